This design comes from an exercise in tuning for small area, a short achievable clock period and few clock cycles on the open sky130 flow, not from production work. RTL that was checked went through simulation tests only; none was proved equivalent to the original. Runs are listed by start time; runs that overlapped did not see each other's results, and the first one shown may already differ from the original design. Not every run is shown, and edits may drop behaviour that the tests do not exercise. Only the layout flow was run in runs 7, 9, 10, 12 and 13; the RTL was not checked for function there. No activity file was given, so power comes from the tool's default toggle rates.

==> flow/design.v <==
`default_nettype none
`timescale 1ns/1ps
module qoi_skid #(
		parameter	[0:0]	OPT_LOWPOWER = 0,
		parameter	[0:0]	OPT_OUTREG = 1,
		parameter	[0:0]	OPT_PASSTHROUGH = 0,
		parameter		DW = 8,
		parameter	[0:0]	OPT_INITIAL = 1'b1
	) (
		input	wire			i_clk, i_reset,
		input	wire			i_valid,
		output	wire			o_ready,
		input	wire	[DW-1:0]	i_data,
		output	wire			o_valid,
		input	wire			i_ready,
		output	reg	[DW-1:0]	o_data
	);
	wire	[DW-1:0]	w_data;
	generate if (OPT_PASSTHROUGH)
	begin : PASSTHROUGH
		assign	{ o_valid, o_ready } = { i_valid, i_ready };
		always @(*)
		if (!i_valid && OPT_LOWPOWER)
			o_data = 0;
		else
			o_data = i_data;
		assign	w_data = 0;
		/*verilator lint_off UNUSED*/
		wire	unused_passthrough;
		assign	unused_passthrough = &{ 1'b0, i_clk, i_reset };
		/*verilator lint_on UNUSED*/
	end else begin : LOGIC
		reg			r_valid;
		reg	[DW-1:0]	r_data;
		always @(posedge i_clk)
		if (i_reset)
			r_valid <= 0;
		else if ((i_valid && o_ready) && (o_valid && !i_ready))
			r_valid <= 1;
		else if (i_ready)
			r_valid <= 0;
		always @(posedge i_clk)
		if (OPT_LOWPOWER && i_reset)
			r_data <= 0;
		else if (OPT_LOWPOWER && (!o_valid || i_ready))
			r_data <= 0;
		else if ((!OPT_LOWPOWER || !OPT_OUTREG || i_valid) && o_ready)
			r_data <= i_data;
		assign	w_data = r_data;
		assign o_ready = !r_valid;
		if (!OPT_OUTREG)
		begin : NET_OUTPUT
			assign	o_valid = !i_reset && (i_valid || r_valid);
			always @(*)
			if (r_valid)
				o_data = r_data;
			else if (!OPT_LOWPOWER || i_valid)
				o_data = i_data;
			else
				o_data = 0;
		end else begin : REG_OUTPUT
			reg	ro_valid;
			always @(posedge i_clk)
			if (i_reset)
				ro_valid <= 0;
			else if (!o_valid || i_ready)
				ro_valid <= (i_valid || r_valid);
			assign	o_valid = ro_valid;
			always @(posedge i_clk)
			if (OPT_LOWPOWER && i_reset)
				o_data <= 0;
			else if (!o_valid || i_ready)
			begin
				if (r_valid)
					o_data <= r_data;
				else if (!OPT_LOWPOWER || i_valid)
					o_data <= i_data;
				else
					o_data <= 0;
			end
		end
	end endgenerate
	/*verilator lint_off UNUSED*/
	wire	unused;
	assign	unused = &{ 1'b0, w_data };
	/*verilator lint_on UNUSED*/
endmodule
`default_nettype none
module	qoi_compress (
		input	wire	i_clk, i_reset,
		input	wire		s_vid_valid,
		output	wire		s_vid_ready,
		input	wire	[23:0]	s_vid_data,
		input	wire		s_vid_hlast,
		input	wire		s_vid_vlast,
		output	reg		m_valid,
		input	wire		m_ready,
		output	reg	[31:0]	m_data,
		output	reg	[1:0]	m_bytes,
		output	reg		m_last
	);
	wire		skd_valid, skd_ready, skd_hlast, skd_vlast;
	wire	[23:0]	skd_data;
	reg		s1_valid, s1_last;
	reg	[5:0]	s1_rhash, s1_ghash, s1_bhash;
	reg	[23:0]	s1_pixel;
	wire		s1_ready;
	reg		s2_valid, s2_last;
	reg	[5:0]	s2_tbl_index;
	reg	[23:0]	s2_pixel;
	reg	[7:0]	s2_gdiff;
	wire		s2_ready;
	reg		s3_valid, s3_last, s3_tbl_valid, s3_rptvalid;
	reg	[23:0]	s3_pixel, s3_tbl_pixel;
	reg	[5:0]	s3_repeats, s3_tblidx;
	reg	[7:0]	s3_rdiff, s3_gdiff, s3_bdiff, s3_rgdiff, s3_bgdiff;
	wire		s3_continue, s3_ready;
	reg	[63:0]	tbl_valid;
	reg	[23:0]	tbl_pixel	[0:63];
	reg		s4_valid, s4_tblset, s4_rptset, s4_last,
			s4_small, s4_bigdf;
	reg	[5:0]	s4_tblidx, s4_repeats, s4_gdiff;
	reg	[23:0]	s4_pixel;
	reg	[3:0]	s4_rgdiff, s4_bgdiff;
	reg	[1:0]	s4_rdiff, s4_bdiff;
	wire		s4_ready;
	wire		gbl_ready;
	reg		gbl_last;
	qoi_skid #(
		.OPT_OUTREG(1'b0), .DW(2+24)
	) u_skid (
		.i_clk(i_clk), .i_reset(i_reset),
		.i_valid(s_vid_valid), .o_ready(s_vid_ready),
		.i_data({ s_vid_hlast, s_vid_vlast, s_vid_data }),
		.o_valid(skd_valid), .i_ready(skd_ready),
		.o_data({ skd_hlast, skd_vlast, skd_data })
	);
	always @(posedge i_clk)
	if (i_reset)
		s1_valid <= 0;
	else if (skd_valid && skd_ready)
		s1_valid <= skd_valid;
	else if (s1_ready)
		s1_valid <= 0;
	always @(posedge i_clk)
	if (i_reset)
		s1_last <= 0;
	else if (skd_valid && skd_ready)
		s1_last <= skd_hlast && skd_vlast;
	else if (s1_ready)
		s1_last <= 0;
	always @(posedge i_clk)
	if (i_reset)
		s1_pixel <= 0;
	else if (skd_valid && skd_ready)
		s1_pixel <= skd_data;
	else if (s1_ready && s1_last)
		s1_pixel <= 0;
	always @(posedge i_clk)
	if (skd_valid && skd_ready)
	begin
		s1_rhash <= skd_data[21:16] + { skd_data[20:16], 1'b0 };
		s1_ghash <= skd_data[13: 8] + { skd_data[11: 8], 2'b0 };
		s1_bhash <= { skd_data[2:0], 3'h0} - skd_data[ 5: 0];
	end
	always @(posedge i_clk)
	if (i_reset)
		s2_valid <= 0;
	else if (s1_valid && s1_ready)
		s2_valid <= 1'b1;
	else if (s2_ready)
		s2_valid <= 1'b0;
	always @(posedge i_clk)
	if (i_reset)
		s2_pixel <= 0;
	else if (s1_valid && s1_ready)
		s2_pixel <= s1_pixel;
	else if (s2_ready && s2_last)
		s2_pixel <= 0;
	always @(posedge i_clk)
	if (i_reset)
		s2_last <= 1'b0;
	else if (s1_valid && s1_ready)
		s2_last <= s1_last;
	else if (s2_ready)
		s2_last <= 1'b0;
	always @(posedge i_clk)
	if (s1_valid && s1_ready)
	begin
		s2_tbl_index <= s1_rhash + s1_ghash + s1_bhash + 6'h35;
		s2_gdiff <= s1_pixel[15: 8] - s2_pixel[15: 8];
	end
	always @(posedge i_clk)
	if (i_reset)
		s3_valid <= 0;
	else if (s2_valid && s2_ready)
		s3_valid <= 1'b1;
	else if (s3_ready)
		s3_valid <= 1'b0;
	always @(posedge i_clk)
	if (i_reset)
	begin
		s3_repeats   <= 0;
		s3_rptvalid  <= 0;
	end else if (s2_valid && s2_ready)
	begin
		if (!s3_continue)
		begin
			s3_rptvalid <= s3_rptvalid && (s3_pixel == s2_pixel);
			s3_repeats <= 0;
		end else if (!s3_rptvalid)
		begin
			s3_rptvalid  <= 1;
			s3_repeats <= 0;
		end else begin
			s3_rptvalid  <= 1;
			s3_repeats <= s3_repeats + 1;
		end
	end else if (s3_valid && s3_ready && s3_last)
	begin
		s3_repeats   <= 0;
		s3_rptvalid  <= 0;
	end
	always @(posedge i_clk)
	if (s2_valid && s2_ready)
		s3_tbl_valid <= tbl_valid[s2_tbl_index];
	always @(posedge i_clk)
	if (s2_valid && s2_ready)
		s3_tbl_pixel <= tbl_pixel[s2_tbl_index];
	always @(posedge i_clk)
	if (i_reset)
		tbl_valid <= 0;
	else if (s2_valid && s2_ready && s2_last)
		tbl_valid <= 0;
	else if (s2_valid && s2_ready)
		tbl_valid[s2_tbl_index] <= 1'b1;
	always @(posedge i_clk)
	if (s2_valid && s2_ready)
		tbl_pixel[s2_tbl_index] <= s2_pixel;
	always @(posedge i_clk)
	if (i_reset)
		s3_pixel <= 0;
	else if (s2_valid && s2_ready)
		s3_pixel <= s2_pixel;
	else if (s3_ready && s3_last)
		s3_pixel <= 0;
	always @(posedge i_clk)
	if (i_reset)
		s3_last <= 1'b0;
	else if (s2_valid && s2_ready)
		s3_last <= s2_last;
	else if (s3_ready)
		s3_last <= 1'b0;
	always @(posedge i_clk)
	if (s2_valid && s2_ready)
	begin
		s3_tblidx <= s2_tbl_index;
		s3_rdiff <= s2_pixel[23:16] - s3_pixel[23:16];
		s3_gdiff <= s2_gdiff;
		s3_bdiff <= s2_pixel[ 7: 0] - s3_pixel[ 7: 0];
		s3_rgdiff <= (s2_pixel[23:16] - s3_pixel[23:16]) - s2_gdiff;
		s3_bgdiff <= (s2_pixel[ 7: 0] - s3_pixel[ 7: 0]) - s2_gdiff;
	end
	assign	s3_continue = (s3_pixel == s2_pixel) &&(s3_repeats < 6'd61)
					&& !s3_last;
	always @(posedge i_clk)
	if (i_reset)
		s4_valid <= 0;
	else if (s3_valid && s3_ready)
		s4_valid <= (!s3_rptvalid || !s3_continue);
	else if (s4_ready)
		s4_valid <= 1'b0;
	always @(posedge i_clk)
	if (i_reset)
		s4_pixel <= 0;
	else if (s3_valid && s3_ready && (!s3_rptvalid || !s3_continue))
		s4_pixel <= s3_pixel;
	else if (s4_ready && s4_last)
		s4_pixel <= 0;
	always @(posedge i_clk)
	if (i_reset)
		s4_last <= 1'b0;
	else if (s3_valid && s3_ready)
		s4_last <= s3_last;
	else if (s4_ready)
		s4_last <= 1'b0;
	always @(posedge i_clk)
	if (s3_valid && s3_ready)
	begin
		s4_tblset <= (s3_pixel == s3_tbl_pixel) && s3_tbl_valid
						&& (s3_tblidx != s4_tblidx);
		s4_tblidx <= s3_tblidx;
		s4_rptset  <= s3_rptvalid && !s3_continue;
		s4_repeats <= s3_repeats;
		s4_small <= ((&s3_rdiff[7:1]) || (s3_rdiff <= 1))
			&&  ((&s3_gdiff[7:1]) || (s3_gdiff <= 1))
			&&  ((&s3_bdiff[7:1]) || (s3_bdiff <= 1));
		s4_bigdf <= ((&s3_gdiff[7:5]) || (s3_gdiff <= 8'd31))	 
			&& ((&s3_rgdiff[7:3]) || (s3_rgdiff <= 8'd7))	 
			&& ((&s3_bgdiff[7:3]) || (s3_bgdiff <= 8'd7));	 
		s4_rdiff <= s3_rdiff[1:0];
		s4_gdiff <= s3_gdiff[5:0];
		s4_bdiff <= s3_bdiff[1:0];
		s4_rgdiff <= s3_rgdiff[3:0];
		s4_bgdiff <= s3_bgdiff[3:0];
	end
	always @(posedge i_clk)
	if (i_reset)
		m_valid <= 1'b0;
	else if (!m_valid || m_ready)
		m_valid <= s4_valid && s4_ready;
	always @(posedge i_clk)
	if (i_reset)
		m_last <= 1'b0;
	else if (s4_valid && s4_ready)
		m_last <= s4_last;
	else if (m_ready)
		m_last <= 1'b0;
	always @(posedge i_clk)
	if (s4_valid && s4_ready)
	begin
		if (s4_rptset)
		begin
			m_data <= { 2'b11, s4_repeats, 24'h0 };
			m_bytes <= 2'd1;
		end else if (s4_tblset)
		begin
			m_data <= { 2'b00, s4_tblidx, 24'h0 };
			m_bytes <= 2'd1;
		end else if (s4_small)
		begin
			m_data <= { 2'b01, s4_rdiff[1:0], s4_gdiff[1:0],
					s4_bdiff[1:0], 24'h0 };
			m_data[29:28] <= s4_rdiff[1:0] + 2'b10;
			m_data[27:26] <= s4_gdiff[1:0] + 2'b10;
			m_data[25:24] <= s4_bdiff[1:0] + 2'b10;
			m_bytes <= 2'd1;
		end else if (s4_bigdf)
		begin
			m_data <= { 2'b10, s4_gdiff[5:0],
				s4_rgdiff[3:0],
				s4_bgdiff[3:0], 16'h0 };
			m_data[29:24] <= s4_gdiff[5:0] + 6'h20;
			m_data[23:20] <= s4_rgdiff[3:0] + 4'h8;
			m_data[19:16] <= s4_bgdiff[3:0] + 4'h8;
			m_bytes <= 2'd2;
		end else begin
			m_data <= { 8'hfe, s4_pixel };
			m_bytes <= 2'd0;
		end
	end
	assign	skd_ready = skd_valid && (!m_valid || m_ready) && !gbl_last;
	assign	s1_ready = gbl_ready;
	assign	s2_ready = gbl_ready;
	assign	s3_ready = gbl_ready;
	assign	s4_ready = gbl_ready;
	assign	gbl_ready = (skd_valid || gbl_last) && (!m_valid || m_ready);
	always @(posedge i_clk)
	if (i_reset)
		gbl_last <= 1'b0;
	else if (skd_valid && skd_ready)
		gbl_last <= skd_hlast && skd_vlast;
	else if (m_valid && m_ready && m_last)
		gbl_last <= 1'b0;
endmodule
`default_nettype none
module	qoi_encoder #(
		parameter	[0:0]	OPT_TUSER_IS_SOF = 1'b0,
		parameter	[0:0]	OPT_LOWPOWER = 1'b0,
		parameter	[15:0]	LGFRAME=16,
		parameter		DW = 64,
		localparam		DB = DW/8,
		localparam		LGDB = $clog2(DB)
	) (
		input	wire		i_clk, i_reset,
		input	wire			s_valid,
		output	wire			s_ready,
		input	wire	[23:0]		s_data,
		input	wire			s_last, s_user,
		output	reg			o_qvalid,
		input	wire			i_qready,
		output	reg	[DW-1:0]	o_qdata,
		output	reg	[LGDB-1:0]	o_qbytes,
		output	reg			o_qlast
	);
	localparam	[1:0]	S_NO_SYNC = 2'b00,
				S_START   = 2'b01,
				S_SYNCD   = 2'b10;
	wire		s_hlast;
	reg	[1:0]	h_state;
	reg	[LGFRAME-1:0]	h_count, h_width;
	wire		syncd, s_vlast;
	reg	[1:0]	v_state;
	reg	[LGFRAME-1:0]	v_count, v_height;
	wire		e_valid, e_ready;
	wire		enc_valid, enc_ready, enc_last;
	wire	[31:0]	enc_data;
	wire	[1:0]	enc_bytes;
	reg	[3:0]	frm_state;
	reg		frm_valid, frm_last;
	reg	[31:0]	frm_data;
	reg	[1:0]	frm_bytes;
	wire		frm_ready;
	assign	s_hlast = (OPT_TUSER_IS_SOF) ? s_last : s_user;
	always @(posedge i_clk)
	if (i_reset)
		h_state <= S_NO_SYNC;
	else if (s_valid && s_ready && s_hlast)
	case(h_state)
	S_NO_SYNC: h_state <= S_START;
	default: h_state <= S_SYNCD;
	endcase
	always @(posedge i_clk)
	if (i_reset)
		{ h_count, h_width } <= 0;
	else if (s_valid && s_ready)
	begin
		if (s_hlast)
		begin
			h_count <= 0;
			h_width <= h_count + 1;
		end else
			h_count <= h_count + 1;
	end
	generate if (OPT_TUSER_IS_SOF)
	begin : GEN_VLAST
		wire	s_sof;
		reg	r_vlast, r_syncd;
		assign	s_sof = s_user;
		always @(posedge i_clk)
		if (i_reset)
			v_state <= S_NO_SYNC;
		else if (s_valid && s_ready && s_sof)
		case(v_state)
		S_NO_SYNC: v_state <= S_START;
		default: v_state <= S_SYNCD;
		endcase
		always @(posedge i_clk)
		if (i_reset)
			{ v_count, v_height } <= 0;
		else if (s_valid && s_ready)
		begin
			if (s_sof)
			begin
				v_count  <= 0;
				v_height <= v_count;
			end else if (s_hlast)
				v_count <= v_count + 1;
		end
		always @(posedge i_clk)
		if (i_reset)
			r_vlast <= 0;
		else if (s_valid && s_ready && s_hlast)
		begin
			r_vlast <= (v_count + 2 >= v_height);
			if (v_state != S_SYNCD)
				r_vlast <= 1'b0;
			else if (r_vlast && s_hlast)
				r_vlast <= 1'b0;
		end
		assign	s_vlast = r_vlast;
		always @(*)
		begin
			r_syncd = (v_state == S_SYNCD);
			if (v_state == S_START && s_valid && s_sof)
				r_syncd = 1'b1;
			if (h_state != S_SYNCD)
				r_syncd = 1'b0;
		end
		assign	syncd = r_syncd;
	end else begin : GEN_SIZES
		assign	s_vlast = s_last;
		always @(posedge i_clk)
		if (i_reset)
			v_state <= S_START;
		else if (s_valid && s_ready && s_vlast && s_hlast)
		case(v_state)
		S_NO_SYNC: v_state <= S_START;
		default: v_state <= S_SYNCD;
		endcase
		always @(posedge i_clk)
		if (i_reset)
			{ v_count, v_height } <= 0;
		else if (s_valid && s_ready)
		begin
			if (s_hlast && s_vlast)
			begin
				v_count  <= 0;
				v_height <= v_count + 1;
			end else if (s_hlast)
				v_count <= v_count + 1;
		end
		assign	syncd = (h_state == S_SYNCD) && (v_state == S_SYNCD);
	end endgenerate
	assign	e_valid = syncd && s_valid;
	assign	s_ready = !syncd || e_ready;
	qoi_compress
	u_compress (
		.i_clk(i_clk), .i_reset(i_reset),
		.s_vid_valid(e_valid), .s_vid_ready(e_ready),
		.s_vid_data(s_data),
		.s_vid_hlast(s_hlast), .s_vid_vlast(s_vlast),
		.m_valid(enc_valid), .m_ready(enc_ready),
		.m_data( enc_data), .m_bytes(enc_bytes),
		.m_last( enc_last)
	);
	assign	enc_ready = (frm_state == FRM_DATA)&&(!frm_valid || frm_ready);
	localparam [3:0]	FRM_IDLE      = 4'h0,
				FRM_START     = 4'h1,
				FRM_HDRMAGIC  = 4'h2,
				FRM_HDRWIDTH  = 4'h3,
				FRM_HDRHEIGHT = 4'h4,
				FRM_HDRFORMAT = 4'h5,
				FRM_DATA      = 4'h6,
				FRM_TRAILER   = 4'h7,
				FRM_LAST      = 4'h8;
	always @(posedge i_clk)
	if (i_reset || !syncd)
	begin
		frm_state <= FRM_IDLE;
		frm_valid <= 1'b0;
		frm_data  <= "qoif";
		frm_bytes <= 2'b00;
		frm_last  <= 1'b0;
	end else if (!frm_valid || frm_ready)
	case(frm_state)
	FRM_IDLE: begin
		if (syncd && (s_valid || enc_valid))
			frm_state <= FRM_START;
		frm_valid <= 1'b0;
		frm_data  <= "qoif";
		frm_bytes <= 2'b00;
		frm_last  <= 1'b0;
		end
	FRM_START: begin
		frm_state <= FRM_HDRMAGIC;
		frm_valid <= 1'b0;
		frm_data  <= "qoif";
		frm_bytes <= 2'b00;
		frm_last  <= 1'b0;
		end
	FRM_HDRMAGIC: begin
		if (!o_qvalid && !sr_last)
		begin
		frm_state <= FRM_HDRWIDTH;
		frm_valid <= 1'b1;
		frm_data  <= "qoif";
		frm_bytes <= 2'b00;
		frm_last  <= 1'b0;
		end end
	FRM_HDRWIDTH: begin
		frm_state <= FRM_HDRHEIGHT;
		frm_valid <= 1'b1;
		frm_data  <= { {(32-LGFRAME){1'b0}}, h_width };
		frm_bytes <= 2'b00;
		frm_last  <= 1'b0;
		end
	FRM_HDRHEIGHT: begin
		frm_state <= FRM_HDRFORMAT;
		frm_valid <= 1'b1;
		frm_data  <= { {(32-LGFRAME){1'b0}}, v_height };
		frm_bytes <= 2'b00;
		frm_last  <= 1'b0;
		end
	FRM_HDRFORMAT: begin
		frm_state <= FRM_DATA;
		frm_valid <= 1'b1;
		frm_data  <= { 8'd3, 8'd1, 16'h0 };
		frm_bytes <= 2'b10;
		frm_last  <= 1'b0;
		end
	FRM_DATA: begin
		if (enc_valid && enc_last)
			frm_state <= FRM_TRAILER;
		frm_valid <= enc_valid;
		case(enc_bytes)
		2'b00: frm_data  <= enc_data;
		2'b01: frm_data  <= { enc_data[31:24], 24'h0 };
		2'b10: frm_data  <= { enc_data[31:16], 16'h0 };
		2'b11: frm_data  <= { enc_data[31: 8],  8'h0 };
		endcase
		frm_bytes <= enc_bytes;
		frm_last  <= 1'b0;
		end
	FRM_TRAILER: begin
		frm_state <= FRM_LAST;
		frm_valid <= 1'b1;
		frm_data  <= 32'h0;
		frm_bytes <= 2'b00;
		frm_last  <= 1'b0;
		end
	FRM_LAST: begin
		frm_state <= FRM_IDLE;
		frm_valid <= 1'b1;
		frm_data  <= 32'h01;
		frm_bytes <= 2'b00;
		frm_last  <= 1'b1;
		end
	default: begin
		frm_state <= FRM_IDLE;
		frm_valid <= 1'b0;
		frm_data  <= 32'b0;
		frm_bytes <= 2'b0;
		frm_last  <= 1'b0;
		end
	endcase
	/*verilator lint_off WIDTH*/
	assign	frm_ready = ((!o_qvalid || i_qready)&&sr_fill <= DB)||(sr_fill < DB && !sr_last);
	/*verilator lint_on WIDTH*/
	reg	[DW+32-1:0]		sreg, new_data;
	reg	[$clog2(DW+32)-3:0]	sr_fill, new_fill;
	reg				sr_last, fl_last, flush;
	always @(*)
	begin
		new_fill = sr_fill;
		/*verilator lint_off WIDTH*/
		if (frm_valid && frm_ready)
		begin
			if (frm_bytes == 0)
				new_fill = new_fill + 4;
			else
				new_fill = new_fill + frm_bytes;
		end
		fl_last = sr_last && (sr_fill <= DB);
		if (frm_valid && frm_ready && !sr_last
					&& (new_fill <= DB))
			fl_last = frm_last;
		flush = sr_last || frm_last;
		if (sr_fill >= DW/8)
			flush = 1'b1;
		if (frm_valid && frm_ready && (new_fill >= DB))
			flush = 1'b1;
		new_data = sreg| ({{(DW){1'b0}}, frm_data}
							<< (DW - (sr_fill*8)));
		/*verilator lint_on WIDTH*/
	end
	always @(posedge i_clk)
	if (i_reset)
	begin
		sr_fill <= 0;
		o_qvalid <= 1'b0;
	end else if ((!o_qvalid || i_qready) && flush)
	begin
		o_qvalid <= 1'b1;
		/*verilator lint_off WIDTH*/
		sr_fill <= new_fill - DB;
		/*verilator lint_on WIDTH*/
		if (sr_last && sr_fill <= DB)
			sr_fill <= (frm_valid) ? new_fill : 0;
		else if (fl_last)
			sr_fill <= 0;
	end else begin
		if (i_qready)
			o_qvalid <= 1'b0;
		if (frm_valid && frm_ready)
			sr_fill <= new_fill;
	end
	always @(posedge i_clk)
	if (i_reset)
		sreg <= 0;
	else if ((!o_qvalid || i_qready) && flush)
	begin
		if (sr_last && sr_fill <= DB)
			sreg <= (frm_valid) ? { frm_data, {(DW){1'b0}} } : {(DW+32){1'b0}};
		else if (fl_last)
			sreg <= 0;
		else if (frm_valid)
			sreg <= { new_data[31:0], {(DW){1'b0}} };
		else
			sreg <= { sreg[31:0], {(DW){1'b0}} };
	end else if (frm_valid && frm_ready)
		sreg <= new_data;
	always @(posedge i_clk)
	if ((!o_qvalid || i_qready)&&(!OPT_LOWPOWER || flush))
		o_qdata <= new_data[DW+31:32];
	always @(posedge i_clk)
	if ((!o_qvalid || i_qready)&&(!OPT_LOWPOWER || flush))
	begin
		/*verilator lint_off WIDTH*/
		if (sr_last && sr_fill <= DB)
			o_qbytes <= sr_fill[LGDB-1:0];
		else if (new_fill >= DB)
			o_qbytes <= 0;
		else
			o_qbytes <= new_fill;
		/*verilator lint_on WIDTH*/
	end
	always @(posedge i_clk)
	if (i_reset || !syncd)
		sr_last <= 1'b0;
	else if ((!o_qvalid || i_qready) && flush)
		sr_last <= (sr_last && sr_fill > DB)
			|| (frm_valid && frm_ready && frm_last && !fl_last);
	else if (frm_valid && frm_ready)
		sr_last <= frm_last;
	always @(posedge i_clk)
	if (!o_qvalid || i_qready)
		o_qlast <= fl_last;
endmodule
==> flow/run.sh <==
#!/bin/bash
# synth_recipe.tcl (not shown) runs the flow's synth.tcl, then flattens the netlist and writes it again
# the make line also repeats each setting of config.mk as NAME=value (left out here)
make -C /OpenROAD-flow-scripts/flow DESIGN_CONFIG=/design/flow/config.mk WORK_HOME=/design/flow/orfs CLKGATE_MAP_FILE= SYNTH_SCRIPT=/design/flow/synth_recipe.tcl finish
==> flow/config.mk <==
export PLATFORM = sky130hd
export DESIGN_NAME = qoi_encoder
export DESIGN_NICKNAME = qoi_encoder
export VERILOG_FILES = /design/flow/design.v
export SDC_FILE = /design/flow/constraint.sdc
export NUM_CORES = 4
export LEC_CHECK = 0
export CAP_MARGIN = 20
export CORE_MARGIN = 2
export CORE_UTILIZATION = 40
export SLEW_MARGIN = 20
==> flow/constraint.sdc <==
create_clock -name core_clock -period 5.5 [get_ports {i_clk}]
set_input_delay 1.1000 -clock core_clock [delete_from_list [all_inputs] [get_ports {i_clk}]]
set_output_delay 1.1000 -clock core_clock [all_outputs]
set_load 0.01 [all_outputs]
==> metrics.md, run 1 <==
| Metric | Value |
|---|---|
| Unrepaired setup endpoints after global routing | false |
| Clock Latency Late Sink | between 800 and 900 ps |
| Antenna-violating nets left | 0 |
| Hold Crit Class | register to register |
| Core ar. | ~210000 um^2 |
| Syn Area/Cell | 14.2 um^2 |
| Setup CP Type | register to register |
| Final worst-path cycle share | 80.8% |
| Hold Crit Depth | 0 |
| Layout area overhead | 14.5% |
| WP data required | about 6000 ps |
| Critical Path AT | between 4000 and 5000 ps |
| Worst vdd ir | ~0.34 mV |
| FF-to-FF setup slack | between 1000 and 1500 ps |
| WL/cell | between 20 and 30 um |
| Register area | about 62000 um^2 |
| Cell variety after synth | 84 |
| Clock Skews | 112 ps |
| Rel. slew slack | a little over a quarter |
| Row cnt | roughly 170 |
| Sequential share of the synthesized area | ~73% |
| Synthesized area | 84800 um^2 |
| Hpwl dp | approximately 150 mm |
| CTS tree | done |
| Nets | approximately 6200 |
| Pins Over Slew Limit | 0 |
| DR vias/cell | ~5.9 |
| Final Hold Viols | 0 |
| Worst-Margin Slew | about 1100 ps |
| Yosys reg bits | 2191 |
| Synthesized instance count | 5973 |
| # IOs | 100 |
| Comb pwr share | approximately 6.8% |
| DRC viols | 0 |
| Die height | between 400 and 500 um |
| Hold path startpoint | u_compress.s3_bgdiff[2]$_DFFE_PN_ |
| Starting density of the core | between 40 and 50% |
| Max-cap violations | 0 |
| Detailed Routing Iterations Pass 1 | 6 |
| Die area | about 220000 um^2 |
| Synth warn | 3 |
| DP Area | roughly 90000 um^2 |
| DR vias | around 54000 |
| Total CTS buffers | around 210 |
| Fill count | 18500 |
| Most common cell in the netlist | edfxtp_1 |
| Share of the synthesized area in the top cell type | 62.8% |
| Setup tns final | 0 ps |
| Multi-input gate area | between 20000 and 25000 um^2 |
| Net load switching power | around 8000 uW |
| Largest buffer count on any clock path | 3 |
| Sequential Power Share | 51.8% |
| Fmax | 225 MHz |
| Setup bufs post-CTS | 0 |
| Synth Flop Type | edfxtp_1 |
| Total congestion overflow | 0 |
| Synth Net Count | ~6100 |
| Startpoint types | register |
| Slowest-stage cell, CP | nor4_1 |
| Buf/Inv on CP | 2 |
| Final-report setup violation count | 0 |
| Cell family with most CP delay | simple AND/OR/NAND/NOR gates |
| Port bufs | between 90 and 100 |
| Worst-path fanout max | 33 |
| Worst Hold Endpoint | u_compress.s4_bgdiff[2]$_DFFE_PP_ |
| Critical path capture point type | register |
| Clk slew on worst S/H paths | about 60 ps |
| Post-CTS resize count | 0 |
| First-pass GRT wire length | 364 mm |
| Clock network fraction of design power | 41.5% |
| Die width | between 400 and 500 um |
| Status | complete, no violations |
| CTS root buf | clkbuf_16 |
| Reg-to-reg endpoint | u_compress.s3_tbl_pixel[0]$_DFFE_PN_ |
| Cell taking the most area after synthesis | edfxtp_1 |
| Number of global-route vias before repair | about 52000 |
| Final Wtd Congestion | about 0.89 |
| Ranking of synthesized cells by area | edfxtp_1 63%, dfxtp_1 9.8%, a22oi_1 6.2%, nor2_1 2.4%, a21oi_1 1.8% |
| Critical Path Max Stage Delay | 1020 ps |
| Async S/R FF share, synth | 0% |
| Count of flip-flops with a built-in enable after synthesis | about 1800 |
| Final WL | 252 mm |
| DRT iter0 DRCs | around 6900 |
| Power per cell area | 362 nW/um^2 |
| Largest net degree at the start of global routing | about 180 |
| Post-synth top cells | 1775 x edfxtp_1, 696 x a22oi_1, 552 x nor2_1 |
| Switching Fraction | 22.9% |
| Layout cells sized above 1 | a little under an eighth |
| Antenna violations before repair | 7 |
| Final Critical Period | 4440 ps |
| Clk sink count | ~2200 |
| Leak | around 0.028 uW |
| Hold buffer count at CTS | 0 |
| Internal power | between 20000 and 30000 uW |
| CP Cell Sequence | clkinv_1, and3_4, buf_4, a22oi_1, a41oi_1, nor4_1, nand3_1 |
| RR Startpoint | u_compress.s2_tbl_index[1]$_DFFE_PP_ |
| H-tree depth | 4 |
| R2r worst-path depth | 7 |
| Fin area | about 97000 um^2 |
| GRT Util Overall | 22.7% |
flip-flops by register name (all words and copies together) (netlist names), 16 cells and up:
| signal | cells |
|---|---|
| u_compress.tbl_valid | 64 |
| u_compress.s3_pixel | 24 |
| u_compress.tbl_pixel | 1536 |
| v_height | 16 |
| h_count | 16 |
| frm_data | 32 |
| u_compress.s1_pixel | 24 |
| v_count | 16 |
| u_compress.s4_pixel | 24 |
| u_compress.u_skid.LOGIC.r_data | 26 |
| u_compress.m_data | 32 |
| u_compress.s2_pixel | 24 |
| sreg | 96 |
| h_width | 16 |
| o_qdata | 64 |
| u_compress.s3_tbl_pixel | 24 |
how the worst max path moves through the flow:
| stage | startpoint | to | slack [ps] | cells past startpoint |
|---|---|---|---|---|
| after floorplan | i_qready | u_compress.tbl_pixel[40][0]$_DFFE_PP_ | 350 | 11 |
| after global placement | i_qready | u_compress.tbl_valid[33]$_SDFFE_PP0N_ | 530 | 12 |
| after detailed placement | i_qready | u_compress.tbl_valid[37]$_SDFFE_PP0N_ | 490 | 12 |
| after CTS | u_compress.s2_tbl_index[1]$_DFFE_PP_ | u_compress.s3_tbl_pixel[13]$_DFFE_PN_ | 1150 | 8 |
| after global routing | sr_fill[2]$_SDFFE_PP0P_ | sreg[65]$_SDFFE_PP0P_ | 790 | 13 |
| final | u_compress.s2_tbl_index[1]$_DFFE_PP_ | u_compress.s3_tbl_pixel[0]$_DFFE_PN_ | 1060 | 7 |
cells by family after synthesis:
logic type / Yosys count / synth area share, %
compound gates: 1848 / 15.4
mux: 74 / 0.928
simple gates: 1151 / 6.11
buf+inv: 494 / 2.23
flops: 2191 / 72.6
fa+ha+maj: 82 / 1.32
xor+xnor: 133 / 1.37
final cells by class:
class,instances,share of cell area [%]
Multi-Input combinational cell,3288,22.2
Timing Repair Buffer,325,3.10
Clock buffer,279,5.82
Sequential cell,2191,63.5
Clock inverter,112,1.32
Inverter,110,0.427
Tap cell,2821,3.63
Antenna cell,2,0.00515
worst register-to-register path: cells and delay by family (launching register included):
kind            cells  cell delay [ps]
flops               1              790
simple gates        3             1800
buf+inv             2              930
compound gates      2              580
per-stage QoR:
stage               cells  total power (uW)  hold slack [ps]  util, %  worst slack [ps]
floorplan            5973             20000              400        -               350
global placement     8735             20900              405     42.7               534
detailed placement   8735             20900              405     42.7               486
CTS                  9126             35300              420     46.0              1150
global route         9127             36200              433     46.0               788
finish               9128             35200              411     46.0              1060
layout by cell type, fill, tap and decap left out, types with 16 or more instances in the layout:
cell type | netlist | layout
a31oi_1 | 147 | 147
a211oi_1 | 39 | 39
clkinv_2 | 0 | 32
a22o_1 | 105 | 105
clkbuf_1 | 291 | 57
nand4_1 | 51 | 51
dfxtp_2 | 0 | 25
nand2_1 | 223 | 222
xnor2_1 | 79 | 79
ha_1 | 69 | 69
buf_12 | 0 | 26
a21oi_1 | 299 | 298
clkdlybuf4s50_1 | 0 | 98
a22oi_1 | 696 | 696
a221oi_1 | 104 | 104
nand3_1 | 86 | 82
mux2_2 | 37 | 37
nor4_1 | 39 | 38
or2_2 | 16 | 16
o21ai_0 | 138 | 138
buf_4 | 1 | 200
a41oi_1 | 61 | 61
and2_1 | 42 | 41
mux2i_1 | 37 | 37
nor2_2 | 1 | 65
and3_1 | 24 | 22
nor3_1 | 48 | 43
nor2_1 | 552 | 486
clkbuf_16 | 0 | 213
xor2_1 | 54 | 53
o21bai_1 | 22 | 22
bufinv_16 | 0 | 20
dfxtp_1 | 416 | 391
inv_1 | 104 | 103
clkinv_1 | 5 | 41
o21a_1 | 52 | 52
o21ai_1 | 21 | 17
edfxtp_1 | 1775 | 1775
a21o_1 | 54 | 54
power groups by stage:
stage | clock, uW | combinational [uW] | sequential, uW
CTS | 14800 | 2350 | 18200
global route | 15400 | 2570 | 18200
global placement | 0 | 2320 | 18500
finish | 14600 | 2390 | 18200
detailed placement | 0 | 2330 | 18600
floorplan | 0 | 1380 | 18600
metal layers:
layer  vias up  routed length, um  track usage, %
met5         -                 21               0
met4         4              10500            9.00
met3       467              22300            4.38
met2      2685             117000            36.2
met1     27400             102000            30.7
li1      23800                  -               -
Testbench counts, summed over its fixed seeds: cycles 35,586.
==> run 2: changes to the inputs <==
==> flow/design.v (replaced) <==
`default_nettype none
module	qoi_encoder (
		input	wire		i_clk, i_reset,
		input	wire		s_valid,
		output	wire		s_ready,
		input	wire	[23:0]	s_data,
		input	wire		s_last, s_user,
		output	reg		o_qvalid,
		input	wire		i_qready,
		output	wire	[63:0]	o_qdata,
		output	reg	[2:0]	o_qbytes,
		output	reg		o_qlast
	);
	wire	stall;
	reg		ir_v, ir_h, ir_l;
	reg	[23:0]	ir_px;
	assign	s_ready = !stall;
	always @(posedge i_clk)
	if (i_reset)
		ir_v <= 1'b0;
	else if (!stall)
		ir_v <= s_valid;
	always @(posedge i_clk)
	if (!stall)
	begin
		ir_px <= s_data;
		ir_h  <= s_user;
		ir_l  <= s_user && s_last;
	end
	reg		hseen, h2, vseen;
	reg	[15:0]	wcnt, hcnt;
	wire		syncd = h2 && vseen;
	always @(posedge i_clk)
	if (i_reset)
	begin
		hseen <= 1'b0;
		h2    <= 1'b0;
		vseen <= 1'b0;
		wcnt  <= 16'h0;
		hcnt  <= 16'h0;
	end else if (!stall && ir_v)
	begin
		if (!hseen)
			wcnt <= wcnt + 1'b1;
		if (ir_h)
		begin
			hseen <= 1'b1;
			if (hseen)
				h2 <= 1'b1;
			if (!vseen)
				hcnt <= hcnt + 1'b1;
			if (ir_l)
				vseen <= 1'b1;
		end
	end
	reg		a_v, a_l, a_ep;
	reg	[23:0]	a_px;
	reg	[7:0]	a_dr, a_dg, a_db;
	reg	[5:0]	a_idx;
	wire	[23:0]	prevpx = (a_v && !a_l) ? a_px : 24'h0;
	wire		eq = (ir_px == prevpx);
	wire		in_a = ir_v && syncd;
	wire		mv_a = a_v && (in_a || a_l);
	wire	[5:0]	ir_r6 = ir_px[21:16], ir_g6 = ir_px[13:8], ir_b6 = ir_px[5:0];
	wire	[5:0]	ir_hash = ir_r6 + { ir_r6[4:0], 1'b0 }
				+ ir_g6 + { ir_g6[3:0], 2'b0 }
				+ { ir_b6[2:0], 3'b0 } - ir_b6 + 6'd53;
	always @(posedge i_clk)
	if (i_reset)
		a_v <= 1'b0;
	else if (!stall)
	begin
		if (in_a)
			a_v <= 1'b1;
		else if (a_l)
			a_v <= 1'b0;
	end
	always @(posedge i_clk)
	if (!stall && in_a)
	begin
		a_px  <= ir_px;
		a_l   <= ir_l;
		a_ep  <= eq;
		a_dr  <= ir_px[23:16] - prevpx[23:16];
		a_dg  <= ir_px[15: 8] - prevpx[15: 8];
		a_db  <= ir_px[ 7: 0] - prevpx[ 7: 0];
		a_idx <= ir_hash;
	end
	reg	[17:0]	tbl	[0:63];
	reg	[63:0]	tbl_v;
	always @(posedge i_clk)
	if (!stall && mv_a)
		tbl[a_idx] <= { a_px[23:8], a_px[7:6] };
	always @(posedge i_clk)
	if (i_reset)
		tbl_v <= 64'h0;
	else if (!stall && mv_a)
	begin
		if (a_l)
			tbl_v <= 64'h0;
		else
			tbl_v[a_idx] <= 1'b1;
	end
	reg		b_v, b_l, b_ep, b_en, b_tv, b_small, b_luma;
	reg	[23:0]	b_px;
	reg	[17:0]	b_tpx;
	reg	[5:0]	b_idx, b_dc;
	reg	[13:0]	b_lc;
	wire	[7:0]	a_drg = a_dr - a_dg;
	wire	[7:0]	a_dbg = a_db - a_dg;
	always @(posedge i_clk)
	if (i_reset)
		b_v <= 1'b0;
	else if (!stall)
		b_v <= mv_a;
	always @(posedge i_clk)
	if (!stall && mv_a)
	begin
		b_px  <= a_px;
		b_l   <= a_l;
		b_ep  <= a_ep;
		b_en  <= eq;
		b_idx <= a_idx;
		b_tv  <= tbl_v[a_idx];
		b_tpx <= tbl[a_idx];
		b_small <= ((&a_dr[7:1]) || !(|a_dr[7:1]))
			&& ((&a_dg[7:1]) || !(|a_dg[7:1]))
			&& ((&a_db[7:1]) || !(|a_db[7:1]));
		b_luma <= ((&a_dg[7:5]) || !(|a_dg[7:5]))
			&& ((&a_drg[7:3]) || !(|a_drg[7:3]))
			&& ((&a_dbg[7:3]) || !(|a_dbg[7:3]));
		b_dc <= { !a_dr[1], a_dr[0], !a_dg[1], a_dg[0],
				!a_db[1], a_db[0] };
		b_lc <= { !a_dg[5], a_dg[4:0], !a_drg[3], a_drg[2:0],
				!a_dbg[3], a_dbg[2:0] };
	end
	reg		run_on;
	reg	[5:0]	rep;
	reg		d_v, d_l;
	reg	[31:0]	d_data;
	reg	[2:0]	d_n;
	wire	[5:0]	rep_i = (b_ep && run_on && (rep != 6'd61))
					? (rep + 1'b1) : 6'd0;
	wire		emit_run = b_l || !b_en || (rep_i == 6'd61);
	wire		hit = b_tv && (b_tpx == { b_px[23:8], b_px[7:6] });
	always @(posedge i_clk)
	if (i_reset)
		run_on <= 1'b0;
	else if (!stall && b_v)
		run_on <= b_ep && !b_l;
	always @(posedge i_clk)
	if (!stall && b_v)
		rep <= rep_i;
	always @(posedge i_clk)
	if (i_reset)
		d_v <= 1'b0;
	else if (!stall)
		d_v <= b_v;
	always @(posedge i_clk)
	if (!stall && b_v)
	begin
		d_l <= b_l;
		if (b_ep)
		begin
			d_data <= emit_run ? { 2'b11, rep_i, 24'h0 } : 32'h0;
			d_n    <= emit_run ? 3'd1 : 3'd0;
		end else if (hit)
		begin
			d_data <= { 2'b00, b_idx, 24'h0 };
			d_n    <= 3'd1;
		end else if (b_small)
		begin
			d_data <= { 2'b01, b_dc, 24'h0 };
			d_n    <= 3'd1;
		end else if (b_luma)
		begin
			d_data <= { 2'b10, b_lc, 16'h0 };
			d_n    <= 3'd2;
		end else begin
			d_data <= { 8'hfe, b_px };
			d_n    <= 3'd4;
		end
	end
	localparam	[1:0]	P_IDLE = 2'd0, P_FILE = 2'd1, P_TRL = 2'd2,
				P_DRAIN = 2'd3;
	reg	[1:0]	pst;
	reg	[4:0]	fill;
	reg		acc_ok;
	reg	[7:0]	acc	[0:15];
	assign	stall = d_v && !acc_ok;
	wire		take = o_qvalid && i_qready;
	wire		hdr = (pst == P_IDLE) && (a_v || b_v || d_v);
	wire		app_c = d_v && acc_ok;
	wire		app_t = (pst == P_TRL) && ((fill <= 5'd8) || take);
	wire		lastword = (pst == P_DRAIN) && (fill <= 5'd8);
	wire	[7:0]	ck	[0:3];
	assign	ck[0] = d_data[31:24];
	assign	ck[1] = d_data[23:16];
	assign	ck[2] = d_data[15: 8];
	assign	ck[3] = d_data[ 7: 0];
	reg	[7:0]	hb	[0:15];
	reg	[7:0]	xb	[0:23];
	reg	[7:0]	nb	[0:15];
	reg	[4:0]	fa, fn;
	reg	[1:0]	pn;
	integer	k;
	always @(*)
	begin
		hb[ 0] = 8'h71; hb[ 1] = 8'h6f; hb[ 2] = 8'h69; hb[ 3] = 8'h66;
		hb[ 4] = 8'h00; hb[ 5] = 8'h00;
		hb[ 6] = wcnt[15:8]; hb[ 7] = wcnt[7:0];
		hb[ 8] = 8'h00; hb[ 9] = 8'h00;
		hb[10] = hcnt[15:8]; hb[11] = hcnt[7:0];
		hb[12] = 8'h03; hb[13] = 8'h01;
		hb[14] = 8'h00; hb[15] = 8'h00;
		for (k = 0; k < 24; k = k + 1)
		begin
			xb[k] = (k < 16) ? acc[k[3:0]] : 8'h0;
			if (app_c && (k[4:0] >= fill) && (k[4:0] < fill + 5'd4))
				xb[k] = xb[k] | ck[k[1:0] - fill[1:0]];
			if (app_t && (k[4:0] == fill + 5'd7))
				xb[k] = xb[k] | 8'h01;
		end
		for (k = 0; k < 16; k = k + 1)
		begin
			if (hdr)
				nb[k] = hb[k];
			else if (take)
				nb[k] = xb[k+8];
			else
				nb[k] = xb[k];
		end
		fa = fill;
		if (app_c)
			fa = fa + d_n;
		if (app_t)
			fa = fa + 5'd8;
		pn = pst;
		case (pst)
		P_IDLE:  if (hdr) pn = P_FILE;
		P_FILE:  if (app_c && d_l) pn = P_TRL;
		P_TRL:   if (app_t) pn = P_DRAIN;
		P_DRAIN: if (take && lastword) pn = P_IDLE;
		endcase
		if (hdr)
			fn = 5'd14;
		else if (take && lastword)
			fn = 5'd0;
		else if (take)
			fn = fa - 5'd8;
		else
			fn = fa;
	end
	always @(posedge i_clk)
	for (k = 0; k < 16; k = k + 1)
		acc[k] <= nb[k];
	always @(posedge i_clk)
	if (i_reset)
	begin
		pst      <= P_IDLE;
		fill     <= 5'd0;
		acc_ok   <= 1'b0;
		o_qvalid <= 1'b0;
		o_qlast  <= 1'b0;
		o_qbytes <= 3'd0;
	end else begin
		pst      <= pn;
		fill     <= fn;
		acc_ok   <= (pn == P_FILE) && (fn <= 5'd12);
		o_qvalid <= (fn >= 5'd8) || ((pn == P_DRAIN) && (fn != 5'd0));
		o_qlast  <= (pn == P_DRAIN) && (fn <= 5'd8);
		o_qbytes <= ((pn == P_DRAIN) && (fn <= 5'd8)) ? fn[2:0] : 3'd0;
	end
	assign	o_qdata = { acc[0], acc[1], acc[2], acc[3],
				acc[4], acc[5], acc[6], acc[7] };
endmodule
==> run 2 against run 1 <==
Compared with the run above:
- via count shrank 24%
- maximum frequency up 11%
- global-route usage rose by 0.71 points
- combinational power is 45% lower
- non-clock buffer count down 48
- synthesized area down 23%
- clock skew decreased by 78 ps
- register-to-register slack gained 450 ps
- synthesized cell count is 26% lower
- die area fell by 23%
- largest cell class unchanged
==> metrics.md, run 2 <==
| Metric | Value |
|---|---|
| Reg-to-reg endpoint | b_tpx[10]$_DFFE_PP_ |
| Antenna-violating nets left | 0 (unchanged) |
| Layout area overhead | 14.7% (about the same) |
| Synthesized area | 65200 um^2 (-23%) |
| Cell variety after synth | 91 (+8.3%) |
| Clk slew on worst S/H paths | 60 ps (about the same) |
| Setup CP Type | register to register |
| Yosys reg bits | 1594 (-27%) |
| Hpwl dp | 124 mm (-17%) |
| Final-report setup violation count | 0 (unchanged) |
| Largest buffer count on any clock path | 3 (unchanged) |
| Hold Crit Depth | 0 (unchanged) |
| DRC viols | 0 (unchanged) |
| RR Startpoint | a_idx[0]$_DFFE_PP_ |
| Largest net degree at the start of global routing | 67 (-62%) |
| Number of global-route vias before repair | 39700 (-24%) |
| Row cnt | 148 (-12%) |
| Count of flip-flops with a built-in enable after synthesis | 1365 (-23%) |
| Register area | 45600 um^2 (-26%) |
| Core ar. | 162000 um^2 (-23%) |
| Cell taking the most area after synthesis | edfxtp_1 |
| Max FFs per register | 1152 (-25%) |
| Max-cap violations | 0 (unchanged) |
| DR vias/cell | 5.99 (+0.68%) |
| Total CTS buffers | 163 (-23%) |
| Most common cell in the netlist | edfxtp_1 |
| Syn Area/Cell | 14.8 um^2 (+4.2%) |
| H-tree depth | 4 (unchanged) |
| Commonest non-fill, non-tap cells in the layout | 1365 x edfxtp_1, 291 x nor2_1, 227 x dfxtp_1 |
| Critical Path AT | 4510 ps (-450 ps) |
| Final WL | 200 mm (-21%) |
| Multi-input gate area | 18500 um^2 (-14%) |
| WP data required | 6020 ps (about the same) |
| DR vias | 41300 (-24%) |
| Die height | 408 um (-12%) |
| Final Hold Viols | 0 (unchanged) |
| CTS tree | done |
| WL/cell | 28.9 um (+5.0%) |
| Worst vdd ir | 0.345 mV (+2.6%) |
| Layout cells sized above 1 | 15.9% (+4.6 points) |
| Final Wtd Congestion | 0.947 (+6.9%) |
| # IOs | 100 (unchanged) |
| Worst Hold Endpoint | b_ep$_DFFE_PP_ |
| Hold Crit Class | register to register |
| Synth Net Count | 4511 (-26%) |
| Hold buffer count at CTS | 0 (unchanged) |
| Critical path capture point type | register |
| Final worst-path cycle share | 72.5% (-8.2 points) |
| Commonest non-fill, non-tap cell in the layout | edfxtp_1 |
| Worst-Margin Slew | 1100 ps (+11.7 ps) |
| Synth Flop Type | edfxtp_1 |
| Unrepaired setup endpoints after global routing | false |
| Final Non-Filler Cells | 6897 (-24%) |
| Placed cell count | 6593 (-25%) |
| Status | complete, no violations |
| Async S/R FF share, synth | 0% (unchanged) |
| Power per cell area | 343 nW/um^2 (-5.2%) |
| Fin area | 74800 um^2 (-23%) |
| Ranking of synthesized cells by area | edfxtp_1 63%, dfxtp_1 7.0%, mux4_2 3.0%, a221oi_1 2.6%, mux2i_1 2.2% |
| Total power | 25600 uW (-27%) |
| Synth warn | 5 (+2) |
| Share of the synthesized area in the top cell type | 62.9% (about the same) |
| Post-synth top cells | 1365 x edfxtp_1, 360 x nor2_1, 229 x dfxtp_1 |
| Final Critical Period | 3990 ps (-454 ps) |
| Port bufs | 99 (unchanged) |
| Hold path startpoint | a_ep$_DFFE_PP_ |
| CTS root buf | clkbuf_16 |
| Starting density of the core | 40.2% (about the same) |
| Leak | 0.0245 uW (-14%) |
| Fmax | 251 MHz (+11%) |
| Most flops, register | tbl |
| DRT iter0 DRCs | 5881 (-15%) |
| Worst-path fanout max | 42 (+27%) |
| Sequential share of the synthesized area | 69.9% (-2.8 points) |
| Nets | 4688 (-25%) |
| Startpoint types | register |
| Detailed Routing Iterations Pass 1 | 6 (unchanged) |
| Total congestion overflow | 0 (unchanged) |
| FF-to-FF setup slack | 1510 ps (+450 ps) |
| Rel. slew slack | 26.7% (-0.52 points) |
| Fill count | 14200 (-23%) |
| Clk sink count | 1594 (-27%) |
| DP Area | 69500 um^2 (-23%) |
| Final Hold Slack | 418 ps (+7.59 ps) |
| R2r worst-path depth | 9 (+2) |
| Die width | 408 um (-12%) |
| Antenna violations before repair | 10 (+3) |
| Pins Over Slew Limit | 0 (unchanged) |
| Post-CTS resize count | 0 (unchanged) |
| Clock Latency Late Sink | 810 ps (-80 ps) |
| Setup tns final | 0 ps (unchanged) |
| GRT Util Overall | 23.5% (+0.71 points) |
| First-pass GRT wire length | 286 mm (-21%) |
| Synthesized instance count | 4406 (-26%) |
| Biggest regs | tbl: 1152 flops, acc: 128 flops, tbl_v: 64 flops |
| Clock Skews | 34.3 ps (-77.6 ps) |
| Setup bufs post-CTS | 0 (unchanged) |
| Die area | 166000 um^2 (-23%) |
run 2: changes by cell type in the layout (fill, tap and decap cells not counted), moves of 80 or more:
cell,before,now
a22oi_1,696,74
edfxtp_1,1775,1365
nor2_1,486,291
dfxtp_1,391,227
mux2i_1,37,144
a31oi_1,147,51
a221oi_1,104,197
o22ai_1,4,96
mux4_2,0,87
a22o_1,105,24
mux2_2,37,117
run 2: worst max-delay path by stage:
stage / startpoint / to
after floorplan: d_v$_SDFFE_PP0N_ / tbl[11][0]$_DFFE_PP_
after global placement: fill[3]$_SDFF_PP0_ / acc[10][1]$_DFF_P_
after detailed placement: fill[3]$_SDFF_PP0_ / acc[11][3]$_DFF_P_
after CTS: fill[3]$_SDFF_PP0_ / acc[11][3]$_DFF_P_
after global routing: fill[3]$_SDFF_PP0_ / acc[11][3]$_DFF_P_
final: a_idx[0]$_DFFE_PP_ / b_tpx[10]$_DFFE_PP_
run 2: final cells by class:
class / instances / area share, %
Clock inverter: 83 / 1.09
Sequential cell: 1594 / 61.0
Inverter: 77 / 0.390
Tap cell: 2175 / 3.64
Clock buffer: 219 / 5.92
Timing Repair Buffer: 277 / 3.25
Antenna cell: 2 / 0.00669
Multi-Input combinational cell: 2470 / 24.8
run 2: critical path, cell delays in order (launching register included):
cell and delay [ps]:
edfxtp_1 480, buf_12 310, buf_4 520, nor2_4 240, buf_4 300, a221oi_1 280
nor2_1 100, o21ai_0 550, nor4bb_1 640, nand4_1 200
run 2: kinds of logic (layout without fill, tap and decap cells):
family	count (synthesis)	count (layout)	share of synthesized area, %
other	0	2	0
flip-flops	1594	1594	69.9
XOR/XNOR	91	91	1.22
AO/OA/AOI/OAI	1066	1066	11.4
multiplexers	348	348	7.23
AND/OR/NAND/NOR	890	890	6.34
buffers and inverters	342	656	2.25
adder cells (fa/ha/maj)	75	75	1.66
run 2: metal layers:
layer	global-route usage, %	routed length [um]	vias to the layer above
met5	0	57	-
met4	9.39	8200	8
met3	4.81	18200	393
met2	36.8	92100	2201
met1	32.0	81100	20900
li1	-	-	17700
run 2: through the flow:
step | setup WS (ps) | util, %
3_3_place_gp | 1550 | 42.8
3_5_place_dp | 1650 | 42.8
2_1_floorplan | 833 | -
5_1_grt | 1280 | 46.0
4_1_cts | 1640 | 46.0
6_report | 1510 | 46.0
run 2: where the power goes:
group	total [uW]	switching (uW)	internal [uW]
clock network	10900	4750	6160
registers	13400	184	13200
logic	1320	651	670
Testbench counts for the RTL of run 2, summed over its fixed seeds: cycles 35,502.
==> run 3: changes to the inputs <==
--- a/flow/config.mk
+++ b/flow/config.mk
@@ -7,5 +7,7 @@
 export LEC_CHECK = 0
+export ABC_CLOCK_PERIOD_IN_PS = 3000
 export CAP_MARGIN = 20
 export CORE_MARGIN = 2
-export CORE_UTILIZATION = 40
+export CORE_UTILIZATION = 60
+export SETUP_SLACK_MARGIN = 2.5
 export SLEW_MARGIN = 20
==> run 3 against run 2 <==
Compared with the run above:
- critical path depth up 2
- setup slack better by 510 ps
- clock-buffer cell count is 11 lower
- die area shrank 33%
- global-route usage grew 12 points
- clock skew shrank 15 ps
- still clean on timing, DRC and antenna
- register-to-register slack gained 510 ps
==> metrics.md, run 3 <==
| Metric | Value |
|---|---|
| Starting density of the core | 60.7% (+21 points) |
| # IOs | 100 (unchanged) |
| WL/cell | 32.4 um (+12%) |
| Critical Path Max Stage Delay | 510 ps (-130 ps) |
| Die width | 334 um (-18%) |
| Die area | 111000 um^2 (-33%) |
| Final worst-path cycle share | 63.2% (-9.3 points) |
| Synthesized area | 65200 um^2 (unchanged) |
| Highest routed layer | met5 |
| Port bufs | 99 (unchanged) |
| Worst-Margin Slew | 1220 ps (+125 ps) |
| Max FFs per register | 1152 (unchanged) |
| Clock network fraction of design power | 42.0% (-0.6 points) |
| Hpwl dp | 117 mm (-5.8%) |
| CP Cell Sequence | fa_1, inv_1, fa_1, fa_1, fa_1, inv_2, ha_4, xnor2_2, xnor2_1, xnor2_1, xnor2_1 |
| Synth Net Count | 4511 (unchanged) |
| Net load switching power | 5450 uW (-2.4%) |
| Synth Flop Type | edfxtp_1 |
| Total CTS buffers | 161 (-1.2%) |
| Fmax | 288 MHz (+15%) |
| Biggest regs | tbl: 1152 flops, acc: 128 flops, tbl_v: 64 flops |
| Antenna violations before repair | 7 (-3) |
| Most frequent CP cell | fa_1 |
| Post-Synth Simple-Gate Area | 6.34% (unchanged) |
| Worst slack, placed | 1460 ps (-188 ps) |
| Rel. slew slack | 18.4% (-8.3 points) |
| WP data required | 6030 ps (about the same) |
| Largest net degree at the start of global routing | 82 (+22%) |
| Largest buffer count on any clock path | 3 (unchanged) |
| Metal2 WL | 90.0 mm (-2.3%) |
| H-tree depth | 4 (unchanged) |
| Startpoint types | register |
| Synth warn | 5 (unchanged) |
| CTS tree | done |
| Final WS setup | 2020 ps (+513 ps) |
| Final Critical Period | 3480 ps (-513 ps) |
| Core ar. | 108000 um^2 (-34%) |
| Setup CP Type | register to register |
| GRT Util Overall | 35.6% (+12 points) |
| Sequential Power Share | 52.6% (+0.3 points) |
| Setup tns final | 0 ps (unchanged) |
| Yosys reg bits | 1594 (unchanged) |
| Worst vdd ir | 0.335 mV (-2.9%) |
| Internal power | 20000 uW (-0.27%) |
| Count of flip-flops with a built-in enable after synthesis | 1365 (unchanged) |
| Clock Latency Late Sink | 790 ps (-20 ps) |
| Final Wtd Congestion | 0.947 (about the same) |
| DRC viols | 0 (unchanged) |
| Unrepaired setup endpoints after global routing | true |
| Post-synth top cells | 1365 x edfxtp_1, 360 x nor2_1, 229 x dfxtp_1 |
| Commonest non-fill, non-tap cell in the layout | edfxtp_1 |
| Worst-path fanout max | 4 (-90%) |
| First-pass GRT wire length | 285 mm (-0.51%) |
| Detailed Routing Iterations Pass 1 | 8 (+2) |
| Most flops, register | tbl |
| Met3 Wirelength | 24.6 mm (+35%) |
| Slowest-stage cell, CP | fa_1 |
| Final Hold Slack | 444 ps (+25.2 ps) |
| CTS root buf | clkbuf_16 |
| Max-cap violations | 0 (unchanged) |
| Synth Area in Compound Gates | 11.4% (unchanged) |
| Final WL | 202 mm (+1.1%) |
| Die height | 334 um (-18%) |
| Power per cell area | 333 nW/um^2 (-2.9%) |
| Status | complete, no violations |
| Share of the synthesized area in the top cell type | 62.9% (unchanged) |
| Antenna-violating nets left | 0 (unchanged) |
| Metal-1 WL | 79.2 mm (-2.4%) |
| Pins Over Slew Limit | 0 (unchanged) |
| DRT iter0 DRCs | 6642 (+13%) |
| Clk sink count | 1594 (unchanged) |
| Final Hold Viols | 0 (unchanged) |
| Row cnt | 120 (-19%) |
| Mux contribution to synthesized area | 7.23% (unchanged) |
| Cell family with most CP delay | adder cells |
| Commonest non-fill, non-tap cells in the layout | 1365 x edfxtp_1, 283 x nor2_1, 224 x dfxtp_1 |
| Final-report setup violation count | 0 (unchanged) |
| Switching Fraction | 21.4% (-0.37 points) |
| Nets | 4808 (+2.6%) |
| Layout cells sized above 1 | 20.5% (+4.5 points) |
| Sequential share of the synthesized area | 69.9% (unchanged) |
| Buf/Inv on CP | 2 (-1) |
| Main combinational cell family by area after synthesis | compound AO/OA/AOI/OAI gates |
| Cell variety after synth | 91 (unchanged) |
| Cell taking the most area after synthesis | edfxtp_1 |
| DR vias | 42900 (+3.8%) |
| Critical Path AT | 4000 ps (-510 ps) |
| Critical path capture point type | register |
| Total congestion overflow | 0 (unchanged) |
| Most common cell in the netlist | edfxtp_1 |
| Post-Synth XOR/XNOR Area | 1.22% (unchanged) |
| Layout area overhead | 17.2% |
| Leak | 0.0255 uW (+4.1%) |
| Hold Crit Class | register to register |
| Ranking of synthesized cells by area | edfxtp_1 63%, dfxtp_1 7.0%, mux4_2 3.0%, a221oi_1 2.6%, mux2i_1 2.2% |
| Number of global-route vias before repair | 40300 (+1.4%) |
| Clock Skews | 19.1 ps (-15.2 ps) |
| Fill count | 7112 (-50%) |
| Hold buffer count at CTS | 0 (unchanged) |
| Syn Area/Cell | 14.8 um^2 (unchanged) |
| Comb pwr share | 5.4% (+0.2 points) |
| Synthesized instance count | 4406 (unchanged) |
| Clk slew on worst S/H paths | 60 ps (about the same) |
| Post-Synth Adder-Cell Area | 1.66% (unchanged) |
| DR vias/cell | 6.87 (+15%) |
| Async S/R FF share, synth | 0% (unchanged) |
run 3: cell count changes in the layout (fill, tap and decap cells not counted), moves of 10 or more:
cell	before	now
clkbuf_16	166	176
nor2_2	64	40
nand2_1	204	194
buf_16	0	12
nor2_4	9	42
a221oi_2	0	21
buf_4	168	215
a221oi_1	197	171
o21ai_0	139	122
a21oi_1	226	212
a21oi_2	1	11
buf_12	9	37
buf_6	0	15
run 3: kinds of logic after synthesis:
family | Yosys count
AOI/OAI and AO/OA | 1066
xor gates and xnor gates | 91
buffers and inverters | 342
and+or+nand+nor | 890
adders and majority gates | 75
muxes | 348
DFF | 1594
run 3: stage by stage:
step                      utilization [%]  power, uW  area [um^2]  instances
after floorplan                         -      14300        65500       4406
after global placement               63.6      15000        68400       5794
after detailed placement             63.6      15000        68400       5794
after CTS                            69.6      25500        74800       6150
after global routing                 71.1      26100        76400       6236
final                                71.1      25500        76400       6237
run 3: cell type report:
cell class	instances	area, um^2	area share, %
timing repair buffer	395	4220	5.52
antenna	1	2.50	0.00327
clock inverter	85	728	0.953
clock buffer	208	4370	5.72
sequential	1594	45600	59.6
tap	1403	1760	2.30
inverter	77	313	0.409
multi-input combinational	2474	19400	25.4
run 3: metal layers:
layer / global-route usage, % / up-vias
met5: 0.738 / -
met4: 13.4 / 4
met3: 8.80 / 452
met2: 52.8 / 2818
met1: 51.4 / 21600
li1: - / 18000
run 3: power groups by stage:
| stage | Sequential (uW) | Clock, uW | Combinational [uW] |
|---|---|---|---|
| 2_1_floorplan | 13700 | 0 | 632 |
| 3_3_place_gp | 13700 | 0 | 1300 |
| 3_5_place_dp | 13700 | 0 | 1320 |
| 4_1_cts | 13400 | 10800 | 1340 |
| 5_1_grt | 13400 | 11200 | 1490 |
| 6_report | 13400 | 10700 | 1370 |
run 3: final timing paths:
| path | startpoint | endpoint | slack (ps) | cells after the start |
|---|---|---|---|---|
| worst max-delay path | ir_px[19]$_DFFE_PN_ | a_idx[5]$_DFFE_PP_ | 2020 | 11 |
| worst min-delay path | a_db[0]$_DFFE_PP_ | b_dc[0]$_DFFE_PP_ | 440 | 0 |
| worst max register to register | ir_px[19]$_DFFE_PN_ | a_idx[5]$_DFFE_PP_ | 2020 | 11 |
| worst min register to register | a_db[0]$_DFFE_PP_ | b_dc[0]$_DFFE_PP_ | 440 | 0 |
run 3: timing repair:
action,4_1_cts,5_1_grt
gates resized for setup,127,141
endpoints found under the setup margin,1269,304
buffers inserted,54,75
pin swaps,19,49
cloned,9,11
==> run 4: changes to the inputs <==
--- a/flow/config.mk
+++ b/flow/config.mk
@@ -7,3 +7,3 @@
 export LEC_CHECK = 0
-export ABC_CLOCK_PERIOD_IN_PS = 3000
+export ABC_CLOCK_PERIOD_IN_PS = 2300
 export CAP_MARGIN = 20
@@ -11,3 +11,3 @@
 export CORE_UTILIZATION = 60
-export SETUP_SLACK_MARGIN = 2.5
+export SETUP_SLACK_MARGIN = 3.2
 export SLEW_MARGIN = 20
==> run 4 against run 3 <==
Compared with the run above:
- largest cell class unchanged
- synthesized area did not move
- combinational power rose by about 40%
- sequential share of layout area fell by 6.2 points
- design area rose by 12%
- register-to-register slack got worse by 140 ps
==> metrics.md, run 4 <==
| Metric | Value |
|---|---|
| DRC viols | 0 (unchanged) |
| Detailed Routing Iterations Pass 1 | 8 (unchanged) |
| Power per cell area | 307 nW/um^2 (-7.8%) |
| Critical path capture point type | register |
| Total CTS buffers | 160 (-0.62%) |
| Layout cells sized above 1 | 37.4% (+17 points) |
| Count of flip-flops with a built-in enable after synthesis | 1365 (unchanged) |
| Core ar. | 108000 um^2 (unchanged) |
| Syn Area/Cell | 14.8 um^2 (unchanged) |
| DR vias | 46700 (+9.0%) |
| Most common cell in the netlist | edfxtp_1 |
| Hold Crit Class | register to register |
| Post-synth top cells | 1365 x edfxtp_1, 360 x nor2_1, 229 x dfxtp_1 |
| Number of global-route vias before repair | 43000 (+6.8%) |
| Port bufs | 99 (unchanged) |
| Commonest non-fill, non-tap cells in the layout | 1365 x edfxtp_1, 353 x buf_4, 262 x nor2_1 |
| Critical Path Max Stage Delay | 610 ps (+100 ps) |
| Placed cell count | 5748 (-0.79%) |
| Setup tns final | 0 ps (unchanged) |
| WL/cell | 34.6 um (+6.7%) |
| WP data required | 6000 ps (-30 ps) |
| Total congestion overflow | 0 (unchanged) |
| Worst-Margin Slew | 990 ps (-233 ps) |
| Total power | 26200 uW (+3.0%) |
| Die width | 334 um (unchanged) |
| Sequential share of the synthesized area | 69.9% (unchanged) |
| Cell taking the most area after synthesis | edfxtp_1 |
| Hpwl dp | 117 mm (+0.25%) |
| Layout area overhead | 31.0% |
| CTS root buf | clkbuf_16 |
| GRT Util Overall | 38.9% (+3.3 points) |
| Clock Skews | 36.9 ps (+17.7 ps) |
| Synth Net Count | 4511 (unchanged) |
| Startpoint types | register |
| Nets | 5203 (+8.2%) |
| Critical Path AT | 4120 ps (+120 ps) |
| Final WL | 229 mm (+13%) |
| Antenna violations before repair | 14 (+7) |
| Final Critical Period | 3620 ps (+145 ps) |
| Worst vdd ir | 0.298 mV (-11%) |
| Ranking of synthesized cells by area | edfxtp_1 63%, dfxtp_1 7.0%, mux4_2 3.0%, a221oi_1 2.6%, mux2i_1 2.2% |
| Status | complete, no violations |
| Synth warn | 5 (unchanged) |
| Max FFs per register | 1152 (unchanged) |
| Share of the synthesized area in the top cell type | 62.9% (unchanged) |
| Worst-path fanout max | 4 (unchanged) |
| Final Non-Filler Cells | 6632 (+6.3%) |
| Final-report setup violation count | 0 (unchanged) |
| CP Cell Sequence | inv_1, ha_1, fa_1, fa_1, fa_1, inv_2, ha_4, xnor2_2, xnor2_1, xnor2_1, xnor2_1 |
| Pins Over Slew Limit | 0 (unchanged) |
| DRT iter0 DRCs | 8039 (+21%) |
| Cell variety after synth | 91 (unchanged) |
| Largest net degree at the start of global routing | 83 (+1.2%) |
| R2r worst-path depth | 11 (unchanged) |
| Most flops, register | tbl |
| Final worst-path cycle share | 65.8% (+2.6 points) |
| Die height | 334 um (unchanged) |
| Final Wtd Congestion | 0.946 (about the same) |
| Clock Latency Late Sink | 790 ps (about the same) |
| # IOs | 100 (unchanged) |
| Max-cap violations | 0 (unchanged) |
| Rel. slew slack | 34.0% (+16 points) |
| Final Hold Viols | 0 (unchanged) |
| Biggest regs | tbl: 1152 flops, acc: 128 flops, tbl_v: 64 flops |
| Synthesized area | 65200 um^2 (unchanged) |
| Clk sink count | 1594 (unchanged) |
| Row cnt | 120 (unchanged) |
| Synthesized instance count | 4406 (unchanged) |
| Unrepaired setup endpoints after global routing | true |
| H-tree depth | 4 (unchanged) |
| Clk slew on worst S/H paths | 60 ps (about the same) |
| Starting density of the core | 60.7% (unchanged) |
| Fmax | 276 MHz (-4.0%) |
| Antenna-violating nets left | 0 (unchanged) |
| Async S/R FF share, synth | 0% (unchanged) |
| Leak | 0.0291 uW (+14%) |
| Commonest non-fill, non-tap cell in the layout | edfxtp_1 |
| Slowest-stage cell, CP | fa_1 |
| CTS tree | done |
| Die area | 111000 um^2 (unchanged) |
| Yosys reg bits | 1594 (unchanged) |
| Synth Flop Type | edfxtp_1 |
| First-pass GRT wire length | 309 mm (+8.4%) |
| Hold Crit Depth | 0 (unchanged) |
| Largest buffer count on any clock path | 3 (unchanged) |
| DR vias/cell | 7.05 (+2.5%) |
| Setup CP Type | register to register |
==> run 4: cells by family (layout without fill, tap and decap cells) <==
family / after synthesis / in the layout / share of synthesized area [%]
AOI/OAI and AO/OA: 1066 / 1068 / 11.4
xor gates and xnor gates: 91 / 92 / 1.22
adders and majority gates: 75 / 75 / 1.66
buffers and inverters: 342 / 1147 / 2.25
DFF: 1594 / 1594 / 69.9
muxes: 348 / 348 / 7.23
other: 0 / 7 / 0
and+or+nand+nor: 890 / 898 / 6.34
==> run 4: cell type report <==
type	instances	area, um^2
diodes	7	17.5
clock inverters	80	718
well taps	1403	1760
repair buffers	784	9610
clock buffers	206	4370
inverters	77	354
fillers	5781	22100
flip-flops and latches	1594	45700
multi-input cells	2481	22900
==> run 4: power breakdown <==
part	internal [uW]	switching (uW)
logic	1050	869
clock network	6190	4600
registers	13300	250
==> run 4: worst paths after layout <==
| path | startpoint | slack (ps) | end |
|---|---|---|---|
| max | ir_px[1]$_DFFE_PN_ | 1880 | a_idx[5]$_DFFE_PP_ |
| min reg2reg | a_ep$_DFFE_PP_ | 420 | b_ep$_DFFE_PP_ |
| max reg2reg | ir_px[1]$_DFFE_PN_ | 1880 | a_idx[5]$_DFFE_PP_ |
| min | a_ep$_DFFE_PP_ | 420 | b_ep$_DFFE_PP_ |
==> run 4: worst max-delay path, delay by kind of cell (launching register included) <==
kind | cells | cell delay [ps]
flops | 1 | 470
buf+inv | 2 | 190
xor+xnor | 4 | 590
fa+ha+maj | 5 | 2120
==> run 4: timing repair <==
action,in CTS,in global routing
gates resized for setup,1130,415
setup buffers,361,162
cloned,42,26
pin swaps,271,277
hold buffers,0,0
setup endpoints to repair,1690,1577
==> run 4: routing by layer <==
layer | wire, um | global-route usage, % | share of wire [%]
met5 | 124 | 0 | 0.054
met4 | 14700 | 19.3 | 6.4
met3 | 32400 | 10.8 | 14
met2 | 99200 | 56.2 | 43
met1 | 82800 | 54.7 | 36
==> run 4: stage by stage <==
step / cell area [um^2] / util (%) / setup slack [ps] / hold WS (ps)
final: 85400 / 79.5 / 1880 / 416
after global routing: 85400 / 79.4 / 1800 / 424
after CTS: 81500 / 75.8 / 2020 / 418
after detailed placement: 68300 / 63.6 / 1860 / 405
after global placement: 68300 / 63.5 / 1870 / 406
after floorplan: 65800 / - / 2090 / 400
==> run 5: changes to the inputs <==
--- a/flow/design.v
+++ b/flow/design.v
@@ -13,6 +13,8 @@
 	);
-	wire	stall;
+	reg	r_ready;
+	wire	stall = !r_ready;
+	assign	s_ready = r_ready;
 	reg		ir_v, ir_h, ir_l;
 	reg	[23:0]	ir_px;
-	assign	s_ready = !stall;
+	reg	[5:0]	ir_hx, ir_hy;
 	always @(posedge i_clk)
@@ -28,2 +30,5 @@
 		ir_l  <= s_user && s_last;
+		ir_hx <= s_data[21:16] + { s_data[20:16], 1'b0 }
+			+ s_data[13:8] + { s_data[11:8], 2'b0 };
+		ir_hy <= { s_data[2:0], 3'b0 } - s_data[5:0] + 6'd53;
 	end
@@ -58,3 +63,3 @@
 	reg	[7:0]	a_dr, a_dg, a_db;
-	reg	[5:0]	a_idx;
+	reg	[7:0]	a_hi, a_lo;	 
 	wire	[23:0]	prevpx = (a_v && !a_l) ? a_px : 24'h0;
@@ -63,6 +68,3 @@
 	wire		mv_a = a_v && (in_a || a_l);
-	wire	[5:0]	ir_r6 = ir_px[21:16], ir_g6 = ir_px[13:8], ir_b6 = ir_px[5:0];
-	wire	[5:0]	ir_hash = ir_r6 + { ir_r6[4:0], 1'b0 }
-				+ ir_g6 + { ir_g6[3:0], 2'b0 }
-				+ { ir_b6[2:0], 3'b0 } - ir_b6 + 6'd53;
+	wire	[5:0]	ir_idx = ir_hx + ir_hy;
 	always @(posedge i_clk)
@@ -86,3 +88,4 @@
 		a_db  <= ir_px[ 7: 0] - prevpx[ 7: 0];
-		a_idx <= ir_hash;
+		a_hi  <= 8'h1 << ir_idx[5:3];
+		a_lo  <= 8'h1 << ir_idx[2:0];
 	end
@@ -90,14 +93,25 @@
 	reg	[63:0]	tbl_v;
-	always @(posedge i_clk)
-	if (!stall && mv_a)
-		tbl[a_idx] <= { a_px[23:8], a_px[7:6] };
-	always @(posedge i_clk)
-	if (i_reset)
-		tbl_v <= 64'h0;
-	else if (!stall && mv_a)
+	reg	[17:0]	rd_px;
+	reg		rd_v;
+	reg	[5:0]	a_idx;
+	integer	j, m;
+	always @(*)
 	begin
-		if (a_l)
-			tbl_v <= 64'h0;
-		else
-			tbl_v[a_idx] <= 1'b1;
+		rd_px = 18'h0;
+		rd_v  = 1'b0;
+		for (j = 0; j < 8; j = j + 1)
+		for (m = 0; m < 8; m = m + 1)
+		if (a_hi[j] && a_lo[m])
+		begin
+			rd_px = rd_px | tbl[j*8+m];
+			rd_v  = rd_v  | tbl_v[j*8+m];
+		end
+		a_idx = 6'h0;
+		for (j = 0; j < 8; j = j + 1)
+		begin
+			if (a_hi[j])
+				a_idx[5:3] = a_idx[5:3] | j[2:0];
+			if (a_lo[j])
+				a_idx[2:0] = a_idx[2:0] | j[2:0];
+		end
 	end
@@ -123,4 +137,4 @@
 		b_idx <= a_idx;
-		b_tv  <= tbl_v[a_idx];
-		b_tpx <= tbl[a_idx];
+		b_tv  <= rd_v && !(b_v && (b_l || (b_idx == a_idx)));
+		b_tpx <= rd_px;
 		b_small <= ((&a_dr[7:1]) || !(|a_dr[7:1]))
@@ -136,7 +150,24 @@
 	end
+	always @(posedge i_clk)
+	if (!stall && b_v)
+		tbl[b_idx] <= { b_px[23:8], b_px[7:6] };
+	always @(posedge i_clk)
+	if (i_reset)
+		tbl_v <= 64'h0;
+	else if (!stall && b_v)
+	begin
+		if (b_l)
+			tbl_v <= 64'h0;
+		else
+			tbl_v[b_idx] <= 1'b1;
+	end
 	reg		run_on;
 	reg	[5:0]	rep;
+	reg	[1:0]	boff;	 
 	reg		d_v, d_l;
-	reg	[31:0]	d_data;
+	reg	[31:0]	d_data;	 
 	reg	[2:0]	d_n;
+	reg	[31:0]	ck;
+	reg	[2:0]	cn;
+	reg	[31:0]	ckr;
 	wire	[5:0]	rep_i = (b_ep && run_on && (rep != 6'd61))
@@ -145,2 +176,31 @@
 	wire		hit = b_tv && (b_tpx == { b_px[23:8], b_px[7:6] });
+	always @(*)
+	begin
+		if (b_ep)
+		begin
+			ck = emit_run ? { 2'b11, rep_i, 24'h0 } : 32'h0;
+			cn = emit_run ? 3'd1 : 3'd0;
+		end else if (hit)
+		begin
+			ck = { 2'b00, b_idx, 24'h0 };
+			cn = 3'd1;
+		end else if (b_small)
+		begin
+			ck = { 2'b01, b_dc, 24'h0 };
+			cn = 3'd1;
+		end else if (b_luma)
+		begin
+			ck = { 2'b10, b_lc, 16'h0 };
+			cn = 3'd2;
+		end else begin
+			ck = { 8'hfe, b_px };
+			cn = 3'd4;
+		end
+		case (boff)
+		2'd0: ckr = ck;
+		2'd1: ckr = { ck[7:0], ck[31:8] };
+		2'd2: ckr = { ck[15:0], ck[31:16] };
+		2'd3: ckr = { ck[23:0], ck[31:24] };
+		endcase
+	end
 	always @(posedge i_clk)
@@ -155,2 +215,7 @@
 	if (i_reset)
+		boff <= 2'd2;
+	else if (!stall && b_v)
+		boff <= b_l ? 2'd2 : (boff + cn[1:0]);
+	always @(posedge i_clk)
+	if (i_reset)
 		d_v <= 1'b0;
@@ -161,23 +226,5 @@
 	begin
-		d_l <= b_l;
-		if (b_ep)
-		begin
-			d_data <= emit_run ? { 2'b11, rep_i, 24'h0 } : 32'h0;
-			d_n    <= emit_run ? 3'd1 : 3'd0;
-		end else if (hit)
-		begin
-			d_data <= { 2'b00, b_idx, 24'h0 };
-			d_n    <= 3'd1;
-		end else if (b_small)
-		begin
-			d_data <= { 2'b01, b_dc, 24'h0 };
-			d_n    <= 3'd1;
-		end else if (b_luma)
-		begin
-			d_data <= { 2'b10, b_lc, 16'h0 };
-			d_n    <= 3'd2;
-		end else begin
-			d_data <= { 8'hfe, b_px };
-			d_n    <= 3'd4;
-		end
+		d_l    <= b_l;
+		d_data <= ckr;
+		d_n    <= cn;
 	end
@@ -189,3 +236,2 @@
 	reg	[7:0]	acc	[0:15];
-	assign	stall = d_v && !acc_ok;
 	wire		take = o_qvalid && i_qready;
@@ -195,7 +241,7 @@
 	wire		lastword = (pst == P_DRAIN) && (fill <= 5'd8);
-	wire	[7:0]	ck	[0:3];
-	assign	ck[0] = d_data[31:24];
-	assign	ck[1] = d_data[23:16];
-	assign	ck[2] = d_data[15: 8];
-	assign	ck[3] = d_data[ 7: 0];
+	wire	[7:0]	lane	[0:3];
+	assign	lane[0] = d_data[31:24];
+	assign	lane[1] = d_data[23:16];
+	assign	lane[2] = d_data[15: 8];
+	assign	lane[3] = d_data[ 7: 0];
 	reg	[7:0]	hb	[0:15];
@@ -219,3 +265,3 @@
 			if (app_c && (k[4:0] >= fill) && (k[4:0] < fill + 5'd4))
-				xb[k] = xb[k] | ck[k[1:0] - fill[1:0]];
+				xb[k] = xb[k] | lane[k[1:0]];
 			if (app_t && (k[4:0] == fill + 5'd7))
@@ -265,2 +311,3 @@
 		o_qbytes <= 3'd0;
+		r_ready  <= 1'b1;
 	end else begin
@@ -272,2 +319,4 @@
 		o_qbytes <= ((pn == P_DRAIN) && (fn <= 5'd8)) ? fn[2:0] : 3'd0;
+		r_ready  <= !((stall ? d_v : b_v)
+				&& !((pn == P_FILE) && (fn <= 5'd12)));
 	end
--- a/flow/config.mk
+++ b/flow/config.mk
@@ -7,7 +7,7 @@
 export LEC_CHECK = 0
-export ABC_CLOCK_PERIOD_IN_PS = 2300
+export ABC_CLOCK_PERIOD_IN_PS = 2500
 export CAP_MARGIN = 20
 export CORE_MARGIN = 2
-export CORE_UTILIZATION = 60
-export SETUP_SLACK_MARGIN = 3.2
+export CORE_UTILIZATION = 40
+export SETUP_SLACK_MARGIN = 3.0
 export SLEW_MARGIN = 20
==> run 5 against run 4 <==
Compared with the run above:
- still clean on timing, DRC and antenna
- synthesized cell count shrank 0.73%
- first-iteration DRC count grew 21%
- register-to-register slack better by 720 ps
- non-clock buffer count fell by 126
- critical endpoint is now d_data[28]$_DFFE_PP_
- largest cell class unchanged
==> metrics.md, run 5 <==
| Metric | Value |
|---|---|
| Synthesized area | 63800 um^2 (-2.2%) |
| Largest buffer count on any clock path | 3 (unchanged) |
| Final-report setup violation count | 0 (unchanged) |
| Synth Flop Type | edfxtp_1 |
| Synth warn | 5 (unchanged) |
| DP Area | 68500 um^2 (+0.19%) |
| Cell taking the most area after synthesis | edfxtp_1 |
| WL/cell | 36.2 um (+4.8%) |
| Worst-path fanout max | 7 (+3) |
| Final WL | 260 mm (+14%) |
| WP data required | 6040 ps (+40 ps) |
| Sequential Power Share | 52.1% (+0.6 points) |
| Fill count | 12900 (+120%) |
| Port bufs | 99 (unchanged) |
| Number of global-route vias before repair | 43100 (+0.10%) |
| Most common cell in the netlist | edfxtp_1 |
| Layout area overhead | 26.1% |
| CTS root buf | clkbuf_16 |
| Worst vdd ir | 0.354 mV (+19%) |
| Worst-Margin Slew | 1310 ps (+320 ps) |
| DRT iter0 DRCs | 9761 (+21%) |
| Reg-to-reg endpoint | d_data[28]$_DFFE_PP_ |
| Biggest regs | tbl: 1152 flops, acc: 128 flops, tbl_v: 64 flops |
| Most frequent CP cell | buf_4 |
| Ranking of synthesized cells by area | edfxtp_1 65%, dfxtp_1 7.3%, a22oi_1 3.1%, a22o_1 2.6%, nor2_1 2.3% |
| Internal power | 20100 uW (-1.8%) |
| Register area | 46300 um^2 (+1.4%) |
| DR vias/cell | 6.64 (-5.7%) |
| Largest net degree at the start of global routing | 70 (-16%) |
| Count of flip-flops with a built-in enable after synthesis | 1386 (+1.5%) |
| H-tree depth | 4 (unchanged) |
| Critical Path Max Stage Delay | 570 ps (-40 ps) |
| Final Hold Viols | 0 (unchanged) |
| Final worst-path cycle share | 52.7% (-13 points) |
| Layout cells sized above 1 | 28.3% (-9.1 points) |
| Clock network fraction of design power | 42.8% (+1.7 points) |
| Fmax | 345 MHz (+25%) |
| Startpoint types | register |
| Hold Crit Class | register to register |
| Most flops, register | tbl |
| Core ar. | 158000 um^2 (+47%) |
| Max FFs per register | 1152 (unchanged) |
| R2r worst-path depth | 11 (unchanged) |
| Final Critical Period | 2900 ps (-722 ps) |
| Total congestion overflow | 0 (unchanged) |
| Syn Area/Cell | 14.6 um^2 (-1.5%) |
| Hpwl dp | 151 mm (+29%) |
| Synth Net Count | 4486 (-0.55%) |
| Nets | 5087 (-2.2%) |
| Hold buffer count at CTS | 0 (unchanged) |
| Die width | 403 um (+21%) |
| Leak | 0.0272 uW (-6.5%) |
| Clk slew on worst S/H paths | 60 ps (about the same) |
| Async S/R FF share, synth | 0% (unchanged) |
| Post-synth top cells | 1386 x edfxtp_1, 386 x nor2_1, 263 x a22oi_1 |
| Share of the synthesized area in the top cell type | 65.3% (+2.4 points) |
| Critical path endpoint | d_data[28]$_DFFE_PP_ |
| Cell variety after synth | 89 (-2.2%) |
| Clock Latency Late Sink | 850 ps (+60 ps) |
| Unrepaired setup endpoints after global routing | true |
| Setup tns final | 0 ps (unchanged) |
| Switching Fraction | 22.4% (+0.63 points) |
| Fin area | 80400 um^2 (-5.8%) |
| Comb pwr share | 5.1% (-2.2 points) |
| Synthesized instance count | 4374 (-0.73%) |
| Sequential share of the synthesized area | 72.5% (+2.7 points) |
| Crit path launch | b_tpx[5]$_DFFE_PP_ |
| First-pass GRT wire length | 348 mm (+13%) |
| Clock Skews | 71.6 ps (+34.7 ps) |
| Antenna violations before repair | 17 (+3) |
| Starting density of the core | 40.3% (-20 points) |
| DRC viols | 0 (unchanged) |
| Yosys reg bits | 1618 (+1.5%) |
| Commonest non-fill, non-tap cell in the layout | edfxtp_1 |
| RR Startpoint | b_tpx[5]$_DFFE_PP_ |
| Clk sink count | 1618 (+1.5%) |
| Status | complete, no violations |
| Setup CP Type | register to register |
| FF-to-FF setup slack | 2600 ps (+720 ps) |
| Die height | 403 um (+21%) |
| # IOs | 100 (unchanged) |
| Pins Over Slew Limit | 0 (unchanged) |
| Net load switching power | 5830 uW (+1.9%) |
| Commonest non-fill, non-tap cells in the layout | 1386 x edfxtp_1, 375 x buf_4, 291 x nor2_1 |
| Row cnt | 146 (+22%) |
| Total CTS buffers | 167 (+4.4%) |
| Antenna-violating nets left | 0 (unchanged) |
| Max-cap violations | 0 (unchanged) |
| Final Wtd Congestion | 0.979 (+3.5%) |
| Power per cell area | 323 nW/um^2 (+5.2%) |
| Multi-input gate area | 19300 um^2 (-16%) |
| DR vias | 47700 (+2.2%) |
| Critical path capture point type | register |
| Slowest-stage cell, CP | edfxtp_1 |
| Rel. slew slack | 12.7% (-21 points) |
| CP Cell Sequence | xor2_2, nor4_4, buf_4, nand3_4, or2_4, nand2_8, clkinvlp_4, buf_4, a21oi_2, o21bai_4, o21ai_2 |
| CTS tree | done |
| GRT Util Overall | 30.7% (-8.2 points) |
| Detailed Routing Iterations Pass 1 | 10 (+2) |
| Critical Path AT | 3440 ps (-680 ps) |
| Die area | 163000 um^2 (+46%) |
[run 5: changes by cell type after synthesis, sizes merged, moves of 28 or more]
cell,delta
a221oi,-91
a222oi,+81
a22o,+164
a22oi,+189
a31oi,-28
buf,-51
mux2,-98
mux2i,-129
mux4,-87
nand4,+29
o21ai,-63
[run 5: kinds of logic after synthesis]
family,count (synthesis),synth area share (%)
compound gates,1254,14.5
xor+xnor,110,1.54
fa+ha+maj,82,1.80
buf+inv,318,1.94
flops,1618,72.5
mux,34,0.577
simple gates,958,7.10
[run 5: layer usage]
metal,vias to the layer above,track usage [%],routed length (um)
met5,-,1.01,387
met3,1056,11.2,40400
li1,18700,-,-
met4,28,19.7,21000
met1,23600,39.6,90600
met2,4341,43.5,108000
[run 5: timing repair]
action,CTS,global route
endpoints found under the setup margin,1381,795
pin swaps,147,167
gates cloned,17,6
resized for setup,869,280
hold endpoints to repair,0,0
buffers inserted,224,112
[run 5: per-stage QoR]
stage                     worst slack (ps)  power, uW  util [%]  hold WS [ps]  std cells
final                                 2600      26000      50.8           431       7187
after detailed placement              1790      15000      43.2           415       6519
after global routing                  2630      26600      50.8           451       7180
after CTS                             2730      25800      49.3           427       7062
after floorplan                       2450      14400         -           400       4374
after global placement                1440      15000      43.2           419       6516
[run 5: power by group through the flow]
stage	clock network (uW)	logic [uW]	registers (uW)
2_1_floorplan	0	676	13800
3_3_place_gp	0	1190	13800
3_5_place_dp	0	1190	13800
4_1_cts	11100	1190	13500
5_1_grt	11600	1410	13500
6_report	11100	1320	13500
[run 5: final cells by class]
class                           count  area share (%)
Clock buffer                      218            5.62
Clock inverter                     84           0.969
Inverter                           85           0.554
Timing Repair inverter              3          0.0280
Timing Repair Buffer              658            7.99
Multi-Input combinational cell   2442            24.0
Sequential cell                  1618            57.6
Antenna cell                        7          0.0218
Tap cell                         2072            3.22
[run 5: worst min-delay path by stage]
| stage | from | endpoint | slack [ps] | depth (start not counted) |
|---|---|---|---|---|
| after global routing | a_ep$_DFFE_PP_ | b_ep$_DFFE_PP_ | 450 | 0 |
| after global placement | a_ep$_DFFE_PP_ | b_ep$_DFFE_PP_ | 420 | 0 |
| after detailed placement | a_ep$_DFFE_PP_ | b_ep$_DFFE_PP_ | 410 | 0 |
| final | a_ep$_DFFE_PP_ | b_ep$_DFFE_PP_ | 430 | 0 |
| after CTS | a_ep$_DFFE_PP_ | b_ep$_DFFE_PP_ | 430 | 0 |
| after floorplan | a_ep$_DFFE_PP_ | b_ep$_DFFE_PP_ | 400 | 0 |
[run 5: worst max-delay path, delay by kind of cell (launching register included)]
| kind | cells | cell delay (ps) |
|---|---|---|
| AOI/OAI and AO/OA | 3 | 380 |
| xor gates and xnor gates | 1 | 240 |
| buffers and inverters | 3 | 560 |
| DFF | 1 | 570 |
| and+or+nand+nor | 4 | 850 |
Testbench counts for the RTL of run 5, summed over its fixed seeds: cycles 35,502.
==> run 6: changes to the inputs <==
--- a/flow/config.mk
+++ b/flow/config.mk
@@ -11,3 +11,5 @@
 export CORE_UTILIZATION = 40
-export SETUP_SLACK_MARGIN = 3.0
+export CTS_CLUSTER_DIAMETER = 70
+export CTS_CLUSTER_SIZE = 24
+export SETUP_SLACK_MARGIN = 2.6
 export SLEW_MARGIN = 20
==> run 6 against run 5 <==
Compared with the run above:
- die area did not move
- clock skew shrank 22 ps
- cell count down 4.6%
- still clean on timing, DRC and antenna
- clock power down 23%
- sequential share of layout area rose by 4.2 points
- critical endpoint is now b_tpx[13]$_DFFE_PP_
- combinational power barely moved
- maximum frequency down 15%
- clock-buffer cell count is 105 lower
- power down 10%
==> metrics.md, run 6 <==
| Metric | Value |
|---|---|
| Leak | 0.0246 uW (-9.7%) |
| Final Hold Viols | 0 (unchanged) |
| Fill count | 13600 (+5.2%) |
| Ranking of synthesized cells by area | edfxtp_1 65%, dfxtp_1 7.3%, a22oi_1 3.1%, a22o_1 2.6%, nor2_1 2.3% |
| Clk slew on worst S/H paths | 90 ps (+30 ps) |
| WL/cell | 37.2 um (+2.8%) |
| GRT Util Overall | 30.4% (-0.35 points) |
| Status | complete, no violations |
| Most flops, register | tbl |
| DRT iter0 DRCs | 9274 (-5.0%) |
| Rel. slew slack | 17.6% (+4.9 points) |
| Antenna-violating nets left | 0 (unchanged) |
| RR Startpoint | a_lo[0]$_SDFFCE_PP0P_ |
| Starting density of the core | 40.3% (unchanged) |
| Final Wtd Congestion | 1.06 (+8.1%) |
| Critical path endpoint | b_tpx[13]$_DFFE_PP_ |
| Setup tns final | 0 ps (unchanged) |
| Total CTS buffers | 101 (-40%) |
| H-tree depth | 3 (-1) |
| First-pass GRT wire length | 343 mm (-1.4%) |
| FF-to-FF setup slack | 2100 ps (-500 ps) |
| Biggest regs | tbl: 1152 flops, acc: 128 flops, tbl_v: 64 flops |
| Layout Utilization | 47.3% (-3.5 points) |
| Synth Area in Compound Gates | 14.5% (unchanged) |
| Count of flip-flops with a built-in enable after synthesis | 1386 (unchanged) |
| Final worst-path cycle share | 61.8% (+9.1 points) |
| DR vias | 45900 (-3.9%) |
| Largest buffer count on any clock path | 3 (unchanged) |
| Internal power | 17800 uW (-12%) |
| Main combinational cell family by area after synthesis | compound AO/OA/AOI/OAI gates |
| Final-report setup violation count | 0 (unchanged) |
| Synth Flop Type | edfxtp_1 |
| Switching Fraction | 23.7% (+1.3 points) |
| Syn Area/Cell | 14.6 um^2 (unchanged) |
| Layout cells sized above 1 | 17.3% (-11 points) |
| Share of the synthesized area in the top cell type | 65.3% (unchanged) |
| Cell taking the most area after synthesis | edfxtp_1 |
| Post-Synth Adder-Cell Area | 1.80% (unchanged) |
| DRC viols | 0 (unchanged) |
| Synth warn | 5 (unchanged) |
| Synthesized area | 63800 um^2 (unchanged) |
| Synth Net Count | 4486 (unchanged) |
| Final Hold Slack | 449 ps (+18.0 ps) |
| Commonest non-fill, non-tap cells in the layout | 1386 x edfxtp_1, 308 x nor2_1, 277 x buf_4 |
| Async S/R FF share, synth | 0% (unchanged) |
| Clk sink count | 1618 (unchanged) |
| Die width | 403 um (unchanged) |
| Post-synth top cells | 1386 x edfxtp_1, 386 x nor2_1, 263 x a22oi_1 |
| Clock Skews | 49.4 ps (-22.2 ps) |
| Clock Latency Late Sink | 780 ps (-70 ps) |
| Commonest non-fill, non-tap cell in the layout | edfxtp_1 |
| Sequential share of the synthesized area | 72.5% (unchanged) |
| Comb pwr share | 5.7% (+0.6 points) |
| Sequential Power Share | 57.8% (+5.7 points) |
| Most common cell in the netlist | edfxtp_1 |
| Max-cap violations | 0 (unchanged) |
| Port bufs | 99 (unchanged) |
| Hpwl dp | 156 mm (+3.3%) |
| Worst-path fanout max | 16 (+9) |
| Layout area overhead | 17.4% |
| WP data required | 5970 ps (-70 ps) |
| Pins Over Slew Limit | 0 (unchanged) |
| Post-Synth Simple-Gate Area | 7.10% (unchanged) |
| Hold buffer count at CTS | 0 (unchanged) |
| Startpoint types | register |
| Critical Path AT | 3870 ps (+430 ps) |
| Die height | 403 um (unchanged) |
| Yosys reg bits | 1618 (unchanged) |
| R2r worst-path depth | 10 (-1) |
| Cell variety after synth | 89 (unchanged) |
| Synthesized instance count | 4374 (unchanged) |
| Nets | 4814 (-5.4%) |
| Clock network fraction of design power | 36.5% (-6.3 points) |
| Hold Crit Class | register to register |
| Worst-Margin Slew | 1230 ps (-78.0 ps) |
| Hold Crit Depth | 0 (unchanged) |
| CTS root buf | clkbuf_16 |
| Reg-to-reg endpoint | b_tpx[13]$_DFFE_PP_ |
| Power per cell area | 312 nW/um^2 (-3.4%) |
| CTS tree | done |
| Row cnt | 146 (unchanged) |
| Final WL | 255 mm (-2.0%) |
| Crit path launch | a_lo[0]$_SDFFCE_PP0P_ |
| Post-Synth XOR/XNOR Area | 1.54% (unchanged) |
| Critical path capture point type | register |
| Worst vdd ir | 0.241 mV (-32%) |
| Detailed Routing Iterations Pass 1 | 11 (+1) |
| Core ar. | 158000 um^2 (unchanged) |
| Max FFs per register | 1152 (unchanged) |
| Net load switching power | 5540 uW (-5.0%) |
| DR vias/cell | 6.69 (+0.78%) |
| Setup CP Type | register to register |
| Total congestion overflow | 0 (unchanged) |
| Final Non-Filler Cells | 6855 (-4.6%) |
| Final Critical Period | 3400 ps (+499 ps) |
| # IOs | 100 (unchanged) |
| Largest net degree at the start of global routing | 70 (unchanged) |
| Unrepaired setup endpoints after global routing | true |
| Fmax | 294 MHz (-15%) |
| Die area | 163000 um^2 (unchanged) |
| Mux contribution to synthesized area | 0.577% (unchanged) |
| Placed cell count | 6515 (-0.061%) |
| Antenna violations before repair | 8 (-9) |
| Number of global-route vias before repair | 41500 (-3.6%) |
run 6: changes by cell type in the layout (fill, tap and decap cells not counted), sizes merged, moves of 6 or more:
cell	before	now
bufinv	10	4
clkinv	70	30
clkdlybuf4s50	18	90
inv	76	104
clkbuf	229	115
buf	614	349
run 6: cells by family after synthesis:
family,after synthesis
simple gates,958
xor+xnor,110
fa+ha+maj,82
buf+inv,318
mux,34
compound gates,1254
flops,1618
run 6: worst max-delay path: stages, from the launching register on:
cell,delay (ps)
edfxtp_1,460
inv_4,170
buf_12,220
nor2_1,70
buf_4,240
a22o_1,220
a221oi_2,250
nand4_1,250
nor4_4,830
buf_4,280
nand3_2,60
run 6: area by class of cell:
type	instances	area, um^2	share of cell area [%]
repair inverters	2	15.0	0.0201
repair buffers	454	4420	5.90
multi-input cells	2440	17600	23.6
well taps	2072	2590	3.46
inverters	85	378	0.505
clock inverters	68	860	1.15
diodes	3	7.51	0.0100
clock buffers	113	2670	3.56
flip-flops and latches	1618	46300	61.8
run 6: timing repair:
item | CTS | global route
gates cloned | 7 | 4
endpoints found under the setup margin | 1191 | 374
resized for setup | 135 | 182
pin swaps | 35 | 54
buffers inserted | 57 | 84
run 6: power groups by stage:
stage	combinational (uW)	sequential (uW)	clock, uW
global placement	1200	13800	0
detailed placement	1220	13800	0
global route	1430	13500	8940
finish	1330	13500	8520
floorplan	676	13800	0
CTS	1230	13500	8530
run 6: per-stage QoR:
| stage | area [um^2] | total power (uW) | setup slack, ps |
|---|---|---|---|
| 3_5_place_dp | 68500 | 15000 | 1650 |
| 2_1_floorplan | 63900 | 14400 | 2350 |
| 3_3_place_gp | 68400 | 15000 | 1640 |
| 4_1_cts | 73200 | 23300 | 2260 |
| 6_report | 74900 | 23300 | 2100 |
| 5_1_grt | 74900 | 23900 | 2200 |
run 6: how the worst min path moves through the flow:
stage | start | end
4_1_cts | a_ep$_DFFE_PP_ | b_ep$_DFFE_PP_
5_1_grt | ir_px[0]$_DFFE_PP_ | a_px[0]$_DFFE_PP_
3_3_place_gp | a_ep$_DFFE_PP_ | b_ep$_DFFE_PP_
3_5_place_dp | a_ep$_DFFE_PP_ | b_ep$_DFFE_PP_
2_1_floorplan | a_ep$_DFFE_PP_ | b_ep$_DFFE_PP_
6_report | a_ep$_DFFE_PP_ | b_ep$_DFFE_PP_
run 6: metal layers:
layer	global-route usage, %	wire length, um	up-vias
li1	-	-	18100
met1	39.2	88100	22600
met2	43.3	106000	4199
met3	10.5	39300	982
met4	20.0	21100	12
met5	0	140	-
==> run 7: changes to the inputs <==
--- a/flow/design.v
+++ b/flow/design.v
@@ -13,4 +13,4 @@
 	);
-	reg	r_ready;
-	wire	stall = !r_ready;
+	reg	r_ready, r_stall;
+	wire	stall = r_stall;
 	assign	s_ready = r_ready;
@@ -63,3 +63,3 @@
 	reg	[7:0]	a_dr, a_dg, a_db;
-	reg	[7:0]	a_hi, a_lo;	 
+	reg	[63:0]	a_sel;		 
 	wire	[23:0]	prevpx = (a_v && !a_l) ? a_px : 24'h0;
@@ -88,4 +88,3 @@
 		a_db  <= ir_px[ 7: 0] - prevpx[ 7: 0];
-		a_hi  <= 8'h1 << ir_idx[5:3];
-		a_lo  <= 8'h1 << ir_idx[2:0];
+		a_sel <= 64'h1 << ir_idx;
 	end
@@ -96,3 +95,3 @@
 	reg	[5:0]	a_idx;
-	integer	j, m;
+	integer	j;
 	always @(*)
@@ -101,16 +100,9 @@
 		rd_v  = 1'b0;
-		for (j = 0; j < 8; j = j + 1)
-		for (m = 0; m < 8; m = m + 1)
-		if (a_hi[j] && a_lo[m])
-		begin
-			rd_px = rd_px | tbl[j*8+m];
-			rd_v  = rd_v  | tbl_v[j*8+m];
-		end
 		a_idx = 6'h0;
-		for (j = 0; j < 8; j = j + 1)
+		for (j = 0; j < 64; j = j + 1)
+		if (a_sel[j])
 		begin
-			if (a_hi[j])
-				a_idx[5:3] = a_idx[5:3] | j[2:0];
-			if (a_lo[j])
-				a_idx[2:0] = a_idx[2:0] | j[2:0];
+			rd_px = rd_px | tbl[j];
+			rd_v  = rd_v  | tbl_v[j];
+			a_idx = a_idx | j[5:0];
 		end
@@ -165,5 +157,4 @@
 	reg	[5:0]	rep;
-	reg	[1:0]	boff;	 
 	reg		d_v, d_l;
-	reg	[31:0]	d_data;	 
+	reg	[31:0]	d_data;
 	reg	[2:0]	d_n;
@@ -171,6 +162,6 @@
 	reg	[2:0]	cn;
-	reg	[31:0]	ckr;
 	wire	[5:0]	rep_i = (b_ep && run_on && (rep != 6'd61))
 					? (rep + 1'b1) : 6'd0;
-	wire		emit_run = b_l || !b_en || (rep_i == 6'd61);
+	wire		emit_run = b_l || !b_en
+				|| (run_on && (rep == 6'd60));
 	wire		hit = b_tv && (b_tpx == { b_px[23:8], b_px[7:6] });
@@ -198,8 +189,2 @@
 		end
-		case (boff)
-		2'd0: ckr = ck;
-		2'd1: ckr = { ck[7:0], ck[31:8] };
-		2'd2: ckr = { ck[15:0], ck[31:16] };
-		2'd3: ckr = { ck[23:0], ck[31:24] };
-		endcase
 	end
@@ -215,7 +200,2 @@
 	if (i_reset)
-		boff <= 2'd2;
-	else if (!stall && b_v)
-		boff <= b_l ? 2'd2 : (boff + cn[1:0]);
-	always @(posedge i_clk)
-	if (i_reset)
 		d_v <= 1'b0;
@@ -227,3 +207,3 @@
 		d_l    <= b_l;
-		d_data <= ckr;
+		d_data <= ck;
 		d_n    <= cn;
@@ -241,7 +221,15 @@
 	wire		lastword = (pst == P_DRAIN) && (fill <= 5'd8);
+	reg	[31:0]	ckr;
 	wire	[7:0]	lane	[0:3];
-	assign	lane[0] = d_data[31:24];
-	assign	lane[1] = d_data[23:16];
-	assign	lane[2] = d_data[15: 8];
-	assign	lane[3] = d_data[ 7: 0];
+	always @(*)
+	case (fill[1:0])
+	2'd0: ckr = d_data;
+	2'd1: ckr = { d_data[7:0], d_data[31:8] };
+	2'd2: ckr = { d_data[15:0], d_data[31:16] };
+	2'd3: ckr = { d_data[23:0], d_data[31:24] };
+	endcase
+	assign	lane[0] = ckr[31:24];
+	assign	lane[1] = ckr[23:16];
+	assign	lane[2] = ckr[15: 8];
+	assign	lane[3] = ckr[ 7: 0];
 	reg	[7:0]	hb	[0:15];
@@ -312,2 +300,3 @@
 		r_ready  <= 1'b1;
+		r_stall  <= 1'b0;
 	end else begin
@@ -321,2 +310,4 @@
 				&& !((pn == P_FILE) && (fn <= 5'd12)));
+		r_stall  <= ((stall ? d_v : b_v)
+				&& !((pn == P_FILE) && (fn <= 5'd12)));
 	end
--- a/flow/config.mk
+++ b/flow/config.mk
@@ -13,3 +13,3 @@
 export CTS_CLUSTER_SIZE = 24
-export SETUP_SLACK_MARGIN = 2.6
+export SETUP_SLACK_MARGIN = 3.0
 export SLEW_MARGIN = 20
==> run 7 against run 6 <==
Compared with the run above:
- design area grew 2.0%
- clock-buffer cell count fell by 5
- maximum frequency grew 17%
- worst hold slack worse by 26 ps
- combinational power increased by 42%
- non-clock buffer count shrank 7
- sequential power increased by 4%
- synthesized cell count down 1.7%
- synthesized area up 1.3%
- flip-flop and latch count rose by 47
==> metrics.md, run 7 <==
| Metric | Value |
|---|---|
| Status | complete, no violations |
| Total congestion overflow | 0 (unchanged) |
| Commonest non-fill, non-tap cells in the layout | 1434 x edfxtp_1, 316 x a22o_1, 283 x nor2_1 |
| Post-synth top cells | 1434 x edfxtp_1, 360 x nor2_1, 316 x a22o_1 |
| Commonest non-fill, non-tap cell in the layout | edfxtp_1 |
| Setup CP Type | register to register |
| Unrepaired setup endpoints after global routing | true |
| Core ar. | 160000 um^2 (+1.3%) |
| Port bufs | 99 (unchanged) |
| Fmax | 344 MHz (+17%) |
| Nets | 4735 (-1.6%) |
| WL/cell | 36.2 um (-2.7%) |
| Syn Area/Cell | 15.0 um^2 (+3.0%) |
| Met2 Usage GRT | 44.5% (+1.2 points) |
| Fin area | 76300 um^2 (+2.0%) |
| Max FFs per register | 1152 (unchanged) |
| Clk sink count | 1665 (+2.9%) |
| Worst-path fanout max | 10 (-6) |
| Clock Skews | 69.8 ps (+20.5 ps) |
| DR vias | 44600 (-2.9%) |
| Largest net degree at the start of global routing | 85 (+21%) |
| Detailed Routing Iterations Pass 1 | 9 (-2) |
| DP Area | 69000 um^2 (+0.81%) |
| # IOs | 100 (unchanged) |
| Row cnt | 147 (+0.68%) |
| Final Wtd Congestion | 0.937 (-12%) |
| Final-report setup violation count | 0 (unchanged) |
| Biggest regs | tbl: 1152 flops, acc: 128 flops |
| Total power | 24600 uW (+5.4%) |
| Clock Latency Late Sink | 790 ps (about the same) |
| CTS root buf | clkbuf_16 |
| Share of the synthesized area in the top cell type | 66.7% (+1.4 points) |
| Max-cap violations | 0 (unchanged) |
| Worst-Margin Slew | 965 ps (-267 ps) |
| Final Hold Viols | 0 (unchanged) |
| Final WL | 249 mm (-2.5%) |
| CTS tree | done |
| Antenna-violating nets left | 0 (unchanged) |
| Hpwl dp | 141 mm (-9.3%) |
| Cell variety after synth | 72 (-19%) |
| Ranking of synthesized cells by area | edfxtp_1 67%, dfxtp_1 7.2%, a22o_1 4.3%, a221oi_1 4.2%, nor2_1 2.1% |
| Total CTS buffers | 101 (unchanged) |
| WP data required | 5970 ps (about the same) |
| Most flops, register | tbl |
| Die area | 165000 um^2 (+1.3%) |
| Layout area overhead | 18.2% |
| Synth Net Count | 4411 (-1.7%) |
| Clk slew on worst S/H paths | 100 ps (about the same) |
| Rel. slew slack | 35.7% (+18 points) |
| Cell taking the most area after synthesis | edfxtp_1 |
| Most common cell in the netlist | edfxtp_1 |
| Critical Path AT | 3380 ps (-490 ps) |
| Layout cells sized above 1 | 21.1% (+3.8 points) |
| Grt met3 use | 7.78% (-2.7 points) |
| Setup tns final | 0 ps (unchanged) |
| Pins Over Slew Limit | 0 (unchanged) |
| Starting density of the core | 40.3% (about the same) |
| M1 GR Usage | 39.0% (-0.25 points) |
| First-pass GRT wire length | 335 mm (-2.3%) |
| Critical path capture point type | register |
| Synthesized instance count | 4299 (-1.7%) |
| Hold Crit Class | register to register |
| Final worst-path cycle share | 52.9% (-8.9 points) |
| H-tree depth | 3 (unchanged) |
| Die height | 406 um (+0.63%) |
| Die width | 406 um (+0.63%) |
| Async S/R FF share, synth | 0% (unchanged) |
| GRT Util Overall | 29.5% (-0.90 points) |
| Sequential share of the synthesized area | 73.8% (+1.3 points) |
| Final Critical Period | 2910 ps (-488 ps) |
| DRC viols | 0 (unchanged) |
| DRT iter0 DRCs | 7840 (-15%) |
| Synth warn | 5 (unchanged) |
| Startpoint types | register |
| Synth Flop Type | edfxtp_1 |
| DR vias/cell | 6.49 (-3.1%) |
| Power per cell area | 323 nW/um^2 (+3.4%) |
| Count of flip-flops with a built-in enable after synthesis | 1434 (+3.5%) |
| Largest buffer count on any clock path | 3 (unchanged) |
| Global routing's busiest layer | met2 |
| Number of global-route vias before repair | 40900 (-1.6%) |
| Synthesized area | 64600 um^2 (+1.3%) |
| Yosys reg bits | 1665 (+2.9%) |
| Antenna violations before repair | 9 (+1) |
| Worst vdd ir | 0.253 mV (+5.1%) |
| Layout Utilization | 47.6% (+0.32 points) |
| Leak | 0.0249 uW (+1.1%) |
==> run 7: power breakdown <==
| part | total, uW | internal, uW | switching, uW |
|---|---|---|---|
| combinational | 1890 | 757 | 1140 |
| clock | 8680 | 3930 | 4760 |
| sequential | 14000 | 13900 | 188 |
==> run 7: per-stage QoR <==
step,instances,hold slack [ps],setup WS [ps]
final,6869,423,2590
after global routing,6863,445,2540
after CTS,6806,426,2680
after detailed placement,6495,406,1710
after global placement,6494,400,1780
after floorplan,4299,400,2430
==> run 7: final timing paths <==
path | from | to | slack, ps | depth (start not counted)
max reg2reg | a_sel[1]$_SDFFCE_PP0P_ | b_tpx[1]$_DFFE_PP_ | 2590 | 5
min reg2reg | a_ep$_DFFE_PP_ | b_ep$_DFFE_PP_ | 420 | 0
min | a_ep$_DFFE_PP_ | b_ep$_DFFE_PP_ | 420 | 0
max | a_sel[1]$_SDFFCE_PP0P_ | b_tpx[1]$_DFFE_PP_ | 2590 | 5
==> run 7: cell families (layout without fill, tap and decap cells) <==
logic type | after synthesis | after routing | synth area share, %
fa+ha+maj | 82 | 82 | 1.77
flops | 1665 | 1665 | 73.8
mux | 48 | 48 | 0.769
compound gates | 1148 | 1148 | 13.3
xor+xnor | 117 | 117 | 1.59
buf+inv | 303 | 706 | 1.79
simple gates | 936 | 936 | 6.93
other cells | 0 | 7 | 0
==> run 7: area by class of cell <==
type	instances	area [um^2]
well taps	2160	2700
inverters	74	309
clock buffers	108	2570
clock inverters	74	990
fillers	13800	84100
multi-input cells	2331	17500
repair buffers	447	4410
flip-flops and latches	1665	47800
diodes	7	17.5
repair inverters	3	15.0
==> run 7: layer usage <==
layer | vias up | wire length [um]
met3 | 765 | 32900
met5 | - | 112
li1 | 17700 | -
met1 | 22600 | 89900
met4 | 14 | 16600
met2 | 3498 | 109000
==> run 7: worst max-delay path, stage by stage, from the launching register on <==
cell	delay, ps
edfxtp_1	450
buf_12	200
a22o_1	230
a221oi_2	230
nand4_1	700
or4_1	760
==> run 7: timing repair <==
item	CTS	global route
hold buffers	0	0
setup buffers	121	52
setup endpoints to repair	1637	502
gates cloned	8	4
pin swaps	84	80
gates resized for setup	571	199
==> run 8: changes to the inputs <==
==> flow/design.v: back to that of run 5 <==
==> run 8 against run 7 <==
Compared with the run above:
- via count increased by 5.0%
- sequential power shrank 4%
- worst hold slack better by 16 ps
- first-iteration DRC count grew 18%
- global-route usage up 0.81 points
- synthesized area fell by 1.3%
- non-clock buffer count is 184 higher
- register-to-register slack improved by 50 ps
- die area is 1.2% lower
- clock skew decreased by 14 ps
- critical path type unchanged
- critical endpoint is now d_data[29]$_DFFE_PP_
- highest routed layer unchanged
==> metrics.md, run 8 <==
| Metric | Value |
|---|---|
| Clock Latency Late Sink | 780 ps (about the same) |
| Share of the synthesized area in the top cell type | 65.3% (-1.4 points) |
| WL/cell | 36.3 um (+0.30%) |
| Final Critical Period | 2860 ps (-54.2 ps) |
| Most flops, register | tbl |
| Synth Area in Compound Gates | 14.5% (+1.2 points) |
| Post-Synth Simple-Gate Area | 7.10% (+0.17 points) |
| Setup CP Type | register to register |
| Largest buffer count on any clock path | 3 (unchanged) |
| Synth Flop Type | edfxtp_1 |
| Critical path endpoint | d_data[29]$_DFFE_PP_ |
| Row cnt | 146 (-0.68%) |
| Final-report setup violation count | 0 (unchanged) |
| Synth warn | 5 (unchanged) |
| Worst vdd ir | 0.288 mV (+14%) |
| GRT Util Overall | 30.3% (+0.81 points) |
| Final Hold Slack | 439 ps (+15.8 ps) |
| Count of flip-flops with a built-in enable after synthesis | 1386 (-3.3%) |
| Die width | 403 um (-0.63%) |
| Ranking of synthesized cells by area | edfxtp_1 65%, dfxtp_1 7.3%, a22oi_1 3.1%, a22o_1 2.6%, nor2_1 2.3% |
| Synthesized instance count | 4374 (+1.7%) |
| Core ar. | 158000 um^2 (-1.3%) |
| Commonest non-fill, non-tap cells in the layout | 1386 x edfxtp_1, 339 x buf_4, 289 x nor2_1 |
| Register area | 46300 um^2 (-3.0%) |
| Fmax | 350 MHz (+1.9%) |
| Hpwl dp | 151 mm (+6.8%) |
| Cell taking the most area after synthesis | edfxtp_1 |
| Die height | 403 um (-0.63%) |
| Critical Path AT | 3380 ps (about the same) |
| Syn Area/Cell | 14.6 um^2 (-3.0%) |
| Clk slew on worst S/H paths | 90 ps (about the same) |
| Unrepaired setup endpoints after global routing | true |
| Clock Skews | 55.9 ps (-14.0 ps) |
| Most common cell in the netlist | edfxtp_1 |
| Layout Utilization | 49.6% (+2.0 points) |
| Total congestion overflow | 0 (unchanged) |
| H-tree depth | 3 (unchanged) |
| Detailed Routing Iterations Pass 1 | 7 (-2) |
| Final Hold Viols | 0 (unchanged) |
| Starting density of the core | 40.3% (about the same) |
| Setup tns final | 0 ps (unchanged) |
| Hold buffer count at CTS | 0 (unchanged) |
| Post-Synth Adder-Cell Area | 1.80% (+0.023 points) |
| Worst-path fanout max | 7 (-3) |
| Die area | 163000 um^2 (-1.2%) |
| Post-Synth XOR/XNOR Area | 1.54% (-0.046 points) |
| Max FFs per register | 1152 (unchanged) |
| Port bufs | 99 (unchanged) |
| Cell variety after synth | 89 (+24%) |
| Power per cell area | 300 nW/um^2 (-7.1%) |
| Critical path capture point type | register |
| Layout area overhead | 23.2% |
| First-pass GRT wire length | 343 mm (+2.3%) |
| Layout cells sized above 1 | 27.2% (+6.1 points) |
| Hold Crit Class | register to register |
| Total power | 23500 uW (-4.4%) |
| Placed cell count | 6519 (+0.37%) |
| Post-synth top cells | 1386 x edfxtp_1, 386 x nor2_1, 263 x a22oi_1 |
| DRC viols | 0 (unchanged) |
| Final WL | 256 mm (+2.8%) |
| Biggest regs | tbl: 1152 flops, acc: 128 flops, tbl_v: 64 flops |
| Multi-input gate area | 19100 um^2 (+9.0%) |
| Rel. slew slack | 12.7% (-23 points) |
| WP data required | 6030 ps (+60 ps) |
| Synthesized area | 63800 um^2 (-1.3%) |
| Async S/R FF share, synth | 0% (unchanged) |
| Antenna violations before repair | 8 (-1) |
| DR vias | 46800 (+5.0%) |
| Final Non-Filler Cells | 7043 (+2.5%) |
| Sequential share of the synthesized area | 72.5% (-1.3 points) |
| Mux contribution to synthesized area | 0.577% (-0.19 points) |
| Reg-to-reg endpoint | d_data[29]$_DFFE_PP_ |
| RR Startpoint | b_tpx[5]$_DFFE_PP_ |
| CTS root buf | clkbuf_16 |
| Number of global-route vias before repair | 42200 (+3.2%) |
| Startpoint types | register |
| Final worst-path cycle share | 51.9% (-0.99 points) |
| Status | complete, no violations |
| Total CTS buffers | 101 (unchanged) |
| Commonest non-fill, non-tap cell in the layout | edfxtp_1 |
| Worst-Margin Slew | 1310 ps (+345 ps) |
| R2r worst-path depth | 11 (+6) |
| CTS tree | done |
| Clk sink count | 1618 (-2.8%) |
| FF-to-FF setup slack | 2640 ps (+50 ps) |
| Synth Net Count | 4486 (+1.7%) |
| Nets | 4994 (+5.5%) |
| DR vias/cell | 6.65 (+2.4%) |
| Final Wtd Congestion | 0.979 (+4.5%) |
| Main combinational cell family by area after synthesis | compound AO/OA/AOI/OAI gates |
| Leak | 0.0262 uW (+5.2%) |
| Yosys reg bits | 1618 (-2.8%) |
| Antenna-violating nets left | 0 (unchanged) |
| Crit path launch | b_tpx[5]$_DFFE_PP_ |
| Fill count | 13100 (-5.3%) |
| Pins Over Slew Limit | 0 (unchanged) |
| DRT iter0 DRCs | 9253 (+18%) |
| Max-cap violations | 0 (unchanged) |
| Largest net degree at the start of global routing | 70 (-18%) |
| # IOs | 100 (unchanged) |
## run 8: timing repair
action / 4_1_cts / 5_1_grt
pin swaps: 144 / 148
gates cloned: 18 / 2
endpoints found under the setup margin: 1393 / 891
setup buffers: 214 / 98
gates resized for setup: 805 / 281
## run 8: worst max-delay path, cell delays in order (launching register included)
cell and delay [ps]:
edfxtp_1 580, xor2_2 240, nor4_4 380, buf_4 190
nand3_4 80, or2_4 270, nand2_4 90, clkinvlp_4 200
buf_6 210, a21oi_2 130, o21bai_4 160, o21ai_2 70
## run 8: final cells by class
class / instances / share of cell area (%)
Clock inverter: 77 / 1.26
Timing Repair Buffer: 631 / 8.22
Tap cell: 2072 / 3.30
Clock buffer: 111 / 3.33
Timing Repair inverter: 3 / 0.0287
Sequential cell: 1618 / 59.0
Inverter: 85 / 0.573
Multi-Input combinational cell: 2442 / 24.3
Antenna cell: 4 / 0.0127
## run 8: metal layers
layer  wire (um)  GRT usage (%)  share of wire [%]
met5         107              0              0.042
met4       19000           18.2                7.4
met3       39400           10.7                 15
met2      107000           43.5                 42
met1       89800           39.3                 35
## run 8: worst min-delay path by stage
stage               cells past startpoint        endpoint  slack (ps)           start
floorplan                               0  b_ep$_DFFE_PP_         400  a_ep$_DFFE_PP_
detailed placement                      0  b_ep$_DFFE_PP_         410  a_ep$_DFFE_PP_
CTS                                     0  b_ep$_DFFE_PP_         440  a_ep$_DFFE_PP_
global route                            0  b_ep$_DFFE_PP_         460  a_ep$_DFFE_PP_
global placement                        0  b_ep$_DFFE_PP_         420  a_ep$_DFFE_PP_
finish                                  0  b_ep$_DFFE_PP_         440  a_ep$_DFFE_PP_
## run 8: cell families (layout without fill, tap and decap cells)
family | after synthesis | count (layout)
AO/OA/AOI/OAI | 1254 | 1254
XOR/XNOR | 110 | 110
adder cells (fa/ha/maj) | 82 | 82
buffers and inverters | 318 | 907
flip-flops | 1618 | 1618
multiplexers | 34 | 34
other | 0 | 4
AND/OR/NAND/NOR | 958 | 962
## run 8: metrics by stage
| stage | setup WS (ps) | cell area, um^2 |
|---|---|---|
| floorplan | 2450 | 64100 |
| global placement | 1440 | 68400 |
| detailed placement | 1790 | 68500 |
| CTS | 2570 | 76600 |
| global route | 2630 | 78600 |
| finish | 2640 | 78600 |
## run 8: power breakdown
group	total, uW	internal (uW)	switching (uW)
sequential	13500	13400	138
combinational	1340	558	780
clock	8690	4020	4680
Testbench counts for the RTL of run 8, summed over its fixed seeds: cycles 35,502.
==> run 9: changes to the inputs <==
--- a/flow/design.v
+++ b/flow/design.v
@@ -13,4 +13,4 @@
 	);
-	reg	r_ready;
-	wire	stall = !r_ready;
+	reg	r_ready, r_stall;
+	wire	stall = r_stall;
 	assign	s_ready = r_ready;
@@ -63,3 +63,5 @@
 	reg	[7:0]	a_dr, a_dg, a_db;
-	reg	[7:0]	a_hi, a_lo;	 
+	reg	[63:0]	a_sel;		 
+	reg	[5:0]	a_idx;		 
+	reg		a_same;		 
 	wire	[23:0]	prevpx = (a_v && !a_l) ? a_px : 24'h0;
@@ -88,4 +90,5 @@
 		a_db  <= ir_px[ 7: 0] - prevpx[ 7: 0];
-		a_hi  <= 8'h1 << ir_idx[5:3];
-		a_lo  <= 8'h1 << ir_idx[2:0];
+		a_sel <= 64'h1 << ir_idx;
+		a_idx <= ir_idx;
+		a_same <= (ir_idx == a_idx);
 	end
@@ -95,4 +98,3 @@
 	reg		rd_v;
-	reg	[5:0]	a_idx;
-	integer	j, m;
+	integer	j;
 	always @(*)
@@ -101,16 +103,7 @@
 		rd_v  = 1'b0;
-		for (j = 0; j < 8; j = j + 1)
-		for (m = 0; m < 8; m = m + 1)
-		if (a_hi[j] && a_lo[m])
+		for (j = 0; j < 64; j = j + 1)
+		if (a_sel[j])
 		begin
-			rd_px = rd_px | tbl[j*8+m];
-			rd_v  = rd_v  | tbl_v[j*8+m];
-		end
-		a_idx = 6'h0;
-		for (j = 0; j < 8; j = j + 1)
-		begin
-			if (a_hi[j])
-				a_idx[5:3] = a_idx[5:3] | j[2:0];
-			if (a_lo[j])
-				a_idx[2:0] = a_idx[2:0] | j[2:0];
+			rd_px = rd_px | tbl[j];
+			rd_v  = rd_v  | tbl_v[j];
 		end
@@ -137,3 +130,3 @@
 		b_idx <= a_idx;
-		b_tv  <= rd_v && !(b_v && (b_l || (b_idx == a_idx)));
+		b_tv  <= rd_v && !(b_v && (b_l || a_same));
 		b_tpx <= rd_px;
@@ -165,5 +158,4 @@
 	reg	[5:0]	rep;
-	reg	[1:0]	boff;	 
 	reg		d_v, d_l;
-	reg	[31:0]	d_data;	 
+	reg	[31:0]	d_data;
 	reg	[2:0]	d_n;
@@ -171,6 +163,6 @@
 	reg	[2:0]	cn;
-	reg	[31:0]	ckr;
 	wire	[5:0]	rep_i = (b_ep && run_on && (rep != 6'd61))
 					? (rep + 1'b1) : 6'd0;
-	wire		emit_run = b_l || !b_en || (rep_i == 6'd61);
+	wire		emit_run = b_l || !b_en
+				|| (run_on && (rep == 6'd60));
 	wire		hit = b_tv && (b_tpx == { b_px[23:8], b_px[7:6] });
@@ -198,8 +190,2 @@
 		end
-		case (boff)
-		2'd0: ckr = ck;
-		2'd1: ckr = { ck[7:0], ck[31:8] };
-		2'd2: ckr = { ck[15:0], ck[31:16] };
-		2'd3: ckr = { ck[23:0], ck[31:24] };
-		endcase
 	end
@@ -215,7 +201,2 @@
 	if (i_reset)
-		boff <= 2'd2;
-	else if (!stall && b_v)
-		boff <= b_l ? 2'd2 : (boff + cn[1:0]);
-	always @(posedge i_clk)
-	if (i_reset)
 		d_v <= 1'b0;
@@ -227,3 +208,3 @@
 		d_l    <= b_l;
-		d_data <= ckr;
+		d_data <= ck;
 		d_n    <= cn;
@@ -237,11 +218,24 @@
 	wire		take = o_qvalid && i_qready;
-	wire		hdr = (pst == P_IDLE) && (a_v || b_v || d_v);
-	wire		app_c = d_v && acc_ok;
-	wire		app_t = (pst == P_TRL) && ((fill <= 5'd8) || take);
 	wire		lastword = (pst == P_DRAIN) && (fill <= 5'd8);
+	wire		done = take && lastword;
+	wire		hdr = ((pst == P_IDLE) || done) && (a_v || b_v || d_v);
+	wire		app_c = d_v && acc_ok;
+	wire	[4:0]	fc = fill + d_n;
+	wire		app_t1 = (pst == P_TRL) && ((fill <= 5'd8) || take);
+	wire		app_t2 = app_c && d_l && ((fc <= 5'd8) || take);
+	wire		app_t = app_t1 || app_t2;
+	wire	[4:0]	tpos = (pst == P_TRL) ? (fill + 5'd7) : (fc + 5'd7);
+	reg	[31:0]	ckr;
 	wire	[7:0]	lane	[0:3];
-	assign	lane[0] = d_data[31:24];
-	assign	lane[1] = d_data[23:16];
-	assign	lane[2] = d_data[15: 8];
-	assign	lane[3] = d_data[ 7: 0];
+	always @(*)
+	case (fill[1:0])
+	2'd0: ckr = d_data;
+	2'd1: ckr = { d_data[7:0], d_data[31:8] };
+	2'd2: ckr = { d_data[15:0], d_data[31:16] };
+	2'd3: ckr = { d_data[23:0], d_data[31:24] };
+	endcase
+	assign	lane[0] = ckr[31:24];
+	assign	lane[1] = ckr[23:16];
+	assign	lane[2] = ckr[15: 8];
+	assign	lane[3] = ckr[ 7: 0];
 	reg	[7:0]	hb	[0:15];
@@ -266,3 +260,3 @@
 				xb[k] = xb[k] | lane[k[1:0]];
-			if (app_t && (k[4:0] == fill + 5'd7))
+			if (app_t && (k[4:0] == tpos))
 				xb[k] = xb[k] | 8'h01;
@@ -286,5 +280,5 @@
 		P_IDLE:  if (hdr) pn = P_FILE;
-		P_FILE:  if (app_c && d_l) pn = P_TRL;
-		P_TRL:   if (app_t) pn = P_DRAIN;
-		P_DRAIN: if (take && lastword) pn = P_IDLE;
+		P_FILE:  if (app_c && d_l) pn = app_t2 ? P_DRAIN : P_TRL;
+		P_TRL:   if (app_t1) pn = P_DRAIN;
+		P_DRAIN: if (done) pn = hdr ? P_FILE : P_IDLE;
 		endcase
@@ -292,3 +286,3 @@
 			fn = 5'd14;
-		else if (take && lastword)
+		else if (done)
 			fn = 5'd0;
@@ -312,2 +306,3 @@
 		r_ready  <= 1'b1;
+		r_stall  <= 1'b0;
 	end else begin
@@ -321,2 +316,4 @@
 				&& !((pn == P_FILE) && (fn <= 5'd12)));
+		r_stall  <= ((stall ? d_v : b_v)
+				&& !((pn == P_FILE) && (fn <= 5'd12)));
 	end
--- a/flow/config.mk
+++ b/flow/config.mk
@@ -13,2 +13,3 @@
 export CTS_CLUSTER_SIZE = 24
+export PLACE_DENSITY = 0.7
 export SETUP_SLACK_MARGIN = 3.0
==> run 9 against run 8 <==
Compared with the run above:
- sequential power rose by 4%
- combinational power rose by 49%
- synthesized cell count fell by 1.4%
- register-to-register slack got worse by 290 ps
- cell count fell by 0.21%
- die area rose by 1.9%
- sequential share of layout area rose by 1.7 points
- first-iteration DRC count rose by 2.1%
- non-clock buffer count fell by 3
- clock skew fell by 12 ps
- design area rose by 0.57%
- critical path depth fell by 5
- still clean
==> metrics.md, run 9 <==
| Metric | Value |
|---|---|
| Status | complete, no violations |
| R2r worst-path depth | 6 (-5) |
| DP Area | 69300 um^2 (+1.3%) |
| DR vias/cell | 6.70 (+0.77%) |
| Setup CP Type | register to register |
| # IOs | 100 (unchanged) |
| Clk slew on worst S/H paths | 100 ps (about the same) |
| Nets | 4910 (-1.7%) |
| Antenna-violating nets left | 0 (unchanged) |
| Share of the synthesized area in the top cell type | 66.6% (+1.3 points) |
| Worst vdd ir | 0.320 mV (+11%) |
| Biggest regs | tbl: 1152 flops, acc: 128 flops |
| Slowest-stage cell, CP | or4_4 |
| DR vias | 47100 (+0.56%) |
| Worst-Margin Slew | 1010 ps (-297 ps) |
| Final Hold Viols | 0 (unchanged) |
| Post-synth top cells | 1441 x edfxtp_1, 365 x nor2_1, 302 x a221oi_1, 302 x a22o_1, 231 x dfxtp_1 |
| Leak | 0.0263 uW (+0.64%) |
| Setup tns final | 0 ps (unchanged) |
| Buf/Inv on CP | 2 (-1) |
| Sequential share of the synthesized area | 73.7% (+1.2 points) |
| Synth Net Count | 4424 (-1.4%) |
| Total congestion overflow | 0 (unchanged) |
| Critical Path Max Stage Delay | 740 ps (+160 ps) |
| Synthesized area | 65000 um^2 (+1.9%) |
| Total power | 23900 uW (+1.5%) |
| Ranking of synthesized cells by area | edfxtp_1 67%, dfxtp_1 7.1%, a221oi_1 4.1%, a22o_1 4.1%, nor2_1 2.1% |
| Clock Skews | 44.2 ps (-11.6 ps) |
| Final Wtd Congestion | 0.958 (-2.2%) |
| Final worst-path cycle share | 57.1% (+5.2 points) |
| Total CTS buffers | 92 (-8.9%) |
| Commonest non-fill, non-tap cells in the layout | 1441 x edfxtp_1, 324 x buf_4, 302 x a22o_1 |
| CP Cell Sequence | buf_12, buf_4, a22o_1, a221oi_4, nand4_1, or4_4 |
| CP Depth | 6 (-5) |
| Hold Crit Class | register to register |
| Count of flip-flops with a built-in enable after synthesis | 1441 (+4.0%) |
| Die width | 407 um (+0.93%) |
| Row cnt | 147 (+0.68%) |
| Die area | 166000 um^2 (+1.9%) |
| Synth Flop Type | edfxtp_1 |
| WP data required | 6010 ps (-20 ps) |
| First-pass GRT wire length | 335 mm (-2.2%) |
| Synthesized instance count | 4312 (-1.4%) |
| Unrepaired setup endpoints after global routing | true |
| Fin area | 79000 um^2 (+0.57%) |
| Largest buffer count on any clock path | 3 (unchanged) |
| Fmax | 318 MHz (-9.1%) |
| Largest net degree at the start of global routing | 89 (+27%) |
| Syn Area/Cell | 15.1 um^2 (+3.4%) |
| DRT iter0 DRCs | 9449 (+2.1%) |
| WL/cell | 36.7 um (+0.98%) |
| Final WL | 258 mm (+0.77%) |
| Final Critical Period | 3140 ps (+287 ps) |
| Layout cells sized above 1 | 24.6% (-2.6 points) |
| Max-cap violations | 0 (unchanged) |
| Commonest non-fill, non-tap cell in the layout | edfxtp_1 |
| Hold Crit Depth | 0 (unchanged) |
| Yosys reg bits | 1672 (+3.3%) |
| Cell taking the most area after synthesis | edfxtp_1 |
| Layout area overhead | 21.6% |
| Hold buffer count at CTS | 0 (unchanged) |
| Clk sink count | 1672 (+3.3%) |
| Pins Over Slew Limit | 0 (unchanged) |
| Clock Latency Late Sink | 810 ps (+30 ps) |
| Cell family with most CP delay | simple AND/OR/NAND/NOR gates |
| Max FFs per register | 1152 (unchanged) |
| Detailed Routing Iterations Pass 1 | 12 (+5) |
| Async S/R FF share, synth | 0% (unchanged) |
| Final-report setup violation count | 0 (unchanged) |
| Core ar. | 161000 um^2 (+1.6%) |
| Power per cell area | 302 nW/um^2 (+0.93%) |
| CTS tree | done |
| H-tree depth | 3 (unchanged) |
| Critical Path AT | 3650 ps (+270 ps) |
| Worst-path fanout max | 8 (+1) |
| Port bufs | 99 (unchanged) |
| Number of global-route vias before repair | 42000 (-0.28%) |
| GRT Util Overall | 29.4% (-0.90 points) |
| Hpwl dp | 135 mm (-10%) |
| DRC viols | 0 (unchanged) |
| Critical path capture point type | register |
| Rel. slew slack | 32.5% (+20 points) |
| Starting density of the core | 40.4% (+0.11 points) |
| Most flops, register | tbl |
| CTS root buf | clkbuf_16 |
| Cell variety after synth | 82 (-7.9%) |
| Die height | 407 um (+0.93%) |
| Most common cell in the netlist | edfxtp_1 |
| Antenna violations before repair | 27 (+19) |
| Synth warn | 5 (unchanged) |
| Startpoint types | register |
==> run 9: changes by cell type after synthesis, moves of 15 or more <==
cell / previous run / this run
a22oi_1: 263 / 22
a221oi_1: 103 / 302
a22o_1: 188 / 302
a222oi_1: 86 / 0
edfxtp_1: 1386 / 1441
nand4_1: 58 / 102
o22ai_1: 80 / 38
and3_1: 36 / 14
nand2_1: 207 / 186
nor2_1: 386 / 365
or4_1: 5 / 26
mux2i_1: 15 / 34
a211oi_1: 40 / 56
a31oi_1: 23 / 8
==> run 9: final cells by class <==
type	instances	area [um^2]
clock inverter	48	621
fill	13000	81900
inverter	76	307
sequential	1672	48000
multi-input combinational	2326	18200
timing repair buffer	628	6900
antenna	16	40.0
tap	2160	2700
timing repair inverter	2	12.5
clock buffer	100	2330
==> run 9: cells by family after synthesis <==
family	count (synthesis)	synth area share, %
DFF	1672	73.7
AOI/OAI and AO/OA	1154	13.5
and+or+nand+nor	926	6.77
buffers and inverters	317	1.93
xor gates and xnor gates	110	1.49
adders and majority gates	82	1.76
muxes	51	0.818
==> run 9: layer usage <==
metal / vias to the layer above / GRT usage (%) / routed length [um]
met4: 20 / 20.1 / 23600
met2: 4700 / 41.9 / 106000
met1: 23000 / 36.0 / 82700
li1: 18100 / - / -
met3: 1263 / 12.6 / 45600
met5: - / 0.238 / 149
==> run 9: per-stage QoR <==
stage,hold WS (ps),utilization [%],std cells,setup WS (ps)
2_1_floorplan,400,-,4312,2450
3_3_place_gp,406,43.0,6464,1400
3_5_place_dp,420,43.1,6470,1290
4_1_cts,444,47.7,6878,2690
5_1_grt,467,49.1,7017,2460
6_report,456,49.1,7028,2360
==> run 9: report_power, final <==
part / switching (uW) / internal [uW] / leakage [uW] / total, uW
Sequential: 192 / 13900 / 0.0150 / 14100
Combinational: 1130 / 852 / 0.00993 / 1990
Clock: 4420 / 3370 / 0.00142 / 7790
==> run 9: final timing paths <==
path | startpoint | end | slack, ps
min | a_dg[2]$_DFFE_PP_ | b_lc[10]$_DFFE_PP_ | 460
max | a_sel[20]$_SDFFCE_PN0P_ | b_tpx[14]$_DFFE_PP_ | 2360
min reg2reg | a_dg[2]$_DFFE_PP_ | b_lc[10]$_DFFE_PP_ | 460
max reg2reg | a_sel[20]$_SDFFCE_PN0P_ | b_tpx[14]$_DFFE_PP_ | 2360
==> run 9: worst reg2reg max path: stages, from the launching register on <==
cell and delay (ps):
edfxtp_1 430, buf_12 180, buf_4 250, a22o_1 320, a221oi_4 250, nand4_1 700
or4_4 740
==> run 9: what timing repair did <==
item | 4_1_cts | 5_1_grt
endpoints found under the setup margin | 1558 | 922
gates cloned | 10 | 14
buffers inserted | 250 | 120
endpoints found under the hold margin | 0 | 0
gates resized for setup | 616 | 262
pin swaps | 152 | 123
==> run 10: changes to the inputs <==
--- a/flow/design.v
+++ b/flow/design.v
@@ -110,9 +110,7 @@
 	end
-	reg		b_v, b_l, b_ep, b_en, b_tv, b_small, b_luma;
+	reg		b_v, b_l, b_ep, b_en, b_tv, b_small;
 	reg	[23:0]	b_px;
 	reg	[17:0]	b_tpx;
-	reg	[5:0]	b_idx, b_dc;
-	reg	[13:0]	b_lc;
-	wire	[7:0]	a_drg = a_dr - a_dg;
-	wire	[7:0]	a_dbg = a_db - a_dg;
+	reg	[5:0]	b_idx;
+	reg	[7:0]	b_dr, b_dg, b_db;
 	always @(posedge i_clk)
@@ -135,9 +133,5 @@
 			&& ((&a_db[7:1]) || !(|a_db[7:1]));
-		b_luma <= ((&a_dg[7:5]) || !(|a_dg[7:5]))
-			&& ((&a_drg[7:3]) || !(|a_drg[7:3]))
-			&& ((&a_dbg[7:3]) || !(|a_dbg[7:3]));
-		b_dc <= { !a_dr[1], a_dr[0], !a_dg[1], a_dg[0],
-				!a_db[1], a_db[0] };
-		b_lc <= { !a_dg[5], a_dg[4:0], !a_drg[3], a_drg[2:0],
-				!a_dbg[3], a_dbg[2:0] };
+		b_dr  <= a_dr;
+		b_dg  <= a_dg;
+		b_db  <= a_db;
 	end
@@ -168,2 +162,11 @@
 	wire		hit = b_tv && (b_tpx == { b_px[23:8], b_px[7:6] });
+	wire	[7:0]	b_drg = b_dr - b_dg;
+	wire	[7:0]	b_dbg = b_db - b_dg;
+	wire		b_luma = ((&b_dg[7:5]) || !(|b_dg[7:5]))
+			&& ((&b_drg[7:3]) || !(|b_drg[7:3]))
+			&& ((&b_dbg[7:3]) || !(|b_dbg[7:3]));
+	wire	[5:0]	b_dc = { !b_dr[1], b_dr[0], !b_dg[1], b_dg[0],
+				!b_db[1], b_db[0] };
+	wire	[13:0]	b_lc = { !b_dg[5], b_dg[4:0], !b_drg[3], b_drg[2:0],
+				!b_dbg[3], b_dbg[2:0] };
 	always @(*)
@@ -218,11 +221,6 @@
 	wire		take = o_qvalid && i_qready;
-	wire		lastword = (pst == P_DRAIN) && (fill <= 5'd8);
-	wire		done = take && lastword;
-	wire		hdr = ((pst == P_IDLE) || done) && (a_v || b_v || d_v);
+	wire		hdr = (pst == P_IDLE) && (a_v || b_v || d_v);
 	wire		app_c = d_v && acc_ok;
-	wire	[4:0]	fc = fill + d_n;
-	wire		app_t1 = (pst == P_TRL) && ((fill <= 5'd8) || take);
-	wire		app_t2 = app_c && d_l && ((fc <= 5'd8) || take);
-	wire		app_t = app_t1 || app_t2;
-	wire	[4:0]	tpos = (pst == P_TRL) ? (fill + 5'd7) : (fc + 5'd7);
+	wire		app_t = (pst == P_TRL) && ((fill <= 5'd8) || take);
+	wire		lastword = (pst == P_DRAIN) && (fill <= 5'd8);
 	reg	[31:0]	ckr;
@@ -260,3 +258,3 @@
 				xb[k] = xb[k] | lane[k[1:0]];
-			if (app_t && (k[4:0] == tpos))
+			if (app_t && (k[4:0] == fill + 5'd7))
 				xb[k] = xb[k] | 8'h01;
@@ -280,5 +278,5 @@
 		P_IDLE:  if (hdr) pn = P_FILE;
-		P_FILE:  if (app_c && d_l) pn = app_t2 ? P_DRAIN : P_TRL;
-		P_TRL:   if (app_t1) pn = P_DRAIN;
-		P_DRAIN: if (done) pn = hdr ? P_FILE : P_IDLE;
+		P_FILE:  if (app_c && d_l) pn = P_TRL;
+		P_TRL:   if (app_t) pn = P_DRAIN;
+		P_DRAIN: if (take && lastword) pn = P_IDLE;
 		endcase
@@ -286,3 +284,3 @@
 			fn = 5'd14;
-		else if (done)
+		else if (take && lastword)
 			fn = 5'd0;
--- a/flow/config.mk
+++ b/flow/config.mk
@@ -13,3 +13,2 @@
 export CTS_CLUSTER_SIZE = 24
-export PLACE_DENSITY = 0.7
 export SETUP_SLACK_MARGIN = 3.0
==> run 10 against run 9 <==
Compared with the run above:
- critical path type unchanged
- core utilization fell by 0.44 points
- clock skew rose by 22 ps
- design area decreased by 0.11%
- largest power group unchanged
- sequential power barely moved
==> metrics.md, run 10 <==
| Metric | Value |
|---|---|
| Status | complete, no violations |
| Port bufs | 99 (unchanged) |
| Hold buffer count at CTS | 0 (unchanged) |
| Fill count | 13700 (+5.3%) |
| Max FFs per register | 1152 (unchanged) |
| Synthesized area | 65100 um^2 (+0.24%) |
| Register area | 48000 um^2 (+0.20%) |
| Number of global-route vias before repair | 41800 (-0.52%) |
| Setup CP Type | register to register |
| Worst vdd ir | 0.281 mV (-12%) |
| Die area | 166000 um^2 (+0.24%) |
| Hold path startpoint | a_db[0]$_DFFE_PP_ |
| Nets | 4835 (-1.5%) |
| CTS root buf | clkbuf_16 |
| Setup tns final | 0 ps (unchanged) |
| Total congestion overflow | 0 (unchanged) |
| DRC viols | 0 (unchanged) |
| Final Non-Filler Cells | 6973 (-0.78%) |
| Yosys reg bits | 1676 (+0.24%) |
| Final Hold Viols | 0 (unchanged) |
| Placed cell count | 6496 (+0.40%) |
| Critical Path Max Stage Delay | 480 ps (-260 ps) |
| Antenna-violating nets left | 0 (unchanged) |
| Die height | 408 um (+0.12%) |
| H-tree depth | 3 (unchanged) |
| Max-cap violations | 0 (unchanged) |
| Critical Path AT | 3540 ps (-110 ps) |
| Worst-Margin Slew | 1020 ps (+2.63 ps) |
| Cell taking the most area after synthesis | edfxtp_1 |
| Largest net degree at the start of global routing | 112 (+26%) |
| Biggest regs | tbl: 1152 flops, acc: 128 flops |
| Final WL | 252 mm (-2.3%) |
| Async S/R FF share, synth | 0% (unchanged) |
| Leak | 0.0260 uW (-1.3%) |
| Final Wtd Congestion | 0.924 (-3.5%) |
| Share of the synthesized area in the top cell type | 66.6% (about the same) |
| Fmax | 330 MHz (+3.6%) |
| Starting density of the core | 40.2% (-0.22 points) |
| Hpwl dp | 144 mm (+6.2%) |
| Unrepaired setup endpoints after global routing | true |
| Critical path capture point type | register |
| Sequential share of the synthesized area | 73.7% (about the same) |
| RR Startpoint | b_dg[0]$_DFFE_PP_ |
| Power per cell area | 317 nW/um^2 (+5.0%) |
| Cell variety after synth | 88 (+7.3%) |
| Pins Over Slew Limit | 0 (unchanged) |
| CTS tree | done |
| Final-report setup violation count | 0 (unchanged) |
| Synthesized instance count | 4300 (-0.28%) |
| Crit path launch | b_dg[0]$_DFFE_PP_ |
| Syn Area/Cell | 15.1 um^2 (+0.52%) |
| Clk slew on worst S/H paths | 90 ps (about the same) |
| Commonest non-fill, non-tap cell in the layout | edfxtp_1 |
| Layout cells sized above 1 | 22.8% (-1.8 points) |
| Antenna violations before repair | 16 (-41%) |
| Most flops, register | tbl |
| GRT Util Overall | 29.2% (-0.22 points) |
| WP data required | 6010 ps (about the same) |
| Die width | 408 um (+0.12%) |
| Clock Latency Late Sink | 760 ps (-50 ps) |
| Synth Flop Type | edfxtp_1 |
| FF-to-FF setup slack | 2470 ps (+110 ps) |
| Rel. slew slack | 32.3% (-0.18 points) |
| CP Cell Sequence | buf_4, ha_4, fa_2, nand2b_4, a21oi_4, and4_1, a311oi_1, or4_4, buf_12, a22o_4, and3_1 |
| Largest buffer count on any clock path | 3 (unchanged) |
| Ranking of synthesized cells by area | edfxtp_1 67%, dfxtp_1 7.1%, a22o_1 4.2%, a221oi_1 4.1%, nor2_1 1.9% |
| Detailed Routing Iterations Pass 1 | 6 (-6) |
| Post-synth top cells | 1445 x edfxtp_1, 326 x nor2_1, 311 x a22o_1 |
| DR vias/cell | 6.49 (-3.1%) |
| First-pass GRT wire length | 339 mm (+1.2%) |
| Final Critical Period | 3030 ps (-109 ps) |
| Startpoint types | register |
| Hold Crit Class | register to register |
| Slowest-stage cell, CP | or4_4 |
| Row cnt | 148 (+0.68%) |
| DRT iter0 DRCs | 8242 (-13%) |
| Clock Skews | 66.5 ps (+22.3 ps) |
| Final worst-path cycle share | 55.1% (-2.0 points) |
| Worst-path fanout max | 10 (+2) |
| Most common cell in the netlist | edfxtp_1 |
| Clk sink count | 1676 (+0.24%) |
| Commonest non-fill, non-tap cells in the layout | 1445 x edfxtp_1, 307 x a22o_1, 280 x buf_4 |
| WL/cell | 36.1 um (-1.5%) |
| Synth warn | 5 (unchanged) |
| Layout area overhead | 21.2% |
| Synth Net Count | 4412 (-0.27%) |
| # IOs | 100 (unchanged) |
| Total CTS buffers | 98 (+6.5%) |
| Count of flip-flops with a built-in enable after synthesis | 1445 (+0.28%) |
| DR vias | 45200 (-3.9%) |
| Multi-input gate area | 18400 um^2 (+1.3%) |
| Core ar. | 162000 um^2 (+0.80%) |
[run 10: cell count changes after synthesis, sizes merged, moves of 9 or more]
cell,delta
and2,-17
a22o,+9
and3,+12
nand2,-11
o31ai,-14
a221o,+9
o21ai,+10
nand2b,+17
clkbuf,+11
buf,-11
o22ai,-11
nor2,-43
[run 10: cells by family after synthesis]
logic type,synth area share (%)
fa+ha+maj,1.76
flops,73.7
simple gates,6.80
xor+xnor,1.42
compound gates,13.6
buf+inv,1.89
mux,0.784
[run 10: worst max-delay path: cells and delay by family (launching register included)]
kind	cells	cell delay (ps)
AND/OR/NAND/NOR	4	1020
adder cells (fa/ha/maj)	2	490
flip-flops	1	430
AO/OA/AOI/OAI	3	520
buffers and inverters	2	330
[run 10: per-layer routing]
metal  track usage (%)  routed length [um]
met1              39.0               91200
met2              42.6              108000
met3              8.68               36100
met4              15.9               16700
met5                 0                 145
[run 10: metrics by stage]
step | cell area (um^2) | worst slack, ps | hold WS, ps | utilization, % | total power, uW
floorplan | 65600 | 2450 | 400 | - | 15500
global placement | 69600 | 1770 | 403 | 42.9 | 16300
detailed placement | 69700 | 1750 | 406 | 43.0 | 16300
CTS | 76800 | 2460 | 428 | 47.4 | 24800
global route | 78900 | 2340 | 434 | 48.7 | 25700
finish | 79000 | 2470 | 428 | 48.7 | 25100
[run 10: where the power goes]
part | leakage (uW) | internal, uW | switching [uW]
Sequential | 0.0150 | 13900 | 178
Combinational | 0.00932 | 1000 | 1310
Clock | 0.00167 | 4050 | 4580
Total | 0.0260 | 19000 | 6070
[run 10: path summary, 6_finish.rpt]
check                           cells past startpoint                        to
worst max-delay path                               11  d_data[13]$_SDFFCE_PP0P_
worst min-delay path                                0         b_db[0]$_DFFE_PP_
worst max register to register                     11  d_data[13]$_SDFFCE_PP0P_
worst min register to register                      0         b_db[0]$_DFFE_PP_
[run 10: timing repair]
action / CTS / global route
resized for setup: 588 / 270
setup endpoints to repair: 1636 / 498
setup buffers: 185 / 103
endpoints found under the hold margin: 0 / 0
gates cloned: 10 / 4
pin swaps: 128 / 106
[run 10: layout make-up]
class / count / share of cell area [%]
Timing Repair Buffer: 558 / 7.57
Timing Repair inverter: 1 / 0.00951
Sequential cell: 1676 / 60.9
Antenna cell: 1 / 0.00317
Clock buffer: 110 / 3.27
Multi-Input combinational cell: 2314 / 23.3
Inverter: 74 / 0.396
Clock inverter: 64 / 1.13
Tap cell: 2175 / 3.45
==> run 11: changes to the inputs <==
--- a/flow/design.v
+++ b/flow/design.v
@@ -110,7 +110,9 @@
 	end
-	reg		b_v, b_l, b_ep, b_en, b_tv, b_small;
+	reg		b_v, b_l, b_ep, b_en, b_tv, b_small, b_luma;
 	reg	[23:0]	b_px;
 	reg	[17:0]	b_tpx;
-	reg	[5:0]	b_idx;
-	reg	[7:0]	b_dr, b_dg, b_db;
+	reg	[5:0]	b_idx, b_dc;
+	reg	[13:0]	b_lc;
+	wire	[7:0]	a_drg = a_dr - a_dg;
+	wire	[7:0]	a_dbg = a_db - a_dg;
 	always @(posedge i_clk)
@@ -133,5 +135,9 @@
 			&& ((&a_db[7:1]) || !(|a_db[7:1]));
-		b_dr  <= a_dr;
-		b_dg  <= a_dg;
-		b_db  <= a_db;
+		b_luma <= ((&a_dg[7:5]) || !(|a_dg[7:5]))
+			&& ((&a_drg[7:3]) || !(|a_drg[7:3]))
+			&& ((&a_dbg[7:3]) || !(|a_dbg[7:3]));
+		b_dc <= { !a_dr[1], a_dr[0], !a_dg[1], a_dg[0],
+				!a_db[1], a_db[0] };
+		b_lc <= { !a_dg[5], a_dg[4:0], !a_drg[3], a_drg[2:0],
+				!a_dbg[3], a_dbg[2:0] };
 	end
@@ -162,11 +168,2 @@
 	wire		hit = b_tv && (b_tpx == { b_px[23:8], b_px[7:6] });
-	wire	[7:0]	b_drg = b_dr - b_dg;
-	wire	[7:0]	b_dbg = b_db - b_dg;
-	wire		b_luma = ((&b_dg[7:5]) || !(|b_dg[7:5]))
-			&& ((&b_drg[7:3]) || !(|b_drg[7:3]))
-			&& ((&b_dbg[7:3]) || !(|b_dbg[7:3]));
-	wire	[5:0]	b_dc = { !b_dr[1], b_dr[0], !b_dg[1], b_dg[0],
-				!b_db[1], b_db[0] };
-	wire	[13:0]	b_lc = { !b_dg[5], b_dg[4:0], !b_drg[3], b_drg[2:0],
-				!b_dbg[3], b_dbg[2:0] };
 	always @(*)
==> run 11 against run 10 <==
Compared with the run above:
- still clean on timing, DRC and antenna
- worst hold slack improved by 9.0 ps
- synthesized area fell by 0.81%
- setup slack better by 310 ps
- sequential share of layout area up 1.8 points
- non-clock buffer count down 65
- register-to-register slack improved by 310 ps
- critical path type unchanged
- highest routed layer unchanged
==> metrics.md, run 11 <==
| Metric | Value |
|---|---|
| Synthesized area | 64600 um^2 (-0.81%) |
| Clk sink count | 1672 (-0.24%) |
| Post-Synth Simple-Gate Area | 6.59% (-0.21 points) |
| GRT Util Overall | 28.8% (-0.39 points) |
| Power per cell area | 322 nW/um^2 (+1.4%) |
| Most common cell in the netlist | edfxtp_1 |
| Mux contribution to synthesized area | 0.778% (-0.0052 points) |
| Total congestion overflow | 0 (unchanged) |
| Final-report setup violation count | 0 (unchanged) |
| Status | complete, no violations |
| Placed cell count | 6453 (-0.66%) |
| Commonest non-fill, non-tap cells in the layout | 1441 x edfxtp_1, 301 x a22o_1, 258 x buf_4 |
| Largest buffer count on any clock path | 3 (unchanged) |
| # IOs | 100 (unchanged) |
| DR vias | 44100 (-2.6%) |
| Synthesized instance count | 4259 (-0.95%) |
| Layout cells sized above 1 | 20.9% (-2.0 points) |
| WP data required | 6030 ps (+20 ps) |
| Die area | 165000 um^2 (-0.80%) |
| Hpwl dp | 140 mm (-3.0%) |
| Startpoint types | register |
| WL/cell | 35.7 um (-1.1%) |
| Count of flip-flops with a built-in enable after synthesis | 1441 (-0.28%) |
| Layout Utilization | 47.6% (-1.0 points) |
| Clock Latency Late Sink | 790 ps (+30 ps) |
| CTS tree | done |
| DR vias/cell | 6.43 (-0.87%) |
| Antenna-violating nets left | 0 (unchanged) |
| FF-to-FF setup slack | 2770 ps (+310 ps) |
| Number of global-route vias before repair | 40300 (-3.7%) |
| Row cnt | 147 (-0.68%) |
| Die height | 406 um (-0.40%) |
| Hold Crit Class | register to register |
| Largest net degree at the start of global routing | 122 (+8.9%) |
| CTS root buf | clkbuf_16 |
| Synth warn | 5 (unchanged) |
| Share of the synthesized area in the top cell type | 67.0% (+0.36 points) |
| Synth Net Count | 4371 (-0.93%) |
| Setup CP Type | register to register |
| Worst-path fanout max | 12 (+2) |
| Register area | 47900 um^2 (-0.21%) |
| Worst-Margin Slew | 1070 ps (+52.1 ps) |
| Sequential share of the synthesized area | 74.1% (+0.42 points) |
| Antenna violations before repair | 16 (unchanged) |
| Final Critical Period | 2730 ps (-305 ps) |
| Layout area overhead | 18.4% |
| Final Non-Filler Cells | 6853 (-1.7%) |
| Main combinational cell family by area after synthesis | compound AO/OA/AOI/OAI gates |
| Async S/R FF share, synth | 0% (unchanged) |
| Leak | 0.0252 uW (-3.0%) |
| First-pass GRT wire length | 327 mm (-3.7%) |
| Worst vdd ir | 0.272 mV (-3.2%) |
| Most flops, register | tbl |
| Synth Area in Compound Gates | 13.4% (-0.25 points) |
| Starting density of the core | 40.2% (+0.083 points) |
| Pins Over Slew Limit | 0 (unchanged) |
| Max FFs per register | 1152 (unchanged) |
| Port bufs | 99 (unchanged) |
| Commonest non-fill, non-tap cell in the layout | edfxtp_1 |
| Final worst-path cycle share | 49.6% (-5.6 points) |
| Total CTS buffers | 97 (-1.0%) |
| Post-synth top cells | 1441 x edfxtp_1, 333 x nor2_1, 308 x a221oi_1 |
| Post-Synth XOR/XNOR Area | 1.47% (+0.054 points) |
| Total power | 24600 uW (-1.8%) |
| Synth Flop Type | edfxtp_1 |
| H-tree depth | 3 (unchanged) |
| Final Wtd Congestion | 0.929 (+0.50%) |
| Fill count | 13700 (+0.64%) |
| Critical path capture point type | register |
| Nets | 4734 (-2.1%) |
| Multi-input gate area | 17300 um^2 (-6.2%) |
| Fmax | 367 MHz (+11%) |
| DRT iter0 DRCs | 7737 (-6.1%) |
| Cell taking the most area after synthesis | edfxtp_1 |
| Final Hold Viols | 0 (unchanged) |
| Ranking of synthesized cells by area | edfxtp_1 67%, dfxtp_1 7.2%, a221oi_1 4.2%, a22o_1 4.1%, nor2_1 1.9% |
| Final WS setup | 2770 ps (+305 ps) |
| Die width | 406 um (-0.40%) |
| Final WL | 245 mm (-2.8%) |
| Syn Area/Cell | 15.2 um^2 (+0.14%) |
| Max-cap violations | 0 (unchanged) |
| DRC viols | 0 (unchanged) |
| Yosys reg bits | 1672 (-0.24%) |
| Unrepaired setup endpoints after global routing | true |
| Setup tns final | 0 ps (unchanged) |
| Biggest regs | tbl: 1152 flops, acc: 128 flops |
| Clk slew on worst S/H paths | 100 ps (about the same) |
| Detailed Routing Iterations Pass 1 | 6 (unchanged) |
| Worst slack, placed | 1810 ps (+65.8 ps) |
| Rel. slew slack | 28.1% (-4.2 points) |
| Cell variety after synth | 84 (-4.5%) |
| Critical Path AT | 3260 ps (-280 ps) |
| Post-Synth Adder-Cell Area | 1.77% (+0.014 points) |
| Clock Skews | 87.4 ps (+20.9 ps) |
| Core ar. | 161000 um^2 (-1.0%) |
-- run 11: cell families after synthesis --
family / after synthesis
AO/OA/AOI/OAI: 1148
XOR/XNOR: 107
adder cells (fa/ha/maj): 82
buffers and inverters: 312
flip-flops: 1672
multiplexers: 46
AND/OR/NAND/NOR: 892
-- run 11: report_power, final --
group,total [uW],leakage [uW],internal [uW],switching (uW)
clock network,8240,0.00159,3760,4480
registers,14200,0.0150,14000,205
logic,2210,0.00866,928,1280
total,24600,0.0252,18700,5960
-- run 11: area by class of cell --
type	count	share of cell area [%]
Sequential cell	1672	62.7
Tap cell	2160	3.53
Multi-Input combinational cell	2277	22.6
Clock buffer	106	3.31
Clock inverter	61	0.964
Antenna cell	3	0.00981
Inverter	81	0.407
Timing Repair Buffer	493	6.51
-- run 11: path summary, 6_finish.rpt --
check                  endpoint  depth (start not counted)              startpoint
min              b_ep$_DFFE_PP_                          0          a_ep$_DFFE_PP_
min reg2reg      b_ep$_DFFE_PP_                          0          a_ep$_DFFE_PP_
max          b_tpx[4]$_DFFE_PP_                          6  a_sel[8]$_SDFFCE_PN0P_
max reg2reg  b_tpx[4]$_DFFE_PP_                          6  a_sel[8]$_SDFFCE_PN0P_
-- run 11: critical path: stages, from the launching register on --
cell      delay [ps]
edfxtp_1         430
buf_12           200
buf_12           170
a22o_4           250
a221oi_4         280
nand4_1          500
or4_4            620
-- run 11: metrics by stage --
step	area [um^2]	hold slack (ps)
floorplan	64700	400
global placement	68900	411
detailed placement	69000	412
CTS	74900	434
global route	76500	459
finish	76500	437
-- run 11: per-layer routing --
metal | track usage (%) | vias up | share of wire (%)
li1 | - | 17600 | -
met4 | 15.1 | 18 | 6.6
met2 | 43.0 | 3411 | 44
met1 | 38.0 | 22300 | 36
met3 | 8.49 | 711 | 14
met5 | 0 | - | 0.043
-- run 11: timing repair --
item | 4_1_cts | 5_1_grt
gates cloned | 2 | 8
endpoints found under the setup margin | 1602 | 665
resized for setup | 557 | 202
hold buffers | 0 | 0
pin swaps | 89 | 72
setup buffers | 133 | 87
Testbench counts for the RTL of run 11, summed over its fixed seeds: cycles 35,502.
==> run 12: changes to the inputs <==
--- a/flow/design.v
+++ b/flow/design.v
@@ -96,4 +96,4 @@
 	reg	[63:0]	tbl_v;
-	reg	[17:0]	rd_px;
-	reg		rd_v;
+	reg	[17:0]	rd_pl, rd_ph;
+	reg		rd_vl, rd_vh;
 	integer	j;
@@ -101,14 +101,24 @@
 	begin
-		rd_px = 18'h0;
-		rd_v  = 1'b0;
-		for (j = 0; j < 64; j = j + 1)
-		if (a_sel[j])
-		begin
-			rd_px = rd_px | tbl[j];
-			rd_v  = rd_v  | tbl_v[j];
+		rd_pl = 18'h0;
+		rd_vl = 1'b0;
+		rd_ph = 18'h0;
+		rd_vh = 1'b0;
+		for (j = 0; j < 32; j = j + 1)
+		begin
+			if (a_sel[j])
+			begin
+				rd_pl = rd_pl | tbl[j];
+				rd_vl = rd_vl | tbl_v[j];
+			end
+			if (a_sel[j+32])
+			begin
+				rd_ph = rd_ph | tbl[j+32];
+				rd_vh = rd_vh | tbl_v[j+32];
+			end
 		end
 	end
-	reg		b_v, b_l, b_ep, b_en, b_tv, b_small, b_luma;
+	reg		b_v, b_l, b_ep, b_en, b_small, b_luma;
+	reg		b_tvl, b_tvh, b_kill;
 	reg	[23:0]	b_px;
-	reg	[17:0]	b_tpx;
+	reg	[17:0]	b_tpl, b_tph;
 	reg	[5:0]	b_idx, b_dc;
@@ -130,4 +140,7 @@
 		b_idx <= a_idx;
-		b_tv  <= rd_v && !(b_v && (b_l || a_same));
-		b_tpx <= rd_px;
+		b_kill <= b_v && (b_l || a_same);
+		b_tvl <= rd_vl;
+		b_tvh <= rd_vh;
+		b_tpl <= rd_pl;
+		b_tph <= rd_ph;
 		b_small <= ((&a_dr[7:1]) || !(|a_dr[7:1]))
@@ -167,3 +180,4 @@
 				|| (run_on && (rep == 6'd60));
-	wire		hit = b_tv && (b_tpx == { b_px[23:8], b_px[7:6] });
+	wire		hit = (b_tvl || b_tvh) && !b_kill
+			&& ((b_tpl | b_tph) == { b_px[23:8], b_px[7:6] });
 	always @(*)
@@ -218,6 +232,11 @@
 	wire		take = o_qvalid && i_qready;
-	wire		hdr = (pst == P_IDLE) && (a_v || b_v || d_v);
-	wire		app_c = d_v && acc_ok;
-	wire		app_t = (pst == P_TRL) && ((fill <= 5'd8) || take);
 	wire		lastword = (pst == P_DRAIN) && (fill <= 5'd8);
+	wire		done = take && lastword;
+	wire		hdr = ((pst == P_IDLE) || done) && (a_v || b_v || d_v);
+	wire		app_c = d_v && acc_ok;
+	wire	[4:0]	fc = fill + d_n;
+	wire		app_t1 = (pst == P_TRL) && ((fill <= 5'd8) || take);
+	wire		app_t2 = app_c && d_l && ((fc <= 5'd8) || take);
+	wire		app_t = app_t1 || app_t2;
+	wire	[4:0]	tpos = (pst == P_TRL) ? (fill + 5'd7) : (fc + 5'd7);
 	reg	[31:0]	ckr;
@@ -239,3 +258,3 @@
 	reg	[4:0]	fa, fn;
-	reg	[1:0]	pn;
+	reg	[1:0]	pn;	 
 	integer	k;
@@ -255,3 +274,3 @@
 				xb[k] = xb[k] | lane[k[1:0]];
-			if (app_t && (k[4:0] == fill + 5'd7))
+			if (app_t && (k[4:0] == tpos))
 				xb[k] = xb[k] | 8'h01;
@@ -274,10 +293,8 @@
 		case (pst)
-		P_IDLE:  if (hdr) pn = P_FILE;
-		P_FILE:  if (app_c && d_l) pn = P_TRL;
-		P_TRL:   if (app_t) pn = P_DRAIN;
-		P_DRAIN: if (take && lastword) pn = P_IDLE;
+		P_IDLE:  pn = P_IDLE;
+		P_FILE:  if (app_c && d_l) pn = app_t2 ? P_DRAIN : P_TRL;
+		P_TRL:   if (app_t1) pn = P_DRAIN;
+		P_DRAIN: if (done) pn = P_IDLE;
 		endcase
-		if (hdr)
-			fn = 5'd14;
-		else if (take && lastword)
+		if (done)
 			fn = 5'd0;
@@ -303,8 +320,10 @@
 	end else begin
-		pst      <= pn;
-		fill     <= fn;
+		pst      <= hdr ? P_FILE : pn;
+		fill     <= hdr ? 5'd14 : fn;
 		acc_ok   <= (pn == P_FILE) && (fn <= 5'd12);
-		o_qvalid <= (fn >= 5'd8) || ((pn == P_DRAIN) && (fn != 5'd0));
-		o_qlast  <= (pn == P_DRAIN) && (fn <= 5'd8);
-		o_qbytes <= ((pn == P_DRAIN) && (fn <= 5'd8)) ? fn[2:0] : 3'd0;
+		o_qvalid <= hdr || (fn >= 5'd8)
+				|| ((pn == P_DRAIN) && (fn != 5'd0));
+		o_qlast  <= !hdr && (pn == P_DRAIN) && (fn <= 5'd8);
+		o_qbytes <= (!hdr && (pn == P_DRAIN) && (fn <= 5'd8))
+				? fn[2:0] : 3'd0;
 		r_ready  <= !((stall ? d_v : b_v)
==> run 12 against run 11 <==
Compared with the run above:
- clock-buffer cell count up 2
- synthesized area up 1.5%
- sequential power about the same
- power up 1.8%
- design area up 1.1%
- combinational power about the same
- critical path depth up 3
- worst hold slack worse by 5.4 ps
- critical endpoint is now b_luma$_DFFE_PP_
==> metrics.md, run 12 <==
| Metric | Value |
|---|---|
| Status | complete, no violations |
| Async S/R FF share, synth | 0% (unchanged) |
| Leak | 0.0251 uW (-0.46%) |
| Comb pwr share | 8.9% (about the same) |
| Clock network fraction of design power | 33.8% (+0.3 points) |
| Synthesized area | 65600 um^2 (+1.5%) |
| Die width | 409 um (+0.75%) |
| Commonest non-fill, non-tap cell in the layout | edfxtp_1 |
| # IOs | 100 (unchanged) |
| Worst-Margin Slew | 1060 ps (-3.86 ps) |
| Cell variety after synth | 84 (unchanged) |
| WL/cell | 31.6 um (-12%) |
| Final Critical Period | 2890 ps (+163 ps) |
| Port bufs | 99 (unchanged) |
| Unrepaired setup endpoints after global routing | true |
| Hold Crit Class | register to register |
| Total CTS buffers | 101 (+4.1%) |
| Final Wtd Congestion | 0.893 (-3.8%) |
| CP Cell Sequence | ha_4, fa_2, nor2b_4, o21a_1, nor2_1, xnor2_1, nand2_1, or4_4, a222oi_1 |
| Biggest regs | tbl: 1152 flops, acc: 128 flops |
| Number of global-route vias before repair | 41200 (+2.3%) |
| Pins Over Slew Limit | 0 (unchanged) |
| Clock Latency Late Sink | 810 ps (+20 ps) |
| Largest buffer count on any clock path | 3 (unchanged) |
| Net load switching power | 6150 uW (+3.2%) |
| Layout cells sized above 1 | 20.5% (-0.42 points) |
| Layout area overhead | 17.9% |
| Internal power | 18900 uW (+1.3%) |
| Row cnt | 148 (+0.68%) |
| Layout Utilization | 47.5% (-0.11 points) |
| H-tree depth | 3 (unchanged) |
| Nets | 4877 (+3.0%) |
| Rel. slew slack | 28.3% (+0.26 points) |
| Core ar. | 163000 um^2 (+1.4%) |
| Detailed Routing Iterations Pass 1 | 6 (unchanged) |
| Slowest-stage cell, CP | or4_4 |
| Clock Skews | 54.5 ps (-32.9 ps) |
| Antenna-violating nets left | 0 (unchanged) |
| Sequential Power Share | 57.3% (-0.2 points) |
| Critical Path AT | 3410 ps (+150 ps) |
| Synth Net Count | 4540 (+3.9%) |
| Setup CP Type | register to register |
| Setup tns final | 0 ps (unchanged) |
| Critical Path Max Stage Delay | 520 ps (-100 ps) |
| Hpwl dp | 128 mm (-8.4%) |
| CTS root buf | clkbuf_16 |
| Clk slew on worst S/H paths | 70 ps (-30 ps) |
| Worst vdd ir | 0.335 mV (+23%) |
| Starting density of the core | 40.3% (+0.057 points) |
| First-pass GRT wire length | 306 mm (-6.2%) |
| Die area | 167000 um^2 (+1.5%) |
| Antenna violations before repair | 6 (-10) |
| Total congestion overflow | 0 (unchanged) |
| Ranking of synthesized cells by area | edfxtp_1 67%, dfxtp_1 7.1%, a22oi_1 5.3%, nor2_1 1.9%, a21oi_1 1.8% |
| Max-cap violations | 0 (unchanged) |
| GRT Util Overall | 25.5% (-3.2 points) |
| Final WL | 222 mm (-9.5%) |
| Yosys reg bits | 1692 (+1.2%) |
| DR vias/cell | 6.21 (-3.4%) |
| Power per cell area | 324 nW/um^2 (+0.63%) |
| Final-report setup violation count | 0 (unchanged) |
| Hold Crit Depth | 0 (unchanged) |
| Fmax | 346 MHz (-5.6%) |
| Commonest non-fill, non-tap cells in the layout | 1461 x edfxtp_1, 464 x a22oi_1, 264 x buf_4 |
| Most common cell in the netlist | edfxtp_1 |
| Share of the synthesized area in the top cell type | 66.9% (-0.085 points) |
| Post-synth top cells | 1461 x edfxtp_1, 465 x a22oi_1, 338 x nor2_1 |
| CTS tree | done |
| Sequential share of the synthesized area | 73.9% (-0.19 points) |
| Cell taking the most area after synthesis | edfxtp_1 |
| Syn Area/Cell | 14.8 um^2 (-2.4%) |
| Hold buffer count at CTS | 0 (unchanged) |
| Count of flip-flops with a built-in enable after synthesis | 1461 (+1.4%) |
| Synth warn | 5 (unchanged) |
| Final Hold Viols | 0 (unchanged) |
| Largest net degree at the start of global routing | 95 (-22%) |
| DR vias | 43600 (-1.1%) |
| Final worst-path cycle share | 52.6% (+3.0 points) |
| Switching Fraction | 24.6% (+0.33 points) |
| Critical path capture point type | register |
| R2r worst-path depth | 9 (+3) |
| Synthesized instance count | 4428 (+4.0%) |
| DRT iter0 DRCs | 5941 (-23%) |
| Synth Flop Type | edfxtp_1 |
| Most flops, register | tbl |
| Die height | 409 um (+0.75%) |
| Max FFs per register | 1152 (unchanged) |
| Worst-path fanout max | 3 (-9) |
| Clk sink count | 1692 (+1.2%) |
| WP data required | 6020 ps (about the same) |
| DRC viols | 0 (unchanged) |
| Startpoint types | register |
-- run 12: cell count changes after synthesis, moves of 9 or more --
cell	previous run	this run
a21o_1	30	18
a21oi_1	227	236
a221oi_1	308	89
a22o_1	304	90
a22oi_1	16	465
clkbuf_1	172	181
edfxtp_1	1441	1461
nand2_1	205	165
nand3_1	31	131
or4_1	21	43
-- run 12: worst max-delay path, delay by kind of cell (launching register included) --
| family | cells | cell delay (ps) |
|---|---|---|
| and+or+nand+nor | 4 | 800 |
| AOI/OAI and AO/OA | 2 | 580 |
| adders and majority gates | 2 | 580 |
| DFF | 1 | 490 |
| xor gates and xnor gates | 1 | 210 |
-- run 12: metrics by stage --
step / hold WS (ps) / setup slack, ps / cells / power [uW] / area [um^2]
after floorplan: 400 / 2420 / 4428 / 15600 / 65900
after global placement: 416 / 1720 / 6593 / 16600 / 69900
final: 431 / 2610 / 7018 / 25000 / 77400
after global routing: 441 / 2450 / 7017 / 25800 / 77400
after CTS: 429 / 2560 / 6945 / 24900 / 76000
after detailed placement: 410 / 1710 / 6594 / 16600 / 69900
-- run 12: repair_timing --
item,4_1_cts,5_1_grt
buffers inserted,169,65
cloned,3,6
endpoints found under the setup margin,1558,839
pin swaps,107,78
gates resized for setup,511,159
-- run 12: logic make-up after synthesis --
family / share of synthesized area [%]
buf+inv: 1.88
simple gates: 7.47
mux: 0.773
fa+ha+maj: 1.75
xor+xnor: 1.55
compound gates: 12.6
flops: 73.9
-- run 12: final timing paths --
kind	startpoint	end	slack, ps
setup reg to reg	a_dg[0]$_DFFE_PP_	b_luma$_DFFE_PP_	2610
hold reg to reg	a_ep$_DFFE_PP_	b_ep$_DFFE_PP_	430
setup / recovery	a_dg[0]$_DFFE_PP_	b_luma$_DFFE_PP_	2610
hold / removal	a_ep$_DFFE_PP_	b_ep$_DFFE_PP_	430
-- run 12: final cells by class --
| class | count | area (um^2) |
|---|---|---|
| Timing Repair Buffer | 473 | 4630 |
| Clock buffer | 108 | 2560 |
| Clock inverter | 71 | 858 |
| Antenna cell | 2 | 5.00 |
| Tap cell | 2175 | 2720 |
| Sequential cell | 1692 | 48600 |
| Multi-Input combinational cell | 2418 | 17700 |
| Inverter | 79 | 317 |
| Fill cell | 13900 | 85400 |
-- run 12: power by group through the flow --
stage	combinational [uW]	clock, uW	sequential [uW]
final	2220	8470	14400
after global routing	2410	8970	14400
after CTS	2040	8550	14400
after detailed placement	1960	0	14600
after global placement	1940	0	14600
after floorplan	1020	0	14600
-- run 12: per-layer routing --
layer  up-vias  global-route usage, %  wire, um
met2      2586                   41.6    104000
met4         4                   11.7     12700
li1      18100                      -         -
met5         -                      0        35
met1     22300                   33.3     83100
met3       581                   4.55     21700
==> run 13: changes to the inputs <==
--- a/flow/design.v
+++ b/flow/design.v
@@ -15,2 +15,3 @@
 	wire	stall = r_stall;
+	reg	en_a, en_b, en_d;
 	assign	s_ready = r_ready;
@@ -82,3 +83,3 @@
 	always @(posedge i_clk)
-	if (!stall && in_a)
+	if (en_a)
 	begin
@@ -133,3 +134,3 @@
 	always @(posedge i_clk)
-	if (!stall && mv_a)
+	if (en_b)
 	begin
@@ -157,3 +158,3 @@
 	always @(posedge i_clk)
-	if (!stall && b_v)
+	if (en_d)
 		tbl[b_idx] <= { b_px[23:8], b_px[7:6] };
@@ -162,3 +163,3 @@
 		tbl_v <= 64'h0;
-	else if (!stall && b_v)
+	else if (en_d)
 	begin
@@ -208,6 +209,6 @@
 		run_on <= 1'b0;
-	else if (!stall && b_v)
+	else if (en_d)
 		run_on <= b_ep && !b_l;
 	always @(posedge i_clk)
-	if (!stall && b_v)
+	if (en_d)
 		rep <= rep_i;
@@ -219,3 +220,3 @@
 	always @(posedge i_clk)
-	if (!stall && b_v)
+	if (en_d)
 	begin
@@ -308,2 +309,13 @@
 		acc[k] <= nb[k];
+	wire	nx_stall = (stall ? d_v : b_v)
+				&& !((pn == P_FILE) && (fn <= 5'd12));
+	wire	nx_ir_v = stall ? ir_v : s_valid;
+	wire	sync_up = !stall && ir_v && ir_h;
+	wire	nx_syncd = (h2 || (sync_up && hseen))
+				&& (vseen || (sync_up && ir_l));
+	wire	nx_in_a = nx_ir_v && nx_syncd;
+	wire	nx_a_v = stall ? a_v : (in_a || (a_v && !a_l));
+	wire	nx_a_l = (!stall && in_a) ? ir_l : a_l;
+	wire	nx_mv_a = nx_a_v && (nx_in_a || nx_a_l);
+	wire	nx_b_v = stall ? b_v : mv_a;
 	always @(posedge i_clk)
@@ -319,3 +331,9 @@
 		r_stall  <= 1'b0;
+		en_a     <= 1'b0;
+		en_b     <= 1'b0;
+		en_d     <= 1'b0;
 	end else begin
+		en_a     <= !nx_stall && nx_in_a;
+		en_b     <= !nx_stall && nx_mv_a;
+		en_d     <= !nx_stall && nx_b_v;
 		pst      <= hdr ? P_FILE : pn;
@@ -328,6 +346,4 @@
 				? fn[2:0] : 3'd0;
-		r_ready  <= !((stall ? d_v : b_v)
-				&& !((pn == P_FILE) && (fn <= 5'd12)));
-		r_stall  <= ((stall ? d_v : b_v)
-				&& !((pn == P_FILE) && (fn <= 5'd12)));
+		r_ready  <= !nx_stall;
+		r_stall  <= nx_stall;
 	end
==> run 13 against run 12 <==
Compared with the run above:
- power grew 2.3%
- setup slack lost 120 ps
- routed wire length grew 3.2%
- synthesized cell count grew 0.61%
- via count grew 1.0%
- maximum frequency shrank 3.9%
- worst hold slack gained 18 ps
- clock-buffer cell count grew 2
- cell count grew 0.56%
- critical path depth grew 2
- largest power group unchanged
- die area grew 0.47%
- first-iteration DRC count grew 21%
==> metrics.md, run 13 <==
| Metric | Value |
|---|---|
| Status | complete, no violations |
| Worst-Margin Slew | 994 ps (-70.0 ps) |
| Max FFs per register | 1152 (unchanged) |
| Total congestion overflow | 0 (unchanged) |
| Final Hold Viols | 0 (unchanged) |
| Leak | 0.0256 uW (+1.9%) |
| Most flops, register | tbl |
| Synthesized area | 65900 um^2 (+0.48%) |
| Final WL | 229 mm (+3.2%) |
| Clock Latency Late Sink | 790 ps (-20 ps) |
| Async S/R FF share, synth | 0% (unchanged) |
| Synth Net Count | 4567 (+0.59%) |
| Max-cap violations | 0 (unchanged) |
| Startpoint types | register |
| Clock Skews | 69.0 ps (+14.5 ps) |
| Nets | 4919 (+0.86%) |
| Cell taking the most area after synthesis | edfxtp_1 |
| Row cnt | 148 (unchanged) |
| DRT iter0 DRCs | 7192 (+21%) |
| Unrepaired setup endpoints after global routing | true |
| Fin area | 77800 um^2 (+0.56%) |
| Number of global-route vias before repair | 40800 (-0.93%) |
| Clk slew on worst S/H paths | 100 ps (+30 ps) |
| DR vias | 44000 (+1.0%) |
| Yosys reg bits | 1695 (+0.18%) |
| Hold buffer count at CTS | 0 (unchanged) |
| Ranking of synthesized cells by area | edfxtp_1 67%, dfxtp_1 7.1%, a22oi_1 5.3%, nor2_1 2.0%, a21oi_1 1.4% |
| Largest buffer count on any clock path | 3 (unchanged) |
| Synth warn | 5 (unchanged) |
| CTS tree | done |
| Rel. slew slack | 33.0% (+4.7 points) |
| Synth Flop Type | edfxtp_1 |
| Worst-path fanout max | 5 (+2) |
| Sequential share of the synthesized area | 73.7% (-0.26 points) |
| Final worst-path cycle share | 54.7% (+2.2 points) |
| WP data required | 6130 ps (+110 ps) |
| Synthesized instance count | 4455 (+0.61%) |
| Critical Path AT | 3640 ps (+230 ps) |
| Largest net degree at the start of global routing | 67 (-29%) |
| Pins Over Slew Limit | 0 (unchanged) |
| Commonest non-fill, non-tap cell in the layout | edfxtp_1 |
| Layout cells sized above 1 | 20.5% (+0.082 points) |
| Syn Area/Cell | 14.8 um^2 (-0.13%) |
| Cell variety after synth | 89 (+6.0%) |
| Share of the synthesized area in the top cell type | 66.6% (-0.32 points) |
| Die height | 410 um (+0.24%) |
| Worst vdd ir | 0.261 mV (-22%) |
| Die area | 168000 um^2 (+0.47%) |
| GRT Util Overall | 26.3% (+0.72 points) |
| Detailed Routing Iterations Pass 1 | 8 (+2) |
| Final Wtd Congestion | 0.892 (-0.17%) |
| Hpwl dp | 130 mm (+2.1%) |
| Clk sink count | 1695 (+0.18%) |
| Setup CP Type | register to register |
| Biggest regs | tbl: 1152 flops, acc: 128 flops |
| Antenna-violating nets left | 0 (unchanged) |
| Post-synth top cells | 1461 x edfxtp_1, 464 x a22oi_1, 347 x nor2_1 |
| First-pass GRT wire length | 314 mm (+2.5%) |
| Count of flip-flops with a built-in enable after synthesis | 1461 (unchanged) |
| Layout area overhead | 18.0% (about the same) |
| Port bufs | 99 (unchanged) |
| H-tree depth | 3 (unchanged) |
| Die width | 410 um (+0.24%) |
| Core ar. | 163000 um^2 (+0.23%) |
| DRC viols | 0 (unchanged) |
| DP Area | 70300 um^2 (+0.61%) |
| Commonest non-fill, non-tap cells in the layout | 1461 x edfxtp_1, 463 x a22oi_1, 296 x buf_4 |
| Most common cell in the netlist | edfxtp_1 |
| Hold Crit Class | register to register |
| Fmax | 332 MHz (-3.9%) |
| CTS root buf | clkbuf_16 |
| WL/cell | 32.4 um (+2.6%) |
| Final Critical Period | 3010 ps (+119 ps) |
| Setup tns final | 0 ps (unchanged) |
| Critical path capture point type | register |
| DR vias/cell | 6.24 (+0.45%) |
| # IOs | 100 (unchanged) |
| Antenna violations before repair | 17 (+11) |
| Power per cell area | 329 nW/um^2 (+1.7%) |
| Final-report setup violation count | 0 (unchanged) |
| Starting density of the core | 40.4% (+0.10 points) |
| Total CTS buffers | 101 (unchanged) |
-- run 13: cell count changes after synthesis, moves of 8 or more --
cell and delta:
a21oi_1 -46, nor2_1 +9, a31oi_1 +12, o32ai_1 +9
nand2b_1 -8, nand2_1 +26, buf_2 +9, nand3_1 -16
and2_1 +13, a211oi_1 +11
-- run 13: where the power goes --
part	leakage, uW	switching (uW)	internal (uW)
Sequential	0.0150	261	14200
Combinational	0.00886	1490	1020
Clock	0.00169	4630	4020
Total	0.0256	6380	19200
-- run 13: worst paths after layout --
kind | from | end | slack, ps | depth (start not counted)
max | d_n[0]$_DFFE_PP_ | o_qvalid$_SDFF_PP0_ | 2490 | 11
min | a_dr[0]$_DFFE_PP_ | b_dc[4]$_DFFE_PP_ | 450 | 0
max reg2reg | d_n[0]$_DFFE_PP_ | o_qvalid$_SDFF_PP0_ | 2490 | 11
min reg2reg | a_dr[0]$_DFFE_PP_ | b_dc[4]$_DFFE_PP_ | 450 | 0
-- run 13: cell type report --
class	instances	area, um^2
fill	14000	85400
sequential	1695	48700
multi-input combinational	2438	18000
timing repair buffer	486	4560
tap	2175	2720
clock buffer	110	2630
clock inverter	66	900
inverter	82	318
timing repair inverter	3	20.0
antenna	2	5.00
-- run 13: cells by family (layout without fill, tap and decap cells) --
| logic type | after synthesis | in the layout | share of synthesized area (%) |
|---|---|---|---|
| flops | 1695 | 1695 | 73.7 |
| buf+inv | 328 | 747 | 1.92 |
| xor+xnor | 118 | 118 | 1.61 |
| compound gates | 1173 | 1174 | 12.8 |
| mux | 50 | 50 | 0.794 |
| other cells | 0 | 2 | 0 |
| simple gates | 1009 | 1014 | 7.44 |
| fa+ha+maj | 82 | 82 | 1.74 |
-- run 13: through the flow --
stage	utilization (%)	hold slack (ps)	setup slack [ps]	power (uW)	std cells
detailed placement	43.1	432	1690	16800	6615
global placement	43.1	430	1750	16800	6614
CTS	46.8	455	2530	25500	6971
floorplan	-	400	2450	15800	4455
finish	47.7	449	2490	25600	7057
global route	47.7	471	2390	26300	7055
-- run 13: what timing repair did --
item                                    in CTS  in global routing
resized for setup                          500                150
gates cloned                                10                  4
setup buffers                              170                 80
endpoints found under the setup margin    1527                428
pin swaps                                   80                 62
-- run 13: worst max-delay path: stages, from the launching register on --
cell       delay [ps]
edfxtp_1          440
ha_4              190
fa_2              510
nor2_4            210
a2bb2oi_4         100
or4b_4            520
buf_4             160
buf_6             120
nand2_8            80
xnor2_4           140
nor2_2             70
o41a_1            380
-- run 13: per-layer routing --
layer / GRT usage [%] / vias up / part of all wire, % / routed length, um
met1: 36.7 / 22400 / 39 / 89000
met3: 5.31 / 490 / 12 / 26400
met5: 0 / - / 0.0035 / 8
met4: 8.67 / 2 / 3.9 / 9010
li1: - / 18200 / - / -
met2: 41.1 / 2905 / 46 / 104000
==> run 14: changes to the inputs <==
--- a/flow/design.v
+++ b/flow/design.v
@@ -15,3 +15,2 @@
 	wire	stall = r_stall;
-	reg	en_a, en_b, en_d;
 	assign	s_ready = r_ready;
@@ -83,3 +82,3 @@
 	always @(posedge i_clk)
-	if (en_a)
+	if (!stall && in_a)
 	begin
@@ -134,3 +133,3 @@
 	always @(posedge i_clk)
-	if (en_b)
+	if (!stall && mv_a)
 	begin
@@ -158,3 +157,3 @@
 	always @(posedge i_clk)
-	if (en_d)
+	if (!stall && b_v)
 		tbl[b_idx] <= { b_px[23:8], b_px[7:6] };
@@ -163,3 +162,3 @@
 		tbl_v <= 64'h0;
-	else if (en_d)
+	else if (!stall && b_v)
 	begin
@@ -209,6 +208,6 @@
 		run_on <= 1'b0;
-	else if (en_d)
+	else if (!stall && b_v)
 		run_on <= b_ep && !b_l;
 	always @(posedge i_clk)
-	if (en_d)
+	if (!stall && b_v)
 		rep <= rep_i;
@@ -220,3 +219,3 @@
 	always @(posedge i_clk)
-	if (en_d)
+	if (!stall && b_v)
 	begin
@@ -233,11 +232,6 @@
 	wire		take = o_qvalid && i_qready;
-	wire		lastword = (pst == P_DRAIN) && (fill <= 5'd8);
-	wire		done = take && lastword;
-	wire		hdr = ((pst == P_IDLE) || done) && (a_v || b_v || d_v);
+	wire		hdr = (pst == P_IDLE) && (a_v || b_v || d_v);
 	wire		app_c = d_v && acc_ok;
-	wire	[4:0]	fc = fill + d_n;
-	wire		app_t1 = (pst == P_TRL) && ((fill <= 5'd8) || take);
-	wire		app_t2 = app_c && d_l && ((fc <= 5'd8) || take);
-	wire		app_t = app_t1 || app_t2;
-	wire	[4:0]	tpos = (pst == P_TRL) ? (fill + 5'd7) : (fc + 5'd7);
+	wire		app_t = (pst == P_TRL) && ((fill <= 5'd8) || take);
+	wire		lastword = (pst == P_DRAIN) && (fill <= 5'd8);
 	reg	[31:0]	ckr;
@@ -259,3 +253,3 @@
 	reg	[4:0]	fa, fn;
-	reg	[1:0]	pn;	 
+	reg	[1:0]	pn;
 	integer	k;
@@ -275,3 +269,3 @@
 				xb[k] = xb[k] | lane[k[1:0]];
-			if (app_t && (k[4:0] == tpos))
+			if (app_t && (k[4:0] == fill + 5'd7))
 				xb[k] = xb[k] | 8'h01;
@@ -294,8 +288,10 @@
 		case (pst)
-		P_IDLE:  pn = P_IDLE;
-		P_FILE:  if (app_c && d_l) pn = app_t2 ? P_DRAIN : P_TRL;
-		P_TRL:   if (app_t1) pn = P_DRAIN;
-		P_DRAIN: if (done) pn = P_IDLE;
+		P_IDLE:  if (hdr) pn = P_FILE;
+		P_FILE:  if (app_c && d_l) pn = P_TRL;
+		P_TRL:   if (app_t) pn = P_DRAIN;
+		P_DRAIN: if (take && lastword) pn = P_IDLE;
 		endcase
-		if (done)
+		if (hdr)
+			fn = 5'd14;
+		else if (take && lastword)
 			fn = 5'd0;
@@ -309,13 +305,2 @@
 		acc[k] <= nb[k];
-	wire	nx_stall = (stall ? d_v : b_v)
-				&& !((pn == P_FILE) && (fn <= 5'd12));
-	wire	nx_ir_v = stall ? ir_v : s_valid;
-	wire	sync_up = !stall && ir_v && ir_h;
-	wire	nx_syncd = (h2 || (sync_up && hseen))
-				&& (vseen || (sync_up && ir_l));
-	wire	nx_in_a = nx_ir_v && nx_syncd;
-	wire	nx_a_v = stall ? a_v : (in_a || (a_v && !a_l));
-	wire	nx_a_l = (!stall && in_a) ? ir_l : a_l;
-	wire	nx_mv_a = nx_a_v && (nx_in_a || nx_a_l);
-	wire	nx_b_v = stall ? b_v : mv_a;
 	always @(posedge i_clk)
@@ -331,19 +316,13 @@
 		r_stall  <= 1'b0;
-		en_a     <= 1'b0;
-		en_b     <= 1'b0;
-		en_d     <= 1'b0;
 	end else begin
-		en_a     <= !nx_stall && nx_in_a;
-		en_b     <= !nx_stall && nx_mv_a;
-		en_d     <= !nx_stall && nx_b_v;
-		pst      <= hdr ? P_FILE : pn;
-		fill     <= hdr ? 5'd14 : fn;
+		pst      <= pn;
+		fill     <= fn;
 		acc_ok   <= (pn == P_FILE) && (fn <= 5'd12);
-		o_qvalid <= hdr || (fn >= 5'd8)
-				|| ((pn == P_DRAIN) && (fn != 5'd0));
-		o_qlast  <= !hdr && (pn == P_DRAIN) && (fn <= 5'd8);
-		o_qbytes <= (!hdr && (pn == P_DRAIN) && (fn <= 5'd8))
-				? fn[2:0] : 3'd0;
-		r_ready  <= !nx_stall;
-		r_stall  <= nx_stall;
+		o_qvalid <= (fn >= 5'd8) || ((pn == P_DRAIN) && (fn != 5'd0));
+		o_qlast  <= (pn == P_DRAIN) && (fn <= 5'd8);
+		o_qbytes <= ((pn == P_DRAIN) && (fn <= 5'd8)) ? fn[2:0] : 3'd0;
+		r_ready  <= !((stall ? d_v : b_v)
+				&& !((pn == P_FILE) && (fn <= 5'd12)));
+		r_stall  <= ((stall ? d_v : b_v)
+				&& !((pn == P_FILE) && (fn <= 5'd12)));
 	end
==> run 14 against run 13 <==
Compared with the run above:
- still clean on timing, DRC and antenna
- die area shrank 0.56%
- cell count decreased by 1.8%
- routed wire length decreased by 6.9%
- core utilization decreased by 0.91 points
- clock power decreased by 1%
- register-to-register slack better by 380 ps
- worst hold slack worse by 12 ps
- clock skew fell by 36 ps
- non-clock buffer count down 95
- via count down 3.4%
- setup slack improved by 380 ps
==> metrics.md, run 14 <==
| Metric | Value |
|---|---|
| Leak | 0.0246 uW (-3.7%) |
| Hpwl dp | 122 mm (-6.6%) |
| Ranking of synthesized cells by area | edfxtp_1 67%, dfxtp_1 7.1%, a22oi_1 5.3%, nor2_1 2.2%, a21oi_1 1.6% |
| Post-Synth Adder-Cell Area | 1.75% (+0.0099 points) |
| Layout area overhead | 16.2% |
| Antenna violations before repair | 12 (-5) |
| Biggest regs | tbl: 1152 flops, acc: 128 flops |
| Max FFs per register | 1152 (unchanged) |
| Critical path capture point type | register |
| Main combinational cell family by area after synthesis | compound AO/OA/AOI/OAI gates |
| Antenna-violating nets left | 0 (unchanged) |
| Clk sink count | 1692 (-0.18%) |
| Slowest-stage cell, CP | clkinvlp_4 |
| Count of flip-flops with a built-in enable after synthesis | 1461 (unchanged) |
| Die width | 409 um (-0.28%) |
| Synthesized area | 65500 um^2 (-0.57%) |
| Mux contribution to synthesized area | 0.754% (-0.039 points) |
| Detailed Routing Iterations Pass 1 | 6 (-2) |
| Final Wtd Congestion | 0.913 (+2.4%) |
| Final WL | 213 mm (-6.9%) |
| Clock Skews | 32.9 ps (-36.1 ps) |
| Number of global-route vias before repair | 40200 (-1.5%) |
| Worst-Margin Slew | 1110 ps (+111 ps) |
| WL/cell | 30.7 um (-5.2%) |
| Commonest non-fill, non-tap cells in the layout | 1461 x edfxtp_1, 458 x a22oi_1, 307 x nor2_1 |
| Worst-path fanout max | 88 (+83) |
| Critical Path AT | 3040 ps (-600 ps) |
| Power per cell area | 328 nW/um^2 (-0.33%) |
| Async S/R FF share, synth | 0% (unchanged) |
| Cell variety after synth | 92 (+3.4%) |
| Cell taking the most area after synthesis | edfxtp_1 |
| DRT iter0 DRCs | 6275 (-13%) |
| Status | complete, no violations |
| Fmax | 380 MHz (+14%) |
| Die area | 167000 um^2 (-0.56%) |
| Most common cell in the netlist | edfxtp_1 |
| DR vias/cell | 6.14 (-1.6%) |
| Synth Flop Type | edfxtp_1 |
| GRT Util Overall | 24.8% (-1.5 points) |
| Final Critical Period | 2630 ps (-377 ps) |
| Startpoint types | register |
| CTS root buf | clkbuf_16 |
| Total CTS buffers | 100 (-0.99%) |
| # IOs | 100 (unchanged) |
| Synth Net Count | 4529 (-0.83%) |
| CP Cell Sequence | inv_16, nand4_1, clkinvlp_4, buf_12 |
| WP data required | 5910 ps (-220 ps) |
| Post-synth top cells | 1461 x edfxtp_1, 459 x a22oi_1, 378 x nor2_1 |
| Layout Utilization | 46.8% (-0.91 points) |
| Synthesized instance count | 4417 (-0.85%) |
| Largest buffer count on any clock path | 3 (unchanged) |
| Max-cap violations | 0 (unchanged) |
| Cell family with most CP delay | buffers and inverters |
| Clk slew on worst S/H paths | 100 ps (about the same) |
| Die height | 409 um (-0.28%) |
| Syn Area/Cell | 14.8 um^2 (+0.29%) |
| Unrepaired setup endpoints after global routing | true |
| Buf/Inv on CP | 3 (+1) |
| Pins Over Slew Limit | 0 (unchanged) |
| Critical Path Max Stage Delay | 780 ps (+260 ps) |
| Largest net degree at the start of global routing | 89 (+33%) |
| Final worst-path cycle share | 47.9% (-6.9 points) |
| Final Hold Viols | 0 (unchanged) |
| Hold Crit Class | register to register |
| Clock Latency Late Sink | 750 ps (-40 ps) |
| Sequential share of the synthesized area | 74.0% (+0.33 points) |
| Fill count | 13900 (-0.093%) |
| Synth Area in Compound Gates | 12.5% (-0.29 points) |
| CTS tree | done |
| DR vias | 42500 (-3.4%) |
| Layout cells sized above 1 | 17.1% (-3.4 points) |
| Setup CP Type | register to register |
| Total congestion overflow | 0 (unchanged) |
| First-pass GRT wire length | 298 mm (-5.2%) |
| DRC viols | 0 (unchanged) |
| Worst vdd ir | 0.295 mV (+13%) |
| Share of the synthesized area in the top cell type | 66.9% (+0.38 points) |
| Synth warn | 5 (unchanged) |
| Final-report setup violation count | 0 (unchanged) |
| H-tree depth | 3 (unchanged) |
| Commonest non-fill, non-tap cell in the layout | edfxtp_1 |
| Setup tns final | 0 ps (unchanged) |
| Starting density of the core | 40.3% (-0.14 points) |
| Post-Synth XOR/XNOR Area | 1.50% (-0.11 points) |
| Most flops, register | tbl |
| Hold buffer count at CTS | 0 (unchanged) |
| Rel. slew slack | 26.3% (-6.7 points) |
| Row cnt | 148 (unchanged) |
| Yosys reg bits | 1692 (-0.18%) |
| Post-Synth Simple-Gate Area | 7.60% (+0.15 points) |
| Port bufs | 99 (unchanged) |
| Nets | 4791 (-2.6%) |
| Core ar. | 163000 um^2 (-0.23%) |
[run 14: cell types whose count changed in the layout (fill, tap and decap cells not counted), sizes merged, moves of 8 or more]
cell,previous run,this run
a211oi,57,47
a21oi,191,215
a31oi,25,11
buf,436,313
clkdlybuf4s15,15,36
nor2,350,378
nor2b,25,17
o21ai,90,82
[run 14: report_power, final]
| group | total, uW | internal [uW] | switching [uW] |
|---|---|---|---|
| clock | 8540 | 3990 | 4540 |
| combinational | 2130 | 892 | 1240 |
| sequential | 14300 | 14100 | 210 |
| total | 25000 | 19000 | 5990 |
[run 14: cell type report]
class                      instances  area (um^2)  area share [%]
inverter                          79          339           0.445
multi-input combinational       2414        17200            22.6
clock inverter                    65          845            1.11
timing repair inverter             1         8.76          0.0115
sequential                      1692        48500            63.8
timing repair buffer             391         3910            5.14
antenna                            4         10.0          0.0131
clock buffer                     109         2580            3.39
tap                             2175         2720            3.57
[run 14: through the flow]
stage	hold WS, ps	std cells	setup slack (ps)	power [uW]	area (um^2)
floorplan	400	4417	2430	15700	65700
global placement	408	6579	1750	16500	69700
detailed placement	411	6579	1770	16600	69800
CTS	427	6882	2810	24900	75300
global route	464	6927	2710	25700	76100
finish	437	6930	2870	25000	76100
[run 14: metal layers]
layer,vias up,GRT usage [%],part of all wire [%]
li1,17800,-,-
met1,21700,34.3,39
met2,2538,39.0,46
met3,495,4.10,10
met4,4,9.94,4.7
met5,-,0,0.010
[run 14: what timing repair did]
item | in CTS | in global routing
resized for setup | 358 | 137
setup buffers | 126 | 42
gates cloned | 3 | 2
setup endpoints to repair | 1651 | 483
pin swaps | 67 | 46
[run 14: cells by family (layout without fill, tap and decap cells)]
group | count (synthesis) | count (layout)
XOR/XNOR | 110 | 110
AND/OR/NAND/NOR | 1025 | 1027
other | 0 | 4
flip-flops | 1692 | 1692
AO/OA/AOI/OAI | 1148 | 1148
multiplexers | 47 | 47
buffers and inverters | 313 | 645
adder cells (fa/ha/maj) | 82 | 82
[run 14: worst reg2reg max path, delay by kind of cell, from the launching register on]
family	cells	cell delay [ps]
AND/OR/NAND/NOR	1	280
flip-flops	1	530
buffers and inverters	3	1400
[run 14: final timing paths]
kind,startpoint,end,slack (ps),cells past startpoint
setup / recovery,r_stall$_SDFF_PP0_,a_db[0]$_DFFE_PP_,2870,4
hold / removal,a_ep$_DFFE_PP_,b_ep$_DFFE_PP_,440,0
setup reg to reg,r_stall$_SDFF_PP0_,a_db[0]$_DFFE_PP_,2870,4
hold reg to reg,a_ep$_DFFE_PP_,b_ep$_DFFE_PP_,440,0
Testbench counts for the RTL of run 14, summed over its fixed seeds: cycles 35,502.
==> run 15: changes to the inputs <==
--- a/flow/design.v
+++ b/flow/design.v
@@ -15,2 +15,3 @@
 	wire	stall = r_stall;
+	reg	en_a, en_b, en_d;
 	assign	s_ready = r_ready;
@@ -82,3 +83,3 @@
 	always @(posedge i_clk)
-	if (!stall && in_a)
+	if (en_a)
 	begin
@@ -133,3 +134,3 @@
 	always @(posedge i_clk)
-	if (!stall && mv_a)
+	if (en_b)
 	begin
@@ -157,3 +158,3 @@
 	always @(posedge i_clk)
-	if (!stall && b_v)
+	if (en_d)
 		tbl[b_idx] <= { b_px[23:8], b_px[7:6] };
@@ -162,3 +163,3 @@
 		tbl_v <= 64'h0;
-	else if (!stall && b_v)
+	else if (en_d)
 	begin
@@ -208,6 +209,6 @@
 		run_on <= 1'b0;
-	else if (!stall && b_v)
+	else if (en_d)
 		run_on <= b_ep && !b_l;
 	always @(posedge i_clk)
-	if (!stall && b_v)
+	if (en_d)
 		rep <= rep_i;
@@ -219,3 +220,3 @@
 	always @(posedge i_clk)
-	if (!stall && b_v)
+	if (en_d)
 	begin
@@ -305,2 +306,13 @@
 		acc[k] <= nb[k];
+	wire	nx_stall = (stall ? d_v : b_v)
+				&& !((pn == P_FILE) && (fn <= 5'd12));
+	wire	nx_ir_v = stall ? ir_v : s_valid;
+	wire	sync_up = !stall && ir_v && ir_h;
+	wire	nx_syncd = (h2 || (sync_up && hseen))
+				&& (vseen || (sync_up && ir_l));
+	wire	nx_in_a = nx_ir_v && nx_syncd;
+	wire	nx_a_v = stall ? a_v : (in_a || (a_v && !a_l));
+	wire	nx_a_l = (!stall && in_a) ? ir_l : a_l;
+	wire	nx_mv_a = nx_a_v && (nx_in_a || nx_a_l);
+	wire	nx_b_v = stall ? b_v : mv_a;
 	always @(posedge i_clk)
@@ -316,3 +328,9 @@
 		r_stall  <= 1'b0;
+		en_a     <= 1'b0;
+		en_b     <= 1'b0;
+		en_d     <= 1'b0;
 	end else begin
+		en_a     <= !nx_stall && nx_in_a;
+		en_b     <= !nx_stall && nx_mv_a;
+		en_d     <= !nx_stall && nx_b_v;
 		pst      <= pn;
@@ -323,6 +341,4 @@
 		o_qbytes <= ((pn == P_DRAIN) && (fn <= 5'd8)) ? fn[2:0] : 3'd0;
-		r_ready  <= !((stall ? d_v : b_v)
-				&& !((pn == P_FILE) && (fn <= 5'd12)));
-		r_stall  <= ((stall ? d_v : b_v)
-				&& !((pn == P_FILE) && (fn <= 5'd12)));
+		r_ready  <= !nx_stall;
+		r_stall  <= nx_stall;
 	end
==> run 15 against run 14 <==
Compared with the run above:
- clock-buffer cell count stayed put
- maximum frequency is 2.0% higher
- sequential power hardly changed
- non-clock buffer count is 35 higher
- core utilization is 0.31 points higher
- synthesized area is 0.27% higher
- combinational power is 4% higher
- setup slack better by 51 ps
- synthesized cell count is 1.1% higher
- die area is 0.27% higher
- largest cell class unchanged
==> metrics.md, run 15 <==
| Metric | Value |
|---|---|
| Total CTS buffers | 101 (+1.0%) |
| DR vias/cell | 6.20 (+0.94%) |
| DRT iter0 DRCs | 6293 (+0.29%) |
| Hpwl dp | 126 mm (+3.6%) |
| Async S/R FF share, synth | 0% (unchanged) |
| CTS root buf | clkbuf_16 |
| Row cnt | 148 (unchanged) |
| Fill count | 14000 (+0.32%) |
| Final WL | 221 mm (+4.0%) |
| Final Hold Viols | 0 (unchanged) |
| Rel. slew slack | 31.0% (+4.6 points) |
| Leak | 0.0247 uW (+0.33%) |
| Largest buffer count on any clock path | 3 (unchanged) |
| Synth Flop Type | edfxtp_1 |
| Largest net degree at the start of global routing | 81 (-9.0%) |
| Share of the synthesized area in the top cell type | 66.8% (-0.18 points) |
| H-tree depth | 3 (unchanged) |
| Antenna-violating nets left | 0 (unchanged) |
| Cell taking the most area after synthesis | edfxtp_1 |
| Sequential share of the synthesized area | 73.9% (-0.11 points) |
| Clk slew on worst S/H paths | 80 ps (-20 ps) |
| Biggest regs | tbl: 1152 flops, acc: 128 flops |
| Critical path capture point type | register |
| Final Critical Period | 2580 ps (-51.3 ps) |
| Startpoint types | register |
| Cell variety after synth | 77 (-16%) |
| Final Non-Filler Cells | 7013 (+1.2%) |
| Clock Latency Late Sink | 780 ps (+30 ps) |
| Most flops, register | tbl |
| Worst-path fanout max | 4 (-95%) |
| Post-synth top cells | 1461 x edfxtp_1, 464 x a22oi_1, 396 x nor2_1 |
| Die area | 168000 um^2 (+0.27%) |
| Die height | 409 um (+0.14%) |
| Worst vdd ir | 0.364 mV (+23%) |
| Fmax | 387 MHz (+2.0%) |
| Commonest non-fill, non-tap cell in the layout | edfxtp_1 |
| Final-report setup violation count | 0 (unchanged) |
| Setup CP Type | register to register |
| Synthesized instance count | 4467 (+1.1%) |
| DR vias | 43500 (+2.2%) |
| Starting density of the core | 40.3% (+0.065 points) |
| Layout cells sized above 1 | 19.3% (+2.2 points) |
| Yosys reg bits | 1695 (+0.18%) |
| Pins Over Slew Limit | 0 (unchanged) |
| Setup tns final | 0 ps (unchanged) |
| GRT Util Overall | 25.6% (+0.80 points) |
| Synthesized area | 65700 um^2 (+0.27%) |
| Power per cell area | 329 nW/um^2 (+0.20%) |
| Status | complete, no violations |
| Unrepaired setup endpoints after global routing | true |
| WL/cell | 31.6 um (+2.7%) |
| Final Wtd Congestion | 0.919 (+0.60%) |
| Synth Net Count | 4579 (+1.1%) |
| Placed cell count | 6641 (+0.94%) |
| Number of global-route vias before repair | 40800 (+1.6%) |
| Hold Crit Class | register to register |
| Critical Path AT | 3140 ps (+100 ps) |
| Antenna violations before repair | 3 (-9) |
| Ranking of synthesized cells by area | edfxtp_1 67%, dfxtp_1 7.1%, a22oi_1 5.3%, nor2_1 2.3%, a21oi_1 1.3% |
| Layout area overhead | 16.8% |
| Syn Area/Cell | 14.7 um^2 (-0.85%) |
| Clk sink count | 1695 (+0.18%) |
| CTS tree | done |
| Max-cap violations | 0 (unchanged) |
| Synth warn | 5 (unchanged) |
| Count of flip-flops with a built-in enable after synthesis | 1461 (unchanged) |
| # IOs | 100 (unchanged) |
| WP data required | 6060 ps (+150 ps) |
| Die width | 409 um (+0.14%) |
| Most common cell in the netlist | edfxtp_1 |
| Final WS setup | 2920 ps (+51.3 ps) |
| Nets | 4870 (+1.6%) |
| Final worst-path cycle share | 46.9% (-0.93 points) |
| Commonest non-fill, non-tap cells in the layout | 1461 x edfxtp_1, 464 x a22oi_1, 309 x nor2_1 |
| Port bufs | 99 (unchanged) |
| First-pass GRT wire length | 307 mm (+3.2%) |
| Total power | 25200 uW (+0.98%) |
| Detailed Routing Iterations Pass 1 | 9 (+3) |
| DRC viols | 0 (unchanged) |
| Worst slack, placed | 1690 ps (-80.6 ps) |
| Max FFs per register | 1152 (unchanged) |
| FF-to-FF setup slack | 2920 ps (+50 ps) |
| Worst-Margin Slew | 1030 ps (-72.1 ps) |
| Clock Skews | 43.4 ps (+10.5 ps) |
| Total congestion overflow | 0 (unchanged) |
| Core ar. | 163000 um^2 (+0.11%) |
[run 15: worst paths after layout]
path                          start                to  cells after the start
hold / removal       a_ep$_DFFE_PP_    b_ep$_DFFE_PP_                      0
setup reg to reg  a_dg[1]$_DFFE_PP_  b_luma$_DFFE_PP_                      8
hold reg to reg      a_ep$_DFFE_PP_    b_ep$_DFFE_PP_                      0
setup / recovery  a_dg[1]$_DFFE_PP_  b_luma$_DFFE_PP_                      8
[run 15: critical path, cell delays in order, from the launching register on]
cell       delay (ps)
edfxtp_1          470
inv_4             140
ha_4              210
nor2b_4           130
o2111ai_4         220
a21oi_2            70
or4b_4            490
or4_4             440
a222oi_1          230
[run 15: kinds of logic after synthesis]
kind of cell             after synthesis  share of synthesized area (%)
XOR/XNOR                              99                           1.32
multiplexers                          53                          0.849
AND/OR/NAND/NOR                     1035                           7.66
adder cells (fa/ha/maj)               82                           1.74
flip-flops                          1695                           73.9
AO/OA/AOI/OAI                       1182                           12.7
buffers and inverters                321                           1.87
[run 15: timing repair]
item	CTS	global route
hold endpoints to repair	0	0
buffers inserted	136	48
gates cloned	2	3
setup endpoints to repair	1476	540
resized for setup	455	157
pin swaps	66	50
hold buffers	0	0
[run 15: report_power, final]
group	internal [uW]	switching (uW)	total, uW
clock	4010	4650	8660
sequential	14100	223	14400
combinational	903	1320	2220
total	19000	6190	25200
[run 15: area by class of cell]
cell class              count  area (um^2)  area share (%)
inverters                  80          325           0.424
well taps                2175         2720            3.55
repair buffers            426         3930            5.12
clock inverters            71          955            1.24
flip-flops and latches   1695        48600            63.4
diodes                      3         7.51         0.00978
clock buffers             109         2580            3.36
multi-input cells        2454        17600            22.9
[run 15: metrics by stage]
step / cell area [um^2] / hold WS (ps) / utilization [%]
finish: 76700 / 443 / 47.1
global placement: 70000 / 404 / 43.0
detailed placement: 70100 / 426 / 43.0
global route: 76700 / 464 / 47.1
floorplan: 66000 / 400 / -
CTS: 75700 / 446 / 46.4
[run 15: per-layer routing]
metal	wire length [um]	global-route usage [%]	vias to the layer above	part of all wire (%)
li1	-	-	18200	-
met1	83900	34.0	22200	38
met2	105000	41.9	2587	47
met3	22500	4.43	497	10
met4	10000	9.64	0	4.5
met5	0	0	-	0
Testbench counts for the RTL of run 15, summed over its fixed seeds: cycles 35,502.
==> run 16: changes to the inputs <==
--- a/flow/config.mk
+++ b/flow/config.mk
@@ -8,3 +8,3 @@
 export ABC_CLOCK_PERIOD_IN_PS = 2500
-export CAP_MARGIN = 20
+export CAP_MARGIN = 10
 export CORE_MARGIN = 2
@@ -14,2 +14,2 @@
 export SETUP_SLACK_MARGIN = 3.0
-export SLEW_MARGIN = 20
+export SLEW_MARGIN = 10
==> run 16 against run 15 <==
Compared with the run above:
- combinational power barely moved
- first-iteration DRC count rose by 0.83%
- core utilization fell by 0.055 points
- register-to-register slack got worse by 20 ps
- still clean on timing, DRC and antenna
- highest routed layer is now met5
==> metrics.md, run 16 <==
| Metric | Value |
|---|---|
| Row cnt | 148 (unchanged) |
| Hpwl dp | 126 mm (-0.17%) |
| Startpoint types | register |
| Antenna-violating nets left | 0 (unchanged) |
| Final worst-path cycle share | 47.4% (+0.42 points) |
| Critical path capture point type | register |
| Core ar. | 163000 um^2 (unchanged) |
| DRC viols | 0 (unchanged) |
| Worst-Margin Slew | 1000 ps (-33.0 ps) |
| Final Critical Period | 2600 ps (+23.0 ps) |
| Pins Over Slew Limit | 0 (unchanged) |
| Layout area overhead | 16.6% |
| Highest routed layer | met5 |
| Nets | 4867 (-0.062%) |
| Most flops, register | tbl |
| Total congestion overflow | 0 (unchanged) |
| Biggest regs | tbl: 1152 flops, acc: 128 flops |
| DR vias/cell | 6.22 (+0.38%) |
| Setup CP Type | register to register |
| Share of the synthesized area in the top cell type | 66.8% (unchanged) |
| Die width | 409 um (unchanged) |
| Critical Path AT | 3170 ps (+30 ps) |
| Fmax | 384 MHz (-0.88%) |
| Leak | 0.0247 uW (about the same) |
| Clock Skews | 40.1 ps (-3.32 ps) |
| Die area | 168000 um^2 (unchanged) |
| Synth Net Count | 4579 (unchanged) |
| Number of global-route vias before repair | 41000 (+0.27%) |
| Final Wtd Congestion | 0.919 (unchanged) |
| Max FFs per register | 1152 (unchanged) |
| Commonest non-fill, non-tap cell in the layout | edfxtp_1 |
| Final Hold Viols | 0 (unchanged) |
| Ranking of synthesized cells by area | edfxtp_1 67%, dfxtp_1 7.1%, a22oi_1 5.3%, nor2_1 2.3%, a21oi_1 1.3% |
| Clk slew on worst S/H paths | 90 ps (about the same) |
| Hold buffer count at CTS | 0 (unchanged) |
| CTS root buf | clkbuf_16 |
| Clk sink count | 1695 (unchanged) |
| Async S/R FF share, synth | 0% (unchanged) |
| Detailed Routing Iterations Pass 1 | 7 (-2) |
| Final WL | 222 mm (+0.15%) |
| # IOs | 100 (unchanged) |
| Yosys reg bits | 1695 (unchanged) |
| WL/cell | 31.6 um (+0.17%) |
| Final-report setup violation count | 0 (unchanged) |
| Fill count | 14000 (+0.26%) |
| Placed cell count | 6640 (-0.015%) |
| Post-synth top cells | 1461 x edfxtp_1, 464 x a22oi_1, 396 x nor2_1 |
| Layout cells sized above 1 | 19.1% (-0.17 points) |
| Total CTS buffers | 101 (unchanged) |
| Most common cell in the netlist | edfxtp_1 |
| Hold Crit Class | register to register |
| Largest net degree at the start of global routing | 81 (unchanged) |
| Final Non-Filler Cells | 7012 (-0.014%) |
| Die height | 409 um (unchanged) |
| Metal2 WL | 105 mm (+0.17%) |
| Synth warn | 5 (unchanged) |
| Met3 Wirelength | 21.1 mm (-5.9%) |
| CTS tree | done |
| Syn Area/Cell | 14.7 um^2 (unchanged) |
| Synthesized area | 65700 um^2 (unchanged) |
| GRT Util Overall | 25.6% (+0.047 points) |
| WP data required | 6060 ps (about the same) |
| Starting density of the core | 40.3% (unchanged) |
| First-pass GRT wire length | 308 mm (about the same) |
| Unrepaired setup endpoints after global routing | true |
| Metal-1 WL | 84.9 mm (+1.1%) |
| Status | complete, no violations |
| Max-cap violations | 0 (unchanged) |
| Largest buffer count on any clock path | 3 (unchanged) |
| DRT iter0 DRCs | 6345 (+0.83%) |
| DR vias | 43600 (+0.36%) |
| Cell taking the most area after synthesis | edfxtp_1 |
| Port bufs | 99 (unchanged) |
| H-tree depth | 3 (unchanged) |
| Power per cell area | 328 nW/um^2 (-0.26%) |
| Synthesized instance count | 4467 (unchanged) |
| Cell variety after synth | 77 (unchanged) |
| Synth Flop Type | edfxtp_1 |
| Clock Latency Late Sink | 770 ps (about the same) |
| Worst vdd ir | 0.327 mV (-10%) |
| Worst-path fanout max | 4 (unchanged) |
| Count of flip-flops with a built-in enable after synthesis | 1461 (unchanged) |
| Antenna violations before repair | 6 (+3) |
| Commonest non-fill, non-tap cells in the layout | 1461 x edfxtp_1, 464 x a22oi_1, 312 x nor2_1 |
| Sequential share of the synthesized area | 73.9% (unchanged) |
| Setup tns final | 0 ps (unchanged) |
| Rel. slew slack | 33.2% (+2.2 points) |
[run 16: what timing repair did]
| item | CTS | global route |
|---|---|---|
| pin swaps | 65 | 48 |
| resized for setup | 452 | 148 |
| gates cloned | 3 | 3 |
| endpoints found under the setup margin | 1486 | 517 |
| buffers inserted | 134 | 47 |
[run 16: critical path: stages (launching register included)]
cell and delay, ps:
edfxtp_1 440, inv_2 130, ha_1 230, nor2b_4 140, o2111ai_4 200, a21oi_1 100
or4b_4 490, or4_4 440, a222oi_1 240
[run 16: cell type report]
class	count	area [um^2]	share of cell area, %
timing repair buffer	423	3920	5.12
clock inverter	70	917	1.20
tap	2175	2720	3.55
multi-input combinational	2454	17500	22.8
antenna	5	12.5	0.0163
clock buffer	110	2600	3.40
sequential	1695	48600	63.5
inverter	80	325	0.424
[run 16: cells by family (layout without fill, tap and decap cells)]
group           count (synthesis)  after routing  synth area share [%]
mux                            53             53                 0.849
compound gates               1182           1182                  12.7
fa+ha+maj                      82             82                  1.74
other cells                     0              5                     0
flops                        1695           1695                  73.9
buf+inv                       321            683                  1.87
simple gates                 1035           1038                  7.66
xor+xnor                       99             99                  1.32
[run 16: per-stage QoR]
step / setup slack, ps / util [%] / power (uW) / hold slack, ps / instance area, um^2
2_1_floorplan: 2460 / - / 15600 / 400 / 66000
3_3_place_gp: 1700 / 43.0 / 16500 / 404 / 70000
3_5_place_dp: 1670 / 43.0 / 16500 / 417 / 70000
4_1_cts: 2890 / 46.4 / 25000 / 451 / 75700
5_1_grt: 2780 / 47.0 / 25800 / 464 / 76600
6_report: 2900 / 47.0 / 25100 / 450 / 76600
[run 16: path summary, 6_finish.rpt]
path,startpoint,endpoint,slack [ps],cells after the start
setup reg to reg,a_dg[1]$_DFFE_PP_,b_luma$_DFFE_PP_,2900,8
setup / recovery,a_dg[1]$_DFFE_PP_,b_luma$_DFFE_PP_,2900,8
hold / removal,a_px[8]$_DFFE_PP_,b_px[8]$_DFFE_PP_,450,0
hold reg to reg,a_px[8]$_DFFE_PP_,b_px[8]$_DFFE_PP_,450,0
[run 16: report_power, final]
part           total, uW  switching (uW)  internal [uW]
logic               2190            1310            874
clock network       8600            4670           3930
registers          14400             225          14100
[run 16: routing by layer]
metal,vias to the layer above,global-route usage [%]
met1,22300,34.1
met2,2595,41.9
met4,4,10.3
li1,18200,-
met3,528,4.12
met5,-,0
==> run 17: changes to the inputs <==
--- a/flow/config.mk
+++ b/flow/config.mk
@@ -8,8 +8,8 @@
 export ABC_CLOCK_PERIOD_IN_PS = 2500
-export CAP_MARGIN = 10
+export CAP_MARGIN = 20
 export CORE_MARGIN = 2
 export CORE_UTILIZATION = 40
-export CTS_CLUSTER_DIAMETER = 70
-export CTS_CLUSTER_SIZE = 24
+export CTS_CLUSTER_DIAMETER = 80
+export CTS_CLUSTER_SIZE = 30
 export SETUP_SLACK_MARGIN = 3.0
-export SLEW_MARGIN = 10
+export SLEW_MARGIN = 20
==> run 17 against run 16 <==
Compared with the run above:
- global-route usage is 0.083 points lower
- core utilization shrank 0.095 points
- synthesized area is the same
- maximum frequency down 0.32%
- register-to-register slack about the same
- clock skew is 17 ps higher
- highest routed layer is now met4
==> metrics.md, run 17 <==
| Metric | Value |
|---|---|
| Detailed Routing Iterations Pass 1 | 6 (-1) |
| Setup CP Type | register to register |
| Largest buffer count on any clock path | 3 (unchanged) |
| Post-synth top cells | 1461 x edfxtp_1, 464 x a22oi_1, 396 x nor2_1 |
| Cell taking the most area after synthesis | edfxtp_1 |
| Sequential Power Share | 58.0% (+0.9 points) |
| Antenna-violating nets left | 0 (unchanged) |
| Internal power | 18500 uW (-2.4%) |
| Synthesized instance count | 4467 (unchanged) |
| Total congestion overflow | 0 (unchanged) |
| Nets | 4868 (+0.021%) |
| Comb pwr share | 9.5% (+0.8 points) |
| Rel. slew slack | 31.3% (-1.8 points) |
| DR vias/cell | 6.22 (about the same) |
| Antenna violations before repair | 5 (-1) |
| Max-cap violations | 0 (unchanged) |
| Final worst-path cycle share | 47.5% (+0.15 points) |
| CTS tree | done |
| Biggest regs | tbl: 1152 flops, acc: 128 flops |
| Synth Net Count | 4579 (unchanged) |
| Ranking of synthesized cells by area | edfxtp_1 67%, dfxtp_1 7.1%, a22oi_1 5.3%, nor2_1 2.3%, a21oi_1 1.3% |
| Worst-path fanout max | 3 (-1) |
| DRT iter0 DRCs | 6233 (-1.8%) |
| Most flops, register | tbl |
| Cell variety after synth | 77 (unchanged) |
| Clock Skews | 57.3 ps (+17.2 ps) |
| Final Hold Viols | 0 (unchanged) |
| WP data required | 6080 ps (+20 ps) |
| Port bufs | 99 (unchanged) |
| Commonest non-fill, non-tap cells in the layout | 1461 x edfxtp_1, 464 x a22oi_1, 307 x nor2_1 |
| Syn Area/Cell | 14.7 um^2 (unchanged) |
| Status | complete, no violations |
| Share of the synthesized area in the top cell type | 66.8% (unchanged) |
| WL/cell | 31.6 um (about the same) |
| Setup tns final | 0 ps (unchanged) |
| Hpwl dp | 126 mm (+0.17%) |
| Async S/R FF share, synth | 0% (unchanged) |
| Layout cells sized above 1 | 19.5% (+0.44 points) |
| Die area | 168000 um^2 (unchanged) |
| First-pass GRT wire length | 307 mm (-0.20%) |
| Leak | 0.0246 uW (-0.20%) |
| Critical Path AT | 3190 ps (+20 ps) |
| Hold buffer count at CTS | 0 (unchanged) |
| Final Critical Period | 2610 ps (+8.45 ps) |
| Final WL | 222 mm (-0.11%) |
| Largest net degree at the start of global routing | 81 (unchanged) |
| Net load switching power | 6280 uW (+1.2%) |
| Final-report setup violation count | 0 (unchanged) |
| Sequential share of the synthesized area | 73.9% (unchanged) |
| Worst-Margin Slew | 1030 ps (+27.4 ps) |
| Clock Latency Late Sink | 770 ps (about the same) |
| Worst vdd ir | 0.291 mV (-11%) |
| Synth warn | 5 (unchanged) |
| Starting density of the core | 40.3% (unchanged) |
| Die height | 409 um (unchanged) |
| H-tree depth | 3 (unchanged) |
| Pins Over Slew Limit | 0 (unchanged) |
| Count of flip-flops with a built-in enable after synthesis | 1461 (unchanged) |
| DRC viols | 0 (unchanged) |
| GRT Util Overall | 25.5% (-0.083 points) |
| Core ar. | 163000 um^2 (unchanged) |
| Unrepaired setup endpoints after global routing | true |
| Fill count | 14000 (-0.086%) |
| Power per cell area | 324 nW/um^2 (-1.3%) |
| Synth Flop Type | edfxtp_1 |
| Max FFs per register | 1152 (unchanged) |
| Clock network fraction of design power | 32.5% (-1.7 points) |
| Total CTS buffers | 87 (-14%) |
| Number of global-route vias before repair | 40800 (-0.49%) |
| Switching Fraction | 25.4% (+0.67 points) |
| DR vias | 43600 (-0.044%) |
| Fmax | 383 MHz (-0.32%) |
| Row cnt | 148 (unchanged) |
| Most common cell in the netlist | edfxtp_1 |
| # IOs | 100 (unchanged) |
| Yosys reg bits | 1695 (unchanged) |
| Clk sink count | 1695 (unchanged) |
| CTS root buf | clkbuf_16 |
| Hold Crit Class | register to register |
| Critical path capture point type | register |
| Die width | 409 um (unchanged) |
| Synthesized area | 65700 um^2 (unchanged) |
| Final Wtd Congestion | 0.919 (unchanged) |
| Layout area overhead | 16.4% |
| Clk slew on worst S/H paths | 120 ps (+30 ps) |
| Commonest non-fill, non-tap cell in the layout | edfxtp_1 |
| Layout Utilization | 46.9% (-0.095 points) |
| Startpoint types | register |
==> run 17: cell count changes in the layout (fill, tap and decap cells not counted), sizes merged <==
| cell | change |
|---|---|
| nor2 | -1 |
| inv | +10 |
| buf | +21 |
| clkbuf | -19 |
| dlygate4sd2 | -1 |
| clkdlybuf4s15 | -4 |
| clkinvlp | -6 |
| clkinv | -4 |
| bufinv | -4 |
| dlymetal6s2s | +1 |
==> run 17: through the flow <==
step	hold slack (ps)	std cells	worst slack, ps	cell area, um^2	power [uW]
2_1_floorplan	400	4467	2460	66000	15600
3_3_place_gp	404	6640	1700	70000	16500
3_5_place_dp	426	6641	1690	70100	16500
4_1_cts	451	6937	2900	75400	24500
5_1_grt	468	7000	2780	76500	25400
6_report	447	7005	2890	76500	24800
==> run 17: path summary, 6_finish.rpt <==
path | depth (start not counted) | endpoint | slack (ps) | start
setup / recovery | 8 | b_luma$_DFFE_PP_ | 2890 | a_dg[0]$_DFFE_PP_
hold / removal | 0 | b_ep$_DFFE_PP_ | 450 | a_ep$_DFFE_PP_
setup reg to reg | 8 | b_luma$_DFFE_PP_ | 2890 | a_dg[0]$_DFFE_PP_
hold reg to reg | 0 | b_ep$_DFFE_PP_ | 450 | a_ep$_DFFE_PP_
==> run 17: what timing repair did <==
| item | 4_1_cts | 5_1_grt |
|---|---|---|
| buffers inserted | 136 | 61 |
| pin swaps | 66 | 49 |
| resized for setup | 481 | 152 |
| gates cloned | 2 | 2 |
| setup endpoints to repair | 1531 | 609 |
==> run 17: power by group through the flow <==
| stage | Combinational [uW] | Sequential (uW) | Clock [uW] |
|---|---|---|---|
| final | 2350 | 14400 | 8060 |
| after global placement | 1900 | 14600 | 0 |
| after floorplan | 994 | 14600 | 0 |
| after detailed placement | 1920 | 14600 | 0 |
| after global routing | 2530 | 14400 | 8520 |
| after CTS | 2050 | 14400 | 8120 |
==> run 17: cells by family after synthesis <==
family | share of synthesized area, %
muxes | 0.849
AOI/OAI and AO/OA | 12.7
DFF | 73.9
and+or+nand+nor | 7.66
xor gates and xnor gates | 1.32
buffers and inverters | 1.87
adders and majority gates | 1.74
==> run 17: layout make-up <==
class | instances | area (um^2) | share of cell area (%)
well taps | 2175 | 2720 | 3.56
diodes | 5 | 12.5 | 0.0164
flip-flops and latches | 1695 | 48700 | 63.6
clock buffers | 92 | 2240 | 2.93
multi-input cells | 2453 | 17500 | 22.9
repair buffers | 439 | 4070 | 5.33
clock inverters | 66 | 928 | 1.21
inverters | 80 | 324 | 0.424
==> run 17: worst max-delay path: stages (launching register included) <==
cell,delay (ps)
edfxtp_1,490
ha_4,220
fa_2,380
nor2b_2,170
o21ai_0,90
a21oi_1,200
nand3_1,130
or4_4,550
a222oi_1,220
==> run 17: routing by layer <==
layer	GRT usage [%]	share of wire (%)	vias to the layer above
met5	0	0	-
li1	-	-	18200
met1	33.9	38	22400
met2	41.9	48	2564
met4	9.51	4.4	0
met3	4.52	9.5	487
==> run 18: changes to the inputs <==
--- a/flow/config.mk
+++ b/flow/config.mk
@@ -7,2 +7,3 @@
 export LEC_CHECK = 0
+export ABC_AREA = 1
 export ABC_CLOCK_PERIOD_IN_PS = 2500
@@ -11,4 +12,4 @@
 export CORE_UTILIZATION = 40
-export CTS_CLUSTER_DIAMETER = 80
-export CTS_CLUSTER_SIZE = 30
+export CTS_CLUSTER_DIAMETER = 70
+export CTS_CLUSTER_SIZE = 24
 export SETUP_SLACK_MARGIN = 3.0
==> run 18 against run 17 <==
Compared with the run above:
- clock power is 7.8% higher
- synthesized area is 2.2% higher
- critical endpoint is now ir_hx[5]$_DFFE_PN_
- via count is 0.26% higher
- worst hold slack worse by 20 ps
- cell count is 10% higher
- sequential share of layout area is 0.14 points lower
- synthesized cell count is 16% higher
- setup slack better by 55 ps
- first-iteration DRC count is 18% lower
- clock skew is 22 ps lower
- still clean
- combinational power is 9.8% lower
- global-route usage is 2.4 points lower
==> metrics.md, run 18 <==
| Metric | Value |
|---|---|
| Main combinational cell family by area after synthesis | simple AND/OR/NAND/NOR gates |
| Final Hold Viols | 0 (unchanged) |
| Hold buffer count at CTS | 0 (unchanged) |
| Cell family with most CP delay | adder cells |
| Power per cell area | 328 nW/um^2 (+1.2%) |
| Share of the synthesized area in the top cell type | 65.3% (-1.5 points) |
| Fmax | 391 MHz (+2.1%) |
| Antenna-violating nets left | 0 (unchanged) |
| Layout cells sized above 1 | 14.2% (-5.3 points) |
| GRT Util Overall | 23.1% (-2.4 points) |
| Post-Synth Simple-Gate Area | 11.6% (+4.0 points) |
| DR vias | 43700 (+0.26%) |
| WL/cell | 26.0 um (-18%) |
| Most common cell in the netlist | edfxtp_1 |
| Ranking of synthesized cells by area | edfxtp_1 65%, dfxtp_1 7.0%, nand2_1 5.3%, nor2_1 2.4%, a221oi_1 2.4% |
| Count of flip-flops with a built-in enable after synthesis | 1461 (unchanged) |
| Worst-path fanout max | 3 (unchanged) |
| Pins Over Slew Limit | 0 (unchanged) |
| Startpoint types | input port |
| First-pass GRT wire length | 287 mm (-6.5%) |
| Final Wtd Congestion | 0.921 (+0.27%) |
| Synth Flop Type | edfxtp_1 |
| Biggest regs | tbl: 1152 flops, acc: 128 flops |
| Status | complete, no violations |
| CTS root buf | clkbuf_16 |
| Max-cap violations | 0 (unchanged) |
| Synth Area in Compound Gates | 10.1% (-2.5 points) |
| Synth warn | 5 (unchanged) |
| H-tree depth | 3 (unchanged) |
| Clock Skews | 35.2 ps (-22.1 ps) |
| CP Cell Sequence | buf_8, fa_1, fa_1, ha_4, a21oi_2, o21ai_2, xor2_1, xor2_1 |
| Commonest non-fill, non-tap cell in the layout | edfxtp_1 |
| Clock Latency Late Sink | 760 ps (about the same) |
| Nets | 5561 (+14%) |
| Hpwl dp | 123 mm (-2.6%) |
| Critical path capture point type | register |
| Syn Area/Cell | 12.9 um^2 (-12%) |
| Sequential share of the synthesized area | 72.3% (-1.6 points) |
| Die height | 414 um (+1.1%) |
| Synth Net Count | 5315 (+16%) |
| Post-Synth XOR/XNOR Area | 0.842% (-0.48 points) |
| DR vias/cell | 5.65 (-9.2%) |
| Synthesized area | 67200 um^2 (+2.2%) |
| Max FFs per register | 1152 (unchanged) |
| Async S/R FF share, synth | 0% (unchanged) |
| Critical Path AT | 3050 ps (-140 ps) |
| Layout area overhead | 14.0% |
| Buf/Inv on CP | 1 (+1) |
| Number of global-route vias before repair | 41200 (+1.2%) |
| Detailed Routing Iterations Pass 1 | 6 (unchanged) |
| DRT iter0 DRCs | 5107 (-18%) |
| Commonest non-fill, non-tap cells in the layout | 1461 x edfxtp_1, 941 x nand2_1, 367 x nor2_1 |
| Die width | 414 um (+1.1%) |
| Clk sink count | 1695 (unchanged) |
| Post-Synth Adder-Cell Area | 1.71% (-0.038 points) |
| Slowest-stage cell, CP | fa_1 |
| Most flops, register | tbl |
| Largest net degree at the start of global routing | 68 (-16%) |
| Starting density of the core | 40.2% (-0.11 points) |
| Layout Utilization | 45.9% (-1.1 points) |
| Unrepaired setup endpoints after global routing | true |
| Row cnt | 150 (+1.4%) |
| Cell variety after synth | 75 (-2.6%) |
| Cell taking the most area after synthesis | edfxtp_1 |
| DRC viols | 0 (unchanged) |
| Leak | 0.0264 uW (+7.0%) |
| Mux contribution to synthesized area | 0.0149% (-0.83 points) |
| Final Critical Period | 2560 ps (-54.9 ps) |
| Rel. slew slack | 31.9% (+0.59 points) |
| Clk slew on worst S/H paths | 90 ps (-30 ps) |
| Worst vdd ir | 0.318 mV (+9.3%) |
| Fill count | 14900 (+5.9%) |
| Hold Crit Class | register to register |
| Worst-Margin Slew | 1020 ps (-6.35 ps) |
| Post-synth top cells | 1461 x edfxtp_1, 951 x nand2_1, 434 x nor2_1 |
| Setup tns final | 0 ps (unchanged) |
| # IOs | 100 (unchanged) |
| Yosys reg bits | 1695 (unchanged) |
| WP data required | 5990 ps (-90 ps) |
| Critical Path Max Stage Delay | 560 ps (about the same) |
| Total CTS buffers | 101 (+16%) |
| Final WL | 201 mm (-9.1%) |
| Core ar. | 167000 um^2 (+2.5%) |
| CTS tree | done |
| Setup CP Type | input port to register |
| Final worst-path cycle share | 46.5% (-1.0 points) |
| Largest buffer count on any clock path | 3 (unchanged) |
| Synthesized instance count | 5203 (+16%) |
| Total congestion overflow | 0 (unchanged) |
| Port bufs | 99 (unchanged) |
| Final-report setup violation count | 0 (unchanged) |
| Die area | 171000 um^2 (+2.2%) |
| Antenna violations before repair | 4 (-1) |
## run 18: changes by cell type in the layout (fill, tap and decap cells not counted), moves of 45 or more
cell,before,now
nand2_1,142,941
a22oi_1,464,2
inv_1,64,311
a21oi_1,159,292
a221oi_1,81,180
nor2_1,307,367
buf_4,270,211
nand3_1,110,167
a22o_1,82,135
a31oi_1,48,3
## run 18: area by class of cell
cell class                 count  area, um^2  share of cell area, %
sequential                  1695       48600                   63.5
multi-input combinational   2947       17100                   22.4
timing repair buffer         355        3170                   4.13
tap                         2204        2760                   3.60
clock buffer                 114        2670                   3.49
inverter                     348        1370                   1.79
clock inverter                71         882                   1.15
timing repair inverter         1        8.76                 0.0114
antenna                        1        2.50                0.00327
## run 18: worst register-to-register path, cell delays in order, from the launching register on
cell and delay, ps:
edfxtp_1 490, inv_1 180, ha_1 250, nand3_1 200, xor2_4 210, buf_4 200
nor4_1 600, a21oi_1 130, nor2_1 130
## run 18: path summary, 6_finish.rpt
path                                         start                endpoint  slack [ps]  depth (start not counted)
worst max-delay path                    s_data[10]      ir_hx[5]$_DFFE_PN_        2940                          8
worst min-delay path                a_ep$_DFFE_PP_          b_ep$_DFFE_PP_         430                          0
worst max register to register  b_idx[1]$_DFFE_PP_  tbl_v[23]$_SDFFE_PP0P_        3030                          8
worst min register to register      a_ep$_DFFE_PP_          b_ep$_DFFE_PP_         430                          0
## run 18: metal layers
layer	GRT usage [%]	vias to the layer above	share of wire, %
li1	-	19600	-
met1	31.4	21900	42
met2	37.3	1901	47
met3	3.68	359	7.5
met4	8.63	2	4.2
met5	0	-	0.0060
## run 18: kinds of logic after synthesis
| logic type | Yosys count |
|---|---|
| adders and majority gates | 82 |
| and+or+nand+nor | 1821 |
| DFF | 1695 |
| muxes | 1 |
| AOI/OAI and AO/OA | 977 |
| buffers and inverters | 565 |
| xor gates and xnor gates | 62 |
## run 18: through the flow
| stage | setup WS (ps) | total power, uW | cells | instance area, um^2 | hold slack [ps] |
|---|---|---|---|---|---|
| 2_1_floorplan | 2430 | 15700 | 5203 | 67300 | 400 |
| 3_3_place_gp | 1670 | 16500 | 7445 | 71400 | 414 |
| 3_5_place_dp | 1660 | 16500 | 7446 | 71500 | 417 |
| 4_1_cts | 2940 | 25100 | 7686 | 76000 | 432 |
| 5_1_grt | 2900 | 25800 | 7735 | 76600 | 434 |
| 6_report | 2940 | 25100 | 7736 | 76600 | 427 |
## run 18: where the power goes
part | internal (uW) | switching, uW | total (uW)
Clock | 4100 | 4580 | 8690
Sequential | 14100 | 182 | 14300
Combinational | 817 | 1300 | 2120
## run 18: timing repair
action,in CTS,in global routing
pin swaps,37,17
gates cloned,3,3
hold endpoints to repair,0,0
buffers inserted,52,46
endpoints found under the setup margin,671,281
gates resized for setup,354,89

-- port drivers added, routing unchanged --
In the flow no input, the clock included, has a driving cell. The finished layouts below were timed again as built, in two steps.
Step 1 sets driving cells, clkbuf_16 on the clock port and buf_2 on the other inputs (assumed; they add their load-dependent delay and slew).
Step 2 adds t to the input delays and takes it off the output delays; t is the mean of the earliest and latest rising clock arrival at the registers after step 1. Input paths then give back, and output paths get back, about the clock's delay inside the block.
Three values: ideal ports, drivers, drivers and shift; two values: the first two.
| run | t (ns) | setup slack, ns | hold slack, ns | slew at the worst register clock pin (ns) |
|---|---|---|---|---|
| run 1 | 0.918 | 1.058 / 1.058 / 0.319 | 0.411 / 0.411 / 0.411 | 0.07 / 0.07 |
| run 2 | 0.876 | 1.512 / 1.512 / 1.512 | 0.418 / 0.418 / 0.418 | 0.06 / 0.06 |
| run 3 | 0.855 | 2.024 / 2.024 / 1.788 | 0.444 / 0.444 / 0.444 | 0.07 / 0.07 |
| run 4 | 0.850 | 1.880 / 1.880 / 1.880 | 0.416 / 0.416 / 0.416 | 0.07 / 0.07 |
| run 5 | 0.907 | 2.601 / 2.601 / 2.176 | 0.431 / 0.424 / 0.431 | 0.07 / 0.07 |
| run 6 | 0.832 | 2.102 / 2.102 / 1.930 | 0.449 / 0.449 / 0.449 | 0.10 / 0.10 |
| run 7 | 0.834 | 2.591 / 2.591 / 2.237 | 0.423 / 0.423 / 0.423 | 0.10 / 0.10 |
| run 8 | 0.839 | 2.645 / 2.645 / 2.229 | 0.439 / 0.439 / 0.439 | 0.10 / 0.10 |
| run 9 | 0.861 | 2.358 / 2.358 / 1.945 | 0.456 / 0.456 / 0.456 | 0.10 / 0.10 |
| run 10 | 0.832 | 2.467 / 2.467 / 2.221 | 0.428 / 0.428 / 0.428 | 0.10 / 0.10 |
| run 11 | 0.841 | 2.772 / 2.772 / 2.248 | 0.437 / 0.437 / 0.437 | 0.10 / 0.10 |
| run 12 | 0.859 | 2.609 / 2.609 / 1.914 | 0.431 / 0.431 / 0.431 | 0.10 / 0.10 |
| run 13 | 0.834 | 2.490 / 2.490 / 1.970 | 0.449 / 0.449 / 0.449 | 0.10 / 0.10 |
| run 14 | 0.812 | 2.867 / 2.867 / 2.279 | 0.437 / 0.437 / 0.437 | 0.10 / 0.10 |
| run 15 | 0.835 | 2.919 / 2.919 / 2.232 | 0.443 / 0.443 / 0.443 | 0.10 / 0.10 |
| run 16 | 0.831 | 2.896 / 2.896 / 2.229 | 0.450 / 0.450 / 0.450 | 0.10 / 0.10 |
| run 17 | 0.825 | 2.887 / 2.887 / 2.216 | 0.447 / 0.447 / 0.447 | 0.12 / 0.12 |
| run 18 | 0.822 | 2.942 / 2.906 / 2.143 | 0.427 / 0.427 / 0.427 | 0.11 / 0.11 |
After both steps setup and hold are still met in every run listed. The setup slack of run 18, which loses most, moves by -0.036 ns with the drivers and by -0.799 ns with both steps.
